This design comes from an exercise in tuning for small area, a short achievable clock period and few clock cycles on the open sky130 flow, not from production work.
Where RTL was checked, it was by simulation tests only, not by an equivalence proof against the original.
Runs are listed by start time; runs that overlapped did not see each other's results, and the first one shown may already differ from the original design.
Not every run is shown, and edits may drop behaviour that the tests do not exercise.
Only the layout flow was run in run 2; the RTL was not checked for function there.

$ cat flow/design.v
`timescale 1ns/1ps
module Fp32Decoder (
  input [31:0] data,
  output sign,
  output [7:0] exponent,
  output [22:0] mantissa,
  output is_zero,
  output is_denorm,
  output is_inf,
  output is_nan
);
  assign sign     = data[31];
  assign exponent = data[30:23];
  assign mantissa = data[22:0];
  wire exponent_all_clr = exponent ==   0 ? 1 : 0;
  wire exponent_all_set = exponent == 255 ? 1 : 0;
  wire mantissa_all_clr = mantissa ==   0 ? 1 : 0;
  assign is_zero   =  exponent_all_clr &  mantissa_all_clr;
  assign is_denorm =  exponent_all_clr & !mantissa_all_clr;
  assign is_inf    =  exponent_all_set &  mantissa_all_clr;
  assign is_nan    =  exponent_all_set & !mantissa_all_clr;
endmodule
`timescale 1ns/1ps
module Fp32ToQ15 (
  input [31:0] fp32_data,
  output [63:0] q15_data
);
  wire sign;
  wire [7:0] exponent;
  wire [22:0] mantissa;
  wire zero, denorm, inf, nan;
  Fp32Decoder decoder(
    .data(fp32_data),
    .sign(sign),
    .exponent(exponent),
    .mantissa(mantissa),
    .is_zero(zero),
    .is_denorm(denorm),
    .is_inf(inf),
    .is_nan(nan)
  );
  wire inf_override  = inf  | (exponent >= 142 ? 1 : 0);
  wire zero_override = zero | (exponent < 78 ? 1 : 0);
  wire [6:0] shamt = 8'd142 - exponent;
  wire signed [63:0] shifted = {2'b1, mantissa, 40'b0} >> shamt;
  wire [63:0] signed_shifted = sign ? -shifted : shifted;
  wire [63:0] mantissa_extended = {sign, 15'b0, mantissa, 25'b0};
  assign q15_data =
    nan           ? 64'h8000000000000000 :
    inf_override  ? (sign ? 64'h8000000000000001 : 64'h7fffffffffffffff) :
    zero_override ? 0 :
                    signed_shifted;
endmodule
`timescale 1ns/1ps
module Q15Decoder (
  input [63:0] data,
  output sign,
  output nan,
  output zero,
  output inf
);
  assign sign = data[63];
  assign inf = (data == 64'h8000000000000001 ? 1 : 0) | (data == 63'h7fffffffffffffff ? 1 : 0);
  assign zero = data[62:0] == 0 ? 1 : 0;
  assign nan = sign & zero;
endmodule
`timescale 1ns/1ps
module Q15ToFp32 (
  input signed [63:0] q15_data,
  output [31:0] fp32_data
);
  wire sign = q15_data[63];
  wire [63:0] unsigned_q15 = sign ? -q15_data : q15_data;
  wire [7:0] exponent;
  wire [22:0] mantissa;
  assign {exponent, mantissa} =
    unsigned_q15[62] == 1 ? {8'd141, unsigned_q15[61:39]} :
    unsigned_q15[61] == 1 ? {8'd140, unsigned_q15[60:38]} :
    unsigned_q15[60] == 1 ? {8'd139, unsigned_q15[59:37]} :
    unsigned_q15[59] == 1 ? {8'd138, unsigned_q15[58:36]} :
    unsigned_q15[58] == 1 ? {8'd137, unsigned_q15[57:35]} :
    unsigned_q15[57] == 1 ? {8'd136, unsigned_q15[56:34]} :
    unsigned_q15[56] == 1 ? {8'd135, unsigned_q15[55:33]} :
    unsigned_q15[55] == 1 ? {8'd134, unsigned_q15[54:32]} :
    unsigned_q15[54] == 1 ? {8'd133, unsigned_q15[53:31]} :
    unsigned_q15[53] == 1 ? {8'd132, unsigned_q15[52:30]} :
    unsigned_q15[52] == 1 ? {8'd131, unsigned_q15[51:29]} :
    unsigned_q15[51] == 1 ? {8'd130, unsigned_q15[50:28]} :
    unsigned_q15[50] == 1 ? {8'd129, unsigned_q15[49:27]} :
    unsigned_q15[49] == 1 ? {8'd128, unsigned_q15[48:26]} :
    unsigned_q15[48] == 1 ? {8'd127, unsigned_q15[47:25]} :
    unsigned_q15[47] == 1 ? {8'd126, unsigned_q15[46:24]} :
    unsigned_q15[46] == 1 ? {8'd125, unsigned_q15[45:23]} :
    unsigned_q15[45] == 1 ? {8'd124, unsigned_q15[44:22]} :
    unsigned_q15[44] == 1 ? {8'd123, unsigned_q15[43:21]} :
    unsigned_q15[43] == 1 ? {8'd122, unsigned_q15[42:20]} :
    unsigned_q15[42] == 1 ? {8'd121, unsigned_q15[41:19]} :
    unsigned_q15[41] == 1 ? {8'd120, unsigned_q15[40:18]} :
    unsigned_q15[40] == 1 ? {8'd119, unsigned_q15[39:17]} :
    unsigned_q15[39] == 1 ? {8'd118, unsigned_q15[38:16]} :
    unsigned_q15[38] == 1 ? {8'd117, unsigned_q15[37:15]} :
    unsigned_q15[37] == 1 ? {8'd116, unsigned_q15[36:14]} :
    unsigned_q15[36] == 1 ? {8'd115, unsigned_q15[35:13]} :
    unsigned_q15[35] == 1 ? {8'd114, unsigned_q15[34:12]} :
    unsigned_q15[34] == 1 ? {8'd113, unsigned_q15[33:11]} :
    unsigned_q15[33] == 1 ? {8'd112, unsigned_q15[32:10]} :
    unsigned_q15[32] == 1 ? {8'd111, unsigned_q15[31:09]} :
    unsigned_q15[31] == 1 ? {8'd110, unsigned_q15[30:08]} :
    unsigned_q15[30] == 1 ? {8'd109, unsigned_q15[29:07]} :
    unsigned_q15[29] == 1 ? {8'd108, unsigned_q15[28:06]} :
    unsigned_q15[28] == 1 ? {8'd107, unsigned_q15[27:05]} :
    unsigned_q15[27] == 1 ? {8'd106, unsigned_q15[26:04]} :
    unsigned_q15[26] == 1 ? {8'd105, unsigned_q15[25:03]} :
    unsigned_q15[25] == 1 ? {8'd104, unsigned_q15[24:02]} :
    unsigned_q15[24] == 1 ? {8'd103, unsigned_q15[23:01]} :
    unsigned_q15[23] == 1 ? {8'd102, unsigned_q15[22:00]} :
    unsigned_q15[22] == 1 ? {8'd101, unsigned_q15[21:00], 1'b0} :
    unsigned_q15[21] == 1 ? {8'd100, unsigned_q15[20:00], 2'b0} :
    unsigned_q15[20] == 1 ? {8'd099, unsigned_q15[19:00], 3'b0} :
    unsigned_q15[19] == 1 ? {8'd098, unsigned_q15[18:00], 4'b0} :
    unsigned_q15[18] == 1 ? {8'd097, unsigned_q15[17:00], 5'b0} :
    unsigned_q15[17] == 1 ? {8'd096, unsigned_q15[16:00], 6'b0} :
    unsigned_q15[16] == 1 ? {8'd095, unsigned_q15[15:00], 7'b0} :
    unsigned_q15[15] == 1 ? {8'd094, unsigned_q15[14:00], 8'b0} :
    unsigned_q15[14] == 1 ? {8'd093, unsigned_q15[13:00], 9'b0} :
    unsigned_q15[13] == 1 ? {8'd092, unsigned_q15[12:00], 10'b0} :
    unsigned_q15[12] == 1 ? {8'd091, unsigned_q15[11:00], 11'b0} :
    unsigned_q15[11] == 1 ? {8'd090, unsigned_q15[10:00], 12'b0} :
    unsigned_q15[10] == 1 ? {8'd089, unsigned_q15[09:00], 13'b0} :
    unsigned_q15[09] == 1 ? {8'd088, unsigned_q15[08:00], 14'b0} :
    unsigned_q15[08] == 1 ? {8'd087, unsigned_q15[07:00], 15'b0} :
    unsigned_q15[07] == 1 ? {8'd086, unsigned_q15[06:00], 16'b0} :
    unsigned_q15[06] == 1 ? {8'd085, unsigned_q15[05:00], 17'b0} :
    unsigned_q15[05] == 1 ? {8'd084, unsigned_q15[04:00], 18'b0} :
    unsigned_q15[04] == 1 ? {8'd083, unsigned_q15[03:00], 19'b0} :
    unsigned_q15[03] == 1 ? {8'd082, unsigned_q15[02:00], 20'b0} :
    unsigned_q15[02] == 1 ? {8'd081, unsigned_q15[01:00], 21'b0} :
    unsigned_q15[01] == 1 ? {8'd080, unsigned_q15[00:00], 22'b0} :
    unsigned_q15[00] == 1 ? {8'd079, 23'b0} :
    0;
  assign fp32_data = 
    q15_data == 64'h8000000000000000 ? 32'h7fc00000 :
    q15_data == 64'h7fffffffffffffff ? 32'h7f800000 :
    q15_data == 64'h8000000000000001 ? 32'hff800000 :
    {sign, exponent, mantissa};
endmodule
`timescale 1ns/1ps
module Q15ToX32 (
  input [63:0] q15_data,
  output [31:0] i32_data,
  output [31:0] u32_data
);
  wire sign, inf, zero, nan;
  Q15Decoder q15_decode(
    .data(q15_data),
    .sign(sign),
    .inf(inf),
    .zero(zero),
    .nan(nan)
  );
  assign u32_data =
    (nan | sign) ? 0 :
    inf ? 32'h7fffffff :
    {16'b0, q15_data[63:48]};
  assign i32_data =
    nan ? 0 :
    inf ? (sign ? 32'h80000000 : 32'h7fffffff) :
    {{16{sign}}, q15_data[63:48]};
endmodule
`timescale 1ns/1ps
module X32ToQ15 (
  input sign_mask,
  input [31:0] x32_data,
  output [63:0] q15_data
);
  wire sign = sign_mask & x32_data[31];
  wire signed [31:0] unsigned_x32 = sign ? -x32_data : x32_data;
  wire overflow = unsigned_x32[31:15] != 0 ? 1 : 0;
  assign q15_data =
    overflow ? (sign ? 64'h8000000000000001 : 64'h7fffffffffffffff) :
    (sign ? {-(unsigned_x32[15:0]), 48'b0} : {unsigned_x32[15:0], 48'b0});
endmodule
`timescale 1ns/1ps
module Q15Adder (
  input signed [63:0] a,
  input signed [63:0] b,
  output signed [63:0] res
);
  wire a_sign, a_nan, a_zero, a_inf;
  Q15Decoder decode_a(
    .data(a),
    .sign(a_sign),
    .nan (a_nan),
    .zero(a_zero),
    .inf (a_inf)
  );
  wire b_sign, b_nan, b_zero, b_inf;
  Q15Decoder decode_b(
    .data(b),
    .sign(b_sign),
    .nan (b_nan),
    .zero(b_zero),
    .inf (b_inf)
  );
  wire nan = a_nan | b_nan | (a_inf & b_inf);
  wire signed [64:0] a_extended = {a_sign, a};
  wire signed [64:0] b_extended = {b_sign, b};
  wire signed [64:0] sum_extended = a_extended + b_extended;
  wire signed [63:0] sum = sum_extended[63:0];
  wire sum_sign = sum[63];
  wire a_b_same_sign   = a_sign ==   b_sign ? 1 : 0;
  wire a_sum_diff_sign = a_sign != sum_sign ? 1 : 0;
  wire overflow = a_inf | b_inf | (a_b_same_sign & a_sum_diff_sign);
  assign res =
    nan      ? 64'h8000000000000000 :
    overflow ? (sum_sign ? 64'h7fffffffffffffff : 64'h8000000000000001) :
               sum;
endmodule
`timescale 1ns/1ps
module Q15Multiplier (
  input signed [63:0] a,
  input signed [63:0] b,
  output signed [63:0] res
);
  wire a_sign, a_nan, a_zero, a_inf;
  Q15Decoder decode_a(
    .data(a),
    .sign(a_sign),
    .nan (a_nan),
    .zero(a_zero),
    .inf (a_inf)
  );
  wire b_sign, b_nan, b_zero, b_inf;
  Q15Decoder decode_b(
    .data(b),
    .sign(b_sign),
    .nan (b_nan),
    .zero(b_zero),
    .inf (b_inf)
  );
  wire signed [126:0] a_extended = {{63{a_sign}}, a};
  wire signed [126:0] b_extended = {{63{b_sign}}, b};
  wire signed [126:0] product_extended = a_extended * b_extended;
  wire signed [63:0]  product = product_extended[111:48];
  wire product_sign  = product[63];
  wire expected_sign = (a_sign ^ b_sign) & !a_zero & !b_zero;
  wire overflow = a_inf | b_inf | (product_sign != expected_sign ? 1 : 0);
  wire nan = a_nan | b_nan | (a_inf & b_inf);
  assign res =
    nan      ? 64'h8000000000000000 :
    overflow ? (expected_sign ? 64'h7fffffffffffffff : 64'h8000000000000001) :
               product;
endmodule
`timescale 1ns / 1ps
module Divider #(parameter WIDTH=4) (
  input clk,
  input reset,
  input launch,
  input [WIDTH-1:0] dividend,
  input [WIDTH-1:0] divisor,
  output reg busy,
  output reg div_by_zero,
  output [WIDTH-1:0] quotient,
  output [WIDTH-1:0] remainder
);
  reg [WIDTH-1:0] divisor_;   
  reg [WIDTH-1:0] quotient_;  
  reg [WIDTH:0] remainder_;   
  reg [$clog2(WIDTH):0] it_count;
  wire div_digit = remainder_ >= divisor_ ? 1 : 0;
  assign quotient = quotient_;
  assign remainder = remainder_[WIDTH-1:0];
  wire [WIDTH:0] remainder_minus_divisor = remainder_ - divisor_;
  wire [WIDTH:0] remainder_updated = div_digit ?
    {remainder_minus_divisor[WIDTH-1:0], quotient[WIDTH-1]} :
    {remainder, quotient[WIDTH-1]};
  wire [$clog2(WIDTH):0] next_it_count  = it_count + 1;
  wire [WIDTH-1:0]       next_quotient  = launch ?
    {dividend[WIDTH-2:0], 1'b0} :
    {quotient[WIDTH-2:0], div_digit};
  wire [WIDTH:0]         next_remainder = launch ?
    {{(WIDTH-1){1'b0}}, dividend[WIDTH-1]} :
    remainder_updated;
  always @(posedge clk, posedge reset) begin
    if (reset) begin
      busy <= 0;
      div_by_zero <= 0;
      it_count <= 0;
      divisor_ <= 0;
      quotient_ <= 0;
      remainder_ <= 0;
    end else if (launch) begin
      if (divisor == 0) begin
        busy <= 0;
        div_by_zero <= 1;
        it_count <= 0;
        divisor_ <= 0;
        quotient_ <= 0;
        remainder_ <= 0;
      end else begin
        busy <= 1;
        div_by_zero <= 0;
        it_count <= 0;
        divisor_ <= divisor;
        quotient_ <= next_quotient;
        remainder_ <= next_remainder;
      end
    end else if (busy) begin
      if (next_it_count == WIDTH) begin
        busy <= 0;
        div_by_zero <= 0;
        it_count <= 0;
        divisor_ <= divisor_;
        quotient_ <= next_quotient;
        remainder_ <= next_remainder;
      end else begin
        busy <= 1;
        div_by_zero <= 0;
        it_count <= next_it_count;
        divisor_ <= divisor_;
        quotient_ <= next_quotient;
        remainder_ <= next_remainder;
      end
    end
  end
endmodule
`timescale 1ns/1ps
module Q15Divider (
  input clk,
  input reset,
  input launch,
  input signed [63:0] a,
  input signed [63:0] b,
  output busy,
  output done,
  output launching,
  output signed [63:0] res
);
  wire a_sign, a_nan, a_zero, a_inf;
  Q15Decoder decode_a(
    .data(a),
    .sign(a_sign),
    .nan (a_nan),
    .zero(a_zero),
    .inf (a_inf)
  );
  wire b_sign, b_nan, b_zero, b_inf;
  Q15Decoder decode_b(
    .data(b),
    .sign(b_sign),
    .nan (b_nan),
    .zero(b_zero),
    .inf (b_inf)
  );
  wire [63:0] a_unsigned = a_sign ? -a : a;
  wire [63:0] b_unsigned = b_sign ? -b : b;
  wire [111:0] a_extended = {a_unsigned, 48'b0};
  wire [111:0] b_extended = {48'b0, b_unsigned};
  wire launch_inner = launch & !a_zero & !b_zero & !a_inf & !a_inf;
  assign launching = launch_inner;
  reg busy_d;
  always @(posedge clk, posedge reset) begin
    if (reset)
      busy_d <= 0;
    else
      busy_d <= busy;
  end
  assign done = busy_d & !busy;
  wire div_by_zero;
  wire [111:0] quotient_extended;
  wire [63:0] quotient = quotient_extended[63:0];
  Divider #(.WIDTH(112)) inner(
    .clk(clk),
    .reset(reset),
    .launch(launch_inner),
    .dividend(a_extended),
    .divisor(b_extended),
    .busy(busy),
    .div_by_zero(div_by_zero),
    .quotient(quotient_extended)
  );
  wire nan = a_nan | b_nan | b_zero | (a_inf & b_inf) | div_by_zero;
  wire res_sign = (a_sign ^ b_sign) & !a_zero;
  assign res =
    busy   ? 0 :
    nan    ? 64'h8000000000000000 :
    a_inf  ? a :
    b_inf  ? 0 :
    a_zero ? 0 :
    (res_sign ? -quotient : quotient);
endmodule
`timescale 1ns/1ps
module Fpu (
  input clk,
  input reset,
  input [3:0] fpu_op,
  input signed [63:0] a_data,
  input signed [63:0] b_data,
  output busy,
  output signed [63:0] fpu_res
);
  wire signed [63:0] prod;
  Q15Multiplier mul(
    .a(a_data),
    .b(b_data),
    .res(prod)
  );
  wire signed [63:0] sum;
  Q15Adder add(
    .a(a_data),
    .b(b_data),
    .res(sum)
  );
  wire signed [63:0] diff;
  Q15Adder sub(
    .a(a_data),
    .b(-b_data),
    .res(diff)
  );
  wire div_busy;
  wire div_done;
  wire div_launching;
  wire launch_div = (fpu_op == 4'b0011 ? 1 : 0) & !div_busy & !div_done;
  wire signed [63:0] quot;
  Q15Divider div(
    .clk(clk),
    .reset(reset),
    .launch(launch_div),
    .a(a_data),
    .b(b_data),
    .busy(div_busy),
    .done(div_done),
    .launching(div_launching),
    .res(quot)
  );
  wire a_sign = a_data[63];
  wire b_sign = b_data[63];
  wire [63:0] unsigned_a_data = a_sign ? -a_data : a_data;
  wire nan = fpu_res == 64'h8000000000000000 ? 1 : 0;
  wire inf = fpu_res == 64'h7fffffffffffffff | fpu_res == 64'h8000000000000001 ? 1 : 0; 
  assign busy = div_busy | div_launching;
  assign fpu_res =
    fpu_op == 4'b0000 ? sum :
    fpu_op == 4'b0001 ? diff :
    fpu_op == 4'b0010 ? prod :
    fpu_op == 4'b0011 ? quot :
    fpu_op == 4'b0100 ? (b_sign          ? -unsigned_a_data : unsigned_a_data) :
    fpu_op == 4'b0101 ? (b_sign          ? -unsigned_a_data : unsigned_a_data) :
    fpu_op == 4'b0110 ? (b_sign ^ a_sign ? -unsigned_a_data : unsigned_a_data) :
    fpu_op == 4'b1000 ? (a_data <= b_data ? 64'h0001000000000000 : 0) :
    fpu_op == 4'b1001 ? (a_data <  b_data ? 64'h0001000000000000 : 0) :
    fpu_op == 4'b1010 ? (a_data == b_data ? 64'h0001000000000000 : 0) :
    fpu_op == 4'b1100 ? (a_data < b_data ? a_data : b_data) :
    fpu_op == 4'b1101 ? (a_data < b_data ? b_data : a_data) :
    64'b0;
endmodule
`timescale 1ns/1ps
module SignedArithShiftWorkaround(
  input signed [31:0] data,
  input [4:0] shamt,
  output [31:0] res
);
  assign res =
    shamt == 5'b00000 ? data[31:0] :
    shamt == 5'b00001 ? { { 1{data[31]}}, data[31: 1] } :
    shamt == 5'b00010 ? { { 2{data[31]}}, data[31: 2] } :
    shamt == 5'b00011 ? { { 3{data[31]}}, data[31: 3] } :
    shamt == 5'b00100 ? { { 4{data[31]}}, data[31: 4] } :
    shamt == 5'b00101 ? { { 5{data[31]}}, data[31: 5] } :
    shamt == 5'b00110 ? { { 6{data[31]}}, data[31: 6] } :
    shamt == 5'b00111 ? { { 7{data[31]}}, data[31: 7] } :
    shamt == 5'b01000 ? { { 8{data[31]}}, data[31: 8] } :
    shamt == 5'b01001 ? { { 9{data[31]}}, data[31: 9] } :
    shamt == 5'b01010 ? { {10{data[31]}}, data[31:10] } :
    shamt == 5'b01011 ? { {11{data[31]}}, data[31:11] } :
    shamt == 5'b01100 ? { {12{data[31]}}, data[31:12] } :
    shamt == 5'b01101 ? { {13{data[31]}}, data[31:13] } :
    shamt == 5'b01110 ? { {14{data[31]}}, data[31:14] } :
    shamt == 5'b01111 ? { {15{data[31]}}, data[31:15] } :
    shamt == 5'b10000 ? { {16{data[31]}}, data[31:16] } :
    shamt == 5'b10001 ? { {17{data[31]}}, data[31:17] } :
    shamt == 5'b10010 ? { {18{data[31]}}, data[31:18] } :
    shamt == 5'b10011 ? { {19{data[31]}}, data[31:19] } :
    shamt == 5'b10100 ? { {20{data[31]}}, data[31:20] } :
    shamt == 5'b10101 ? { {21{data[31]}}, data[31:21] } :
    shamt == 5'b10110 ? { {22{data[31]}}, data[31:22] } :
    shamt == 5'b10111 ? { {23{data[31]}}, data[31:23] } :
    shamt == 5'b11000 ? { {24{data[31]}}, data[31:24] } :
    shamt == 5'b11001 ? { {25{data[31]}}, data[31:25] } :
    shamt == 5'b11010 ? { {26{data[31]}}, data[31:26] } :
    shamt == 5'b11011 ? { {27{data[31]}}, data[31:27] } :
    shamt == 5'b11100 ? { {28{data[31]}}, data[31:28] } :
    shamt == 5'b11101 ? { {29{data[31]}}, data[31:29] } :
    shamt == 5'b11110 ? { {30{data[31]}}, data[31:30] } :
    shamt == 5'b11111 ? { {31{data[31]}}, data[31:31] } :
    32'b0;
endmodule
module Alu(
  input [3:0] alu_op,
  input [31:0] a_data,
  input [31:0] b_data,
  output [31:0] alu_res
);
  wire signed [31:0] signed_a_data = $signed(a_data);
  wire signed [31:0] signed_b_data = $signed(b_data);
  wire [4:0] shamt = b_data[4:0];
  wire [31:0] signed_shifted_data;
  SignedArithShiftWorkaround sasw(
    .data(a_data),
    .shamt(shamt),
    .res(signed_shifted_data)
  ); 
  assign alu_res =
    alu_op == 4'b0000 ? a_data + b_data :
    alu_op == 4'b0001 ? a_data - b_data :
    alu_op == 4'b0010 ? a_data * b_data :
    alu_op == 4'b0100 ? a_data << shamt :
    alu_op == 4'b0110 ? a_data >> shamt :
    alu_op == 4'b0111 ? signed_shifted_data :
    alu_op == 4'b1001 ? a_data & b_data :
    alu_op == 4'b1010 ? a_data | b_data :
    alu_op == 4'b1011 ? a_data ^ b_data :
    alu_op == 4'b1100 ? a_data < b_data ? 1 : 0 :
    alu_op == 4'b1101 ? signed_a_data < signed_b_data ? 1 : 0 :
    {32'b0};
endmodule
`timescale 1ns/1ps
module AluInputMux(
  input [2:0] src,
  input [31:0] instr_addr,
  input [31:0] instr,
  input [31:0] rs_data,
  input [63:0] xs_data,
  output [31:0] data
);
  wire sign = instr[31];
  wire [31:0] imm12   = { {20{ sign }}, instr[31:20]              };
  wire [31:0] imm20   = {               instr[31:12], 12'b0       };
  wire [31:0] imm12hl = { {20{ sign }}, instr[31:25], instr[11:7] };
  wire [31:0] xs_fp32;
  Q15ToFp32 xs_cvt(
    .q15_data(xs_data),
    .fp32_data(xs_fp32)
  );
  assign data = 
    src == 3'b000 ? 0 :
    src == 3'b001 ? instr_addr + 4 :
    src == 3'b010 ? instr_addr :
    src == 3'b011 ? rs_data :
    src == 3'b100 ? imm12 :
    src == 3'b101 ? imm20 :
    src == 3'b110 ? xs_fp32 :
    src == 3'b111 ? imm12hl :
    32'b0;
endmodule
`timescale 1ns/1ps
module FpuInputMux(
  input [2:0] src,
  input [31:0] rs_data,
  input signed [63:0] xs_data,
  output [63:0] data
);
  wire [63:0] rs_float_q15;
  Fp32ToQ15 rs_float_cvt(
    .fp32_data(rs_data),
    .q15_data(rs_float_q15)
  );
  wire [63:0] rs_int_q15;
  X32ToQ15 rs_int_cvt(
    .sign_mask(src[0]),
    .x32_data(rs_data),
    .q15_data(rs_int_q15)
  );
  assign data =
    src == 3'b000 ? 0 :
    src == 3'b001 ? 64'h0001000000000000 :
    src == 3'b010 ? xs_data :
    src == 3'b011 ? rs_float_q15 :
    src == 3'b100 ? rs_int_q15 :
    src == 3'b101 ? rs_int_q15 :
    32'b0;
endmodule
`timescale 1ns/1ps
module BranchInputMux(
  input [2:0] src,
  input [31:0] instr_addr,
  input [31:0] instr,
  input [31:0] rs_data,
  output [31:0] data
);
  wire sign = instr[31];
  wire [31:0] imm12 = { {20{ sign }}, instr[31:20]        };
  wire [31:0] branch_offset = { {20{ instr[31] }},     instr[7], instr[30:25],  instr[11:8], 1'b0 };
  wire [31:0] jump_offset   = { {12{ instr[31] }}, instr[19:12],    instr[20], instr[30:21], 1'b0 };
  assign data = 
    src == 3'b000 ? 0 :
    src == 3'b001 ? instr_addr + 4 :
    src == 3'b010 ? instr_addr :
    src == 3'b011 ? rs_data :
    src == 3'b100 ? imm12 :
    src == 3'b101 ? jump_offset :
    src == 3'b110 ? branch_offset :
    32'b0;
endmodule
`timescale 1ns/1ps
module BranchUnit(
  input [1:0] branch_op,
  input [31:0] branch_base_data,
  input [31:0] branch_offset_data,
  input [31:0] instr_addr,
  input alu_res_is_zero,
  output [31:0] next_pc
);
  wire take_branch = (branch_op[0] & ~alu_res_is_zero) | (branch_op[1] & alu_res_is_zero);
  assign next_pc = take_branch ? branch_base_data + branch_offset_data : instr_addr + 4;
endmodule
`timescale 1ns/1ps
module RegisterWriteMux(
  input [2:0] src,
  input [31:0] alu_res,
  input [31:0] mem_read_data,
  input [63:0] fpu_res,
  output [31:0] reg_write_data
);
  wire [31:0] fpu_res_fp32;
  Q15ToFp32 fpu_res_float_cvt(
    .q15_data(fpu_res),
    .fp32_data(fpu_res_fp32)
  );
  wire [31:0] fpu_res_i32;
  wire [31:0] fpu_res_u32;
  Q15ToX32 fpu_res_int_cvt(
    .q15_data(fpu_res),
    .i32_data(fpu_res_i32),
    .u32_data(fpu_res_u32)
  );
  assign reg_write_data =
    src == 3'b000 ? fpu_res_i32 :
    src == 3'b001 ? fpu_res_u32 :
    src == 3'b010 ? alu_res :
    src == 3'b100 ? mem_read_data :
    src == 3'b110 ? fpu_res_fp32 :
    32'b0;
endmodule
`timescale 1ns/1ps
module XmmRegisterWriteMux(
  input [2:0] src,
  input [31:0] alu_res,
  input [31:0] mem_read_data,
  input [63:0] fpu_res,
  output [63:0] xmm_write_data
);
  wire [63:0] alu_res_float_q15;
  Fp32ToQ15 alu_res_float_cvt(
    .fp32_data(alu_res),
    .q15_data(alu_res_float_q15)
  );
  wire [63:0] mem_read_data_q15;
  Fp32ToQ15 mem_read_data_cvt(
    .fp32_data(mem_read_data),
    .q15_data(mem_read_data_q15)
  );
  wire [63:0] alu_res_int_q15;
  X32ToQ15 alu_res_int_cvt(
    .sign_mask(src[0]),
    .x32_data(alu_res),
    .q15_data(alu_res_int_q15)
  );
  assign xmm_write_data =
    src[2:1] == 2'b00 ? alu_res_int_q15 :
    src[2:1] == 2'b01 ? alu_res_float_q15 :
    src[2:1] == 2'b10 ? mem_read_data_q15 :
    src[2:1] == 2'b11 ? fpu_res :
    64'b0;
endmodule
`timescale 1ns/1ps
module MemoryWriteMux(
  input [1:0] src,
  input [31:0] rs2_data,
  input [63:0] xs2_data,
  output [31:0] mem_write_data
);
  wire [31:0] xs2_fp32;
  Q15ToFp32 xs2_cvt(
    .q15_data(xs2_data),
    .fp32_data(xs2_fp32)
  );
  assign mem_write_data =
    src == 2'b01 ? rs2_data :
    src == 2'b10 ? xs2_fp32 :
    32'b0;
endmodule
`timescale 1ns/1ps
module InstructionControlExtractor(
  input [31:0] instr,
  output reg should_read_mem,
  output reg should_write_mem,
  output reg should_write_reg,
  output reg should_write_xmm,
  output [4:0] rs1_addr,
  output [4:0] rs2_addr,
  output [4:0] rd_addr,
  output reg [2:0] alu_a_src,
  output reg [2:0] alu_b_src,
  output reg [3:0] fpu_op,
  output reg [2:0] fpu_a_src,
  output reg [2:0] fpu_b_src,
  output reg [2:0] reg_write_src,
  output reg [2:0] xmm_write_src,
  output reg [1:0] mem_write_src
);
  assign rs1_addr = instr[19:15];
  assign rs2_addr = instr[24:20];
  assign rd_addr = instr[11:7];
  localparam ALU_SRC_ZERO      = 3'b000;
  localparam ALU_SRC_PC_PLUS4  = 3'b001;
  localparam ALU_SRC_PC        = 3'b010;
  localparam ALU_SRC_REG       = 3'b011;
  localparam ALU_SRC_IMM12     = 3'b100;
  localparam ALU_SRC_IMM20     = 3'b101;
  localparam ALU_SRC_XMM       = 3'b110;
  localparam ALU_SRC_IMM12HL   = 3'b111;
  localparam ALU_SRC_DONT_CARE = 3'b000;
  localparam FPU_SRC_ZERO      = 3'b000;
  localparam FPU_SRC_ONE       = 3'b001;
  localparam FPU_SRC_XMM       = 3'b010;
  localparam FPU_SRC_REG_FP32  = 3'b011;
  localparam FPU_SRC_REG_U32   = 3'b100;
  localparam FPU_SRC_REG_I32   = 3'b101;
  localparam FPU_SRC_DONT_CARE = 3'b000;
  localparam REG_WRITE_SRC_FPU_U32   = 3'b000;
  localparam REG_WRITE_SRC_FPU_I32   = 3'b001;
  localparam REG_WRITE_SRC_ALU       = 3'b010;
  localparam REG_WRITE_SRC_MEM       = 3'b100;
  localparam REG_WRITE_SRC_FPU_FP32  = 3'b110;
  localparam REG_WRITE_SRC_DONT_CARE = 3'b000;
  localparam XMM_WRITE_SRC_ALU_U32   = 3'b000;
  localparam XMM_WRITE_SRC_ALU_I32   = 3'b001;
  localparam XMM_WRITE_SRC_ALU_FP32  = 3'b010;
  localparam XMM_WRITE_SRC_MEM       = 3'b100;
  localparam XMM_WRITE_SRC_FPU       = 3'b110;
  localparam XMM_WRITE_SRC_DONT_CARE = 3'b000;
  localparam MEM_WRITE_SRC_REG = 2'b01;
  localparam MEM_WRITE_SRC_XMM = 2'b10;
  localparam MEM_WRITE_SRC_DONT_CARE = 2'b00;
  always @(*) begin
    case (instr[6:2])
      5'h00: begin
        should_read_mem        <= 1;
        should_write_mem       <= 0;
        should_write_reg       <= 1;
        should_write_xmm       <= 0;
        alu_a_src              <= ALU_SRC_REG;
        alu_b_src              <= ALU_SRC_IMM12;
        fpu_op                 <= 4'b0000;
        fpu_a_src              <= FPU_SRC_DONT_CARE;
        fpu_b_src              <= FPU_SRC_DONT_CARE;
        reg_write_src          <= REG_WRITE_SRC_MEM;
        xmm_write_src          <= XMM_WRITE_SRC_DONT_CARE;
        mem_write_src          <= MEM_WRITE_SRC_DONT_CARE;
      end
      5'h01: begin
        should_read_mem        <= 1;
        should_write_mem       <= 0;
        should_write_reg       <= 0;
        should_write_xmm       <= 1;
        alu_a_src              <= ALU_SRC_REG;
        alu_b_src              <= ALU_SRC_IMM12;
        fpu_op                 <= 4'b0000;
        fpu_a_src              <= FPU_SRC_DONT_CARE;
        fpu_b_src              <= FPU_SRC_DONT_CARE;
        reg_write_src          <= REG_WRITE_SRC_DONT_CARE;
        xmm_write_src          <= XMM_WRITE_SRC_MEM;
        mem_write_src          <= MEM_WRITE_SRC_DONT_CARE;
      end
      5'h03: begin
        should_read_mem        <= 0;
        should_write_mem       <= 0;
        should_write_reg       <= 0;
        should_write_xmm       <= 0;
        alu_a_src              <= ALU_SRC_DONT_CARE;
        alu_b_src              <= ALU_SRC_DONT_CARE;
        fpu_op                 <= 4'b0000;
        fpu_a_src              <= FPU_SRC_DONT_CARE;
        fpu_b_src              <= FPU_SRC_DONT_CARE;
        reg_write_src          <= REG_WRITE_SRC_DONT_CARE;
        xmm_write_src          <= XMM_WRITE_SRC_DONT_CARE;
        mem_write_src          <= MEM_WRITE_SRC_DONT_CARE;
      end
      5'h04: begin
        should_read_mem        <= 0;
        should_write_mem       <= 0;
        should_write_reg       <= 1;
        should_write_xmm       <= 0;
        alu_a_src              <= ALU_SRC_REG;
        alu_b_src              <= ALU_SRC_IMM12;
        fpu_op                 <= 4'b0000;
        fpu_a_src              <= FPU_SRC_DONT_CARE;
        fpu_b_src              <= FPU_SRC_DONT_CARE;
        reg_write_src          <= REG_WRITE_SRC_ALU;
        xmm_write_src          <= XMM_WRITE_SRC_DONT_CARE;
        mem_write_src          <= MEM_WRITE_SRC_DONT_CARE;
      end
      5'h05: begin
        should_read_mem        <= 0;
        should_write_mem       <= 0;
        should_write_reg       <= 1;
        should_write_xmm       <= 0;
        alu_a_src              <= ALU_SRC_PC;
        alu_b_src              <= ALU_SRC_IMM20;
        fpu_op                 <= 4'b0000;
        fpu_a_src              <= FPU_SRC_DONT_CARE;
        fpu_b_src              <= FPU_SRC_DONT_CARE;
        reg_write_src          <= REG_WRITE_SRC_ALU;
        xmm_write_src          <= XMM_WRITE_SRC_DONT_CARE;
        mem_write_src          <= MEM_WRITE_SRC_DONT_CARE;
      end
      5'h08: begin
        should_read_mem        <= 0;
        should_write_mem       <= 1;
        should_write_reg       <= 0;
        should_write_xmm       <= 0;
        alu_a_src              <= ALU_SRC_REG;
        alu_b_src              <= ALU_SRC_IMM12HL;
        fpu_op                 <= 4'b0000;
        fpu_a_src              <= FPU_SRC_DONT_CARE;
        fpu_b_src              <= FPU_SRC_DONT_CARE;
        reg_write_src          <= REG_WRITE_SRC_DONT_CARE;
        xmm_write_src          <= XMM_WRITE_SRC_DONT_CARE;
        mem_write_src          <= MEM_WRITE_SRC_REG;
      end
      5'h09: begin
        should_read_mem        <= 0;
        should_write_mem       <= 1;
        should_write_reg       <= 0;
        should_write_xmm       <= 0;
        alu_a_src              <= ALU_SRC_REG;
        alu_b_src              <= ALU_SRC_IMM12HL;
        fpu_op                 <= 4'b0000;
        fpu_a_src              <= FPU_SRC_DONT_CARE;
        fpu_b_src              <= FPU_SRC_DONT_CARE;
        reg_write_src          <= REG_WRITE_SRC_DONT_CARE;
        xmm_write_src          <= XMM_WRITE_SRC_DONT_CARE;
        mem_write_src          <= MEM_WRITE_SRC_XMM;
      end
      5'h0c: begin
        should_read_mem        <= 0;
        should_write_mem       <= 0;
        should_write_reg       <= 1;
        should_write_xmm       <= 0;
        alu_a_src              <= ALU_SRC_REG;
        alu_b_src              <= ALU_SRC_REG;
        fpu_op                 <= 4'b0000;
        fpu_a_src              <= FPU_SRC_DONT_CARE;
        fpu_b_src              <= FPU_SRC_DONT_CARE;
        reg_write_src          <= REG_WRITE_SRC_ALU;
        xmm_write_src          <= XMM_WRITE_SRC_DONT_CARE;
        mem_write_src          <= MEM_WRITE_SRC_DONT_CARE;
      end
      5'h0d: begin
        should_read_mem        <= 0;
        should_write_mem       <= 0;
        should_write_reg       <= 1;
        should_write_xmm       <= 0;
        alu_a_src              <= ALU_SRC_ZERO;
        alu_b_src              <= ALU_SRC_IMM20;
        fpu_op                 <= 4'b0000;
        fpu_a_src              <= FPU_SRC_DONT_CARE;
        fpu_b_src              <= FPU_SRC_DONT_CARE;
        reg_write_src          <= REG_WRITE_SRC_ALU;
        xmm_write_src          <= XMM_WRITE_SRC_DONT_CARE;
        mem_write_src          <= MEM_WRITE_SRC_DONT_CARE;
      end
      5'h14: begin
        case (instr[31:27])
          5'h00: begin  
            should_read_mem        <= 0;
            should_write_mem       <= 0;
            should_write_reg       <= 0;
            should_write_xmm       <= 1;
            alu_a_src              <= ALU_SRC_DONT_CARE;
            alu_b_src              <= ALU_SRC_DONT_CARE;
            fpu_op                 <= 4'b0000;
            fpu_a_src              <= FPU_SRC_XMM;
            fpu_b_src              <= FPU_SRC_XMM;
            reg_write_src          <= REG_WRITE_SRC_DONT_CARE;
            xmm_write_src          <= XMM_WRITE_SRC_FPU;
            mem_write_src          <= MEM_WRITE_SRC_DONT_CARE;
          end
          5'h01: begin  
            should_read_mem        <= 0;
            should_write_mem       <= 0;
            should_write_reg       <= 0;
            should_write_xmm       <= 1;
            alu_a_src              <= ALU_SRC_DONT_CARE;
            alu_b_src              <= ALU_SRC_DONT_CARE;
            fpu_op                 <= 4'b0001;
            fpu_a_src              <= FPU_SRC_XMM;
            fpu_b_src              <= FPU_SRC_XMM;
            reg_write_src          <= REG_WRITE_SRC_DONT_CARE;
            xmm_write_src          <= XMM_WRITE_SRC_FPU;
            mem_write_src          <= MEM_WRITE_SRC_DONT_CARE;
          end
          5'h02: begin  
            should_read_mem        <= 0;
            should_write_mem       <= 0;
            should_write_reg       <= 0;
            should_write_xmm       <= 1;
            alu_a_src              <= ALU_SRC_DONT_CARE;
            alu_b_src              <= ALU_SRC_DONT_CARE;
            fpu_op                 <= 4'b0010;
            fpu_a_src              <= FPU_SRC_XMM;
            fpu_b_src              <= FPU_SRC_XMM;
            reg_write_src          <= REG_WRITE_SRC_DONT_CARE;
            xmm_write_src          <= XMM_WRITE_SRC_FPU;
            mem_write_src          <= MEM_WRITE_SRC_DONT_CARE;
          end
          5'h03: begin  
            should_read_mem        <= 0;
            should_write_mem       <= 0;
            should_write_reg       <= 0;
            should_write_xmm       <= 1;
            alu_a_src              <= ALU_SRC_DONT_CARE;
            alu_b_src              <= ALU_SRC_DONT_CARE;
            fpu_op                 <= 4'b0011;
            fpu_a_src              <= FPU_SRC_XMM;
            fpu_b_src              <= FPU_SRC_XMM;
            reg_write_src          <= REG_WRITE_SRC_DONT_CARE;
            xmm_write_src          <= XMM_WRITE_SRC_FPU;
            mem_write_src          <= MEM_WRITE_SRC_DONT_CARE;
          end
          5'h04: begin  
            should_read_mem        <= 0;
            should_write_mem       <= 0;
            should_write_reg       <= 0;
            should_write_xmm       <= 1;
            alu_a_src              <= ALU_SRC_DONT_CARE;
            alu_b_src              <= ALU_SRC_DONT_CARE;
            fpu_op                 <= {2'b01, instr[13:12]};
            fpu_a_src              <= FPU_SRC_XMM;
            fpu_b_src              <= FPU_SRC_XMM;
            reg_write_src          <= REG_WRITE_SRC_DONT_CARE;
            xmm_write_src          <= XMM_WRITE_SRC_FPU;
            mem_write_src          <= MEM_WRITE_SRC_DONT_CARE;
          end
          5'h05: begin  
            should_read_mem        <= 0;
            should_write_mem       <= 0;
            should_write_reg       <= 0;
            should_write_xmm       <= 1;
            alu_a_src              <= ALU_SRC_DONT_CARE;
            alu_b_src              <= ALU_SRC_DONT_CARE;
            fpu_op                 <= {3'b110, instr[12]};
            fpu_a_src              <= FPU_SRC_XMM;
            fpu_b_src              <= FPU_SRC_XMM;
            reg_write_src          <= REG_WRITE_SRC_DONT_CARE;
            xmm_write_src          <= XMM_WRITE_SRC_FPU;
            mem_write_src          <= MEM_WRITE_SRC_DONT_CARE;
          end
          5'h14: begin  
            should_read_mem        <= 0;
            should_write_mem       <= 0;
            should_write_reg       <= 1;
            should_write_xmm       <= 0;
            alu_a_src              <= ALU_SRC_DONT_CARE;
            alu_b_src              <= ALU_SRC_DONT_CARE;
            fpu_op                 <= {2'b10, instr[13:12]};
            fpu_a_src              <= FPU_SRC_XMM;
            fpu_b_src              <= FPU_SRC_XMM;
            reg_write_src          <= REG_WRITE_SRC_FPU_U32;
            xmm_write_src          <= XMM_WRITE_SRC_DONT_CARE;
            mem_write_src          <= MEM_WRITE_SRC_DONT_CARE;
          end
          5'h18: begin  
            should_read_mem        <= 0;
            should_write_mem       <= 0;
            should_write_reg       <= 1;
            should_write_xmm       <= 0;
            alu_a_src              <= ALU_SRC_DONT_CARE;
            alu_b_src              <= ALU_SRC_DONT_CARE;
            fpu_op                 <= 4'b0000;
            fpu_a_src              <= FPU_SRC_XMM;
            fpu_b_src              <= FPU_SRC_ZERO;
            reg_write_src          <= instr[20] ? REG_WRITE_SRC_FPU_U32 : REG_WRITE_SRC_FPU_I32;
            xmm_write_src          <= XMM_WRITE_SRC_DONT_CARE;
            mem_write_src          <= MEM_WRITE_SRC_DONT_CARE;
          end
          5'h1A: begin  
            should_read_mem        <= 0;
            should_write_mem       <= 0;
            should_write_reg       <= 0;
            should_write_xmm       <= 1;
            alu_a_src              <= ALU_SRC_REG;
            alu_b_src              <= ALU_SRC_ZERO;
            fpu_op                 <= 4'b0000;
            fpu_a_src              <= FPU_SRC_DONT_CARE;
            fpu_b_src              <= FPU_SRC_DONT_CARE;
            reg_write_src          <= REG_WRITE_SRC_DONT_CARE;
            xmm_write_src          <= instr[20] ? XMM_WRITE_SRC_ALU_U32 : XMM_WRITE_SRC_ALU_I32;
            mem_write_src          <= MEM_WRITE_SRC_DONT_CARE;
          end
          5'h1C: begin  
            should_read_mem        <= 0;
            should_write_mem       <= 0;
            should_write_reg       <= 1;
            should_write_xmm       <= 0;
            alu_a_src              <= ALU_SRC_DONT_CARE;
            alu_b_src              <= ALU_SRC_DONT_CARE;
            fpu_op                 <= 4'b0000;
            fpu_a_src              <= FPU_SRC_XMM;
            fpu_b_src              <= FPU_SRC_ZERO;
            reg_write_src          <= REG_WRITE_SRC_FPU_FP32;
            xmm_write_src          <= XMM_WRITE_SRC_DONT_CARE;
            mem_write_src          <= MEM_WRITE_SRC_DONT_CARE;
          end
          5'h1E: begin  
            should_read_mem        <= 0;
            should_write_mem       <= 0;
            should_write_reg       <= 0;
            should_write_xmm       <= 1;
            alu_a_src              <= ALU_SRC_REG;
            alu_b_src              <= ALU_SRC_ZERO;
            fpu_op                 <= 4'b0000;
            fpu_a_src              <= FPU_SRC_DONT_CARE;
            fpu_b_src              <= FPU_SRC_DONT_CARE;
            reg_write_src          <= REG_WRITE_SRC_DONT_CARE;
            xmm_write_src          <= XMM_WRITE_SRC_ALU_FP32;
            mem_write_src          <= MEM_WRITE_SRC_DONT_CARE;
          end
          default: begin
            should_read_mem        <= 0;
            should_write_mem       <= 0;
            should_write_reg       <= 0;
            should_write_xmm       <= 0;
            alu_a_src              <= ALU_SRC_DONT_CARE;
            alu_b_src              <= ALU_SRC_DONT_CARE;
            fpu_op                 <= 4'b0000;
            fpu_a_src              <= FPU_SRC_DONT_CARE;
            fpu_b_src              <= FPU_SRC_DONT_CARE;
            reg_write_src          <= REG_WRITE_SRC_DONT_CARE;
            xmm_write_src          <= XMM_WRITE_SRC_DONT_CARE;
            mem_write_src          <= MEM_WRITE_SRC_DONT_CARE;
          end
        endcase
      end
      5'h18: begin
        should_read_mem        <= 0;
        should_write_mem       <= 0;
        should_write_reg       <= 0;
        should_write_xmm       <= 0;
        alu_a_src              <= ALU_SRC_REG;
        alu_b_src              <= ALU_SRC_REG;
        fpu_op                 <= 4'b0000;
        fpu_a_src              <= FPU_SRC_DONT_CARE;
        fpu_b_src              <= FPU_SRC_DONT_CARE;
        reg_write_src          <= REG_WRITE_SRC_DONT_CARE;
        xmm_write_src          <= XMM_WRITE_SRC_DONT_CARE;
        mem_write_src          <= MEM_WRITE_SRC_DONT_CARE;
      end
      5'h19: begin
        should_read_mem        <= 0;
        should_write_mem       <= 0;
        should_write_reg       <= 1;
        should_write_xmm       <= 0;
        alu_a_src              <= ALU_SRC_PC_PLUS4;
        alu_b_src              <= ALU_SRC_ZERO;
        fpu_op                 <= 4'b0000;
        fpu_a_src              <= FPU_SRC_DONT_CARE;
        fpu_b_src              <= FPU_SRC_DONT_CARE;
        reg_write_src          <= REG_WRITE_SRC_ALU;
        xmm_write_src          <= XMM_WRITE_SRC_DONT_CARE;
        mem_write_src          <= MEM_WRITE_SRC_DONT_CARE;
      end
      5'h1b: begin
        should_read_mem        <= 0;
        should_write_mem       <= 0;
        should_write_reg       <= 1;
        should_write_xmm       <= 0;
        alu_a_src              <= ALU_SRC_PC_PLUS4;
        alu_b_src              <= ALU_SRC_ZERO;
        fpu_op                 <= 4'b0000;
        fpu_a_src              <= FPU_SRC_DONT_CARE;
        fpu_b_src              <= FPU_SRC_DONT_CARE;
        reg_write_src          <= REG_WRITE_SRC_ALU;
        xmm_write_src          <= XMM_WRITE_SRC_DONT_CARE;
        mem_write_src          <= MEM_WRITE_SRC_DONT_CARE;
      end
      default: begin
        should_read_mem        <= 0;
        should_write_mem       <= 0;
        should_write_reg       <= 0;
        should_write_xmm       <= 0;
        alu_a_src              <= ALU_SRC_DONT_CARE;
        alu_b_src              <= ALU_SRC_DONT_CARE;
        fpu_op                 <= 4'b0000;
        fpu_a_src              <= FPU_SRC_DONT_CARE;
        fpu_b_src              <= FPU_SRC_DONT_CARE;
        reg_write_src          <= REG_WRITE_SRC_DONT_CARE;
        xmm_write_src          <= XMM_WRITE_SRC_DONT_CARE;
        mem_write_src          <= MEM_WRITE_SRC_DONT_CARE;
      end
    endcase
  end
endmodule
`timescale 1ns/1ps
module InstructionAluOpTranslator(
  input [31:0] instr,
  output reg [3:0] alu_op
);
  wire [2:0] funct3 = instr[14:12];
  wire [7:0] funct7 = instr[31:25];
  always @(*) begin
    case (instr[6:2])
      5'h04:  
        case (funct3)
          3'b000: alu_op = 4'b0000;
          3'b001: alu_op = 4'b0100;
          3'b010: alu_op = 4'b1101;
          3'b011: alu_op = 4'b1100;
          3'b100: alu_op = 4'b1011;
          3'b101: alu_op = funct7[5] ? 4'b0111 : 4'b0110;
          3'b110: alu_op = 4'b1010;
          3'b111: alu_op = 4'b1001;
        endcase
      5'h0c:  
        case (funct3)
          3'b000: alu_op =
            funct7[0] ? 4'b0010 :
            funct7[5] ? 4'b0001 :
            4'b0000;
          3'b001: alu_op = 4'b0100;
          3'b010: alu_op = 4'b1101;
          3'b011: alu_op = 4'b1100;
          3'b100: alu_op = 4'b1011;
          3'b101: alu_op = funct7[5] ? 4'b0111 : 4'b0110;
          3'b110: alu_op = 4'b1010;
          3'b111: alu_op = 4'b1001;
        endcase
      5'h18: begin
        case (funct3)
          3'b000: alu_op = 4'b0001;  
          3'b001: alu_op = 4'b0001;  
          3'b100: alu_op = 4'b1101;  
          3'b101: alu_op = 4'b1101;  
          3'b110: alu_op = 4'b1100;  
          3'b111: alu_op = 4'b1100;  
          default: alu_op = 4'b0000;
        endcase
      end
      default: alu_op = 4'b0000;  
    endcase
  end
endmodule
`timescale 1ns/1ps
module InstructionBranchSelTranslator(
  input [31:0] instr,
  output reg [1:0] branch_op,
  output reg [2:0] branch_base_src,
  output reg [2:0] branch_offset_src
);
  localparam BRANCH_NEVER        = 2'b00;
  localparam BRANCH_ALU_NON_ZERO = 2'b01;
  localparam BRANCH_ALU_ZERO     = 2'b10;
  localparam BRANCH_ALWAYS       = 2'b11;
  localparam BRANCH_DONT_CARE    = 2'b00;
  localparam BRANCH_SRC_ZERO      = 3'b000;
  localparam BRANCH_SRC_PC_PLUS4  = 3'b001;
  localparam BRANCH_SRC_PC        = 3'b010;
  localparam BRANCH_SRC_REG       = 3'b011;
  localparam BRANCH_SRC_IMM12     = 3'b100;
  localparam BRANCH_SRC_JUMP      = 3'b101;
  localparam BRANCH_SRC_BRANCH    = 3'b110;
  localparam BRANCH_SRC_DONT_CARE = 3'b000;
  wire [2:0] funct3 = instr[14:12];
  always @(*) begin
    case (instr[6:2])
      5'h18: begin
        case (funct3)
        3'b000:  branch_op <= BRANCH_ALU_ZERO;
        3'b001:  branch_op <= BRANCH_ALU_NON_ZERO;
        3'b100:  branch_op <= BRANCH_ALU_NON_ZERO;
        3'b101:  branch_op <= BRANCH_ALU_ZERO;
        3'b110:  branch_op <= BRANCH_ALU_NON_ZERO;
        3'b111:  branch_op <= BRANCH_ALU_ZERO;
        default: branch_op <= BRANCH_DONT_CARE;
        endcase
        branch_base_src   <= BRANCH_SRC_PC;
        branch_offset_src <= BRANCH_SRC_BRANCH;
      end
      5'h19: begin
        branch_op         <= BRANCH_ALWAYS;
        branch_base_src   <= BRANCH_SRC_REG;
        branch_offset_src <= BRANCH_SRC_IMM12;
      end
      5'h1b: begin
        branch_op         <= BRANCH_ALWAYS;
        branch_base_src   <= BRANCH_SRC_PC;
        branch_offset_src <= BRANCH_SRC_JUMP;
      end
      default: begin
        branch_op         <= BRANCH_NEVER;
        branch_base_src   <= BRANCH_SRC_ZERO;
        branch_offset_src <= BRANCH_SRC_ZERO;
      end
    endcase
  end
endmodule
`timescale 1ns/1ps
module RegisterFile(
  input clk,
  input reset,
  input [4:0] read_addr1,
  input [4:0] read_addr2,
  input should_write,
  input [4:0] write_addr,
  input [31:0] write_data,
  output [31:0] read_data1,
  output [31:0] read_data2
);
  wire [32*32-1:0] flat;
  assign flat[31:0] = 32'b0;
  genvar g;
  generate
    for (g = 1; g < 32; g = g + 1) begin : entry
      reg [31:0] q;
      always @(posedge clk, posedge reset) begin
        if (reset)
          q <= 0;
        else if (should_write && write_addr == g)
          q <= write_data;
      end
      assign flat[g*32 +: 32] = q;
    end
  endgenerate
  assign read_data1 = flat[read_addr1*32 +: 32];
  assign read_data2 = flat[read_addr2*32 +: 32];
endmodule
`timescale 1ns/1ps
module XmmRegisterFile(
  input clk,
  input reset,
  input [4:0] read_addr1,
  input [4:0] read_addr2,
  input should_write,
  input [4:0] write_addr,
  input [63:0] write_data,
  output [63:0] read_data1,
  output [63:0] read_data2
);
  wire [32*64-1:0] flat;
  genvar g;
  generate
    for (g = 0; g < 32; g = g + 1) begin : entry
      reg [63:0] q;
      always @(posedge clk, posedge reset) begin
        if (reset)
          q <= 0;
        else if (should_write && write_addr == g)
          q <= write_data;
      end
      assign flat[g*64 +: 64] = q;
    end
  endgenerate
  assign read_data1 = flat[read_addr1*64 +: 64];
  assign read_data2 = flat[read_addr2*64 +: 64];
endmodule
`timescale 1ns/1ps
module ProgramCounter(
  input clk,
  input reset,
  input no_update,
  input [31:0] next_pc,
  output [31:0] instr_addr
);
  reg [31:0] pc;
  assign instr_addr = pc;
  always @(posedge clk, posedge reset) begin
    if (reset)
      pc <= 0;
    else if (no_update)
      pc <= pc;
    else
      pc <= next_pc;
  end
endmodule
`timescale 1ns/1ps
module Riscv(
  input clk,
  input reset,
  input [31:0] instr,
  input [31:0] mem_read_data,
  output [31:0] instr_addr,
  output [31:0] data_addr,
  output should_read_mem,
  output should_write_mem,
  output [31:0] mem_write_data
);
wire [31:0] next_pc;
wire [2:0] alu_a_src, alu_b_src;
wire [2:0] fpu_a_src, fpu_b_src;
wire [2:0] branch_base_src, branch_offset_src;
wire [2:0] reg_write_src;
wire [2:0] xmm_write_src;
wire [1:0] mem_write_src;
wire [3:0] alu_op;
wire [3:0] fpu_op;
wire [1:0] branch_op;
wire [4:0] rs1_addr, rs2_addr, rd_addr;
wire [31:0] rs1_data, rs2_data;
wire [63:0] xs1_data, xs2_data;
wire [31:0] a_data, b_data;
wire [63:0] fa_data, fb_data;
wire [31:0] branch_base_data, branch_offset_data;
wire fpu_busy;
wire [31:0] alu_res;
wire [63:0] fpu_res;
wire should_write_reg;
wire should_write_xmm;
wire [31:0] reg_write_data;
wire [63:0] xmm_write_data;
wire no_update = fpu_busy;
assign data_addr = alu_res;
wire alu_res_is_zero = alu_res == 0 ? 1 : 0;
ProgramCounter pc(.clk(clk), .reset(reset),
  .no_update(no_update),
  .next_pc(next_pc),
  .instr_addr(instr_addr)
);
wire should_write_mem_;
InstructionControlExtractor instr_ctrl_extract(
  .instr(instr),
  .should_read_mem(should_read_mem),
  .should_write_mem(should_write_mem_),
  .should_write_reg(should_write_reg),
  .should_write_xmm(should_write_xmm),
  .rs1_addr(rs1_addr),
  .rs2_addr(rs2_addr),
  .rd_addr(rd_addr),
  .alu_a_src(alu_a_src),
  .alu_b_src(alu_b_src),
  .fpu_op(fpu_op),
  .fpu_a_src(fpu_a_src),
  .fpu_b_src(fpu_b_src),
  .reg_write_src(reg_write_src),
  .xmm_write_src(xmm_write_src),
  .mem_write_src(mem_write_src)
);
assign should_write_mem = should_write_mem_ & ~no_update;
InstructionAluOpTranslator instr_alu_op_trans(
  .instr(instr),
  .alu_op(alu_op)
);
InstructionBranchSelTranslator instr_branch_sel_trans(
  .instr(instr),
  .branch_op(branch_op),
  .branch_base_src(branch_base_src),
  .branch_offset_src(branch_offset_src)
);
RegisterFile reg_file(.clk(clk), .reset(reset),
  .read_addr1(rs1_addr),
  .read_addr2(rs2_addr),
  .write_addr(rd_addr),
  .should_write(should_write_reg & ~no_update),
  .write_data(reg_write_data),
  .read_data1(rs1_data),
  .read_data2(rs2_data)
);
XmmRegisterFile xmm_reg_file(.clk(clk), .reset(reset),
  .read_addr1(rs1_addr),
  .read_addr2(rs2_addr),
  .write_addr(rd_addr),
  .should_write(should_write_xmm & ~no_update),
  .write_data(xmm_write_data),
  .read_data1(xs1_data),
  .read_data2(xs2_data)
);
AluInputMux alu_a_mux(
  .src(alu_a_src),
  .instr_addr(instr_addr),
  .instr(instr),
  .rs_data(rs1_data),
  .xs_data(xs1_data),
  .data(a_data)
);
AluInputMux alu_b_mux(
  .src(alu_b_src),
  .instr_addr(instr_addr),
  .instr(instr),
  .rs_data(rs2_data),
  .xs_data(xs2_data),
  .data(b_data)
);
FpuInputMux fpu_a_mux(
  .src(fpu_a_src),
  .rs_data(rs1_data),
  .xs_data(xs1_data),
  .data(fa_data)
);
FpuInputMux fpu_b_mux(
  .src(fpu_b_src),
  .rs_data(rs2_data),
  .xs_data(xs2_data),
  .data(fb_data)
);
BranchInputMux branch_base_mux(
  .src(branch_base_src),
  .instr_addr(instr_addr),
  .instr(instr),
  .rs_data(rs1_data),
  .data(branch_base_data)
);
BranchInputMux branch_offset_mux(
  .src(branch_offset_src),
  .instr_addr(instr_addr),
  .instr(instr),
  .rs_data(rs2_data),
  .data(branch_offset_data)
);
Alu alu(
  .alu_op(alu_op),
  .a_data(a_data),
  .b_data(b_data),
  .alu_res(alu_res)
);
Fpu fpu(.clk(clk), .reset(reset),
  .fpu_op(fpu_op),
  .a_data(fa_data),
  .b_data(fb_data),
  .busy(fpu_busy),
  .fpu_res(fpu_res)
);
BranchUnit branch_unit(
  .branch_op(branch_op),
  .branch_base_data(branch_base_data),
  .branch_offset_data(branch_offset_data),
  .instr_addr(instr_addr),
  .alu_res_is_zero(alu_res_is_zero),
  .next_pc(next_pc)
);
RegisterWriteMux reg_write_mux(
  .src(reg_write_src),
  .alu_res(alu_res),
  .mem_read_data(mem_read_data),
  .fpu_res(fpu_res),
  .reg_write_data(reg_write_data)
);
XmmRegisterWriteMux xmm_write_mux(
  .src(xmm_write_src),
  .alu_res(alu_res),
  .mem_read_data(mem_read_data),
  .fpu_res(fpu_res),
  .xmm_write_data(xmm_write_data)
);
MemoryWriteMux mem_write_mux(
  .src(mem_write_src),
  .rs2_data(rs2_data),
  .xs2_data(xs2_data),
  .mem_write_data(mem_write_data)
);
endmodule
$ cat flow/run.sh
#!/bin/bash
# synth_recipe.tcl (not shown) runs the flow's synth.tcl, then flattens the netlist and writes it again
# the make line also repeats each setting of config.mk as NAME=value (left out here)
make -C /OpenROAD-flow-scripts/flow DESIGN_CONFIG=/design/flow/config.mk WORK_HOME=/design/flow/orfs CLKGATE_MAP_FILE= SYNTH_SCRIPT=/design/flow/synth_recipe.tcl finish
$ cat flow/config.mk
export PLATFORM = sky130hd
export DESIGN_NAME = Riscv
export DESIGN_NICKNAME = Riscv
export VERILOG_FILES = /design/flow/design.v
export SDC_FILE = /design/flow/constraint.sdc
export NUM_CORES = 8
export LEC_CHECK = 0
export CAP_MARGIN = 20
export CORE_MARGIN = 2
export CORE_UTILIZATION = 30
export PLACE_DENSITY = 0.45
export SLEW_MARGIN = 20
$ cat flow/constraint.sdc
create_clock -name core_clock -period 60.0 [get_ports {clk}]
set_input_delay 12.0000 -clock core_clock [delete_from_list [all_inputs] [get_ports {clk}]]
set_output_delay 12.0000 -clock core_clock [all_outputs]
set_load 0.01 [all_outputs]
==> flow_summary.toml, run 1 <==
[run_status]
run_status = "complete, no violations"

[worst_setup_path]
worstPathArrival_ns = 27.37
cp_slowest_cell = "clkdlybuf4s50_1"
setup.worst_path.start = "instr[16]"
worstSetupEndpointType = "primary output"
crit_family = "buffers and inverters"
path_buf_inv = 13
criticalPathCategory = "input port to primary output"
crit_required_ns = 48.00
max_stage_delay_ns = 0.79
startpoint_type = "input port"
reg2reg_from = "xmm_reg_file.entry[19].q[63]$_DFFE_PP0P_"
rrSetupSlack_ns = 34.24
crit_fanout = 72

[route]
drc = 0
viasPerCell = 6.00
vias = 371000
drt_first_pass_iters = 10
wl_per_cell_um = 37.2
drt-initial-drc-count = 45200
ant_nets = 0
routed_wl_um = 2310000

[global_route]
grt.busiest_layer = "met2"
grt_pass1_wl_um = 3140000
grt_pass1_vias = 369000
grtUsageMet1 = 0.405
use_met3 = 0.0981
grt_max_degree = 188
grt-ovfl-total = 0
antenna_found_initial = 304
grt_util_met2 = 0.512
grt_usage = 0.336

[yosys]
synth_ff_type = "dfrtp_1"
synth_cell_types = 145
synth_seq_cells = 3372
seq_area_frac_synth = 0.213
syn_inst = 45100
synthArstFlopShare = 1.00
synthAdderAreaFrac = 0.256
synth_area_per_cell_um2 = 8.81
synth-edff-count = 0
synth_compound_area_frac = 0.155
muxShareOfSynthArea = 0.120
synth-simple-area-share = 0.146
synth-xor-area-share = 0.0231
synth_area_um2 = 397000
ys.warnings.count = 8
synth_top_family_by_area = "adder cells"

[clock_network]
cts.clk_slew.worst_paths_ns = 0.06
post-cts-setup-buffer-count = 0
cts_resized = 0
clk_latency_ns = 1.12
cts.htree.levels = 5
cts_tree = "done"
numClockSinks = 3372
cts-hold-fix-buffers = 0
cts-buffers-inserted = 417
cts_buffer_depth = 5
clockRootBuffer = "clkbuf_16"

[worst_hold_path]
hold_class = "register to register"
worstHoldStart = "fpu.div.inner.quotient_[90]$_DFFE_PP0P_"

[timing]
fin_crit_ns = 39.37
finalMaxSlewViolations = 0
grt_setup_unrepaired = "false"
fmax_ghz = 0.0254
finalSetupViolCount = 0
skew_ns = 0.128
slew_headroom = 0.0935
worstMarginPinSlew_ns = 1.35
finalCritPeriodShare = 0.656
final-hold-violation-count = 0
fin_setup_tns_ns = 0

[job]
drv_cap = 0

[finish]
layout.nets = 49200
fillers = 137000
synthToLayoutAreaGrowth_pct = 10.7
drive_above_1_share = 0.124

[floorplanning]
ios = 164
start_util = 0.301
die_h_um = 1150
fp-row-count = 422
dieArea_um2 = 1330000
coreArea_um2 = 1320000
dieWidth_um = 1150

[place]
place_congestion = 1.04
io_buffers = 161
hpwl_um = 1710000
==> Yosys cell counts, types with 645 or more instances <==
cell type	n	area share
nand2_1	7072	0.067
inv_1	4863	0.046
fa_1	4470	0.23
o21ai_0	3631	0.046
dfrtp_1	3372	0.21
nor2_1	3229	0.031
clkbuf_1	2724	0.026
a21oi_1	2134	0.027
mux4_2	1371	0.078
mux2i_1	1172	0.030
ha_1	958	0.030
nand3_1	722	0.0091
xnor2_1	667	0.015
nor3_1	645	0.0081
==> cells in the final DEF (no fill, tap or decap), drive strengths merged, types with 218 or more instances in the layout <==
cell    netlist  routed
nand2      7074    7074
inv        4917    4922
fa         4470    4470
o21ai      3836    3836
dfrtp      3372    3372
nor2       3241    3241
a21oi      2139    2139
buf        1112    1882
mux4       1374    1374
mux2i      1172    1172
ha          958     958
nand3       725     725
xnor2       671     671
nor3        652     652
clkbuf     2724     597
o211ai      463     463
a31oi       425     425
a22oi       422     422
mux2        418     418
diode         0     354
xor2        354     354
a211oi      336     336
o22ai       290     290
nand4       263     263
and3        263     263
a21o        258     258
and2        234     234
nor4        218     218
==> worst min-delay path, stage by stage, from the launching register on <==
cell and delay [ns]:
dfrtp_1 0.33, nand2_1 0.05, o21ai_0 0.06
==> final cells by class <==
class / count / area (um^2) / share of cell area
multi-input cells: 32900 / 283000 / 0.645
flip-flops and latches: 3372 / 84400 / 0.192
well taps: 17600 / 22000 / 0.0501
inverters: 4957 / 18700 / 0.0425
repair buffers: 2028 / 16400 / 0.0372
clock buffers: 596 / 12100 / 0.0276
clock inverters: 137 / 1500 / 0.00342
diodes: 354 / 886 / 0.00202
==> stage by stage <==
step           instance area, um^2  std cells  setup WS (ns)  utilization  hold slack [ns]
2_1_floorplan               397000      45100           1.05            -            0.417
3_3_place_gp                424000      60800          20.58        0.321            0.464
3_5_place_dp                425000      60800          20.98        0.322            0.468
4_1_cts                     438000      61600          21.06        0.332            0.481
5_1_grt                     439000      61800          20.36        0.333            0.493
6_report                    439000      61900          20.63        0.333            0.475
==> metal layers <==
layer / up-vias / wire, um
li1: 150000 / -
met1: 193000 / 861000
met2: 21800 / 1010000
met3: 6026 / 233000
met4: 102 / 203000
met5: - / 798
==> logic make-up (layout without fill, tap and decap cells) <==
logic type	Yosys count	in the layout
flops	3372	3372
xor+xnor	1029	1029
other cells	0	354
mux	2964	2964
buf+inv	8793	7718
simple gates	13500	13500
fa+ha+maj	5428	5428
compound gates	9986	9986
==> path summary, 6_finish.rpt <==
kind | end | cells after the start
worst min register to register | fpu.div.inner.quotient_[90]$_DFFE_PP0P_ | 2
worst max-delay path | data_addr[30] | 41
worst min-delay path | fpu.div.inner.quotient_[90]$_DFFE_PP0P_ | 2
min in group asynchronous | pc.pc[22]$_DFFE_PP0N_ | 2
max in group asynchronous | fpu.div.inner.busy$_DFF_PP0_ | 11
worst max register to register | reg_file.entry[7].q[15]$_DFFE_PP0P_ | 64
==> sequential cells by signal, indices dropped and copies added (netlist names) <==
| register | count |
|---|---|
| fpu.div.inner.divisor_ | 64 |
| fpu.div.inner.quotient_ | 112 |
| fpu.div.inner.busy | 1 |
| xmm_reg_file.entry.q | 2048 |
| fpu.div.inner.div_by_zero | 1 |
| pc.pc | 32 |
| reg_file.entry.q | 992 |
| fpu.div.inner.remainder_ | 113 |
| fpu.div.busy_d | 1 |
| fpu.div.inner.it_count | 8 |
Testbench counts, summed over its fixed seeds: cycles 107,889.
Power of run 1 is not shown: the default activity estimate is doubtful for this run.
==> run 2: too many edits to list; what changed since run 1 <==
flow/design.v: 1460 -> 4334 lines; modules unchanged: 0
  Fp32ToQ15: edited, 30 -> 21 lines
  Q15ToFp32: edited, 79 -> 29 lines
  Q15ToX32: edited, 22 -> 18 lines
  X32ToQ15: edited, 12 -> 13 lines
  BoothMul64x34: new, 3749 lines, shown in part
  MulFA: new, 4 lines
  MulHA: new, 4 lines
  Fpu: edited, 64 -> 88 lines
  Alu: edited, 29 -> 47 lines
  RegisterFile: edited, 29 -> 30 lines
  RdBit32: new, 15 lines
  RfAoi222: new, 3 lines
  RfAoi22: new, 3 lines
  RfNand4: new, 3 lines
  RfNand3: new, 3 lines
  RfOr3: new, 3 lines
  XmmRegisterFile: edited, 28 -> 25 lines
  Riscv: edited, 174 -> 267 lines
  removed: Fp32Decoder, Q15Decoder, Q15Adder, Q15Multiplier, Divider, Q15Divider, SignedArithShiftWorkaround, AluInputMux, FpuInputMux, BranchInputMux, BranchUnit, RegisterWriteMux, XmmRegisterWriteMux, MemoryWriteMux, InstructionControlExtractor, InstructionAluOpTranslator, InstructionBranchSelTranslator, ProgramCounter
  code outside the modules changed too, not shown
==> module Fp32ToQ15 as of run 2 <==
module Fp32ToQ15 (
  input [31:0] fp32_data,
  output [63:0] q15_data
);
  wire sign = fp32_data[31];
  wire [7:0] exponent = fp32_data[30:23];
  wire [22:0] mantissa = fp32_data[22:0];
  wire exp_ones = exponent == 8'd255;
  wire man_zero = mantissa == 23'b0;
  wire nan  = exp_ones & !man_zero;
  wire inf  = exponent >= 8'd142;
  wire zero = exponent < 8'd79;       
  wire [7:0] sh8 = 8'd142 - exponent;
  wire [63:0] shifted = {1'b1, mantissa, 40'b0} >> sh8[5:0];
  wire [63:0] signed_shifted = sign ? -shifted : shifted;
  assign q15_data =
    nan  ? 64'h8000000000000000 :
    inf  ? (sign ? 64'h8000000000000001 : 64'h7fffffffffffffff) :
    zero ? 64'b0 :
           signed_shifted;
endmodule
==> module Q15ToFp32 as of run 2 <==
module Q15ToFp32 (
  input [63:0] q15_data,
  output [31:0] fp32_data
);
  wire sign = q15_data[63];
  wire [63:0] u = sign ? -q15_data : q15_data;
  wire [62:0] n0 = u[62:0];
  wire z5 = n0[62:31] == 0;
  wire [62:0] n1 = z5 ? {n0[30:0], 32'b0} : n0;
  wire z4 = n1[62:47] == 0;
  wire [62:0] n2 = z4 ? {n1[46:0], 16'b0} : n1;
  wire z3 = n2[62:55] == 0;
  wire [62:0] n3 = z3 ? {n2[54:0], 8'b0} : n2;
  wire z2 = n3[62:59] == 0;
  wire [62:0] n4 = z2 ? {n3[58:0], 4'b0} : n3;
  wire z1 = n4[62:61] == 0;
  wire [62:0] n5 = z1 ? {n4[60:0], 2'b0} : n4;
  wire z0 = !n5[62];
  wire [62:0] n6 = z0 ? {n5[61:0], 1'b0} : n5;
  wire nz = n6[62];
  wire [5:0] lz = {z5, z4, z3, z2, z1, z0};
  wire [7:0] exponent = nz ? 8'd141 - {2'b0, lz} : 8'd0;
  wire [22:0] mantissa = n6[61:39];
  assign fp32_data =
    q15_data == 64'h8000000000000000 ? 32'h7fc00000 :
    q15_data == 64'h7fffffffffffffff ? 32'h7f800000 :
    q15_data == 64'h8000000000000001 ? 32'hff800000 :
    {sign, exponent, mantissa};
endmodule
==> module Q15ToX32 as of run 2 <==
module Q15ToX32 (
  input [63:0] q15_data,
  output [31:0] i32_data,
  output [31:0] u32_data
);
  wire sign = q15_data[63];
  wire zero = q15_data[62:0] == 0;
  wire nan  = sign & zero;
  wire inf  = (q15_data == 64'h8000000000000001) | (q15_data == 64'h7fffffffffffffff);
  assign u32_data =
    (nan | sign) ? 32'b0 :
    inf ? 32'h7fffffff :
    {16'b0, q15_data[63:48]};
  assign i32_data =
    nan ? 32'b0 :
    inf ? (sign ? 32'h80000000 : 32'h7fffffff) :
    {{16{sign}}, q15_data[63:48]};
endmodule
==> module X32ToQ15 as of run 2 <==
module X32ToQ15 (
  input sign_mask,
  input [31:0] x32_data,
  output [63:0] q15_data
);
  wire sign = sign_mask & x32_data[31];
  wire [31:0] unsigned_x32 = sign ? -x32_data : x32_data;
  wire overflow = unsigned_x32[31:15] != 0;
  wire [15:0] neg_lo = -unsigned_x32[15:0];
  assign q15_data =
    overflow ? (sign ? 64'h8000000000000001 : 64'h7fffffffffffffff) :
    (sign ? {neg_lo, 48'b0} : {unsigned_x32[15:0], 48'b0});
endmodule
==> module BoothMul64x34 as of run 2, first 37 of 3749 lines <==
module BoothMul64x34(input [63:0] a, input [33:0] bm, input [63:0] acc, input hi, output [63:0] p);
  wire [34:0] bx = {bm, 1'b0};
  wire neg0 = bx[2] & ~(bx[1] & bx[0]);
  wire s1_0 = bx[1] ^ bx[0];
  wire s2_0 = (bx[2] & ~bx[1] & ~bx[0]) | (~bx[2] & bx[1] & bx[0]);
  wire neg1 = bx[4] & ~(bx[3] & bx[2]);
  wire s1_1 = bx[3] ^ bx[2];
  wire s2_1 = (bx[4] & ~bx[3] & ~bx[2]) | (~bx[4] & bx[3] & bx[2]);
  wire neg2 = bx[6] & ~(bx[5] & bx[4]);
  wire s1_2 = bx[5] ^ bx[4];
  wire s2_2 = (bx[6] & ~bx[5] & ~bx[4]) | (~bx[6] & bx[5] & bx[4]);
  wire neg3 = bx[8] & ~(bx[7] & bx[6]);
  wire s1_3 = bx[7] ^ bx[6];
  wire s2_3 = (bx[8] & ~bx[7] & ~bx[6]) | (~bx[8] & bx[7] & bx[6]);
  wire neg4 = bx[10] & ~(bx[9] & bx[8]);
  wire s1_4 = bx[9] ^ bx[8];
  wire s2_4 = (bx[10] & ~bx[9] & ~bx[8]) | (~bx[10] & bx[9] & bx[8]);
  wire neg5 = bx[12] & ~(bx[11] & bx[10]);
  wire s1_5 = bx[11] ^ bx[10];
  wire s2_5 = (bx[12] & ~bx[11] & ~bx[10]) | (~bx[12] & bx[11] & bx[10]);
  wire neg6 = bx[14] & ~(bx[13] & bx[12]);
  wire s1_6 = bx[13] ^ bx[12];
  wire s2_6 = (bx[14] & ~bx[13] & ~bx[12]) | (~bx[14] & bx[13] & bx[12]);
  wire neg7 = bx[16] & ~(bx[15] & bx[14]);
  wire s1_7 = bx[15] ^ bx[14];
  wire s2_7 = (bx[16] & ~bx[15] & ~bx[14]) | (~bx[16] & bx[15] & bx[14]);
  wire neg8 = bx[18] & ~(bx[17] & bx[16]);
  wire s1_8 = bx[17] ^ bx[16];
  wire s2_8 = (bx[18] & ~bx[17] & ~bx[16]) | (~bx[18] & bx[17] & bx[16]);
  wire neg9 = bx[20] & ~(bx[19] & bx[18]);
  wire s1_9 = bx[19] ^ bx[18];
  wire s2_9 = (bx[20] & ~bx[19] & ~bx[18]) | (~bx[20] & bx[19] & bx[18]);
  wire neg10 = bx[22] & ~(bx[21] & bx[20]);
  wire s1_10 = bx[21] ^ bx[20];
  wire s2_10 = (bx[22] & ~bx[21] & ~bx[20]) | (~bx[22] & bx[21] & bx[20]);
  wire neg11 = bx[24] & ~(bx[23] & bx[22]);
  wire s1_11 = bx[23] ^ bx[22];
==> module MulFA as of run 2 <==
module MulFA(input a, input b, input c, output s, output co);
  assign s = a ^ b ^ c;
  assign co = (a & b) | (a & c) | (b & c);
endmodule
==> module MulHA as of run 2 <==
module MulHA(input a, input b, output s, output co);
  assign s = a ^ b;
  assign co = a & b;
endmodule
==> module Fpu as of run 2 <==
module Fpu (
  input f_add, input f_sub, input f_mul, input f_div, input f_sgn, input f_mm,
  input f_cmp, input f_cvtws, input f_mvxw, input f_cvtsw, input i_fsw,
  input [2:0] f3,
  input r20,
  input [63:0] a,
  input [63:0] b,
  input [31:0] x1,
  input [31:0] x2,
  input mul_int,
  input mul_ph,
  input [63:0] mul_pl,
  input [63:0] d_q,
  input d_neg,
  output [63:0] res,
  output [31:0] ires,
  output [63:0] mul_p,
  output div_special,
  output [62:0] div_au,
  output [62:0] div_bu,
  output div_big,
  output div_neg
);
  localparam [63:0] NAN  = 64'h8000000000000000;
  localparam [63:0] PINF = 64'h7fffffffffffffff;
  localparam [63:0] NINF = 64'h8000000000000001;
  wire a_sign = a[63];
  wire b_sign = b[63];
  wire a_zero = a[62:0] == 63'b0;
  wire b_zero = b[62:0] == 63'b0;
  wire a_nan  = a_sign & a_zero;
  wire b_nan  = b_sign & b_zero;
  wire a_inf  = (a == PINF) | (a == NINF);
  wire b_inf  = (b == PINF) | (b == NINF);
  wire [63:0] bx = b ^ {64{f_sub}};
  wire [63:0] sum = a + bx + {63'b0, f_sub};
  wire bs_sign = f_sub ? (b_zero ? b_sign : !b_sign) : b_sign;
  wire add_nan = a_nan | b_nan | (a_inf & b_inf);
  wire add_ovf = a_inf | b_inf | ((a_sign == bs_sign) & (a_sign != sum[63]));
  wire [63:0] add_res = add_nan ? NAN : add_ovf ? (sum[63] ? PINF : NINF) : sum;
  wire [63:0] ma = mul_int ? {x1, 32'b0} : a;
  wire [33:0] mb = mul_int ? {2'b00, x2} : mul_ph ? {b[63], b[63], b[63:32]} : {2'b00, b[31:0]};
  BoothMul64x34 mul(.a(ma), .bm(mb), .acc(mul_ph ? mul_pl : 64'b0), .hi(mul_ph), .p(mul_p));
  wire exp_sign = (a_sign ^ b_sign) & !a_zero & !b_zero;
  wire mul_nan = a_nan | b_nan | (a_inf & b_inf);
  wire mul_ovf = a_inf | b_inf | (mul_p[63] != exp_sign);
  wire [63:0] mul_res = mul_nan ? NAN : mul_ovf ? (exp_sign ? PINF : NINF) : mul_p;
  wire [63:0] neg_a = -a;
  wire flip = f3[1] ? b_sign : (a_sign ^ b_sign);
  wire [63:0] sgn_res = (f3[1:0] == 2'b11) ? 64'b0 : (flip ? neg_a : a);
  wire lt = $signed(a) < $signed(b);
  wire eq = a == b;
  reg cmp;
  always @* begin
    case (f3[1:0])
      2'b00: cmp = lt | eq;
      2'b01: cmp = lt;
      2'b10: cmp = eq;
      default: cmp = 1'b0;
    endcase
  end
  wire [63:0] mm_res = (lt ^ f3[0]) ? a : b;
  wire [63:0] neg_b = -b;
  assign div_au  = a_sign ? neg_a[62:0] : a[62:0];
  assign div_bu  = b_sign ? neg_b[62:0] : b[62:0];
  assign div_neg = a_sign ^ b_sign;
  assign div_big = {16'b0, div_au[62:16]} >= div_bu;
  assign div_special = a_nan | b_nan | a_zero | b_zero | a_inf | b_inf;
  wire [63:0] div_spec_res = (a_nan | b_nan | b_zero | (a_inf & b_inf)) ? NAN : a_inf ? a : 64'b0;
  wire [63:0] quot = d_neg ? -d_q : d_q;
  wire [63:0] div_res = div_special ? div_spec_res : quot;
  wire [63:0] a0 = a_inf ? {~a[63:1], a[0]} : a;
  wire [31:0] fp32;
  Q15ToFp32 to_fp32(.q15_data(i_fsw ? b : a0), .fp32_data(fp32));
  wire [31:0] i32, u32;
  Q15ToX32 to_x32(.q15_data(a0), .i32_data(i32), .u32_data(u32));
  wire [63:0] from_x32;
  X32ToQ15 from_x(.sign_mask(!r20), .x32_data(x1), .q15_data(from_x32));
  assign res = (f_add | f_sub) ? add_res :
               f_mul           ? mul_res :
               f_div           ? div_res :
               f_sgn           ? sgn_res :
               f_mm            ? mm_res :
                                 from_x32;
  assign ires = f_cmp   ? {31'b0, cmp} :
                f_cvtws ? (r20 ? i32 : u32) :
                          fp32;
endmodule
==> module Alu as of run 2 <==
module Alu(
  input [2:0] f3,
  input is_op,
  input ir30,
  input ir25,
  input [31:0] a,
  input [31:0] b,
  input [31:0] mul_lo,
  output [31:0] res,
  output [31:0] sum,
  output eq,
  output lt,
  output ltu
);
  assign sum = a + b;
  wire [32:0] d = {1'b0, a} - {1'b0, b};
  wire [31:0] diff = d[31:0];
  assign ltu = d[32];
  assign eq  = diff == 32'b0;
  assign lt  = (a[31] ^ b[31]) ? a[31] : d[32];
  wire left = f3 == 3'b001;
  wire fill = ir30 & a[31] & !left;
  wire [31:0] ra, sh, rsh;
  genvar i;
  generate
    for (i = 0; i < 32; i = i + 1) begin : rv
      assign ra[i]  = a[31 - i];
      assign rsh[i] = sh[31 - i];
    end
  endgenerate
  wire [63:0] shx = {{32{fill}}, left ? ra : a} >> b[4:0];
  assign sh = shx[31:0];
  reg [31:0] r;
  always @* begin
    case (f3)
      3'b000: r = (is_op & ir25) ? mul_lo : (is_op & ir30) ? diff : sum;
      3'b001: r = rsh;
      3'b010: r = {31'b0, lt};
      3'b011: r = {31'b0, ltu};
      3'b100: r = a ^ b;
      3'b101: r = sh;
      3'b110: r = a | b;
      default: r = a & b;
    endcase
  end
  assign res = r;
endmodule
==> module RegisterFile as of run 2 <==
module RegisterFile(
  input [32*32-1:0] q,
  input [31:0] valid,
  input [4:0] ra1,
  input [4:0] ra2,
  output [31:0] rd1,
  output [31:0] rd2
);
  wire [31:0] s1, s2;
  genvar g, j;
  generate
    for (g = 0; g < 32; g = g + 1) begin : sel
      if (g == 0) begin : z
        assign s1[g] = 1'b0;
        assign s2[g] = 1'b0;
      end else begin : nz
        assign s1[g] = (ra1 == g) & valid[g];
        assign s2[g] = (ra2 == g) & valid[g];
      end
    end
    for (j = 0; j < 32; j = j + 1) begin : bt
      wire [31:0] col;
      for (g = 0; g < 32; g = g + 1) begin : c
        assign col[g] = q[g*32 + j];
      end
      RdBit32 r1(.s(s1), .d(col), .y(rd1[j]));
      RdBit32 r2(.s(s2), .d(col), .y(rd2[j]));
    end
  endgenerate
endmodule
==> module RdBit32 as of run 2 <==
module RdBit32(input [31:0] s, input [31:0] d, output y);
  wire [10:0] t;
  genvar k;
  generate
    for (k = 0; k < 10; k = k + 1) begin : g
      RfAoi222 u(.a0(s[3*k]), .b0(d[3*k]), .a1(s[3*k+1]), .b1(d[3*k+1]), .a2(s[3*k+2]), .b2(d[3*k+2]), .y(t[k]));
    end
  endgenerate
  RfAoi22 u10(.a0(s[30]), .b0(d[30]), .a1(s[31]), .b1(d[31]), .y(t[10]));
  wire n0, n1, n2;
  RfNand4 x0(.a(t[0]), .b(t[1]), .c(t[2]), .d(t[3]), .y(n0));
  RfNand4 x1(.a(t[4]), .b(t[5]), .c(t[6]), .d(t[7]), .y(n1));
  RfNand3 x2(.a(t[8]), .b(t[9]), .c(t[10]), .y(n2));
  RfOr3 o(.a(n0), .b(n1), .c(n2), .y(y));
endmodule
==> module RfAoi222 as of run 2 <==
module RfAoi222(input a0, input b0, input a1, input b1, input a2, input b2, output y);
  assign y = ~((a0 & b0) | (a1 & b1) | (a2 & b2));
endmodule
==> module RfAoi22 as of run 2 <==
module RfAoi22(input a0, input b0, input a1, input b1, output y);
  assign y = ~((a0 & b0) | (a1 & b1));
endmodule
==> module RfNand4 as of run 2 <==
module RfNand4(input a, input b, input c, input d, output y);
  assign y = ~(a & b & c & d);
endmodule
==> module RfNand3 as of run 2 <==
module RfNand3(input a, input b, input c, output y);
  assign y = ~(a & b & c);
endmodule
==> module RfOr3 as of run 2 <==
module RfOr3(input a, input b, input c, output y);
  assign y = a | b | c;
endmodule
==> module XmmRegisterFile as of run 2 <==
module XmmRegisterFile(
  input [32*64-1:0] q,
  input [31:0] valid,
  input [4:0] ra1,
  input [4:0] ra2,
  output [63:0] rd1,
  output [63:0] rd2
);
  wire [31:0] s1, s2;
  genvar g, j;
  generate
    for (g = 0; g < 32; g = g + 1) begin : sel
      assign s1[g] = (ra1 == g) & valid[g];
      assign s2[g] = (ra2 == g) & valid[g];
    end
    for (j = 0; j < 64; j = j + 1) begin : bt
      wire [31:0] col;
      for (g = 0; g < 32; g = g + 1) begin : c
        assign col[g] = q[g*64 + j];
      end
      RdBit32 r1(.s(s1), .d(col), .y(rd1[j]));
      RdBit32 r2(.s(s2), .d(col), .y(rd2[j]));
    end
  endgenerate
endmodule
==> module Riscv as of run 2 <==
module Riscv(
  input clk,
  input reset,
  input [31:0] instr,
  input [31:0] mem_read_data,
  output [31:0] instr_addr,
  output [31:0] data_addr,
  output should_read_mem,
  output should_write_mem,
  output [31:0] mem_write_data
);
  reg [31:0] pc;                  
  reg [31:0] ir;                  
  reg [31:0] xpc;                 
  reg        xv;                  
  reg        m_wi, m_wx;          
  reg        m_late;              
  reg        m_ld;                
  reg        m_cvt;               
  reg [4:0]  m_rd;
  reg [63:0] m_res;
  reg [31:0] m_addr;
  reg [31:0] m_wdata;
  reg        m_rd_mem, m_wr_mem;
  reg        w_wi, w_wx, w_cvt;
  reg [4:0]  w_rd;
  reg [63:0] w_data;
  reg [32*32-1:0] xq;
  reg [31:0]      xvalid;
  reg [32*64-1:0] fq;
  reg [31:0]      fvalid;
  reg        mul_ph;
  reg [63:0] mul_pl;
  reg        d_busy, d_done;
  reg [5:0]  d_cnt;
  reg [62:0] d_r;                 
  reg [62:0] d_b;                 
  reg [63:0] d_n;                 
  reg [63:0] d_q;                 
  reg        d_neg;
  assign instr_addr       = pc;
  assign data_addr        = m_addr;
  assign mem_write_data   = m_wdata;
  assign should_read_mem  = m_rd_mem;
  assign should_write_mem = m_wr_mem;
  wire [4:0] op  = ir[6:2];
  wire [2:0] f3  = ir[14:12];
  wire [4:0] f5  = ir[31:27];
  wire [4:0] rd  = ir[11:7];
  wire [4:0] rs1 = ir[19:15];
  wire [4:0] rs2 = ir[24:20];
  wire i_load  = op == 5'h00;
  wire i_flw   = op == 5'h01;
  wire i_opimm = op == 5'h04;
  wire i_auipc = op == 5'h05;
  wire i_store = op == 5'h08;
  wire i_fsw   = op == 5'h09;
  wire i_op    = op == 5'h0c;
  wire i_lui   = op == 5'h0d;
  wire i_fp    = op == 5'h14;
  wire i_br    = op == 5'h18;
  wire i_jalr  = op == 5'h19;
  wire i_jal   = op == 5'h1b;
  wire f_add   = i_fp & (f5 == 5'h00);
  wire f_sub   = i_fp & (f5 == 5'h01);
  wire f_mul   = i_fp & (f5 == 5'h02);
  wire f_div   = i_fp & (f5 == 5'h03);
  wire f_sgn   = i_fp & (f5 == 5'h04);
  wire f_mm    = i_fp & (f5 == 5'h05);
  wire f_cmp   = i_fp & (f5 == 5'h14);
  wire f_cvtws = i_fp & (f5 == 5'h18);
  wire f_cvtsw = i_fp & (f5 == 5'h1a);
  wire f_mvxw  = i_fp & (f5 == 5'h1c);
  wire f_mvwx  = i_fp & (f5 == 5'h1e);
  wire f_bin   = f_add | f_sub | f_mul | f_div | f_sgn | f_mm | f_cmp;
  wire use_x1 = i_load | i_flw | i_store | i_fsw | i_opimm | i_op | i_br | i_jalr | f_cvtsw | f_mvwx;
  wire use_x2 = i_store | i_op | i_br;
  wire use_f1 = f_bin | f_cvtws | f_mvxw;
  wire use_f2 = f_bin | i_fsw;
  wire wr_x = (i_load | i_opimm | i_auipc | i_op | i_lui | i_jal | i_jalr | f_cmp | f_cvtws | f_mvxw) & (rd != 5'd0);
  wire wr_f = i_flw | f_add | f_sub | f_mul | f_div | f_sgn | f_mm | f_cvtsw | f_mvwx;
  wire m1 = m_rd == rs1;
  wire m2 = m_rd == rs2;
  wire w1 = w_rd == rs1;
  wire w2 = w_rd == rs2;
  wire haz = (m_late & m_wi & ((use_x1 & m1) | (use_x2 & m2)))
           | (m_late & m_wx & ((use_f1 & m1) | (use_f2 & m2)))
           | (w_cvt & ((use_f1 & w1) | (use_f2 & w2)));
  wire [31:0] rf_x1, rf_x2;
  wire [63:0] rf_f1, rf_f2;
  RegisterFile xrf(.q(xq), .valid(xvalid), .ra1(rs1), .ra2(rs2), .rd1(rf_x1), .rd2(rf_x2));
  XmmRegisterFile frf(.q(fq), .valid(fvalid), .ra1(rs1), .ra2(rs2), .rd1(rf_f1), .rd2(rf_f2));
  wire [31:0] x1 = (m_wi & m1) ? m_res[31:0] : (w_wi & w1) ? w_data[31:0] : rf_x1;
  wire [31:0] x2 = (m_wi & m2) ? m_res[31:0] : (w_wi & w2) ? w_data[31:0] : rf_x2;
  wire [63:0] a  = (m_wx & m1) ? m_res : (w_wx & w1) ? w_data : rf_f1;
  wire [63:0] b  = (m_wx & m2) ? m_res : (w_wx & w2) ? w_data : rf_f2;
  wire [31:0] imm_i = {{20{ir[31]}}, ir[31:20]};
  wire [31:0] imm_s = {{20{ir[31]}}, ir[31:25], ir[11:7]};
  wire [31:0] imm_b = {{20{ir[31]}}, ir[7], ir[30:25], ir[11:8], 1'b0};
  wire [31:0] imm_j = {{12{ir[31]}}, ir[19:12], ir[20], ir[30:21], 1'b0};
  wire [31:0] imm_u = {ir[31:12], 12'b0};
  wire [31:0] bop = (i_op | i_br) ? x2 : (i_store | i_fsw) ? imm_s : imm_i;
  wire [63:0] mul_p;
  wire [31:0] alu_res;
  wire        alu_eq, alu_lt, alu_ltu;
  wire [31:0] alu_sum;
  Alu alu(.f3(f3), .is_op(i_op), .ir30(ir[30]), .ir25(ir[25]), .a(x1), .b(bop), .mul_lo(mul_p[31:0]),
          .res(alu_res), .sum(alu_sum), .eq(alu_eq), .lt(alu_lt), .ltu(alu_ltu));
  wire [31:0] tgt_sum = xpc + (i_br ? imm_b : i_jal ? imm_j : imm_u);
  reg br_taken;
  always @* begin
    case (f3)
      3'b000: br_taken = alu_eq;
      3'b001: br_taken = !alu_eq;
      3'b100: br_taken = alu_lt;
      3'b101: br_taken = !alu_lt;
      3'b110: br_taken = alu_ltu;
      3'b111: br_taken = !alu_ltu;
      default: br_taken = 1'b0;
    endcase
  end
  wire [63:0] fpu_res;
  wire [31:0] fpu_ires;
  wire        div_special;
  wire [62:0] div_au, div_bu;
  wire        div_big, div_neg;
  Fpu fpu(.f_add(f_add), .f_sub(f_sub), .f_mul(f_mul), .f_div(f_div), .f_sgn(f_sgn), .f_mm(f_mm),
          .f_cmp(f_cmp), .f_cvtws(f_cvtws), .f_mvxw(f_mvxw), .f_cvtsw(f_cvtsw), .i_fsw(i_fsw),
          .f3(f3), .r20(ir[20]),
          .a(a), .b(b), .x1(x1), .x2(x2), .mul_int(i_op), .mul_ph(mul_ph), .mul_pl(mul_pl),
          .d_q(d_q), .d_neg(d_neg),
          .res(fpu_res), .ires(fpu_ires), .mul_p(mul_p),
          .div_special(div_special), .div_au(div_au), .div_bu(div_bu), .div_big(div_big), .div_neg(div_neg));
  wire div_wait = f_div & !div_special & !d_done;
  wire mul_wait = f_mul & !mul_ph;
  wire stall    = xv & (haz | div_wait | mul_wait);
  wire commit   = xv & !stall;
  wire launch   = xv & f_div & !div_special & !haz & !d_busy & !d_done;
  wire redirect = commit & (i_jal | i_jalr | (i_br & br_taken));
  wire [31:0] target = i_jalr ? alu_sum : tgt_sum;
  wire [31:0] ires = (i_opimm | i_op) ? alu_res :
                     i_auipc          ? tgt_sum :
                     i_lui            ? imm_u :
                     (i_jal | i_jalr) ? pc :
                     f_mvwx           ? x1 :
                                        fpu_ires;
  wire [63:0] xres = wr_f & !f_mvwx ? fpu_res : {32'b0, ires};
  always @(posedge clk or posedge reset) begin
    if (reset) begin
      pc <= 32'b0;
      xv <= 1'b0;
    end else if (!stall) begin
      pc <= redirect ? target : pc + 32'd4;
      xv <= !redirect;
    end
  end
  always @(posedge clk) begin
    if (!stall) begin
      ir  <= instr;
      xpc <= pc;
    end
  end
  always @(posedge clk or posedge reset) begin
    if (reset) begin
      m_wi <= 1'b0; m_wx <= 1'b0; m_late <= 1'b0; m_ld <= 1'b0; m_cvt <= 1'b0;
      m_rd_mem <= 1'b0; m_wr_mem <= 1'b0;
    end else begin
      m_wi     <= commit & wr_x;
      m_wx     <= commit & wr_f;
      m_late   <= commit & (i_load | i_flw | f_mvwx);
      m_ld     <= commit & (i_load | i_flw);
      m_cvt    <= commit & (i_flw | f_mvwx);
      m_rd_mem <= commit & (i_load | i_flw);
      m_wr_mem <= commit & (i_store | i_fsw);
    end
  end
  always @(posedge clk) begin
    m_rd    <= rd;
    m_res   <= xres;
    m_addr  <= alu_sum;
    m_wdata <= i_fsw ? fpu_ires : x2;
  end
  always @(posedge clk or posedge reset) begin
    if (reset) begin
      w_wi <= 1'b0; w_wx <= 1'b0; w_cvt <= 1'b0;
    end else begin
      w_wi  <= m_wi;
      w_wx  <= m_wx;
      w_cvt <= m_cvt;
    end
  end
  always @(posedge clk) begin
    w_rd   <= m_rd;
    w_data <= m_ld ? {32'b0, mem_read_data} : m_res;
  end
  wire [63:0] w_conv;
  Fp32ToQ15 wcvt(.fp32_data(w_data[31:0]), .q15_data(w_conv));
  wire [63:0] w_fdata = w_cvt ? w_conv : w_data;
  integer k;
  always @(posedge clk) begin
    for (k = 1; k < 32; k = k + 1)
      if (w_wi && w_rd == k) xq[k*32 +: 32] <= w_data[31:0];
    for (k = 0; k < 32; k = k + 1)
      if (w_wx && w_rd == k) fq[k*64 +: 64] <= w_fdata;
  end
  always @(posedge clk or posedge reset) begin
    if (reset) begin
      xvalid <= 32'b0;
      fvalid <= 32'b0;
    end else begin
      for (k = 1; k < 32; k = k + 1)
        if (w_wi && w_rd == k) xvalid[k] <= 1'b1;
      for (k = 0; k < 32; k = k + 1)
        if (w_wx && w_rd == k) fvalid[k] <= 1'b1;
    end
  end
  always @(posedge clk or posedge reset) begin
    if (reset)
      mul_ph <= 1'b0;
    else if (xv & f_mul & !haz & !mul_ph)
      mul_ph <= 1'b1;
    else if (commit)
      mul_ph <= 1'b0;
  end
  always @(posedge clk)
    mul_pl <= mul_p;
  wire [63:0] d_t1  = {d_r, d_n[63]};
  wire [64:0] d_s1  = {1'b0, d_t1} - {2'b0, d_b};
  wire        d_g1  = !d_s1[64];
  wire [62:0] d_r1  = d_g1 ? d_s1[62:0] : d_t1[62:0];
  wire [63:0] d_t2  = {d_r1, d_n[62]};
  wire [64:0] d_s2  = {1'b0, d_t2} - {2'b0, d_b};
  wire        d_g2  = !d_s2[64];
  wire [62:0] d_r2  = d_g2 ? d_s2[62:0] : d_t2[62:0];
  always @(posedge clk or posedge reset) begin
    if (reset) begin
      d_busy <= 1'b0;
      d_done <= 1'b0;
      d_cnt  <= 6'd0;
    end else if (launch) begin
      d_busy <= 1'b1;
      d_done <= 1'b0;
      d_cnt  <= div_big ? 6'd55 : 6'd31;
    end else if (d_busy) begin
      d_cnt <= d_cnt - 6'd1;
      if (d_cnt == 6'd0) begin
        d_busy <= 1'b0;
        d_done <= 1'b1;
      end
    end else if (commit) begin
      d_done <= 1'b0;
    end
  end
  always @(posedge clk) begin
    if (launch) begin
      d_b   <= div_bu;
      d_neg <= div_neg;
      d_r   <= div_big ? 63'b0 : {16'b0, div_au[62:16]};
      d_n   <= div_big ? {1'b0, div_au} : {div_au[15:0], 48'b0};
      d_q   <= 64'b0;
    end else if (d_busy) begin
      d_r <= d_r2;
      d_n <= {d_n[61:0], 2'b00};
      d_q <= {d_q[61:0], d_g1, d_g2};
    end
  end
endmodule
--- a/flow/config.mk
+++ b/flow/config.mk
@@ -10,3 +10,5 @@
 export CORE_UTILIZATION = 30
 export PLACE_DENSITY = 0.45
 export SLEW_MARGIN = 20
+export SYNTH_HIERARCHICAL = 1
+export SYNTH_MINIMUM_KEEP_SIZE = 0
==> flow_summary.toml, run 2 <==
[worst_setup_path]
criticalPathCategory = "register to register"
worstPathArrival_ns = 19.48
worstSetupEndpointType = "register"
cpMostUsedCell = "buf_4"
crit_fanout = 42
crit_required_ns = 61.00
max_stage_delay_ns = 0.91
cp_slowest_cell = "nor4_1"
startpoint_type = "register"

[timing]
worstMarginPinSlew_ns = 1.36
finalMaxSlewViolations = 0
slew_headroom = 0.0830
fin_crit_ns = 18.47
finalSetupViolCount = 0
skew_ns = 0.142
fmax_ghz = 0.0541
finalCritPeriodShare = 0.308
final-hold-violation-count = 0
fin_setup_tns_ns = 0
grt_setup_unrepaired = "false"

[yosys]
synth_area_um2 = 252000
synth_area_per_cell_um2 = 11.3
syn_inst = 22200
ys.warnings.count = 73

[floorplanning]
coreArea_um2 = 837000
fp-row-count = 336
ios = 164
dieWidth_um = 920
dieArea_um2 = 846000
start_util = 0.301
die_h_um = 920

[clock_network]
post-cts-setup-buffer-count = 0
clockRootBuffer = "clkbuf_16"
numClockSinks = 3737
clk_latency_ns = 1.16
cts_tree = "done"
cts_buffer_depth = 4
cts.clk_slew.worst_paths_ns = 0.06
cts-hold-fix-buffers = 0
cts_resized = 0
cts.htree.levels = 5
cts-buffers-inserted = 426

[place]
io_buffers = 161
place_congestion = 1.04
hpwl_um = 1020000

[job]
drv_cap = 0

[route]
drt-initial-drc-count = 41500
viasPerCell = 6.63
routed_wl_um = 1490000
vias = 226000
drt_first_pass_iters = 14
drc = 0
ant_nets = 0
wl_per_cell_um = 43.5

[global_route]
grt-ovfl-total = 0
grt_pass1_vias = 213000
grt_pass1_wl_um = 1950000
grt_max_degree = 130
antenna_found_initial = 252
grt_usage = 0.334

[finish]
layout.nets = 24100
drive_above_1_share = 0.131
final_cell_mix = "3293 x edfxtp_1, 1925 x a222oi_1, 1486 x xnor2_1"
largest_register = "fq"
top_regs = "fq x2048, xq x992"
synthToLayoutAreaGrowth_pct = 13.5
largest_register_ff_count = 2048
fillers = 84000
final_common_cell = "edfxtp_1"

[worst_hold_path]
hold_class = "register to register"

[run_status]
run_status = "complete, no violations"
[run 2: changes by cell type in the layout (fill, tap and decap cells not counted), sizes merged, moves of 563 or more]
cell,delta
mux2i,-563
a222oi,+1905
inv,-4422
edfxtp,+3293
xnor2,+821
dfrtp,-3258
nand2,-5932
buf,-892
a22oi,+857
a21oi,-1104
o21ai,-2853
mux4,-1352
fa,-3468
nor2,-2184
[run 2: layer usage]
metal  up-vias  wire [um]  global-route usage
met5         -        577             0.00101
met4        82     110000               0.209
met3      3654     177000               0.107
met2     16300     625000               0.488
met1    117000     575000               0.428
li1      89700          -                   -
[run 2: path summary, 6_finish.rpt]
check,startpoint,endpoint,slack (ns),cells after the start
min in group asynchronous,reset,fvalid[22]$_DFFE_PP0P_,11.57,2
setup reg to reg,ir[22]$_DFFE_PN_,m_res[47]$_SDFF_PN0_,41.53,43
hold / removal,m_cvt$_DFF_PP0_,w_cvt$_DFF_PP0_,0.36,0
setup / recovery,ir[22]$_DFFE_PN_,m_res[47]$_SDFF_PN0_,41.53,43
hold reg to reg,m_cvt$_DFF_PP0_,w_cvt$_DFF_PP0_,0.36,0
max in group asynchronous,reset,m_rd_mem$_DFF_PP0_,46.86,3
[run 2: layout make-up]
class / count / area [um^2] / share of cell area
Inverter: 489 / 1850 / 0.00647
Tap cell: 11200 / 14000 / 0.0488
Timing Repair Buffer: 1150 / 9320 / 0.0326
Clock buffer: 550 / 11400 / 0.0398
Sequential cell: 3737 / 108000 / 0.379
Multi-Input combinational cell: 16500 / 138000 / 0.482
Clock inverter: 230 / 2240 / 0.00782
Antenna cell: 335 / 838 / 0.00293
[run 2: critical path: cells and delay by family (launching register included)]
family	cells	cell delay (ns)
buf+inv	7	3.26
flops	1	0.32
mux	3	1.38
compound gates	12	4.67
xor+xnor	2	0.28
fa+ha+maj	8	3.60
simple gates	11	4.59
[run 2: metrics by stage]
step / util / setup slack [ns] / std cells / instance area (um^2) / hold slack (ns)
after CTS: 0.341 / 42.09 / 33800 / 285000 / 0.360
final: 0.342 / 41.53 / 34200 / 286000 / 0.361
after detailed placement: 0.324 / 42.14 / 33100 / 271000 / 0.336
after floorplan: - / 44.98 / 22400 / 252000 / 0.331
after global routing: 0.341 / 41.66 / 34000 / 285000 / 0.367
after global placement: 0.324 / 42.14 / 33100 / 271000 / 0.339
Power of run 2 is not shown: the default activity estimate is doubtful for this run.
==> inputs of run 3 (changes only) <==
--- a/flow/design.v
+++ b/flow/design.v
@@ -1,88 +1,3 @@
-`timescale 1ns/1ps
-module Fp32ToQ15 (
-  input [31:0] fp32_data,
-  output [63:0] q15_data
-);
-  wire sign = fp32_data[31];
-  wire [7:0] exponent = fp32_data[30:23];
-  wire [22:0] mantissa = fp32_data[22:0];
-  wire exp_ones = exponent == 8'd255;
-  wire man_zero = mantissa == 23'b0;
-  wire nan  = exp_ones & !man_zero;
-  wire inf  = exponent >= 8'd142;
-  wire zero = exponent < 8'd79;       
-  wire [7:0] sh8 = 8'd142 - exponent;
-  wire [63:0] shifted = {1'b1, mantissa, 40'b0} >> sh8[5:0];
-  wire [63:0] signed_shifted = sign ? -shifted : shifted;
-  assign q15_data =
-    nan  ? 64'h8000000000000000 :
-    inf  ? (sign ? 64'h8000000000000001 : 64'h7fffffffffffffff) :
-    zero ? 64'b0 :
-           signed_shifted;
-endmodule
-`timescale 1ns/1ps
-module Q15ToFp32 (
-  input [63:0] q15_data,
-  output [31:0] fp32_data
-);
-  wire sign = q15_data[63];
-  wire [63:0] u = sign ? -q15_data : q15_data;
-  wire [62:0] n0 = u[62:0];
-  wire z5 = n0[62:31] == 0;
-  wire [62:0] n1 = z5 ? {n0[30:0], 32'b0} : n0;
-  wire z4 = n1[62:47] == 0;
-  wire [62:0] n2 = z4 ? {n1[46:0], 16'b0} : n1;
-  wire z3 = n2[62:55] == 0;
-  wire [62:0] n3 = z3 ? {n2[54:0], 8'b0} : n2;
-  wire z2 = n3[62:59] == 0;
-  wire [62:0] n4 = z2 ? {n3[58:0], 4'b0} : n3;
-  wire z1 = n4[62:61] == 0;
-  wire [62:0] n5 = z1 ? {n4[60:0], 2'b0} : n4;
-  wire z0 = !n5[62];
-  wire [62:0] n6 = z0 ? {n5[61:0], 1'b0} : n5;
-  wire nz = n6[62];
-  wire [5:0] lz = {z5, z4, z3, z2, z1, z0};
-  wire [7:0] exponent = nz ? 8'd141 - {2'b0, lz} : 8'd0;
-  wire [22:0] mantissa = n6[61:39];
-  assign fp32_data =
-    q15_data == 64'h8000000000000000 ? 32'h7fc00000 :
-    q15_data == 64'h7fffffffffffffff ? 32'h7f800000 :
-    q15_data == 64'h8000000000000001 ? 32'hff800000 :
-    {sign, exponent, mantissa};
-endmodule
-`timescale 1ns/1ps
-module Q15ToX32 (
-  input [63:0] q15_data,
-  output [31:0] i32_data,
-  output [31:0] u32_data
-);
-  wire sign = q15_data[63];
-  wire zero = q15_data[62:0] == 0;
-  wire nan  = sign & zero;
-  wire inf  = (q15_data == 64'h8000000000000001) | (q15_data == 64'h7fffffffffffffff);
-  assign u32_data =
-    (nan | sign) ? 32'b0 :
-    inf ? 32'h7fffffff :
-    {16'b0, q15_data[63:48]};
-  assign i32_data =
-    nan ? 32'b0 :
-    inf ? (sign ? 32'h80000000 : 32'h7fffffff) :
-    {{16{sign}}, q15_data[63:48]};
-endmodule
-`timescale 1ns/1ps
-module X32ToQ15 (
-  input sign_mask,
-  input [31:0] x32_data,
-  output [63:0] q15_data
-);
-  wire sign = sign_mask & x32_data[31];
-  wire [31:0] unsigned_x32 = sign ? -x32_data : x32_data;
-  wire overflow = unsigned_x32[31:15] != 0;
-  wire [15:0] neg_lo = -unsigned_x32[15:0];
-  assign q15_data =
-    overflow ? (sign ? 64'h8000000000000001 : 64'h7fffffffffffffff) :
-    (sign ? {neg_lo, 48'b0} : {unsigned_x32[15:0], 48'b0});
-endmodule
 module BoothMul64x34(input [63:0] a, input [33:0] bm, input [63:0] acc, input hi, output [63:0] p);
   wire [34:0] bx = {bm, 1'b0};
   wire neg0 = bx[2] & ~(bx[1] & bx[0]);
@@ -3841,163 +3756,15 @@
   assign co = a & b;
 endmodule
 `timescale 1ns/1ps
-module Fpu (
-  input f_add, input f_sub, input f_mul, input f_div, input f_sgn, input f_mm,
-  input f_cmp, input f_cvtws, input f_mvxw, input f_cvtsw, input i_fsw,
-  input [2:0] f3,
-  input r20,
-  input [63:0] a,
-  input [63:0] b,
-  input [31:0] x1,
-  input [31:0] x2,
-  input mul_int,
-  input mul_ph,
-  input [63:0] mul_pl,
-  input [63:0] d_q,
-  input d_neg,
-  output [63:0] res,
-  output [31:0] ires,
-  output [63:0] mul_p,
-  output div_special,
-  output [62:0] div_au,
-  output [62:0] div_bu,
-  output div_big,
-  output div_neg
-);
-  localparam [63:0] NAN  = 64'h8000000000000000;
-  localparam [63:0] PINF = 64'h7fffffffffffffff;
-  localparam [63:0] NINF = 64'h8000000000000001;
-  wire a_sign = a[63];
-  wire b_sign = b[63];
-  wire a_zero = a[62:0] == 63'b0;
-  wire b_zero = b[62:0] == 63'b0;
-  wire a_nan  = a_sign & a_zero;
-  wire b_nan  = b_sign & b_zero;
-  wire a_inf  = (a == PINF) | (a == NINF);
-  wire b_inf  = (b == PINF) | (b == NINF);
-  wire [63:0] bx = b ^ {64{f_sub}};
-  wire [63:0] sum = a + bx + {63'b0, f_sub};
-  wire bs_sign = f_sub ? (b_zero ? b_sign : !b_sign) : b_sign;
-  wire add_nan = a_nan | b_nan | (a_inf & b_inf);
-  wire add_ovf = a_inf | b_inf | ((a_sign == bs_sign) & (a_sign != sum[63]));
-  wire [63:0] add_res = add_nan ? NAN : add_ovf ? (sum[63] ? PINF : NINF) : sum;
-  wire [63:0] ma = mul_int ? {x1, 32'b0} : a;
-  wire [33:0] mb = mul_int ? {2'b00, x2} : mul_ph ? {b[63], b[63], b[63:32]} : {2'b00, b[31:0]};
-  BoothMul64x34 mul(.a(ma), .bm(mb), .acc(mul_ph ? mul_pl : 64'b0), .hi(mul_ph), .p(mul_p));
-  wire exp_sign = (a_sign ^ b_sign) & !a_zero & !b_zero;
-  wire mul_nan = a_nan | b_nan | (a_inf & b_inf);
-  wire mul_ovf = a_inf | b_inf | (mul_p[63] != exp_sign);
-  wire [63:0] mul_res = mul_nan ? NAN : mul_ovf ? (exp_sign ? PINF : NINF) : mul_p;
-  wire [63:0] neg_a = -a;
-  wire flip = f3[1] ? b_sign : (a_sign ^ b_sign);
-  wire [63:0] sgn_res = (f3[1:0] == 2'b11) ? 64'b0 : (flip ? neg_a : a);
-  wire lt = $signed(a) < $signed(b);
-  wire eq = a == b;
-  reg cmp;
-  always @* begin
-    case (f3[1:0])
-      2'b00: cmp = lt | eq;
-      2'b01: cmp = lt;
-      2'b10: cmp = eq;
-      default: cmp = 1'b0;
-    endcase
-  end
-  wire [63:0] mm_res = (lt ^ f3[0]) ? a : b;
-  wire [63:0] neg_b = -b;
-  assign div_au  = a_sign ? neg_a[62:0] : a[62:0];
-  assign div_bu  = b_sign ? neg_b[62:0] : b[62:0];
-  assign div_neg = a_sign ^ b_sign;
-  assign div_big = {16'b0, div_au[62:16]} >= div_bu;
-  assign div_special = a_nan | b_nan | a_zero | b_zero | a_inf | b_inf;
-  wire [63:0] div_spec_res = (a_nan | b_nan | b_zero | (a_inf & b_inf)) ? NAN : a_inf ? a : 64'b0;
-  wire [63:0] quot = d_neg ? -d_q : d_q;
-  wire [63:0] div_res = div_special ? div_spec_res : quot;
-  wire [63:0] a0 = a_inf ? {~a[63:1], a[0]} : a;
-  wire [31:0] fp32;
-  Q15ToFp32 to_fp32(.q15_data(i_fsw ? b : a0), .fp32_data(fp32));
-  wire [31:0] i32, u32;
-  Q15ToX32 to_x32(.q15_data(a0), .i32_data(i32), .u32_data(u32));
-  wire [63:0] from_x32;
-  X32ToQ15 from_x(.sign_mask(!r20), .x32_data(x1), .q15_data(from_x32));
-  assign res = (f_add | f_sub) ? add_res :
-               f_mul           ? mul_res :
-               f_div           ? div_res :
-               f_sgn           ? sgn_res :
-               f_mm            ? mm_res :
-                                 from_x32;
-  assign ires = f_cmp   ? {31'b0, cmp} :
-                f_cvtws ? (r20 ? i32 : u32) :
-                          fp32;
-endmodule
-`timescale 1ns/1ps
-module Alu(
-  input [2:0] f3,
-  input is_op,
-  input ir30,
-  input ir25,
-  input [31:0] a,
-  input [31:0] b,
-  input [31:0] mul_lo,
-  output [31:0] res,
-  output [31:0] sum,
-  output eq,
-  output lt,
-  output ltu
-);
-  assign sum = a + b;
-  wire [32:0] d = {1'b0, a} - {1'b0, b};
-  wire [31:0] diff = d[31:0];
-  assign ltu = d[32];
-  assign eq  = diff == 32'b0;
-  assign lt  = (a[31] ^ b[31]) ? a[31] : d[32];
-  wire left = f3 == 3'b001;
-  wire fill = ir30 & a[31] & !left;
-  wire [31:0] ra, sh, rsh;
-  genvar i;
-  generate
-    for (i = 0; i < 32; i = i + 1) begin : rv
-      assign ra[i]  = a[31 - i];
-      assign rsh[i] = sh[31 - i];
-    end
-  endgenerate
-  wire [63:0] shx = {{32{fill}}, left ? ra : a} >> b[4:0];
-  assign sh = shx[31:0];
-  reg [31:0] r;
-  always @* begin
-    case (f3)
-      3'b000: r = (is_op & ir25) ? mul_lo : (is_op & ir30) ? diff : sum;
-      3'b001: r = rsh;
-      3'b010: r = {31'b0, lt};
-      3'b011: r = {31'b0, ltu};
-      3'b100: r = a ^ b;
-      3'b101: r = sh;
-      3'b110: r = a | b;
-      default: r = a & b;
-    endcase
-  end
-  assign res = r;
-endmodule
-`timescale 1ns/1ps
 module RegisterFile(
   input [32*32-1:0] q,
-  input [31:0] valid,
-  input [4:0] ra1,
-  input [4:0] ra2,
+  input [31:0] s1,
+  input [31:0] s2,
   output [31:0] rd1,
   output [31:0] rd2
 );
-  wire [31:0] s1, s2;
   genvar g, j;
   generate
-    for (g = 0; g < 32; g = g + 1) begin : sel
-      if (g == 0) begin : z
-        assign s1[g] = 1'b0;
-        assign s2[g] = 1'b0;
-      end else begin : nz
-        assign s1[g] = (ra1 == g) & valid[g];
-        assign s2[g] = (ra2 == g) & valid[g];
-      end
-    end
     for (j = 0; j < 32; j = j + 1) begin : bt
       wire [31:0] col;
       for (g = 0; g < 32; g = g + 1) begin : c
@@ -4041,19 +3808,13 @@
 `timescale 1ns/1ps
 module XmmRegisterFile(
   input [32*64-1:0] q,
-  input [31:0] valid,
-  input [4:0] ra1,
-  input [4:0] ra2,
+  input [31:0] s1,
+  input [31:0] s2,
   output [63:0] rd1,
   output [63:0] rd2
 );
-  wire [31:0] s1, s2;
   genvar g, j;
   generate
-    for (g = 0; g < 32; g = g + 1) begin : sel
-      assign s1[g] = (ra1 == g) & valid[g];
-      assign s2[g] = (ra2 == g) & valid[g];
-    end
     for (j = 0; j < 64; j = j + 1) begin : bt
       wire [31:0] col;
       for (g = 0; g < 32; g = g + 1) begin : c
@@ -4076,10 +3837,17 @@
   output should_write_mem,
   output [31:0] mem_write_data
 );
+  localparam [63:0] NAN  = 64'h8000000000000000;
+  localparam [63:0] PINF = 64'h7fffffffffffffff;
+  localparam [63:0] NINF = 64'h8000000000000001;
   reg [31:0] pc;                  
   reg [31:0] ir;                  
   reg [31:0] xpc;                 
   reg        xv;                  
+  reg [31:0] sel1, sel2;          
+  reg i_load, i_flw, i_opimm, i_auipc, i_store, i_fsw, i_op, i_lui, i_br, i_jalr, i_jal;
+  reg f_add, f_sub, f_mul, f_div, f_sgn, f_mm, f_cmp, f_cvtws, f_cvtsw, f_mvxw, f_mvwx;
+  reg use_x1, use_x2, use_f1, use_f2, wr_x, wr_f, is_mul, alu_sub;
   reg        m_wi, m_wx;          
   reg        m_late;              
   reg        m_ld;                
@@ -4098,54 +3866,77 @@
   reg [31:0]      fvalid;
   reg        mul_ph;
   reg [63:0] mul_pl;
+  reg        d_pa, d_pc;          
   reg        d_busy, d_done;
   reg [5:0]  d_cnt;
   reg [62:0] d_r;                 
   reg [62:0] d_b;                 
-  reg [63:0] d_n;                 
-  reg [63:0] d_q;                 
+  reg [63:0] d_nq;                
   reg        d_neg;
   assign instr_addr       = pc;
   assign data_addr        = m_addr;
   assign mem_write_data   = m_wdata;
   assign should_read_mem  = m_rd_mem;
   assign should_write_mem = m_wr_mem;
-  wire [4:0] op  = ir[6:2];
+  function [64:0] add64;
+    input [63:0] x, y;
+    input c;
+    reg [63:0] g, p, gg, pp;
+    reg [64:0] cy;
+    integer i, d;
+    begin
+      g = x & y;
+      p = x ^ y;
+      gg = g;
+      pp = p;
+      gg[0] = g[0] | (p[0] & c);
+      for (d = 1; d < 64; d = d * 2)
+        for (i = 2*d - 1; i < 64; i = i + 2*d) begin
+          gg[i] = gg[i] | (pp[i] & gg[i-d]);
+          pp[i] = pp[i] & pp[i-d];
+        end
+      for (d = 16; d >= 1; d = d / 2)
+        for (i = 3*d - 1; i < 64; i = i + 2*d) begin
+          gg[i] = gg[i] | (pp[i] & gg[i-d]);
+          pp[i] = pp[i] & pp[i-d];
+        end
+      cy[0] = c;
+      for (i = 0; i < 64; i = i + 1)
+        cy[i+1] = gg[i];
+      add64 = {cy[64], p ^ cy[63:0]};
+    end
+  endfunction
+  wire [4:0] n_op = instr[6:2];
+  wire [4:0] n_f5 = instr[31:27];
+  wire [4:0] n_rd = instr[11:7];
+  wire n_load  = n_op == 5'h00;
+  wire n_flw   = n_op == 5'h01;
+  wire n_opimm = n_op == 5'h04;
+  wire n_auipc = n_op == 5'h05;
+  wire n_store = n_op == 5'h08;
+  wire n_fsw   = n_op == 5'h09;
+  wire n_op_   = n_op == 5'h0c;
+  wire n_lui   = n_op == 5'h0d;
+  wire n_fp    = n_op == 5'h14;
+  wire n_br    = n_op == 5'h18;
+  wire n_jalr  = n_op == 5'h19;
+  wire n_jal   = n_op == 5'h1b;
+  wire n_fadd  = n_fp & (n_f5 == 5'h00);
+  wire n_fsub  = n_fp & (n_f5 == 5'h01);
+  wire n_fmul  = n_fp & (n_f5 == 5'h02);
+  wire n_fdiv  = n_fp & (n_f5 == 5'h03);
+  wire n_fsgn  = n_fp & (n_f5 == 5'h04);
+  wire n_fmm   = n_fp & (n_f5 == 5'h05);
+  wire n_fcmp  = n_fp & (n_f5 == 5'h14);
+  wire n_cvtws = n_fp & (n_f5 == 5'h18);
+  wire n_cvtsw = n_fp & (n_f5 == 5'h1a);
+  wire n_mvxw  = n_fp & (n_f5 == 5'h1c);
+  wire n_mvwx  = n_fp & (n_f5 == 5'h1e);
+  wire n_fbin  = n_fadd | n_fsub | n_fmul | n_fdiv | n_fsgn | n_fmm | n_fcmp;
   wire [2:0] f3  = ir[14:12];
-  wire [4:0] f5  = ir[31:27];
   wire [4:0] rd  = ir[11:7];
   wire [4:0] rs1 = ir[19:15];
   wire [4:0] rs2 = ir[24:20];
-  wire i_load  = op == 5'h00;
-  wire i_flw   = op == 5'h01;
-  wire i_opimm = op == 5'h04;
-  wire i_auipc = op == 5'h05;
-  wire i_store = op == 5'h08;
-  wire i_fsw   = op == 5'h09;
-  wire i_op    = op == 5'h0c;
-  wire i_lui   = op == 5'h0d;
-  wire i_fp    = op == 5'h14;
-  wire i_br    = op == 5'h18;
-  wire i_jalr  = op == 5'h19;
-  wire i_jal   = op == 5'h1b;
-  wire f_add   = i_fp & (f5 == 5'h00);
-  wire f_sub   = i_fp & (f5 == 5'h01);
-  wire f_mul   = i_fp & (f5 == 5'h02);
-  wire f_div   = i_fp & (f5 == 5'h03);
-  wire f_sgn   = i_fp & (f5 == 5'h04);
-  wire f_mm    = i_fp & (f5 == 5'h05);
-  wire f_cmp   = i_fp & (f5 == 5'h14);
-  wire f_cvtws = i_fp & (f5 == 5'h18);
-  wire f_cvtsw = i_fp & (f5 == 5'h1a);
-  wire f_mvxw  = i_fp & (f5 == 5'h1c);
-  wire f_mvwx  = i_fp & (f5 == 5'h1e);
-  wire f_bin   = f_add | f_sub | f_mul | f_div | f_sgn | f_mm | f_cmp;
-  wire use_x1 = i_load | i_flw | i_store | i_fsw | i_opimm | i_op | i_br | i_jalr | f_cvtsw | f_mvwx;
-  wire use_x2 = i_store | i_op | i_br;
-  wire use_f1 = f_bin | f_cvtws | f_mvxw;
-  wire use_f2 = f_bin | i_fsw;
-  wire wr_x = (i_load | i_opimm | i_auipc | i_op | i_lui | i_jal | i_jalr | f_cmp | f_cvtws | f_mvxw) & (rd != 5'd0);
-  wire wr_f = i_flw | f_add | f_sub | f_mul | f_div | f_sgn | f_mm | f_cvtsw | f_mvwx;
   wire m1 = m_rd == rs1;
   wire m2 = m_rd == rs2;
   wire w1 = w_rd == rs1;
@@ -4155,8 +3946,8 @@
            | (w_cvt & ((use_f1 & w1) | (use_f2 & w2)));
   wire [31:0] rf_x1, rf_x2;
   wire [63:0] rf_f1, rf_f2;
-  RegisterFile xrf(.q(xq), .valid(xvalid), .ra1(rs1), .ra2(rs2), .rd1(rf_x1), .rd2(rf_x2));
-  XmmRegisterFile frf(.q(fq), .valid(fvalid), .ra1(rs1), .ra2(rs2), .rd1(rf_f1), .rd2(rf_f2));
+  RegisterFile xrf(.q(xq), .s1(sel1 & xvalid), .s2(sel2 & xvalid), .rd1(rf_x1), .rd2(rf_x2));
+  XmmRegisterFile frf(.q(fq), .s1(sel1 & fvalid), .s2(sel2 & fvalid), .rd1(rf_f1), .rd2(rf_f2));
   wire [31:0] x1 = (m_wi & m1) ? m_res[31:0] : (w_wi & w1) ? w_data[31:0] : rf_x1;
   wire [31:0] x2 = (m_wi & m2) ? m_res[31:0] : (w_wi & w2) ? w_data[31:0] : rf_x2;
   wire [63:0] a  = (m_wx & m1) ? m_res : (w_wx & w1) ? w_data : rf_f1;
@@ -4167,13 +3958,39 @@
   wire [31:0] imm_j = {{12{ir[31]}}, ir[19:12], ir[20], ir[30:21], 1'b0};
   wire [31:0] imm_u = {ir[31:12], 12'b0};
   wire [31:0] bop = (i_op | i_br) ? x2 : (i_store | i_fsw) ? imm_s : imm_i;
+  wire [64:0] alu_sx  = add64({32'b0, x1}, {32'b0, bop ^ {32{alu_sub}}}, alu_sub);
+  wire [31:0] alu_sum = alu_sx[31:0];
+  wire        alu_ltu = !alu_sx[32];
+  wire        alu_eq  = alu_sum == 32'b0;
+  wire        alu_lt  = (x1[31] ^ bop[31]) ? x1[31] : alu_sum[31];
+  wire        sh_left = f3 == 3'b001;
+  wire        sh_fill = ir[30] & x1[31] & !sh_left;
+  wire [31:0] sh_in, sh_out, sh_rev;
+  genvar gi;
+  generate
+    for (gi = 0; gi < 32; gi = gi + 1) begin : rv
+      assign sh_in[gi]  = sh_left ? x1[31 - gi] : x1[gi];
+      assign sh_rev[gi] = sh_out[31 - gi];
+    end
+  endgenerate
+  wire [63:0] sh_x = {{32{sh_fill}}, sh_in} >> bop[4:0];
+  assign sh_out = sh_x[31:0];
   wire [63:0] mul_p;
-  wire [31:0] alu_res;
-  wire        alu_eq, alu_lt, alu_ltu;
-  wire [31:0] alu_sum;
-  Alu alu(.f3(f3), .is_op(i_op), .ir30(ir[30]), .ir25(ir[25]), .a(x1), .b(bop), .mul_lo(mul_p[31:0]),
-          .res(alu_res), .sum(alu_sum), .eq(alu_eq), .lt(alu_lt), .ltu(alu_ltu));
-  wire [31:0] tgt_sum = xpc + (i_br ? imm_b : i_jal ? imm_j : imm_u);
+  reg [31:0] alu_res;
+  always @* begin
+    case (f3)
+      3'b000: alu_res = is_mul ? mul_p[31:0] : alu_sum;      
+      3'b001: alu_res = sh_rev;
+      3'b010: alu_res = {31'b0, alu_lt};
+      3'b011: alu_res = {31'b0, alu_ltu};
+      3'b100: alu_res = x1 ^ bop;
+      3'b101: alu_res = sh_out;
+      3'b110: alu_res = x1 | bop;
+      default: alu_res = x1 & bop;
+    endcase
+  end
+  wire [64:0] tgt_sx  = add64({32'b0, xpc}, {32'b0, i_br ? imm_b : i_jal ? imm_j : imm_u}, 1'b0);
+  wire [31:0] tgt_sum = tgt_sx[31:0];
   reg br_taken;
   always @* begin
     case (f3)
@@ -4186,23 +4003,93 @@
       default: br_taken = 1'b0;
     endcase
   end
-  wire [63:0] fpu_res;
-  wire [31:0] fpu_ires;
-  wire        div_special;
-  wire [62:0] div_au, div_bu;
-  wire        div_big, div_neg;
-  Fpu fpu(.f_add(f_add), .f_sub(f_sub), .f_mul(f_mul), .f_div(f_div), .f_sgn(f_sgn), .f_mm(f_mm),
-          .f_cmp(f_cmp), .f_cvtws(f_cvtws), .f_mvxw(f_mvxw), .f_cvtsw(f_cvtsw), .i_fsw(i_fsw),
-          .f3(f3), .r20(ir[20]),
-          .a(a), .b(b), .x1(x1), .x2(x2), .mul_int(i_op), .mul_ph(mul_ph), .mul_pl(mul_pl),
-          .d_q(d_q), .d_neg(d_neg),
-          .res(fpu_res), .ires(fpu_ires), .mul_p(mul_p),
-          .div_special(div_special), .div_au(div_au), .div_bu(div_bu), .div_big(div_big), .div_neg(div_neg));
+  wire a_sign = a[63];
+  wire b_sign = b[63];
+  wire a_zero = a[62:0] == 63'b0;
+  wire b_zero = b[62:0] == 63'b0;
+  wire a_nan  = a_sign & a_zero;
+  wire b_nan  = b_sign & b_zero;
+  wire a_inf  = (a == PINF) | (a == NINF);
+  wire b_inf  = (b == PINF) | (b == NINF);
+  wire        sgn_flip = f3[1] ? b_sign : (a_sign ^ b_sign);
+  wire        add_sub = f_sub | f_cmp | f_mm | (f_sgn & sgn_flip) | (f_div & (!d_done | d_neg));
+  wire [63:0] add_a   = (f_div | f_sgn) ? 64'b0 : a;
+  wire [63:0] add_b   = ((f_div & d_done) ? d_nq : ((f_div & d_pa) | f_sgn) ? a : b) ^ {64{add_sub}};
+  wire [64:0] add_sx  = add64(add_a, add_b, add_sub);
+  wire [63:0] add_sum = add_sx[63:0];
+  wire add_bs  = f_sub ? (b_zero ? b_sign : !b_sign) : b_sign;
+  wire add_nan = a_nan | b_nan | (a_inf & b_inf);
+  wire add_ovf = a_inf | b_inf | ((a_sign == add_bs) & (a_sign != add_sum[63]));
+  wire [63:0] add_res = add_nan ? NAN : add_ovf ? (add_sum[63] ? PINF : NINF) : add_sum;
+  wire [63:0] mul_a = is_mul ? {x1, 32'b0} : a;
+  wire [33:0] mul_b = is_mul ? {2'b00, x2} : mul_ph ? {b[63], b[63], b[63:32]} : {2'b00, b[31:0]};
+  BoothMul64x34 mul(.a(mul_a), .bm(mul_b), .acc(mul_ph ? mul_pl : 64'b0), .hi(mul_ph), .p(mul_p));
+  wire mul_es  = (a_sign ^ b_sign) & !a_zero & !b_zero;
+  wire mul_nan = a_nan | b_nan | (a_inf & b_inf);
+  wire mul_ovf = a_inf | b_inf | (mul_p[63] != mul_es);
+  wire [63:0] mul_res = mul_nan ? NAN : mul_ovf ? (mul_es ? PINF : NINF) : mul_p;
+  wire [63:0] sgn_res = (f3[1:0] == 2'b11) ? 64'b0 : add_sum;
+  wire f_lt = (a_sign ^ b_sign) ? a_sign : add_sum[63];
+  wire f_eq = add_sum == 64'b0;
+  reg f_cmpr;
+  always @* begin
+    case (f3[1:0])
+      2'b00: f_cmpr = f_lt | f_eq;
+      2'b01: f_cmpr = f_lt;
+      2'b10: f_cmpr = f_eq;
+      default: f_cmpr = 1'b0;
+    endcase
+  end
+  wire [63:0] mm_res = (f_lt ^ f3[0]) ? a : b;
+  wire [62:0] div_au = a_sign ? add_sum[62:0] : a[62:0];
+  wire [62:0] div_bu = b_sign ? add_sum[62:0] : b[62:0];
+  wire div_special = a_nan | b_nan | a_zero | b_zero | a_inf | b_inf;
+  wire [63:0] div_spec_res = (a_nan | b_nan | b_zero | (a_inf & b_inf)) ? NAN : a_inf ? a : 64'b0;
+  wire [63:0] div_res = div_special ? div_spec_res : add_sum;
+  wire cs_sign = !ir[20] & x1[31];
+  wire cs_ovf  = cs_sign ? !((x1[31:15] == 17'h1ffff) & (x1[14:0] != 15'b0)) : (x1[31:15] != 17'b0);
+  wire [63:0] cvtsw_res = cs_ovf ? (cs_sign ? NINF : PINF) : {x1[15:0], 48'b0};
+  wire [63:0] a0 = a_inf ? {~a[63:1], a[0]} : a;
+  wire a0_sign = a0[63];
+  wire a0_nan  = a_nan;
+  wire [31:0] cvt_u32 = (a0_nan | a0_sign) ? 32'b0 : a_inf ? 32'h7fffffff : {16'b0, a0[63:48]};
+  wire [31:0] cvt_i32 = a0_nan ? 32'b0 : a_inf ? (a0_sign ? 32'h80000000 : 32'h7fffffff) : {{16{a0_sign}}, a0[63:48]};
+  wire [63:0] fp_in = i_fsw ? b : a0;
+  wire        fp_sign = fp_in[63];
+  wire [63:0] fp_u = fp_sign ? -fp_in : fp_in;
+  wire [62:0] fn0 = fp_u[62:0];
+  wire fz5 = fn0[62:31] == 0;
+  wire [62:0] fn1 = fz5 ? {fn0[30:0], 32'b0} : fn0;
+  wire fz4 = fn1[62:47] == 0;
+  wire [62:0] fn2 = fz4 ? {fn1[46:0], 16'b0} : fn1;
+  wire fz3 = fn2[62:55] == 0;
+  wire [62:0] fn3 = fz3 ? {fn2[54:0], 8'b0} : fn2;
+  wire fz2 = fn3[62:59] == 0;
+  wire [62:0] fn4 = fz2 ? {fn3[58:0], 4'b0} : fn3;
+  wire fz1 = fn4[62:61] == 0;
+  wire [62:0] fn5 = fz1 ? {fn4[60:0], 2'b0} : fn4;
+  wire fz0 = !fn5[62];
+  wire [62:0] fn6 = fz0 ? {fn5[61:0], 1'b0} : fn5;
+  wire [7:0] fp_exp = fn6[62] ? 8'd141 - {2'b0, fz5, fz4, fz3, fz2, fz1, fz0} : 8'd0;
+  wire [31:0] fp32 = (fp_in == NAN)  ? 32'h7fc00000 :
+                     (fp_in == PINF) ? 32'h7f800000 :
+                     (fp_in == NINF) ? 32'hff800000 :
+                                       {fp_sign, fp_exp, fn6[61:39]};
+  wire [63:0] fpu_res = (f_add | f_sub) ? add_res :
+                        f_mul           ? mul_res :
+                        f_div           ? div_res :
+                        f_sgn           ? sgn_res :
+                        f_mm            ? mm_res :
+                                          cvtsw_res;
+  wire [31:0] fpu_ires = f_cmp   ? {31'b0, f_cmpr} :
+                         f_cvtws ? (ir[20] ? cvt_i32 : cvt_u32) :
+                                   fp32;
   wire div_wait = f_div & !div_special & !d_done;
   wire mul_wait = f_mul & !mul_ph;
   wire stall    = xv & (haz | div_wait | mul_wait);
   wire commit   = xv & !stall;
-  wire launch   = xv & f_div & !div_special & !haz & !d_busy & !d_done;
+  wire d_idle   = !d_pa & !d_pc & !d_busy & !d_done;
+  wire launch   = xv & f_div & !div_special & !haz & d_idle;
   wire redirect = commit & (i_jal | i_jalr | (i_br & br_taken));
   wire [31:0] target = i_jalr ? alu_sum : tgt_sum;
   wire [31:0] ires = (i_opimm | i_op) ? alu_res :
@@ -4221,10 +4108,46 @@
       xv <= !redirect;
     end
   end
+  integer k;
   always @(posedge clk) begin
     if (!stall) begin
       ir  <= instr;
       xpc <= pc;
+      for (k = 0; k < 32; k = k + 1) begin
+        sel1[k] <= instr[19:15] == k;
+        sel2[k] <= instr[24:20] == k;
+      end
+      i_load  <= n_load;
+      i_flw   <= n_flw;
+      i_opimm <= n_opimm;
+      i_auipc <= n_auipc;
+      i_store <= n_store;
+      i_fsw   <= n_fsw;
+      i_op    <= n_op_;
+      i_lui   <= n_lui;
+      i_br    <= n_br;
+      i_jalr  <= n_jalr;
+      i_jal   <= n_jal;
+      f_add   <= n_fadd;
+      f_sub   <= n_fsub;
+      f_mul   <= n_fmul;
+      f_div   <= n_fdiv;
+      f_sgn   <= n_fsgn;
+      f_mm    <= n_fmm;
+      f_cmp   <= n_fcmp;
+      f_cvtws <= n_cvtws;
+      f_cvtsw <= n_cvtsw;
+      f_mvxw  <= n_mvxw;
+      f_mvwx  <= n_mvwx;
+      use_x1  <= n_load | n_flw | n_store | n_fsw | n_opimm | n_op_ | n_br | n_jalr | n_cvtsw | n_mvwx;
+      use_x2  <= n_store | n_op_ | n_br;
+      use_f1  <= n_fbin | n_cvtws | n_mvxw;
+      use_f2  <= n_fbin | n_fsw;
+      wr_x    <= (n_load | n_opimm | n_auipc | n_op_ | n_lui | n_jal | n_jalr | n_fcmp | n_cvtws | n_mvxw) & (n_rd != 5'd0);
+      wr_f    <= n_flw | n_fadd | n_fsub | n_fmul | n_fdiv | n_fsgn | n_fmm | n_cvtsw | n_mvwx;
+      is_mul  <= n_op_ & (instr[14:12] == 3'b000) & instr[25];
+      alu_sub <= n_br | ((n_op_ | n_opimm) & (instr[14:13] == 2'b01))
+               | (n_op_ & (instr[14:12] == 3'b000) & instr[30] & !instr[25]);
     end
   end
   always @(posedge clk or posedge reset) begin
@@ -4245,7 +4168,7 @@
     m_rd    <= rd;
     m_res   <= xres;
     m_addr  <= alu_sum;
-    m_wdata <= i_fsw ? fpu_ires : x2;
+    m_wdata <= i_fsw ? fp32 : x2;
   end
   always @(posedge clk or posedge reset) begin
     if (reset) begin
@@ -4260,10 +4183,20 @@
     w_rd   <= m_rd;
     w_data <= m_ld ? {32'b0, mem_read_data} : m_res;
   end
-  wire [63:0] w_conv;
-  Fp32ToQ15 wcvt(.fp32_data(w_data[31:0]), .q15_data(w_conv));
+  wire        wc_sign = w_data[31];
+  wire [7:0]  wc_exp  = w_data[30:23];
+  wire [22:0] wc_man  = w_data[22:0];
+  wire        wc_nan  = (wc_exp == 8'd255) & (wc_man != 23'b0);
+  wire        wc_inf  = wc_exp >= 8'd142;
+  wire        wc_zero = wc_exp < 8'd79;         
+  wire [7:0]  wc_sh   = 8'd142 - wc_exp;        
+  wire [63:0] wc_abs  = {1'b1, wc_man, 40'b0} >> wc_sh[5:0];
+  wire [63:0] wc_val  = wc_sign ? -wc_abs : wc_abs;
+  wire [63:0] w_conv  = wc_nan  ? NAN :
+                        wc_inf  ? (wc_sign ? NINF : PINF) :
+                        wc_zero ? 64'b0 :
+                                  wc_val;
   wire [63:0] w_fdata = w_cvt ? w_conv : w_data;
-  integer k;
   always @(posedge clk) begin
     for (k = 1; k < 32; k = k + 1)
       if (w_wi && w_rd == k) xq[k*32 +: 32] <= w_data[31:0];
@@ -4291,23 +4224,33 @@
   end
   always @(posedge clk)
     mul_pl <= mul_p;
-  wire [63:0] d_t1  = {d_r, d_n[63]};
-  wire [64:0] d_s1  = {1'b0, d_t1} - {2'b0, d_b};
-  wire        d_g1  = !d_s1[64];
-  wire [62:0] d_r1  = d_g1 ? d_s1[62:0] : d_t1[62:0];
-  wire [63:0] d_t2  = {d_r1, d_n[62]};
-  wire [64:0] d_s2  = {1'b0, d_t2} - {2'b0, d_b};
-  wire        d_g2  = !d_s2[64];
-  wire [62:0] d_r2  = d_g2 ? d_s2[62:0] : d_t2[62:0];
+  wire       d_zin = d_cnt < 6'd24;           
+  wire       d_n1  = d_nq[63] & !d_zin;
+  wire       d_n2  = d_nq[62] & !d_zin;
+  wire [63:0] d_t1 = d_pc ? {1'b0, d_r} : {d_r, d_n1};
+  wire [64:0] d_s1 = add64(d_t1, {1'b1, ~d_b}, 1'b1);
+  wire        d_g1 = d_s1[64];
+  wire [62:0] d_r1 = d_g1 ? d_s1[62:0] : d_t1[62:0];
+  wire [63:0] d_t2 = {d_r1, d_n2};
+  wire [64:0] d_s2 = add64(d_t2, {1'b1, ~d_b}, 1'b1);
+  wire        d_g2 = d_s2[64];
+  wire [62:0] d_r2 = d_g2 ? d_s2[62:0] : d_t2[62:0];
   always @(posedge clk or posedge reset) begin
     if (reset) begin
+      d_pa   <= 1'b0;
+      d_pc   <= 1'b0;
       d_busy <= 1'b0;
       d_done <= 1'b0;
       d_cnt  <= 6'd0;
     end else if (launch) begin
+      d_pa <= 1'b1;
+    end else if (d_pa) begin
+      d_pa <= 1'b0;
+      d_pc <= 1'b1;
+    end else if (d_pc) begin
+      d_pc   <= 1'b0;
       d_busy <= 1'b1;
-      d_done <= 1'b0;
-      d_cnt  <= div_big ? 6'd55 : 6'd31;
+      d_cnt  <= d_g1 ? 6'd55 : 6'd31;
     end else if (d_busy) begin
       d_cnt <= d_cnt - 6'd1;
       if (d_cnt == 6'd0) begin
@@ -4321,14 +4264,18 @@
   always @(posedge clk) begin
     if (launch) begin
       d_b   <= div_bu;
-      d_neg <= div_neg;
-      d_r   <= div_big ? 63'b0 : {16'b0, div_au[62:16]};
-      d_n   <= div_big ? {1'b0, div_au} : {div_au[15:0], 48'b0};
-      d_q   <= 64'b0;
+      d_neg <= a_sign ^ b_sign;
+    end else if (d_pa) begin
+      d_r   <= {16'b0, div_au[62:16]};
+      d_nq  <= {div_au[15:0], 48'b0};
+    end else if (d_pc) begin
+      if (d_g1) begin                         
+        d_r  <= 63'b0;
+        d_nq <= {1'b0, d_r[46:0], d_nq[63:48]};
+      end
     end else if (d_busy) begin
-      d_r <= d_r2;
-      d_n <= {d_n[61:0], 2'b00};
-      d_q <= {d_q[61:0], d_g1, d_g2};
+      d_r  <= d_r2;
+      d_nq <= {d_nq[61:0], d_g1, d_g2};
     end
   end
 endmodule
==> flow/flow/run.sh (new file) <==
#!/bin/bash
set -euo pipefail
export SETUP_SLACK_MARGIN=46
bash standard.sh > standard.log 2>&1
==> flow/standard.sh (new file) <==
#!/bin/bash
# synth_recipe.tcl (not shown) runs the flow's synth.tcl, then flattens the netlist and writes it again
# the make line also repeats each setting of config.mk as NAME=value (left out here)
make -C /OpenROAD-flow-scripts/flow DESIGN_CONFIG=/design/flow/config.mk WORK_HOME=/design/flow/orfs CLKGATE_MAP_FILE= SYNTH_SCRIPT=/design/flow/synth_recipe.tcl "${@:-finish}"
--- a/flow/config.mk
+++ b/flow/config.mk
@@ -8,6 +8,8 @@
 export CAP_MARGIN = 20
 export CORE_MARGIN = 2
 export CORE_UTILIZATION = 30
+export CTS_CLUSTER_DIAMETER = 100
+export CTS_CLUSTER_SIZE = 20
 export PLACE_DENSITY = 0.45
 export SLEW_MARGIN = 20
 export SYNTH_HIERARCHICAL = 1
removed: flow/run.sh
==> flow_summary.toml, run 3 <==
[run_status]
run_status = "complete, no violations"

[global_route]
grt_pass1_vias = 194000
grt_usage = 0.323
grt.busiest_layer = "met2"
grt_util_met2 = 0.459
grtUsageMet1 = 0.410
use_met3 = 0.113
antenna_found_initial = 171
grt_max_degree = 124
grt-ovfl-total = 0
grt_pass1_wl_um = 1770000

[yosys]
yosys-top-cells-area = "edfxtp_1 43%, fa_1 9.5%, a222oi_1 8.2%"
synth_area_um2 = 236000
synthArstFlopShare = 0.0308
seq_area_frac_synth = 0.465
synth_area_per_cell_um2 = 11.9
synth-edff-count = 3380
synth_common_cells = "3380 x edfxtp_1, 1921 x a222oi_1, 1257 x xnor2_1, 1121 x fa_1, 1081 x nand2_1"
synth_area_leader_cell = "edfxtp_1"
synth_cell_types = 132
syn_inst = 19800
synth_seq_cells = 3762
synth_most_common_cell = "edfxtp_1"
synth_ff_type = "edfxtp_1"
ys.warnings.count = 71
synth_top_area_frac = 0.430

[worst_setup_path]
setup.worst_path.start = "sel2[9]$_DFFE_PN_"
crit_fanout = 64
rrSetupSlack_ns = 45.89
r2r_end = "m_res[37]$_SDFF_PN0_"
cp_slowest_cell = "or3_4"
criticalPathCategory = "register to register"
worstPathArrival_ns = 14.96
cpMostUsedCell = "fa_1"
max_stage_delay_ns = 0.62
reg2reg_depth = 47
reg2reg_from = "sel2[9]$_DFFE_PN_"
crit_required_ns = 60.85
startpoint_type = "register"
worstSetupEndpointType = "register"

[timing]
skew_ns = 0.164
slew_headroom = 0.103
fin_setup_tns_ns = 0
worstMarginPinSlew_ns = 1.33
final-hold-violation-count = 0
grt_setup_unrepaired = "true"
finalMaxSlewViolations = 0
fin_crit_ns = 14.11
fmax_ghz = 0.0709
finalCritPeriodShare = 0.235
finalSetupViolCount = 0

[route]
vias = 208000
ant_nets = 0
wl_per_cell_um = 43.8
drc = 0
routed_wl_um = 1360000
drt-initial-drc-count = 40800
drt_first_pass_iters = 13
viasPerCell = 6.70

[job]
drv_cap = 0

[finish]
synthToLayoutAreaGrowth_pct = 14.0
final_common_cell = "edfxtp_1"
layout.nets = 22100
regArea_um2 = 110000
largest_register_ff_count = 2048
final_cell_mix = "3380 x edfxtp_1, 1921 x a222oi_1, 1240 x xnor2_1"
fillers = 78000
multi_input_area_um2 = 124000
top_regs = "fq x2048, xq x992"
drive_above_1_share = 0.141
largest_register = "fq"

[clock_network]
cts-hold-fix-buffers = 0
cts-buffers-inserted = 230
clk_latency_ns = 1.09
numClockSinks = 3762
cts_tree = "done"
cts_buffer_depth = 4
clockRootBuffer = "clkbuf_16"
cts.htree.levels = 4
cts.clk_slew.worst_paths_ns = 0.10

[floorplanning]
coreArea_um2 = 783000
fp-row-count = 325
start_util = 0.301
dieArea_um2 = 793000
ios = 164
die_h_um = 891
dieWidth_um = 891

[worst_hold_path]
hold_class = "register to register"
holdPathEnd = "w_cvt$_DFF_PP0_"
holdPathStages = 0
worstHoldStart = "m_cvt$_DFF_PP0_"

[place]
io_buffers = 161
place_congestion = 1.05
hpwl_um = 899000
-- run 3: changes by cell type in the layout (fill, tap and decap cells not counted), sizes merged, moves of 106 or more --
cell,before,now
diode,335,151
fa,1002,1121
buf,990,1185
clkinv,185,21
a21oi,1035,858
xnor2,1492,1261
and3,206,48
mux2i,609,367
clkbuf,550,321
ha,711,598
and2,148,254
nor2,1057,929
xor2,345,223
mux2,321,185
-- run 3: repair_timing --
action,4_1_cts,5_1_grt
gates resized for setup,382,284
endpoints found under the setup margin,236,133
gates cloned,14,22
pin swaps,49,128
setup buffers,61,98
-- run 3: layout make-up --
class / count / share of cell area
Antenna cell: 151 / 0.00141
Tap cell: 10500 / 0.0487
Multi-Input combinational cell: 14400 / 0.461
Clock inverter: 45 / 0.00245
Sequential cell: 3762 / 0.409
Timing Repair Buffer: 1370 / 0.0480
Inverter: 496 / 0.00707
Clock buffer: 305 / 0.0227
-- run 3: metrics by stage --
step	hold slack (ns)	area, um^2	worst slack [ns]	util	instances
2_1_floorplan	0.331	236000	46.59	-	19900
3_3_place_gp	0.357	257000	42.82	0.328	30300
3_5_place_dp	0.342	257000	42.82	0.328	30300
4_1_cts	0.380	266000	46.00	0.339	30700
5_1_grt	0.382	268000	45.96	0.343	30900
6_report	0.375	269000	45.89	0.343	31000
-- run 3: worst max-delay path, delay by kind of cell (launching register included) --
| kind | cells | cell delay [ns] |
|---|---|---|
| xor gates and xnor gates | 3 | 0.57 |
| adders and majority gates | 7 | 3.46 |
| and+or+nand+nor | 8 | 2.24 |
| DFF | 1 | 0.42 |
| buffers and inverters | 11 | 2.56 |
| AOI/OAI and AO/OA | 16 | 4.15 |
| muxes | 2 | 0.39 |
-- run 3: kinds of logic after synthesis --
logic type,Yosys count,synth area share
simple gates,4315,0.0907
other cells,1,0.0000159
mux,582,0.0274
compound gates,6167,0.204
fa+ha+maj,1721,0.127
buf+inv,1777,0.0304
flops,3762,0.465
xor+xnor,1484,0.0552
-- run 3: how the worst max path moves through the flow --
stage / end / cells after the start / slack, ns
2_1_floorplan: d_busy$_DFFE_PP0P_ / 1 / 46.59
3_3_place_gp: m_res[58]$_SDFF_PN0_ / 51 / 42.82
3_5_place_dp: m_res[58]$_SDFF_PN0_ / 51 / 42.82
4_1_cts: instr_addr[29] / 1 / 46.00
5_1_grt: m_res[30]$_DFF_P_ / 49 / 45.96
6_report: m_res[37]$_SDFF_PN0_ / 47 / 45.89
-- run 3: per-module statistics from Yosys, one instance, submodules excluded, a selection --
module / flops+latches / copies in the design / area [um^2] / cells
BoothMul64x34: 0 / 1 / 25700 / 3663
RfAoi222: 0 / 1920 / 10.0 / 1
RfNand4: 0 / 384 / 6.26 / 1
RfAoi22: 0 / 192 / 12.5 / 1
MulHA: 0 / 76 / 12.5 / 1
RfNand3: 0 / 192 / 5.00 / 1
MulFA: 0 / 995 / 20.0 / 1
Riscv: 3762 / 1 / 163000 / 12200
RfOr3: 0 / 192 / 6.26 / 1
-- run 3: per-layer routing --
layer | up-vias | wire [um] | share of wire
li1 | 80600 | - | -
met1 | 107000 | 503000 | 0.37
met2 | 16600 | 555000 | 0.41
met3 | 3807 | 184000 | 0.14
met4 | 70 | 117000 | 0.086
met5 | - | 453 | 0.00033
Testbench counts for the RTL of run 3, summed over its fixed seeds: cycles 107,835.
Power of run 3 is not shown: default switching activity piles up to over one toggle a cycle in this logic, so the estimate is an artifact.
==> inputs of run 4 (changes only) <==
--- a/flow/design.v
+++ b/flow/design.v
@@ -3331,420 +3331,8 @@
   wire n3277 = ~n1103;
   wire [95:0] ra = {n3276, n3274, n3272, n3270, n3268, n3266, n3264, n3262, n3260, n3258, n3256, n3254, n3252, n3250, n3248, n3246, n3244, n3242, n3240, n3238, n3236, n3234, n3232, n3230, n3228, n3226, n3224, n3222, n3220, n3218, n3216, n3214, n3212, n3210, n3208, n3206, n3204, n3202, n3200, n3198, n3196, n3194, n3192, n3190, n3188, n3186, n3184, n3182, n3180, n3178, n3176, n3174, n3172, n3170, n3168, n3166, n3164, n3162, n3160, n3158, n3156, n3154, n3152, n3150, n3148, n3146, n3144, n3142, n3140, n3138, n3136, n3134, n3132, n3130, n3128, n3126, n3124, n3122, n3120, n3118, n3116, n3114, n3112, n3110, n3108, n3106, n3104, n3102, n3100, n3098, n3096, n3094, n3092, n3090, n3088, n3087};
   wire [95:0] rb = {n3277, n3275, n3273, n3271, n3269, n3267, n3265, n3263, n3261, n3259, n3257, n3255, n3253, n3251, n3249, n3247, n3245, n3243, n3241, n3239, n3237, n3235, n3233, n3231, n3229, n3227, n3225, n3223, n3221, n3219, n3217, n3215, n3213, n3211, n3209, n3207, n3205, n3203, n3201, n3199, n3197, n3195, n3193, n3191, n3189, n3187, n3185, n3183, n3181, n3179, n3177, n3175, n3173, n3171, n3169, n3167, n3165, n3163, n3161, n3159, n3157, n3155, n3153, n3151, n3149, n3147, n3145, n3143, n3141, n3139, n3137, n3135, n3133, n3131, n3129, n3127, n3125, n3123, n3121, n3119, n3117, n3115, n3113, n3111, n3109, n3107, n3105, n3103, n3101, n3099, n3097, n3095, n3093, n3091, n3089, acc[0]};
-  wire [95:0] g = ra & rb;
-  wire [95:0] pp = ra ^ rb;
-  wire n3278 = g[15] | (pp[15] & g[14]);
-  wire n3279 = pp[15] & pp[14];
-  wire n3280 = g[13] | (pp[13] & g[12]);
-  wire n3281 = pp[13] & pp[12];
-  wire n3282 = n3278 | (n3279 & n3280);
-  wire n3283 = n3279 & n3281;
-  wire n3284 = g[11] | (pp[11] & g[10]);
-  wire n3285 = pp[11] & pp[10];
-  wire n3286 = g[9] | (pp[9] & g[8]);
-  wire n3287 = pp[9] & pp[8];
-  wire n3288 = n3284 | (n3285 & n3286);
-  wire n3289 = n3285 & n3287;
-  wire n3290 = n3282 | (n3283 & n3288);
-  wire n3291 = n3283 & n3289;
-  wire n3292 = g[7] | (pp[7] & g[6]);
-  wire n3293 = pp[7] & pp[6];
-  wire n3294 = g[5] | (pp[5] & g[4]);
-  wire n3295 = pp[5] & pp[4];
-  wire n3296 = n3292 | (n3293 & n3294);
-  wire n3297 = n3293 & n3295;
-  wire n3298 = g[3] | (pp[3] & g[2]);
-  wire n3299 = pp[3] & pp[2];
-  wire n3300 = g[1] | (pp[1] & g[0]);
-  wire n3301 = pp[1] & pp[0];
-  wire n3302 = n3298 | (n3299 & n3300);
-  wire n3303 = n3299 & n3301;
-  wire n3304 = n3296 | (n3297 & n3302);
-  wire n3305 = n3297 & n3303;
-  wire n3306 = n3290 | (n3291 & n3304);
-  wire n3307 = n3291 & n3305;
-  wire n3308 = g[17] | (pp[17] & g[16]);
-  wire n3309 = pp[17] & pp[16];
-  wire n3310 = g[19] | (pp[19] & g[18]);
-  wire n3311 = pp[19] & pp[18];
-  wire n3312 = g[21] | (pp[21] & g[20]);
-  wire n3313 = pp[21] & pp[20];
-  wire n3314 = g[23] | (pp[23] & g[22]);
-  wire n3315 = pp[23] & pp[22];
-  wire n3316 = g[25] | (pp[25] & g[24]);
-  wire n3317 = pp[25] & pp[24];
-  wire n3318 = g[27] | (pp[27] & g[26]);
-  wire n3319 = pp[27] & pp[26];
-  wire n3320 = g[29] | (pp[29] & g[28]);
-  wire n3321 = pp[29] & pp[28];
-  wire n3322 = g[31] | (pp[31] & g[30]);
-  wire n3323 = pp[31] & pp[30];
-  wire n3324 = g[33] | (pp[33] & g[32]);
-  wire n3325 = pp[33] & pp[32];
-  wire n3326 = g[35] | (pp[35] & g[34]);
-  wire n3327 = pp[35] & pp[34];
-  wire n3328 = g[37] | (pp[37] & g[36]);
-  wire n3329 = pp[37] & pp[36];
-  wire n3330 = g[39] | (pp[39] & g[38]);
-  wire n3331 = pp[39] & pp[38];
-  wire n3332 = g[41] | (pp[41] & g[40]);
-  wire n3333 = pp[41] & pp[40];
-  wire n3334 = g[43] | (pp[43] & g[42]);
-  wire n3335 = pp[43] & pp[42];
-  wire n3336 = g[45] | (pp[45] & g[44]);
-  wire n3337 = pp[45] & pp[44];
-  wire n3338 = g[47] | (pp[47] & g[46]);
-  wire n3339 = pp[47] & pp[46];
-  wire n3340 = g[49] | (pp[49] & g[48]);
-  wire n3341 = pp[49] & pp[48];
-  wire n3342 = g[51] | (pp[51] & g[50]);
-  wire n3343 = pp[51] & pp[50];
-  wire n3344 = g[53] | (pp[53] & g[52]);
-  wire n3345 = pp[53] & pp[52];
-  wire n3346 = g[55] | (pp[55] & g[54]);
-  wire n3347 = pp[55] & pp[54];
-  wire n3348 = g[57] | (pp[57] & g[56]);
-  wire n3349 = pp[57] & pp[56];
-  wire n3350 = g[59] | (pp[59] & g[58]);
-  wire n3351 = pp[59] & pp[58];
-  wire n3352 = g[61] | (pp[61] & g[60]);
-  wire n3353 = pp[61] & pp[60];
-  wire n3354 = g[63] | (pp[63] & g[62]);
-  wire n3355 = pp[63] & pp[62];
-  wire n3356 = g[65] | (pp[65] & g[64]);
-  wire n3357 = pp[65] & pp[64];
-  wire n3358 = g[67] | (pp[67] & g[66]);
-  wire n3359 = pp[67] & pp[66];
-  wire n3360 = g[69] | (pp[69] & g[68]);
-  wire n3361 = pp[69] & pp[68];
-  wire n3362 = g[71] | (pp[71] & g[70]);
-  wire n3363 = pp[71] & pp[70];
-  wire n3364 = g[73] | (pp[73] & g[72]);
-  wire n3365 = pp[73] & pp[72];
-  wire n3366 = g[75] | (pp[75] & g[74]);
-  wire n3367 = pp[75] & pp[74];
-  wire n3368 = g[77] | (pp[77] & g[76]);
-  wire n3369 = pp[77] & pp[76];
-  wire n3370 = g[79] | (pp[79] & g[78]);
-  wire n3371 = pp[79] & pp[78];
-  wire n3372 = g[81] | (pp[81] & g[80]);
-  wire n3373 = pp[81] & pp[80];
-  wire n3374 = g[83] | (pp[83] & g[82]);
-  wire n3375 = pp[83] & pp[82];
-  wire n3376 = g[85] | (pp[85] & g[84]);
-  wire n3377 = pp[85] & pp[84];
-  wire n3378 = g[87] | (pp[87] & g[86]);
-  wire n3379 = pp[87] & pp[86];
-  wire n3380 = g[89] | (pp[89] & g[88]);
-  wire n3381 = pp[89] & pp[88];
-  wire n3382 = g[91] | (pp[91] & g[90]);
-  wire n3383 = pp[91] & pp[90];
-  wire n3384 = g[93] | (pp[93] & g[92]);
-  wire n3385 = pp[93] & pp[92];
-  wire n3386 = g[95] | (pp[95] & g[94]);
-  wire n3387 = pp[95] & pp[94];
-  wire n3388 = n3310 | (n3311 & n3308);
-  wire n3389 = n3311 & n3309;
-  wire n3390 = n3314 | (n3315 & n3312);
-  wire n3391 = n3315 & n3313;
-  wire n3392 = n3318 | (n3319 & n3316);
-  wire n3393 = n3319 & n3317;
-  wire n3394 = n3322 | (n3323 & n3320);
-  wire n3395 = n3323 & n3321;
-  wire n3396 = n3326 | (n3327 & n3324);
-  wire n3397 = n3327 & n3325;
-  wire n3398 = n3330 | (n3331 & n3328);
-  wire n3399 = n3331 & n3329;
-  wire n3400 = n3334 | (n3335 & n3332);
-  wire n3401 = n3335 & n3333;
-  wire n3402 = n3338 | (n3339 & n3336);
-  wire n3403 = n3339 & n3337;
-  wire n3404 = n3342 | (n3343 & n3340);
-  wire n3405 = n3343 & n3341;
-  wire n3406 = n3346 | (n3347 & n3344);
-  wire n3407 = n3347 & n3345;
-  wire n3408 = n3350 | (n3351 & n3348);
-  wire n3409 = n3351 & n3349;
-  wire n3410 = n3354 | (n3355 & n3352);
-  wire n3411 = n3355 & n3353;
-  wire n3412 = n3358 | (n3359 & n3356);
-  wire n3413 = n3359 & n3357;
-  wire n3414 = n3362 | (n3363 & n3360);
-  wire n3415 = n3363 & n3361;
-  wire n3416 = n3366 | (n3367 & n3364);
-  wire n3417 = n3367 & n3365;
-  wire n3418 = n3370 | (n3371 & n3368);
-  wire n3419 = n3371 & n3369;
-  wire n3420 = n3374 | (n3375 & n3372);
-  wire n3421 = n3375 & n3373;
-  wire n3422 = n3378 | (n3379 & n3376);
-  wire n3423 = n3379 & n3377;
-  wire n3424 = n3382 | (n3383 & n3380);
-  wire n3425 = n3383 & n3381;
-  wire n3426 = n3386 | (n3387 & n3384);
-  wire n3427 = n3387 & n3385;
-  wire n3428 = n3390 | (n3391 & n3388);
-  wire n3429 = n3391 & n3389;
-  wire n3430 = n3394 | (n3395 & n3392);
-  wire n3431 = n3395 & n3393;
-  wire n3432 = n3398 | (n3399 & n3396);
-  wire n3433 = n3399 & n3397;
-  wire n3434 = n3402 | (n3403 & n3400);
-  wire n3435 = n3403 & n3401;
-  wire n3436 = n3406 | (n3407 & n3404);
-  wire n3437 = n3407 & n3405;
-  wire n3438 = n3410 | (n3411 & n3408);
-  wire n3439 = n3411 & n3409;
-  wire n3440 = n3414 | (n3415 & n3412);
-  wire n3441 = n3415 & n3413;
-  wire n3442 = n3418 | (n3419 & n3416);
-  wire n3443 = n3419 & n3417;
-  wire n3444 = n3422 | (n3423 & n3420);
-  wire n3445 = n3423 & n3421;
-  wire n3446 = n3426 | (n3427 & n3424);
-  wire n3447 = n3427 & n3425;
-  wire n3448 = n3430 | (n3431 & n3428);
-  wire n3449 = n3431 & n3429;
-  wire n3450 = n3434 | (n3435 & n3432);
-  wire n3451 = n3435 & n3433;
-  wire n3452 = n3438 | (n3439 & n3436);
-  wire n3453 = n3439 & n3437;
-  wire n3454 = n3442 | (n3443 & n3440);
-  wire n3455 = n3443 & n3441;
-  wire n3456 = n3446 | (n3447 & n3444);
-  wire n3457 = n3447 & n3445;
-  wire n3458 = n3450 | (n3451 & n3448);
-  wire n3459 = n3451 & n3449;
-  wire n3460 = n3454 | (n3455 & n3452);
-  wire n3461 = n3455 & n3453;
-  wire n3462 = n3460 | (n3461 & n3458);
-  wire n3463 = n3461 & n3459;
-  wire n3464 = n3452 | (n3453 & n3458);
-  wire n3465 = n3453 & n3459;
-  wire n3466 = n3456 | (n3457 & n3462);
-  wire n3467 = n3457 & n3463;
-  wire n3468 = n3432 | (n3433 & n3448);
-  wire n3469 = n3433 & n3449;
-  wire n3470 = n3436 | (n3437 & n3458);
-  wire n3471 = n3437 & n3459;
-  wire n3472 = n3440 | (n3441 & n3464);
-  wire n3473 = n3441 & n3465;
-  wire n3474 = n3444 | (n3445 & n3462);
-  wire n3475 = n3445 & n3463;
-  wire n3476 = n3392 | (n3393 & n3428);
-  wire n3477 = n3393 & n3429;
-  wire n3478 = n3396 | (n3397 & n3448);
-  wire n3479 = n3397 & n3449;
-  wire n3480 = n3400 | (n3401 & n3468);
-  wire n3481 = n3401 & n3469;
-  wire n3482 = n3404 | (n3405 & n3458);
-  wire n3483 = n3405 & n3459;
-  wire n3484 = n3408 | (n3409 & n3470);
-  wire n3485 = n3409 & n3471;
-  wire n3486 = n3412 | (n3413 & n3464);
-  wire n3487 = n3413 & n3465;
-  wire n3488 = n3416 | (n3417 & n3472);
-  wire n3489 = n3417 & n3473;
-  wire n3490 = n3420 | (n3421 & n3462);
-  wire n3491 = n3421 & n3463;
-  wire n3492 = n3424 | (n3425 & n3474);
-  wire n3493 = n3425 & n3475;
-  wire n3494 = n3312 | (n3313 & n3388);
-  wire n3495 = n3313 & n3389;
-  wire n3496 = n3316 | (n3317 & n3428);
-  wire n3497 = n3317 & n3429;
-  wire n3498 = n3320 | (n3321 & n3476);
-  wire n3499 = n3321 & n3477;
-  wire n3500 = n3324 | (n3325 & n3448);
-  wire n3501 = n3325 & n3449;
-  wire n3502 = n3328 | (n3329 & n3478);
-  wire n3503 = n3329 & n3479;
-  wire n3504 = n3332 | (n3333 & n3468);
-  wire n3505 = n3333 & n3469;
-  wire n3506 = n3336 | (n3337 & n3480);
-  wire n3507 = n3337 & n3481;
-  wire n3508 = n3340 | (n3341 & n3458);
-  wire n3509 = n3341 & n3459;
-  wire n3510 = n3344 | (n3345 & n3482);
-  wire n3511 = n3345 & n3483;
-  wire n3512 = n3348 | (n3349 & n3470);
-  wire n3513 = n3349 & n3471;
-  wire n3514 = n3352 | (n3353 & n3484);
-  wire n3515 = n3353 & n3485;
-  wire n3516 = n3356 | (n3357 & n3464);
-  wire n3517 = n3357 & n3465;
-  wire n3518 = n3360 | (n3361 & n3486);
-  wire n3519 = n3361 & n3487;
-  wire n3520 = n3364 | (n3365 & n3472);
-  wire n3521 = n3365 & n3473;
-  wire n3522 = n3368 | (n3369 & n3488);
-  wire n3523 = n3369 & n3489;
-  wire n3524 = n3372 | (n3373 & n3462);
-  wire n3525 = n3373 & n3463;
-  wire n3526 = n3376 | (n3377 & n3490);
-  wire n3527 = n3377 & n3491;
-  wire n3528 = n3380 | (n3381 & n3474);
-  wire n3529 = n3381 & n3475;
-  wire n3530 = n3384 | (n3385 & n3492);
-  wire n3531 = n3385 & n3493;
-  wire n3532 = g[18] | (pp[18] & n3308);
-  wire n3533 = pp[18] & n3309;
-  wire n3534 = g[20] | (pp[20] & n3388);
-  wire n3535 = pp[20] & n3389;
-  wire n3536 = g[22] | (pp[22] & n3494);
-  wire n3537 = pp[22] & n3495;
-  wire n3538 = g[24] | (pp[24] & n3428);
-  wire n3539 = pp[24] & n3429;
-  wire n3540 = g[26] | (pp[26] & n3496);
-  wire n3541 = pp[26] & n3497;
-  wire n3542 = g[28] | (pp[28] & n3476);
-  wire n3543 = pp[28] & n3477;
-  wire n3544 = g[30] | (pp[30] & n3498);
-  wire n3545 = pp[30] & n3499;
-  wire n3546 = g[32] | (pp[32] & n3448);
-  wire n3547 = pp[32] & n3449;
-  wire n3548 = g[34] | (pp[34] & n3500);
-  wire n3549 = pp[34] & n3501;
-  wire n3550 = g[36] | (pp[36] & n3478);
-  wire n3551 = pp[36] & n3479;
-  wire n3552 = g[38] | (pp[38] & n3502);
-  wire n3553 = pp[38] & n3503;
-  wire n3554 = g[40] | (pp[40] & n3468);
-  wire n3555 = pp[40] & n3469;
-  wire n3556 = g[42] | (pp[42] & n3504);
-  wire n3557 = pp[42] & n3505;
-  wire n3558 = g[44] | (pp[44] & n3480);
-  wire n3559 = pp[44] & n3481;
-  wire n3560 = g[46] | (pp[46] & n3506);
-  wire n3561 = pp[46] & n3507;
-  wire n3562 = g[48] | (pp[48] & n3458);
-  wire n3563 = pp[48] & n3459;
-  wire n3564 = g[50] | (pp[50] & n3508);
-  wire n3565 = pp[50] & n3509;
-  wire n3566 = g[52] | (pp[52] & n3482);
-  wire n3567 = pp[52] & n3483;
-  wire n3568 = g[54] | (pp[54] & n3510);
-  wire n3569 = pp[54] & n3511;
-  wire n3570 = g[56] | (pp[56] & n3470);
-  wire n3571 = pp[56] & n3471;
-  wire n3572 = g[58] | (pp[58] & n3512);
-  wire n3573 = pp[58] & n3513;
-  wire n3574 = g[60] | (pp[60] & n3484);
-  wire n3575 = pp[60] & n3485;
-  wire n3576 = g[62] | (pp[62] & n3514);
-  wire n3577 = pp[62] & n3515;
-  wire n3578 = g[64] | (pp[64] & n3464);
-  wire n3579 = pp[64] & n3465;
-  wire n3580 = g[66] | (pp[66] & n3516);
-  wire n3581 = pp[66] & n3517;
-  wire n3582 = g[68] | (pp[68] & n3486);
-  wire n3583 = pp[68] & n3487;
-  wire n3584 = g[70] | (pp[70] & n3518);
-  wire n3585 = pp[70] & n3519;
-  wire n3586 = g[72] | (pp[72] & n3472);
-  wire n3587 = pp[72] & n3473;
-  wire n3588 = g[74] | (pp[74] & n3520);
-  wire n3589 = pp[74] & n3521;
-  wire n3590 = g[76] | (pp[76] & n3488);
-  wire n3591 = pp[76] & n3489;
-  wire n3592 = g[78] | (pp[78] & n3522);
-  wire n3593 = pp[78] & n3523;
-  wire n3594 = g[80] | (pp[80] & n3462);
-  wire n3595 = pp[80] & n3463;
-  wire n3596 = g[82] | (pp[82] & n3524);
-  wire n3597 = pp[82] & n3525;
-  wire n3598 = g[84] | (pp[84] & n3490);
-  wire n3599 = pp[84] & n3491;
-  wire n3600 = g[86] | (pp[86] & n3526);
-  wire n3601 = pp[86] & n3527;
-  wire n3602 = g[88] | (pp[88] & n3474);
-  wire n3603 = pp[88] & n3475;
-  wire n3604 = g[90] | (pp[90] & n3528);
-  wire n3605 = pp[90] & n3529;
-  wire n3606 = g[92] | (pp[92] & n3492);
-  wire n3607 = pp[92] & n3493;
-  wire n3608 = g[94] | (pp[94] & n3530);
-  wire n3609 = pp[94] & n3531;
-  wire n3610 = g[16] | (pp[16] & n3306);
-  wire n3611 = n3308 | (n3309 & n3306);
-  wire n3612 = n3532 | (n3533 & n3306);
-  wire n3613 = n3388 | (n3389 & n3306);
-  wire n3614 = n3534 | (n3535 & n3306);
-  wire n3615 = n3494 | (n3495 & n3306);
-  wire n3616 = n3536 | (n3537 & n3306);
-  wire n3617 = n3428 | (n3429 & n3306);
-  wire n3618 = n3538 | (n3539 & n3306);
-  wire n3619 = n3496 | (n3497 & n3306);
-  wire n3620 = n3540 | (n3541 & n3306);
-  wire n3621 = n3476 | (n3477 & n3306);
-  wire n3622 = n3542 | (n3543 & n3306);
-  wire n3623 = n3498 | (n3499 & n3306);
-  wire n3624 = n3544 | (n3545 & n3306);
-  wire n3625 = n3448 | (n3449 & n3306);
-  wire n3626 = n3546 | (n3547 & n3306);
-  wire n3627 = n3500 | (n3501 & n3306);
-  wire n3628 = n3548 | (n3549 & n3306);
-  wire n3629 = n3478 | (n3479 & n3306);
-  wire n3630 = n3550 | (n3551 & n3306);
-  wire n3631 = n3502 | (n3503 & n3306);
-  wire n3632 = n3552 | (n3553 & n3306);
-  wire n3633 = n3468 | (n3469 & n3306);
-  wire n3634 = n3554 | (n3555 & n3306);
-  wire n3635 = n3504 | (n3505 & n3306);
-  wire n3636 = n3556 | (n3557 & n3306);
-  wire n3637 = n3480 | (n3481 & n3306);
-  wire n3638 = n3558 | (n3559 & n3306);
-  wire n3639 = n3506 | (n3507 & n3306);
-  wire n3640 = n3560 | (n3561 & n3306);
-  wire n3641 = n3458 | (n3459 & n3306);
-  wire n3642 = n3562 | (n3563 & n3306);
-  wire n3643 = n3508 | (n3509 & n3306);
-  wire n3644 = n3564 | (n3565 & n3306);
-  wire n3645 = n3482 | (n3483 & n3306);
-  wire n3646 = n3566 | (n3567 & n3306);
-  wire n3647 = n3510 | (n3511 & n3306);
-  wire n3648 = n3568 | (n3569 & n3306);
-  wire n3649 = n3470 | (n3471 & n3306);
-  wire n3650 = n3570 | (n3571 & n3306);
-  wire n3651 = n3512 | (n3513 & n3306);
-  wire n3652 = n3572 | (n3573 & n3306);
-  wire n3653 = n3484 | (n3485 & n3306);
-  wire n3654 = n3574 | (n3575 & n3306);
-  wire n3655 = n3514 | (n3515 & n3306);
-  wire n3656 = n3576 | (n3577 & n3306);
-  wire n3657 = n3464 | (n3465 & n3306);
-  wire n3658 = n3578 | (n3579 & n3306);
-  wire n3659 = n3516 | (n3517 & n3306);
-  wire n3660 = n3580 | (n3581 & n3306);
-  wire n3661 = n3486 | (n3487 & n3306);
-  wire n3662 = n3582 | (n3583 & n3306);
-  wire n3663 = n3518 | (n3519 & n3306);
-  wire n3664 = n3584 | (n3585 & n3306);
-  wire n3665 = n3472 | (n3473 & n3306);
-  wire n3666 = n3586 | (n3587 & n3306);
-  wire n3667 = n3520 | (n3521 & n3306);
-  wire n3668 = n3588 | (n3589 & n3306);
-  wire n3669 = n3488 | (n3489 & n3306);
-  wire n3670 = n3590 | (n3591 & n3306);
-  wire n3671 = n3522 | (n3523 & n3306);
-  wire n3672 = n3592 | (n3593 & n3306);
-  wire n3673 = n3462 | (n3463 & n3306);
-  wire n3674 = n3594 | (n3595 & n3306);
-  wire n3675 = n3524 | (n3525 & n3306);
-  wire n3676 = n3596 | (n3597 & n3306);
-  wire n3677 = n3490 | (n3491 & n3306);
-  wire n3678 = n3598 | (n3599 & n3306);
-  wire n3679 = n3526 | (n3527 & n3306);
-  wire n3680 = n3600 | (n3601 & n3306);
-  wire n3681 = n3474 | (n3475 & n3306);
-  wire n3682 = n3602 | (n3603 & n3306);
-  wire n3683 = n3528 | (n3529 & n3306);
-  wire n3684 = n3604 | (n3605 & n3306);
-  wire n3685 = n3492 | (n3493 & n3306);
-  wire n3686 = n3606 | (n3607 & n3306);
-  wire n3687 = n3530 | (n3531 & n3306);
-  wire n3688 = n3608 | (n3609 & n3306);
-  wire [95:16] t = {pp[95] ^ n3688, pp[94] ^ n3687, pp[93] ^ n3686, pp[92] ^ n3685, pp[91] ^ n3684, pp[90] ^ n3683, pp[89] ^ n3682, pp[88] ^ n3681, pp[87] ^ n3680, pp[86] ^ n3679, pp[85] ^ n3678, pp[84] ^ n3677, pp[83] ^ n3676, pp[82] ^ n3675, pp[81] ^ n3674, pp[80] ^ n3673, pp[79] ^ n3672, pp[78] ^ n3671, pp[77] ^ n3670, pp[76] ^ n3669, pp[75] ^ n3668, pp[74] ^ n3667, pp[73] ^ n3666, pp[72] ^ n3665, pp[71] ^ n3664, pp[70] ^ n3663, pp[69] ^ n3662, pp[68] ^ n3661, pp[67] ^ n3660, pp[66] ^ n3659, pp[65] ^ n3658, pp[64] ^ n3657, pp[63] ^ n3656, pp[62] ^ n3655, pp[61] ^ n3654, pp[60] ^ n3653, pp[59] ^ n3652, pp[58] ^ n3651, pp[57] ^ n3650, pp[56] ^ n3649, pp[55] ^ n3648, pp[54] ^ n3647, pp[53] ^ n3646, pp[52] ^ n3645, pp[51] ^ n3644, pp[50] ^ n3643, pp[49] ^ n3642, pp[48] ^ n3641, pp[47] ^ n3640, pp[46] ^ n3639, pp[45] ^ n3638, pp[44] ^ n3637, pp[43] ^ n3636, pp[42] ^ n3635, pp[41] ^ n3634, pp[40] ^ n3633, pp[39] ^ n3632, pp[38] ^ n3631, pp[37] ^ n3630, pp[36] ^ n3629, pp[35] ^ n3628, pp[34] ^ n3627, pp[33] ^ n3626, pp[32] ^ n3625, pp[31] ^ n3624, pp[30] ^ n3623, pp[29] ^ n3622, pp[28] ^ n3621, pp[27] ^ n3620, pp[26] ^ n3619, pp[25] ^ n3618, pp[24] ^ n3617, pp[23] ^ n3616, pp[22] ^ n3615, pp[21] ^ n3614, pp[20] ^ n3613, pp[19] ^ n3612, pp[18] ^ n3611, pp[17] ^ n3610, pp[16] ^ n3306};
+  wire [95:0] tt = ra + rb;
+  wire [95:16] t = tt[95:16];
   assign p = hi ? t[79:16] : t[95:32];
 endmodule
 module MulFA(input a, input b, input c, output s, output co);
@@ -3857,6 +3445,8 @@
   reg [31:0] m_addr;
   reg [31:0] m_wdata;
   reg        m_rd_mem, m_wr_mem;
+  reg        m_fmt;               
+  reg        m_mes;               
   reg        w_wi, w_wx, w_cvt;
   reg [4:0]  w_rd;
   reg [63:0] w_data;
@@ -3948,10 +3538,11 @@
   wire [63:0] rf_f1, rf_f2;
   RegisterFile xrf(.q(xq), .s1(sel1 & xvalid), .s2(sel2 & xvalid), .rd1(rf_x1), .rd2(rf_x2));
   XmmRegisterFile frf(.q(fq), .s1(sel1 & fvalid), .s2(sel2 & fvalid), .rd1(rf_f1), .rd2(rf_f2));
-  wire [31:0] x1 = (m_wi & m1) ? m_res[31:0] : (w_wi & w1) ? w_data[31:0] : rf_x1;
-  wire [31:0] x2 = (m_wi & m2) ? m_res[31:0] : (w_wi & w2) ? w_data[31:0] : rf_x2;
-  wire [63:0] a  = (m_wx & m1) ? m_res : (w_wx & w1) ? w_data : rf_f1;
-  wire [63:0] b  = (m_wx & m2) ? m_res : (w_wx & w2) ? w_data : rf_f2;
+  wire [63:0] m_val = (m_fmt & (m_res[63] != m_mes)) ? (m_mes ? PINF : NINF) : m_res;
+  wire [31:0] x1 = (m_wi & m1) ? m_val[31:0] : (w_wi & w1) ? w_data[31:0] : rf_x1;
+  wire [31:0] x2 = (m_wi & m2) ? m_val[31:0] : (w_wi & w2) ? w_data[31:0] : rf_x2;
+  wire [63:0] a  = (m_wx & m1) ? m_val : (w_wx & w1) ? w_data : rf_f1;
+  wire [63:0] b  = (m_wx & m2) ? m_val : (w_wx & w2) ? w_data : rf_f2;
   wire [31:0] imm_i = {{20{ir[31]}}, ir[31:20]};
   wire [31:0] imm_s = {{20{ir[31]}}, ir[31:25], ir[11:7]};
   wire [31:0] imm_b = {{20{ir[31]}}, ir[7], ir[30:25], ir[11:8], 1'b0};
@@ -4025,9 +3616,9 @@
   wire [33:0] mul_b = is_mul ? {2'b00, x2} : mul_ph ? {b[63], b[63], b[63:32]} : {2'b00, b[31:0]};
   BoothMul64x34 mul(.a(mul_a), .bm(mul_b), .acc(mul_ph ? mul_pl : 64'b0), .hi(mul_ph), .p(mul_p));
   wire mul_es  = (a_sign ^ b_sign) & !a_zero & !b_zero;
-  wire mul_nan = a_nan | b_nan | (a_inf & b_inf);
-  wire mul_ovf = a_inf | b_inf | (mul_p[63] != mul_es);
-  wire [63:0] mul_res = mul_nan ? NAN : mul_ovf ? (mul_es ? PINF : NINF) : mul_p;
+  wire mul_special = a_zero | b_zero | a_inf | b_inf;
+  wire [63:0] mul_spec_res = (a_nan | b_nan | (a_inf & b_inf)) ? NAN :
+                             (a_inf | b_inf) ? (mul_es ? PINF : NINF) : 64'b0;
   wire [63:0] sgn_res = (f3[1:0] == 2'b11) ? 64'b0 : add_sum;
   wire f_lt = (a_sign ^ b_sign) ? a_sign : add_sum[63];
   wire f_eq = add_sum == 64'b0;
@@ -4076,7 +3667,7 @@
                      (fp_in == NINF) ? 32'hff800000 :
                                        {fp_sign, fp_exp, fn6[61:39]};
   wire [63:0] fpu_res = (f_add | f_sub) ? add_res :
-                        f_mul           ? mul_res :
+                        f_mul           ? (mul_special ? mul_spec_res : mul_p) :   
                         f_div           ? div_res :
                         f_sgn           ? sgn_res :
                         f_mm            ? mm_res :
@@ -4085,7 +3676,7 @@
                          f_cvtws ? (ir[20] ? cvt_i32 : cvt_u32) :
                                    fp32;
   wire div_wait = f_div & !div_special & !d_done;
-  wire mul_wait = f_mul & !mul_ph;
+  wire mul_wait = f_mul & !mul_ph & !mul_special;
   wire stall    = xv & (haz | div_wait | mul_wait);
   wire commit   = xv & !stall;
   wire d_idle   = !d_pa & !d_pc & !d_busy & !d_done;
@@ -4153,7 +3744,7 @@
   always @(posedge clk or posedge reset) begin
     if (reset) begin
       m_wi <= 1'b0; m_wx <= 1'b0; m_late <= 1'b0; m_ld <= 1'b0; m_cvt <= 1'b0;
-      m_rd_mem <= 1'b0; m_wr_mem <= 1'b0;
+      m_rd_mem <= 1'b0; m_wr_mem <= 1'b0; m_fmt <= 1'b0;
     end else begin
       m_wi     <= commit & wr_x;
       m_wx     <= commit & wr_f;
@@ -4162,6 +3753,7 @@
       m_cvt    <= commit & (i_flw | f_mvwx);
       m_rd_mem <= commit & (i_load | i_flw);
       m_wr_mem <= commit & (i_store | i_fsw);
+      m_fmt    <= commit & f_mul & !mul_special;
     end
   end
   always @(posedge clk) begin
@@ -4169,6 +3761,7 @@
     m_res   <= xres;
     m_addr  <= alu_sum;
     m_wdata <= i_fsw ? fp32 : x2;
+    m_mes   <= mul_es;
   end
   always @(posedge clk or posedge reset) begin
     if (reset) begin
@@ -4181,7 +3774,7 @@
   end
   always @(posedge clk) begin
     w_rd   <= m_rd;
-    w_data <= m_ld ? {32'b0, mem_read_data} : m_res;
+    w_data <= m_ld ? {32'b0, mem_read_data} : m_val;
   end
   wire        wc_sign = w_data[31];
   wire [7:0]  wc_exp  = w_data[30:23];
@@ -4217,7 +3810,7 @@
   always @(posedge clk or posedge reset) begin
     if (reset)
       mul_ph <= 1'b0;
-    else if (xv & f_mul & !haz & !mul_ph)
+    else if (xv & f_mul & !haz & !mul_ph & !mul_special)
       mul_ph <= 1'b1;
     else if (commit)
       mul_ph <= 1'b0;
==> flow/flow/run.sh (replaced) <==
#!/bin/bash
set -euo pipefail
export SETUP_SLACK_MARGIN=46.3
bash standard.sh > standard.log 2>&1
==> flow_summary.toml, run 4 <==
[worst_setup_path]
setup.worst_path.start = "sel1[21]$_DFFE_PN_"
startpoint_type = "register"
max_stage_delay_ns = 0.70
reg2reg_from = "sel1[21]$_DFFE_PN_"
path_buf_inv = 5
crit_required_ns = 60.86
crit_fanout = 45
worstSetupEndpointType = "register"
criticalPathCategory = "register to register"
worstPathArrival_ns = 14.78
crit_family = "simple AND/OR/NAND/NOR gates"
cp_slowest_cell = "or3_1"

[route]
vias = 211000
routed_wl_um = 1400000
drt-initial-drc-count = 40400
viasPerCell = 6.68
drc = 0
drt_first_pass_iters = 15
ant_nets = 0
wl_per_cell_um = 44.4

[timing]
fmax_ghz = 0.0718
finalMaxSlewViolations = 0
slew_headroom = 0.0909
skew_ns = 0.212
fin_setup_tns_ns = 0
grt_setup_unrepaired = "true"
finalSetupViolCount = 0
fin_crit_ns = 13.92
final-hold-violation-count = 0
worstMarginPinSlew_ns = 1.35
finalCritPeriodShare = 0.232

[global_route]
grt_pass1_vias = 197000
grt_pass1_wl_um = 1830000
grt-ovfl-total = 0
antenna_found_initial = 195
grt_max_degree = 133
grt_usage = 0.330

[yosys]
synth_compound_area_frac = 0.211
synth-xor-area-share = 0.0541
synth_top_area_frac = 0.424
synth_area_leader_cell = "edfxtp_1"
syn_inst = 20400
yosys-top-cells-area = "edfxtp_1 42%, fa_1 9.4%, a222oi_1 8.2%"
seq_area_frac_synth = 0.459
synthAdderAreaFrac = 0.125
synth_top_family_by_area = "compound AO/OA/AOI/OAI gates"
synth_area_um2 = 239000
synth-edff-count = 3380
muxShareOfSynthArea = 0.0274
synthArstFlopShare = 0.0311
synth_most_common_cell = "edfxtp_1"
synth_cell_types = 115
synth_common_cells = "3380 x edfxtp_1, 1968 x a222oi_1, 1294 x xnor2_1, 1157 x nand2_1, 1120 x fa_1"
synth-simple-area-share = 0.0933
synth_seq_cells = 3764
synth_ff_type = "edfxtp_1"
synth_area_per_cell_um2 = 11.7
ys.warnings.count = 71

[finish]
largest_register = "fq"
top_regs = "fq x2048, xq x992"
final_common_cell = "edfxtp_1"
layout.nets = 22600
largest_register_ff_count = 2048
fillers = 79300
final_cell_mix = "3380 x edfxtp_1, 1968 x a222oi_1, 1280 x xnor2_1"
drive_above_1_share = 0.137
synthToLayoutAreaGrowth_pct = 13.0

[floorplanning]
dieArea_um2 = 804000
fp-row-count = 327
ios = 164
coreArea_um2 = 794000
start_util = 0.301
dieWidth_um = 897
die_h_um = 897

[worst_hold_path]
worstHoldStart = "m_cvt$_DFF_PP0_"
hold_class = "register to register"

[clock_network]
cts-hold-fix-buffers = 0
cts.clk_slew.worst_paths_ns = 0.10
cts-buffers-inserted = 231
clockRootBuffer = "clkbuf_16"
cts_tree = "done"
numClockSinks = 3764
clk_latency_ns = 1.15
cts_buffer_depth = 4
cts.htree.levels = 4

[place]
io_buffers = 161
hpwl_um = 955000
place_congestion = 1.05

[job]
drv_cap = 0

[run_status]
run_status = "complete, no violations"
run 4: cell families after synthesis:
| family | after synthesis |
|---|---|
| buf+inv | 1862 |
| flops | 3764 |
| simple gates | 4511 |
| compound gates | 6498 |
| mux | 601 |
| fa+ha+maj | 1718 |
| other cells | 1 |
| xor+xnor | 1472 |
run 4: path summary, 6_finish.rpt:
path	end	slack, ns	depth (start not counted)
max	m_res[17]$_DFF_P_	46.08	35
min	w_cvt$_DFF_PP0_	0.37	0
max reg2reg	m_res[17]$_DFF_P_	46.08	35
min reg2reg	w_cvt$_DFF_PP0_	0.37	0
max in group asynchronous	fvalid[14]$_DFFE_PP0P_	46.48	5
min in group asynchronous	pc[27]$_DFFE_PP0N_	11.54	3
run 4: final cells by class:
cell class	instances	area (um^2)	area share
multi-input combinational	14900	127000	0.469
sequential	3764	110000	0.406
tap	10500	13200	0.0487
timing repair buffer	1340	11500	0.0424
clock buffer	317	6180	0.0229
inverter	499	1900	0.00703
clock inverter	49	752	0.00278
antenna	123	308	0.00114
run 4: routing by layer:
layer  vias to the layer above  track usage  wire length, um
li1                      82900            -                -
met1                    109000        0.413           517000
met2                     15800        0.491           593000
met3                      3448       0.0969           169000
met4                        62        0.229           122000
met5                         -     0.000710              655
run 4: metrics by stage:
| step | hold slack (ns) | area, um^2 | instances | setup slack, ns | util |
|---|---|---|---|---|---|
| finish | 0.368 | 270000 | 31600 | 46.08 | 0.341 |
| CTS | 0.374 | 269000 | 31400 | 46.18 | 0.338 |
| detailed placement | 0.342 | 260000 | 30900 | 44.17 | 0.328 |
| global route | 0.382 | 270000 | 31500 | 46.14 | 0.340 |
| global placement | 0.343 | 260000 | 30900 | 44.06 | 0.328 |
| floorplan | 0.331 | 240000 | 20600 | 46.44 | - |
run 4: repair_timing:
action | CTS | global route
gates cloned | 4 | 15
endpoints found under the setup margin | 294 | 253
pin swaps | 24 | 38
buffers inserted | 68 | 68
resized for setup | 640 | 168
run 4: per-module statistics from Yosys (local to each module, per instance), a selection:
module,cell area (um^2),cells inside
Riscv,164000,12400
RfNand4,6.26,1
RfAoi222,10.0,1
MulFA,20.0,1
RfOr3,6.26,1
MulHA,12.5,1
RfNand3,5.00,1
BoothMul64x34,28000,4106
RfAoi22,12.5,1
run 4: worst register-to-register path, delay by kind of cell, from the launching register on:
family / cells / cell delay [ns]
and+or+nand+nor: 13 / 5.52
AOI/OAI and AO/OA: 13 / 4.64
buffers and inverters: 5 / 1.59
muxes: 2 / 0.75
DFF: 1 / 0.53
adders and majority gates: 1 / 0.51
xor gates and xnor gates: 1 / 0.14
Testbench counts for the RTL of run 4, summed over its fixed seeds: cycles 104,155.
Power of run 4 is left out for the same reason.
--- run 5: outline of the changes from run 4 ---
flow/design.v: 3874 -> 2370 lines; modules unchanged: 10
  BoothMul64x18: new, 1770 lines, shown in part
  Riscv: edited, 458 -> 521 lines
  removed: BoothMul64x34
==> module BoothMul64x18 as of run 5, first 36 of 1770 lines <==
module BoothMul64x18(input [63:0] a, input [17:0] bm, input [64:0] acc, output [80:0] t);
  wire [18:0] bx = {bm, 1'b0};
  wire neg0 = bx[2] & ~(bx[1] & bx[0]);
  wire s1_0 = bx[1] ^ bx[0];
  wire s2_0 = (bx[2] & ~bx[1] & ~bx[0]) | (~bx[2] & bx[1] & bx[0]);
  wire neg1 = bx[4] & ~(bx[3] & bx[2]);
  wire s1_1 = bx[3] ^ bx[2];
  wire s2_1 = (bx[4] & ~bx[3] & ~bx[2]) | (~bx[4] & bx[3] & bx[2]);
  wire neg2 = bx[6] & ~(bx[5] & bx[4]);
  wire s1_2 = bx[5] ^ bx[4];
  wire s2_2 = (bx[6] & ~bx[5] & ~bx[4]) | (~bx[6] & bx[5] & bx[4]);
  wire neg3 = bx[8] & ~(bx[7] & bx[6]);
  wire s1_3 = bx[7] ^ bx[6];
  wire s2_3 = (bx[8] & ~bx[7] & ~bx[6]) | (~bx[8] & bx[7] & bx[6]);
  wire neg4 = bx[10] & ~(bx[9] & bx[8]);
  wire s1_4 = bx[9] ^ bx[8];
  wire s2_4 = (bx[10] & ~bx[9] & ~bx[8]) | (~bx[10] & bx[9] & bx[8]);
  wire neg5 = bx[12] & ~(bx[11] & bx[10]);
  wire s1_5 = bx[11] ^ bx[10];
  wire s2_5 = (bx[12] & ~bx[11] & ~bx[10]) | (~bx[12] & bx[11] & bx[10]);
  wire neg6 = bx[14] & ~(bx[13] & bx[12]);
  wire s1_6 = bx[13] ^ bx[12];
  wire s2_6 = (bx[14] & ~bx[13] & ~bx[12]) | (~bx[14] & bx[13] & bx[12]);
  wire neg7 = bx[16] & ~(bx[15] & bx[14]);
  wire s1_7 = bx[15] ^ bx[14];
  wire s2_7 = (bx[16] & ~bx[15] & ~bx[14]) | (~bx[16] & bx[15] & bx[14]);
  wire neg8 = bx[18] & ~(bx[17] & bx[16]);
  wire s1_8 = bx[17] ^ bx[16];
  wire s2_8 = (bx[18] & ~bx[17] & ~bx[16]) | (~bx[18] & bx[17] & bx[16]);
  wire n0 = ((s1_0 & a[0]) | (s2_0 & 1'b0)) ^ neg0;
  wire n1 = ((s1_0 & a[1]) | (s2_0 & a[0])) ^ neg0;
  wire n2 = ((s1_0 & a[2]) | (s2_0 & a[1])) ^ neg0;
  wire n3 = ((s1_0 & a[3]) | (s2_0 & a[2])) ^ neg0;
  wire n4 = ((s1_0 & a[4]) | (s2_0 & a[3])) ^ neg0;
  wire n5 = ((s1_0 & a[5]) | (s2_0 & a[4])) ^ neg0;
  wire n6 = ((s1_0 & a[6]) | (s2_0 & a[5])) ^ neg0;
==> module Riscv, changes in run 5 <==
@@ -16,6 +16,11 @@
   reg [31:0] ir;                  
   reg [31:0] xpc;                 
   reg        xv;                  
+  reg        xhit0, xhit1;        
+  reg [11:0] bt_tag0, bt_tag1;
+  reg [11:0] bt_tgt0, bt_tgt1;
+  reg        bt_v0, bt_v1;
+  reg        bt_lru;              
   reg [31:0] sel1, sel2;          
   reg i_load, i_flw, i_opimm, i_auipc, i_store, i_fsw, i_op, i_lui, i_br, i_jalr, i_jal;
   reg f_add, f_sub, f_mul, f_div, f_sgn, f_mm, f_cmp, f_cvtws, f_cvtsw, f_mvxw, f_mvwx;
@@ -38,8 +43,8 @@
   reg [31:0]      xvalid;
   reg [32*64-1:0] fq;
   reg [31:0]      fvalid;
-  reg        mul_ph;
-  reg [63:0] mul_pl;
+  reg [1:0]  mul_ph;
+  reg [64:0] mul_pl;
   reg        d_pa, d_pc;          
   reg        d_busy, d_done;
   reg [5:0]  d_cnt;
@@ -184,7 +189,7 @@
   wire b_zero = b[62:0] == 63'b0;
   wire a_nan  = a_sign & a_zero;
   wire b_nan  = b_sign & b_zero;
-  wire a_inf  = (a == PINF) | (a == NINF);
+  wire a_inf  = (a == PINF) | (a == NINF);    
   wire b_inf  = (b == PINF) | (b == NINF);
   wire        sgn_flip = f3[1] ? b_sign : (a_sign ^ b_sign);
   wire        add_sub = f_sub | f_cmp | f_mm | (f_sgn & sgn_flip) | (f_div & (!d_done | d_neg));
@@ -196,9 +201,19 @@
   wire add_nan = a_nan | b_nan | (a_inf & b_inf);
   wire add_ovf = a_inf | b_inf | ((a_sign == add_bs) & (a_sign != add_sum[63]));
   wire [63:0] add_res = add_nan ? NAN : add_ovf ? (add_sum[63] ? PINF : NINF) : add_sum;
-  wire [63:0] mul_a = is_mul ? {x1, 32'b0} : a;
-  wire [33:0] mul_b = is_mul ? {2'b00, x2} : mul_ph ? {b[63], b[63], b[63:32]} : {2'b00, b[31:0]};
-  BoothMul64x34 mul(.a(mul_a), .bm(mul_b), .acc(mul_ph ? mul_pl : 64'b0), .hi(mul_ph), .p(mul_p));
+  wire [63:0] mul_a = is_mul ? {16'b0, x1, 16'b0} : a;
+  reg  [17:0] mul_b;
+  always @* begin
+    case (mul_ph)
+      2'd0:    mul_b = {2'b00, is_mul ? x2[15:0] : b[15:0]};
+      2'd1:    mul_b = {2'b00, is_mul ? x2[31:16] : b[31:16]};
+      2'd2:    mul_b = {2'b00, b[47:32]};
+      default: mul_b = {b[63], b[63], b[63:48]};
+    endcase
+  end
+  wire [80:0] mul_t;
+  BoothMul64x18 mul(.a(mul_a), .bm(mul_b), .acc(mul_ph == 2'd0 ? 65'b0 : mul_pl), .t(mul_t));
+  assign mul_p = mul_t[63:0];
   wire mul_es  = (a_sign ^ b_sign) & !a_zero & !b_zero;
   wire mul_special = a_zero | b_zero | a_inf | b_inf;
   wire [63:0] mul_spec_res = (a_nan | b_nan | (a_inf & b_inf)) ? NAN :
@@ -224,13 +239,16 @@
   wire cs_sign = !ir[20] & x1[31];
   wire cs_ovf  = cs_sign ? !((x1[31:15] == 17'h1ffff) & (x1[14:0] != 15'b0)) : (x1[31:15] != 17'b0);
   wire [63:0] cvtsw_res = cs_ovf ? (cs_sign ? NINF : PINF) : {x1[15:0], 48'b0};
-  wire [63:0] a0 = a_inf ? {~a[63:1], a[0]} : a;
-  wire a0_sign = a0[63];
-  wire a0_nan  = a_nan;
-  wire [31:0] cvt_u32 = (a0_nan | a0_sign) ? 32'b0 : a_inf ? 32'h7fffffff : {16'b0, a0[63:48]};
-  wire [31:0] cvt_i32 = a0_nan ? 32'b0 : a_inf ? (a0_sign ? 32'h80000000 : 32'h7fffffff) : {{16{a0_sign}}, a0[63:48]};
-  wire [63:0] fp_in = i_fsw ? b : a0;
+  wire a_pinf = a == PINF;
+  wire a_ninf = a == NINF;
+  wire [31:0] cvt_u32 = (a_nan | a_pinf) ? 32'b0 : a_ninf ? 32'h7fffffff :
+                        a_sign ? 32'b0 : {16'b0, a[63:48]};
+  wire [31:0] cvt_i32 = a_nan ? 32'b0 : a_pinf ? 32'h80000000 : a_ninf ? 32'h7fffffff :
+                        {{16{a_sign}}, a[63:48]};
+  wire [63:0] fp_in = i_fsw ? b : a;
   wire        fp_sign = fp_in[63];
+  wire        fp_pinf = fp_in == PINF;
+  wire        fp_ninf = fp_in == NINF;
   wire [63:0] fp_u = fp_sign ? -fp_in : fp_in;
   wire [62:0] fn0 = fp_u[62:0];
   wire fz5 = fn0[62:31] == 0;
@@ -246,10 +264,10 @@
   wire fz0 = !fn5[62];
   wire [62:0] fn6 = fz0 ? {fn5[61:0], 1'b0} : fn5;
   wire [7:0] fp_exp = fn6[62] ? 8'd141 - {2'b0, fz5, fz4, fz3, fz2, fz1, fz0} : 8'd0;
-  wire [31:0] fp32 = (fp_in == NAN)  ? 32'h7fc00000 :
-                     (fp_in == PINF) ? 32'h7f800000 :
-                     (fp_in == NINF) ? 32'hff800000 :
-                                       {fp_sign, fp_exp, fn6[61:39]};
+  wire [31:0] fp32 = (fp_in == NAN)                    ? 32'h7fc00000 :
+                     (i_fsw ? fp_pinf : fp_ninf)       ? 32'h7f800000 :
+                     (i_fsw ? fp_ninf : fp_pinf)       ? 32'hff800000 :
+                                                         {fp_sign, fp_exp, fn6[61:39]};
   wire [63:0] fpu_res = (f_add | f_sub) ? add_res :
                         f_mul           ? (mul_special ? mul_spec_res : mul_p) :   
                         f_div           ? div_res :
@@ -260,17 +278,24 @@
                          f_cvtws ? (ir[20] ? cvt_i32 : cvt_u32) :
                                    fp32;
   wire div_wait = f_div & !div_special & !d_done;
-  wire mul_wait = f_mul & !mul_ph & !mul_special;
+  wire mul_wait = (f_mul & !mul_special & (mul_ph != 2'd3)) | (is_mul & (mul_ph != 2'd1));
   wire stall    = xv & (haz | div_wait | mul_wait);
   wire commit   = xv & !stall;
   wire d_idle   = !d_pa & !d_pc & !d_busy & !d_done;
   wire launch   = xv & f_div & !div_special & !haz & d_idle;
-  wire redirect = commit & (i_jal | i_jalr | (i_br & br_taken));
+  wire x_taken  = i_jal | i_jalr | (i_br & br_taken);
   wire [31:0] target = i_jalr ? alu_sum : tgt_sum;
+  wire [31:0] xpc4 = xpc + 32'd4;
+  wire xpred    = xhit0 | xhit1;
+  wire mispred  = xpred ? (!x_taken | (target != pc)) : x_taken;
+  wire redirect = commit & mispred;
+  wire [31:0] next_pc = x_taken ? target : xpc4;
+  wire f_hit0 = bt_v0 & (bt_tag0 == pc[13:2]);
+  wire f_hit1 = bt_v1 & (bt_tag1 == pc[13:2]) & !f_hit0;
   wire [31:0] ires = (i_opimm | i_op) ? alu_res :
                      i_auipc          ? tgt_sum :
                      i_lui            ? imm_u :
-                     (i_jal | i_jalr) ? pc :
+                     (i_jal | i_jalr) ? xpc4 :
                      f_mvwx           ? x1 :
                                         fpu_ires;
   wire [63:0] xres = wr_f & !f_mvwx ? fpu_res : {32'b0, ires};
@@ -279,10 +304,48 @@
       pc <= 32'b0;
       xv <= 1'b0;
     end else if (!stall) begin
-      pc <= redirect ? target : pc + 32'd4;
+      pc <= redirect ? next_pc : f_hit0 ? {pc[31:14], bt_tgt0, 2'b00} :
+            f_hit1 ? {pc[31:14], bt_tgt1, 2'b00} : pc + 32'd4;
       xv <= !redirect;
     end
   end
+  always @(posedge clk) begin
+    if (!stall) begin
+      xhit0 <= f_hit0;
+      xhit1 <= f_hit1;
+    end
+  end
+  always @(posedge clk or posedge reset) begin
+    if (reset) begin
+      bt_v0  <= 1'b0;
+      bt_v1  <= 1'b0;
+      bt_lru <= 1'b0;
+    end else if (commit & (i_br | i_jal | i_jalr | xpred)) begin
+      if (x_taken) begin
+        if (xhit0 | (!xhit1 & !bt_lru)) begin
+          bt_v0  <= 1'b1;
+          bt_lru <= 1'b1;
+        end else begin
+          bt_v1  <= 1'b1;
+          bt_lru <= 1'b0;
+        end
+      end else begin
+        if (xhit0) bt_v0 <= 1'b0;
+        if (xhit1) bt_v1 <= 1'b0;
+      end
+    end
+  end
+  always @(posedge clk) begin
+    if (commit & (i_br | i_jal | i_jalr | xpred) & x_taken) begin
+      if (xhit0 | (!xhit1 & !bt_lru)) begin
+        bt_tag0 <= xpc[13:2];
+        bt_tgt0 <= target[13:2];
+      end else begin
+        bt_tag1 <= xpc[13:2];
+        bt_tgt1 <= target[13:2];
+      end
+    end
+  end
   integer k;
   always @(posedge clk) begin
     if (!stall) begin
@@ -393,14 +456,14 @@
   end
   always @(posedge clk or posedge reset) begin
     if (reset)
-      mul_ph <= 1'b0;
-    else if (xv & f_mul & !haz & !mul_ph & !mul_special)
-      mul_ph <= 1'b1;
+      mul_ph <= 2'd0;
+    else if (xv & !haz & mul_wait)
+      mul_ph <= mul_ph + 2'd1;
     else if (commit)
-      mul_ph <= 1'b0;
+      mul_ph <= 2'd0;
   end
   always @(posedge clk)
-    mul_pl <= mul_p;
+    mul_pl <= mul_t[80:16];
   wire       d_zin = d_cnt < 6'd24;           
   wire       d_n1  = d_nq[63] & !d_zin;
   wire       d_n2  = d_nq[62] & !d_zin;
==> flow_summary.toml, run 5 <==
[run_status]
run_status = "complete, no violations"

[timing]
worstMarginPinSlew_ns = 1.39
finalCritPeriodShare = 0.232
finalMaxSlewViolations = 0
fin_setup_tns_ns = 0
grt_setup_unrepaired = "true"
final-hold-violation-count = 0
slew_headroom = 0.0723
fmax_ghz = 0.0719
fin_crit_ns = 13.90
timing.hold.ws_ns = 0.383
finalSetupViolCount = 0
skew_ns = 0.163

[worst_setup_path]
setup.worst_path.start = "sel1[18]$_DFFE_PN_"
r2r_end = "m_res[3]$_DFF_P_"
path_buf_inv = 4
reg2reg_from = "sel1[18]$_DFFE_PN_"
startpoint_type = "register"
cpMostUsedCell = "a21o_1"
rrSetupSlack_ns = 46.10
max_stage_delay_ns = 1.21
crit_required_ns = 60.94
worstSetupEndpointType = "register"
crit_fanout = 29
crit_cells = 48
worstPathArrival_ns = 14.84
critical_path.endpoint = "m_res[3]$_DFF_P_"
reg2reg_depth = 48
crit_family = "compound AO/OA/AOI/OAI gates"
cp_slowest_cell = "a222oi_1"
criticalPathCategory = "register to register"

[clock_network]
cts.clk_slew.worst_paths_ns = 0.09
cts-buffers-inserted = 231
cts_buffer_depth = 4
clockRootBuffer = "clkbuf_16"
clk_latency_ns = 1.14
numClockSinks = 3819
cts_tree = "done"
cts.htree.levels = 4
cts-hold-fix-buffers = 0

[yosys]
synth_seq_cells = 3819
synth_area_per_cell_um2 = 11.7
syn_inst = 19000
synth_ff_type = "edfxtp_1"
synth_area_um2 = 222000
synth_most_common_cell = "edfxtp_1"
ys.warnings.count = 71
synth_common_cells = "3430 x edfxtp_1, 1938 x a222oi_1, 1253 x nand2_1, 1124 x nor2_1, 1043 x a21oi_1"
synth_cell_types = 121
seq_area_frac_synth = 0.502
synth-edff-count = 3430
synth_area_leader_cell = "edfxtp_1"
synthArstFlopShare = 0.0317
synth_top_area_frac = 0.464
yosys-top-cells-area = "edfxtp_1 46%, a222oi_1 8.7%, fa_1 5.6%"

[finish]
largest_register = "fq"
fillers = 73700
drive_above_1_share = 0.126
multi_input_area_um2 = 108000
synthToLayoutAreaGrowth_pct = 12.8
top_regs = "fq x2048, xq x992, mul_pl x65"
largest_register_ff_count = 2048
regArea_um2 = 111000
final_common_cell = "edfxtp_1"
final_cell_mix = "3430 x edfxtp_1, 1938 x a222oi_1, 1244 x nand2_1"
layout.nets = 20600

[floorplanning]
coreArea_um2 = 737000
dieArea_um2 = 747000
ios = 164
dieWidth_um = 864
die_h_um = 864
start_util = 0.301
fp-row-count = 315

[global_route]
grt-ovfl-total = 0
grt_max_degree = 113
grt_pass1_vias = 181000
grt_pass1_wl_um = 1620000
grt_usage = 0.311
antenna_found_initial = 180

[route]
wl_per_cell_um = 41.5
drt-initial-drc-count = 40300
routed_wl_um = 1220000
vias = 195000
ant_nets = 0
drt_first_pass_iters = 14
viasPerCell = 6.62
drc = 0

[place]
hpwl_um = 844000
io_buffers = 161
place_congestion = 1.02

[job]
drv_cap = 0

[worst_hold_path]
hold_class = "register to register"
-- run 5: cell count changes in the layout (fill, tap and decap cells not counted), sizes merged, moves of 98 or more --
cell / change
nand2: +98
a22oi: -487
buf: -153
xnor2: -481
nor2: +157
ha: -112
fa: -494
-- run 5: timing repair --
| item | in CTS | in global routing |
|---|---|---|
| gates resized for setup | 381 | 87 |
| pin swaps | 15 | 41 |
| setup buffers | 41 | 24 |
| gates cloned | 1 | 6 |
| endpoints found under the hold margin | 0 | 0 |
| endpoints found under the setup margin | 212 | 208 |
-- run 5: metrics by stage --
stage           util  area (um^2)  worst slack (ns)  instances
2_1_floorplan      -       222000             46.48      19100
3_3_place_gp   0.328       242000             43.22      28900
3_5_place_dp   0.328       242000             43.45      29000
4_1_cts        0.338       249000             46.16      29400
5_1_grt        0.340       250000             46.09      29400
6_report       0.340       250000             46.10      29500
-- run 5: cell type report --
cell class,count,area share
clock inverters,47,0.00258
well taps,9827,0.0491
multi-input cells,13700,0.430
repair buffers,1203,0.0400
clock buffers,313,0.0246
flip-flops and latches,3819,0.445
inverters,474,0.00718
diodes,103,0.00103
-- run 5: cells by family after synthesis --
kind of cell,count (synthesis),synth area share
adder cells (fa/ha/maj),1112,0.0838
multiplexers,571,0.0276
XOR/XNOR,1057,0.0418
AO/OA/AOI/OAI,6171,0.215
flip-flops,3819,0.502
AND/OR/NAND/NOR,4665,0.102
other,1,0.0000169
buffers and inverters,1585,0.0277
-- run 5: per-module statistics from Yosys, one instance, submodules excluded, a selection --
module,area [um^2],times used,cells,flops+latches
Riscv,169000,1,13200,3819
BoothMul64x18,16100,1,2379,0
MulFA,20.0,500,1,0
MulHA,12.5,69,1,0
RfAoi222,10.0,1920,1,0
RfNand4,6.26,384,1,0
RfOr3,6.26,192,1,0
RfNand3,5.00,192,1,0
-- run 5: how the worst min path moves through the flow --
stage / start / end / slack, ns / depth (start not counted)
after detailed placement: m_cvt$_DFF_PP0_ / w_cvt$_DFF_PP0_ / 0.33 / 0
after global placement: m_cvt$_DFF_PP0_ / w_cvt$_DFF_PP0_ / 0.34 / 0
after global routing: m_cvt$_DFF_PP0_ / w_cvt$_DFF_PP0_ / 0.40 / 0
after CTS: m_cvt$_DFF_PP0_ / w_cvt$_DFF_PP0_ / 0.38 / 0
after floorplan: m_cvt$_DFF_PP0_ / w_cvt$_DFF_PP0_ / 0.33 / 0
final: m_cvt$_DFF_PP0_ / w_cvt$_DFF_PP0_ / 0.38 / 0
-- run 5: metal layers --
| layer | track usage | share of wire | vias up |
|---|---|---|---|
| li1 | - | - | 78000 |
| met4 | 0.185 | 0.072 | 54 |
| met2 | 0.456 | 0.42 | 14100 |
| met5 | 0.000762 | 0.00032 | - |
| met3 | 0.0827 | 0.12 | 2691 |
| met1 | 0.410 | 0.39 | 100000 |
Testbench counts for the RTL of run 5, summed over its fixed seeds: cycles 105,531.
Power of run 5 is left out for the same reason.
==> inputs of run 6 (changes only) <==
--- a/flow/design.v
+++ b/flow/design.v
@@ -1885,6 +1885,8 @@
   reg        m_rd_mem, m_wr_mem;
   reg        m_fmt;               
   reg        m_mes;               
+  reg        m_afmt;              
+  reg        m_ainf, m_asame, m_asign;
   reg        w_wi, w_wx, w_cvt;
   reg [4:0]  w_rd;
   reg [63:0] w_data;
@@ -1976,7 +1978,10 @@
   wire [63:0] rf_f1, rf_f2;
   RegisterFile xrf(.q(xq), .s1(sel1 & xvalid), .s2(sel2 & xvalid), .rd1(rf_x1), .rd2(rf_x2));
   XmmRegisterFile frf(.q(fq), .s1(sel1 & fvalid), .s2(sel2 & fvalid), .rd1(rf_f1), .rd2(rf_f2));
-  wire [63:0] m_val = (m_fmt & (m_res[63] != m_mes)) ? (m_mes ? PINF : NINF) : m_res;
+  wire        m_aovf = m_ainf | (m_asame & (m_asign != m_res[63]));
+  wire        m_sat  = (m_afmt & m_aovf) | (m_fmt & (m_res[63] != m_mes));
+  wire        m_satp = m_afmt ? m_res[63] : m_mes;
+  wire [63:0] m_val  = m_sat ? (m_satp ? PINF : NINF) : m_res;
   wire [31:0] x1 = (m_wi & m1) ? m_val[31:0] : (w_wi & w1) ? w_data[31:0] : rf_x1;
   wire [31:0] x2 = (m_wi & m2) ? m_val[31:0] : (w_wi & w2) ? w_data[31:0] : rf_x2;
   wire [63:0] a  = (m_wx & m1) ? m_val : (w_wx & w1) ? w_data : rf_f1;
@@ -2048,8 +2053,7 @@
   wire [63:0] add_sum = add_sx[63:0];
   wire add_bs  = f_sub ? (b_zero ? b_sign : !b_sign) : b_sign;
   wire add_nan = a_nan | b_nan | (a_inf & b_inf);
-  wire add_ovf = a_inf | b_inf | ((a_sign == add_bs) & (a_sign != add_sum[63]));
-  wire [63:0] add_res = add_nan ? NAN : add_ovf ? (add_sum[63] ? PINF : NINF) : add_sum;
+  wire [63:0] add_res = add_nan ? NAN : add_sum;       
   wire [63:0] mul_a = is_mul ? {16'b0, x1, 16'b0} : a;
   reg  [17:0] mul_b;
   always @* begin
@@ -2240,7 +2244,7 @@
   always @(posedge clk or posedge reset) begin
     if (reset) begin
       m_wi <= 1'b0; m_wx <= 1'b0; m_late <= 1'b0; m_ld <= 1'b0; m_cvt <= 1'b0;
-      m_rd_mem <= 1'b0; m_wr_mem <= 1'b0; m_fmt <= 1'b0;
+      m_rd_mem <= 1'b0; m_wr_mem <= 1'b0; m_fmt <= 1'b0; m_afmt <= 1'b0;
     end else begin
       m_wi     <= commit & wr_x;
       m_wx     <= commit & wr_f;
@@ -2250,6 +2254,7 @@
       m_rd_mem <= commit & (i_load | i_flw);
       m_wr_mem <= commit & (i_store | i_fsw);
       m_fmt    <= commit & f_mul & !mul_special;
+      m_afmt   <= commit & (f_add | f_sub) & !add_nan;
     end
   end
   always @(posedge clk) begin
@@ -2258,6 +2263,9 @@
     m_addr  <= alu_sum;
     m_wdata <= i_fsw ? fp32 : x2;
     m_mes   <= mul_es;
+    m_ainf  <= a_inf | b_inf;
+    m_asame <= a_sign == add_bs;
+    m_asign <= a_sign;
   end
   always @(posedge clk or posedge reset) begin
     if (reset) begin
==> flow/flow/run.sh (replaced) <==
#!/bin/bash
set -euo pipefail
export SETUP_SLACK_MARGIN=46.8
bash standard.sh > standard.log 2>&1
==> flow_summary.toml, run 6 <==
[worst_setup_path]
worstSetupEndpointType = "primary output"
worstPathArrival_ns = 1.69
rrSetupSlack_ns = 46.45
path_buf_inv = 1
startpoint_type = "register"
max_stage_delay_ns = 0.53
reg2reg_from = "sel1[14]$_DFFE_PN_"
crit_fanout = 2
r2r_end = "m_res[28]$_DFF_P_"
crit_required_ns = 48.00
crit_chain = "buf_6"
reg2reg_depth = 38
cp_slowest_cell = "dfrtp_4"
crit_family = "flip-flops"
criticalPathCategory = "register to primary output"

[run_status]
run_status = "complete, no violations"

[timing]
fin_setup_tns_ns = 0
fmax_ghz = 0.0730
skew_ns = 0.177
worstMarginPinSlew_ns = 1.37
finalCritPeriodShare = 0.228
finalMaxSlewViolations = 0
grt_setup_unrepaired = "true"
slew_headroom = 0.0810
finalSetupViolCount = 0
final-hold-violation-count = 0
timing.hold.ws_ns = 0.363
fin_crit_ns = 13.69

[route]
vias = 195000
routed_wl_um = 1290000
ant_nets = 0
wl_per_cell_um = 43.9
drt_first_pass_iters = 17
drt-initial-drc-count = 38500
viasPerCell = 6.62
drc = 0

[yosys]
synth_area_per_cell_um2 = 11.8
seq_area_frac_synth = 0.505
synth_area_um2 = 221000
synthArstFlopShare = 0.0319
synth_ff_type = "edfxtp_1"
synth_most_common_cell = "edfxtp_1"
yosys-top-cells-area = "edfxtp_1 47%, a222oi_1 8.8%, fa_1 5.7%"
synth_seq_cells = 3823
synth_common_cells = "3430 x edfxtp_1, 1934 x a222oi_1, 1307 x nor2_1, 1050 x nand2_1, 1025 x a21oi_1"
synth_top_area_frac = 0.466
syn_inst = 18700
synth-edff-count = 3430
synth_area_leader_cell = "edfxtp_1"
synth_cell_types = 124
ys.warnings.count = 71

[clock_network]
cts_tree = "done"
cts-buffers-inserted = 237
clockRootBuffer = "clkbuf_16"
cts.htree.levels = 4
cts.clk_slew.worst_paths_ns = 0.09
numClockSinks = 3823
clk_latency_ns = 1.16
cts_buffer_depth = 4

[floorplanning]
dieArea_um2 = 743000
fp-row-count = 315
die_h_um = 862
start_util = 0.301
ios = 164
coreArea_um2 = 735000
dieWidth_um = 862

[place]
hpwl_um = 887000
dpl_cell_area_um2 = 241000
io_buffers = 161
place_congestion = 1.05

[worst_hold_path]
holdPathStages = 0
holdPathEnd = "w_cvt$_DFF_PP0_"
hold_class = "register to register"
worstHoldStart = "m_cvt$_DFF_PP0_"

[finish]
layout.nets = 20500
stdcell_area_um2 = 251000
top_regs = "fq x2048, xq x992, mul_pl x65"
final_common_cell = "edfxtp_1"
largest_register = "fq"
synthToLayoutAreaGrowth_pct = 13.8
drive_above_1_share = 0.142
largest_register_ff_count = 2048
fillers = 73500
final_cell_mix = "3430 x edfxtp_1, 1934 x a222oi_1, 1200 x nor2_1"

[global_route]
antenna_found_initial = 211
grt_pass1_vias = 181000
grt-ovfl-total = 0
grt_pass1_wl_um = 1700000
grt_usage = 0.332
grt_max_degree = 119

[job]
drv_cap = 0
-- run 6: worst max-delay path by stage --
| stage | from | endpoint | cells after the start |
|---|---|---|---|
| floorplan | reset | bt_lru$_DFFE_PP0P_ | 1 |
| global placement | ir[18]$_DFFE_PN_ | m_res[21]$_DFF_P_ | 52 |
| detailed placement | ir[18]$_DFFE_PN_ | m_res[21]$_DFF_P_ | 52 |
| CTS | m_ld$_DFF_PP0_ | should_read_mem | 1 |
| global route | m_ld$_DFF_PP0_ | should_read_mem | 1 |
| finish | pc[3]$_DFFE_PP0N_ | instr_addr[3] | 1 |
-- run 6: logic make-up after synthesis --
logic type               after synthesis  share of synthesized area
flip-flops                          3823                      0.505
XOR/XNOR                            1035                     0.0412
AO/OA/AOI/OAI                       5943                      0.207
buffers and inverters               1545                     0.0275
AND/OR/NAND/NOR                     4588                      0.101
other                                  1                  0.0000170
adder cells (fa/ha/maj)             1112                     0.0843
multiplexers                         700                     0.0339
-- run 6: cell type report --
cell class | instances | area, um^2 | share of cell area
Timing Repair Buffer | 1260 | 10800 | 0.0429
Antenna cell | 185 | 463 | 0.00184
Sequential cell | 3823 | 112000 | 0.444
Tap cell | 9827 | 12300 | 0.0489
Clock inverter | 51 | 758 | 0.00302
Multi-Input combinational cell | 13500 | 107000 | 0.427
Inverter | 483 | 1850 | 0.00735
Clock buffer | 326 | 6380 | 0.0254
-- run 6: per-module statistics from Yosys (local to each module, per instance), excerpt --
module,cells,flip-flops and latches
MulFA,1,0
RfNand4,1,0
RfNand3,1,0
BoothMul64x18,2379,0
MulHA,1,0
RfAoi222,1,0
Riscv,12900,3823
RfOr3,1,0
RfAoi22,1,0
-- run 6: stage by stage --
stage | cells | worst slack [ns] | utilization
floorplan | 18900 | 46.50 | -
global placement | 28800 | 44.23 | 0.328
detailed placement | 28800 | 44.28 | 0.329
CTS | 29200 | 46.24 | 0.340
global route | 29400 | 46.29 | 0.342
finish | 29500 | 46.31 | 0.342
-- run 6: worst register-to-register path, delay by kind of cell (launching register included) --
kind	cells	cell delay, ns
DFF	1	0.44
and+or+nand+nor	13	4.08
adders and majority gates	1	0.31
xor gates and xnor gates	1	0.14
buffers and inverters	8	2.51
AOI/OAI and AO/OA	15	5.93
-- run 6: routing by layer --
| layer | track usage | vias up | wire (um) |
|---|---|---|---|
| li1 | - | 77200 | - |
| met5 | 0.000512 | - | 472 |
| met4 | 0.202 | 66 | 95700 |
| met1 | 0.441 | 101000 | 505000 |
| met2 | 0.484 | 14200 | 541000 |
| met3 | 0.0887 | 2943 | 150000 |
-- run 6: timing repair --
action,CTS,global route
setup buffers,61,22
gates resized for setup,690,151
hold buffers,0,0
cloned,4,2
pin swaps,14,22
setup endpoints to repair,349,307
Testbench counts for the RTL of run 6, summed over its fixed seeds: cycles 105,531.
Power of run 6 is left out for the same reason.
==> inputs of run 7 (changes only) <==
--- a/flow/design.v
+++ b/flow/design.v
@@ -2010,10 +2010,12 @@
   wire [63:0] sh_x = {{32{sh_fill}}, sh_in} >> bop[4:0];
   assign sh_out = sh_x[31:0];
   wire [63:0] mul_p;
+  wire [80:0] mul_t;
   reg [31:0] alu_res;
   always @* begin
     case (f3)
-      3'b000: alu_res = is_mul ? mul_p[31:0] : alu_sum;      
+      3'b000: alu_res = !is_mul ? alu_sum :                   
+                        (mul_ph == 2'd0) ? mul_t[47:16] : mul_t[31:0];
       3'b001: alu_res = sh_rev;
       3'b010: alu_res = {31'b0, alu_lt};
       3'b011: alu_res = {31'b0, alu_ltu};
@@ -2064,7 +2066,6 @@
       default: mul_b = {b[63], b[63], b[63:48]};
     endcase
   end
-  wire [80:0] mul_t;
   BoothMul64x18 mul(.a(mul_a), .bm(mul_b), .acc(mul_ph == 2'd0 ? 65'b0 : mul_pl), .t(mul_t));
   assign mul_p = mul_t[63:0];
   wire mul_es  = (a_sign ^ b_sign) & !a_zero & !b_zero;
@@ -2131,7 +2132,7 @@
                          f_cvtws ? (ir[20] ? cvt_i32 : cvt_u32) :
                                    fp32;
   wire div_wait = f_div & !div_special & !d_done;
-  wire mul_wait = (f_mul & !mul_special & (mul_ph != 2'd3)) | (is_mul & (mul_ph != 2'd1));
+  wire mul_wait = (f_mul & !mul_special & (mul_ph != 2'd3)) | (is_mul & (mul_ph != 2'd1) & (x2[31:16] != 16'b0));
   wire stall    = xv & (haz | div_wait | mul_wait);
   wire commit   = xv & !stall;
   wire d_idle   = !d_pa & !d_pc & !d_busy & !d_done;
==> flow_summary.toml, run 7 <==
[run_status]
run_status = "complete, no violations"

[yosys]
synthArstFlopShare = 0.0319
synth_cell_types = 135
synth_top_area_frac = 0.464
ys.warnings.count = 71
synth_common_cells = "3430 x edfxtp_1, 1933 x a222oi_1, 1349 x nor2_1, 1077 x a21oi_1, 1064 x nand2_1"
synth_seq_cells = 3823
syn_inst = 19000
synth_area_per_cell_um2 = 11.7
synth_area_leader_cell = "edfxtp_1"
synth_area_um2 = 222000
seq_area_frac_synth = 0.503
synth_most_common_cell = "edfxtp_1"
synth-edff-count = 3430
yosys-top-cells-area = "edfxtp_1 46%, a222oi_1 8.7%, fa_1 5.7%"
synth_ff_type = "edfxtp_1"

[route]
drt_first_pass_iters = 14
vias = 197000
drc = 0
ant_nets = 0
viasPerCell = 6.63
top_layer_used = "met5"
wl_met3_um = 145000
wl_per_cell_um = 43.5
routed_wl_um = 1290000
wl_met1_um = 486000
dr_wl_met2_um = 551000
drt-initial-drc-count = 39000

[clock_network]
numClockSinks = 3823
cts_buffer_depth = 4
clk_latency_ns = 1.15
cts.htree.levels = 4
cts_tree = "done"
clockRootBuffer = "clkbuf_16"
cts.clk_slew.worst_paths_ns = 0.10
cts-buffers-inserted = 240

[timing]
fmax_ghz = 0.0727
skew_ns = 0.133
finalCritPeriodShare = 0.229
fin_setup_tns_ns = 0
grt_setup_unrepaired = "true"
worstMarginPinSlew_ns = 1.41
fin_crit_ns = 13.76
final-hold-violation-count = 0
finalMaxSlewViolations = 0
slew_headroom = 0.0586
finalSetupViolCount = 0

[global_route]
antenna_found_initial = 169
grt_pass1_vias = 184000
grt_max_degree = 108
grt_pass1_wl_um = 1700000
grt-ovfl-total = 0
grt_usage = 0.329

[worst_setup_path]
criticalPathCategory = "register to primary output"
cp_slowest_cell = "dfrtp_4"
crit_family = "flip-flops"
worstSetupEndpointType = "primary output"
max_stage_delay_ns = 0.54
startpoint_type = "register"
crit_fanout = 2
crit_required_ns = 48.00
crit_chain = "buf_6"
worstPathArrival_ns = 1.76
path_buf_inv = 1

[job]
drv_cap = 0

[finish]
final_cell_mix = "3430 x edfxtp_1, 1933 x a222oi_1, 1266 x nor2_1"
drive_above_1_share = 0.141
synthToLayoutAreaGrowth_pct = 13.8
final_common_cell = "edfxtp_1"
largest_register = "fq"
largest_register_ff_count = 2048
top_regs = "fq x2048, xq x992, mul_pl x65"
layout.nets = 20700

[floorplanning]
dieArea_um2 = 746000
dieWidth_um = 864
ios = 164
die_h_um = 864
fp-row-count = 315
coreArea_um2 = 736000
start_util = 0.301

[place]
io_buffers = 161
place_congestion = 1.05
hpwl_um = 882000

[worst_hold_path]
hold_class = "register to register"
## run 7: area by class of cell
type | instances | area (um^2)
Antenna cell | 155 | 388
Clock buffer | 325 | 6400
Clock inverter | 56 | 851
Fill cell | 73900 | 484000
Inverter | 506 | 1930
Multi-Input combinational cell | 13700 | 108000
Sequential cell | 3823 | 112000
Tap cell | 9827 | 12300
Timing Repair Buffer | 1271 | 11100
Timing Repair inverter | 2 | 10.0
## run 7: cell families (layout without fill, tap and decap cells)
logic type               after synthesis  count (layout)  share of synthesized area
other                                  1             283                  0.0000169
AND/OR/NAND/NOR                     4708            4713                      0.103
flip-flops                          3823            3823                      0.503
XOR/XNOR                            1067            1067                     0.0421
AO/OA/AOI/OAI                       6129            6130                      0.213
multiplexers                         560             560                     0.0272
adder cells (fa/ha/maj)             1113            1113                     0.0840
buffers and inverters               1599            2160                     0.0284
## run 7: modules after synthesis (local to each module, per instance), a selection
module,flops+latches,times used,cell area (um^2),cells
RfNand3,0,192,5.00,1
RfAoi222,0,1920,10.0,1
MulFA,0,500,20.0,1
MulHA,0,69,12.5,1
BoothMul64x18,0,1,16100,2379
RfAoi22,0,192,12.5,1
RfNand4,0,384,6.26,1
RfOr3,0,192,6.26,1
Riscv,3823,1,169000,13200
## run 7: path summary, 6_finish.rpt
| kind | start | endpoint | slack, ns | cells past startpoint |
|---|---|---|---|---|
| worst min-delay path | m_cvt$_DFF_PP0_ | w_cvt$_DFF_PP0_ | 0.36 | 0 |
| worst min register to register | m_cvt$_DFF_PP0_ | w_cvt$_DFF_PP0_ | 0.36 | 0 |
| min in group asynchronous | reset | xvalid[21]$_DFFE_PP0P_ | 11.48 | 2 |
| worst max register to register | fvalid[15]$_DFFE_PP0P_ | m_res[27]$_DFF_P_ | 46.70 | 43 |
| worst max-delay path | pc[9]$_DFFE_PP0N_ | instr_addr[9] | 46.24 | 1 |
| max in group asynchronous | reset | pc[27]$_DFFE_PP0P_ | 46.98 | 5 |
## run 7: layer usage
| metal | GRT usage | up-vias |
|---|---|---|
| li1 | - | 78100 |
| met1 | 0.417 | 101000 |
| met2 | 0.489 | 14300 |
| met3 | 0.0858 | 3143 |
| met4 | 0.228 | 50 |
| met5 | 0 | - |
## run 7: metrics by stage
step | hold slack, ns | cells | util | worst slack [ns] | cell area, um^2
floorplan | 0.331 | 19100 | - | 46.50 | 222000
global placement | 0.342 | 29000 | 0.328 | 43.82 | 242000
detailed placement | 0.347 | 29000 | 0.329 | 44.00 | 242000
CTS | 0.359 | 29500 | 0.340 | 46.21 | 251000
global route | 0.371 | 29600 | 0.342 | 46.22 | 252000
finish | 0.358 | 29700 | 0.343 | 46.24 | 252000
## run 7: timing repair
item	CTS	global route
buffers inserted	55	31
endpoints found under the setup margin	308	256
pin swaps	25	51
gates resized for setup	748	171
gates cloned	7	6
hold buffers	0	0
Testbench counts for the RTL of run 7, summed over its fixed seeds: cycles 104,016.
Power of run 7 is left out for the same reason.
==> inputs of run 8 (changes only) <==
--- a/flow/design.v
+++ b/flow/design.v
@@ -1936,6 +1936,27 @@
       add64 = {cy[64], p ^ cy[63:0]};
     end
   endfunction
+  function [6:0] lzc64;
+    input [63:0] v;
+    reg [63:0] zr, zn;
+    reg [6*64-1:0] cr, cn;
+    integer l, g;
+    begin
+      zr = ~v;
+      cr = 0;
+      for (l = 0; l < 6; l = l + 1) begin
+        zn = 0;
+        cn = 0;
+        for (g = 0; g < (32 >> l); g = g + 1) begin
+          zn[g] = zr[2*g+1] & zr[2*g];
+          cn[6*g +: 6] = zr[2*g+1] ? (cr[6*(2*g) +: 6] | (6'd1 << l)) : cr[6*(2*g+1) +: 6];
+        end
+        zr = zn;
+        cr = cn;
+      end
+      lzc64 = {zr[0], cr[5:0]};
+    end
+  endfunction
   wire [4:0] n_op = instr[6:2];
   wire [4:0] n_f5 = instr[31:27];
   wire [4:0] n_rd = instr[11:7];
@@ -2105,19 +2126,15 @@
   wire        fp_ninf = fp_in == NINF;
   wire [63:0] fp_u = fp_sign ? -fp_in : fp_in;
   wire [62:0] fn0 = fp_u[62:0];
-  wire fz5 = fn0[62:31] == 0;
-  wire [62:0] fn1 = fz5 ? {fn0[30:0], 32'b0} : fn0;
-  wire fz4 = fn1[62:47] == 0;
-  wire [62:0] fn2 = fz4 ? {fn1[46:0], 16'b0} : fn1;
-  wire fz3 = fn2[62:55] == 0;
-  wire [62:0] fn3 = fz3 ? {fn2[54:0], 8'b0} : fn2;
-  wire fz2 = fn3[62:59] == 0;
-  wire [62:0] fn4 = fz2 ? {fn3[58:0], 4'b0} : fn3;
-  wire fz1 = fn4[62:61] == 0;
-  wire [62:0] fn5 = fz1 ? {fn4[60:0], 2'b0} : fn4;
-  wire fz0 = !fn5[62];
-  wire [62:0] fn6 = fz0 ? {fn5[61:0], 1'b0} : fn5;
-  wire [7:0] fp_exp = fn6[62] ? 8'd141 - {2'b0, fz5, fz4, fz3, fz2, fz1, fz0} : 8'd0;
+  wire [6:0]  fp_lzc = lzc64({fn0, 1'b1});
+  wire [5:0]  fz = fp_lzc[5:0];
+  wire [62:0] fn1 = fz[5] ? {fn0[30:0], 32'b0} : fn0;
+  wire [62:0] fn2 = fz[4] ? {fn1[46:0], 16'b0} : fn1;
+  wire [62:0] fn3 = fz[3] ? {fn2[54:0], 8'b0} : fn2;
+  wire [62:0] fn4 = fz[2] ? {fn3[58:0], 4'b0} : fn3;
+  wire [62:0] fn5 = fz[1] ? {fn4[60:0], 2'b0} : fn4;
+  wire [62:0] fn6 = fz[0] ? {fn5[61:0], 1'b0} : fn5;
+  wire [7:0] fp_exp = (fn0 != 63'b0) ? 8'd141 - {2'b0, fz} : 8'd0;
   wire [31:0] fp32 = (fp_in == NAN)                    ? 32'h7fc00000 :
                      (i_fsw ? fp_pinf : fp_ninf)       ? 32'h7f800000 :
                      (i_fsw ? fp_ninf : fp_pinf)       ? 32'hff800000 :
@@ -2154,14 +2171,17 @@
                                         fpu_ires;
   wire [63:0] xres = wr_f & !f_mvwx ? fpu_res : {32'b0, ires};
   always @(posedge clk or posedge reset) begin
-    if (reset) begin
-      pc <= 32'b0;
+    if (reset)
       xv <= 1'b0;
-    end else if (!stall) begin
+    else if (!stall)
+      xv <= !redirect;
+  end
+  always @(posedge clk) begin
+    if (reset)
+      pc <= 32'b0;
+    else if (!stall)
       pc <= redirect ? next_pc : f_hit0 ? {pc[31:14], bt_tgt0, 2'b00} :
             f_hit1 ? {pc[31:14], bt_tgt1, 2'b00} : pc + 32'd4;
-      xv <= !redirect;
-    end
   end
   always @(posedge clk) begin
     if (!stall) begin
@@ -2245,20 +2265,20 @@
   always @(posedge clk or posedge reset) begin
     if (reset) begin
       m_wi <= 1'b0; m_wx <= 1'b0; m_late <= 1'b0; m_ld <= 1'b0; m_cvt <= 1'b0;
-      m_rd_mem <= 1'b0; m_wr_mem <= 1'b0; m_fmt <= 1'b0; m_afmt <= 1'b0;
+      m_fmt <= 1'b0; m_afmt <= 1'b0;
     end else begin
       m_wi     <= commit & wr_x;
       m_wx     <= commit & wr_f;
       m_late   <= commit & (i_load | i_flw | f_mvwx);
       m_ld     <= commit & (i_load | i_flw);
       m_cvt    <= commit & (i_flw | f_mvwx);
-      m_rd_mem <= commit & (i_load | i_flw);
-      m_wr_mem <= commit & (i_store | i_fsw);
       m_fmt    <= commit & f_mul & !mul_special;
       m_afmt   <= commit & (f_add | f_sub) & !add_nan;
     end
   end
   always @(posedge clk) begin
+    m_rd_mem <= commit & (i_load | i_flw);
+    m_wr_mem <= commit & (i_store | i_fsw);
     m_rd    <= rd;
     m_res   <= xres;
     m_addr  <= alu_sum;
==> flow_summary.toml, run 8 <==
[run_status]
run_status = "complete, no violations"

[worst_setup_path]
startpoint_type = "register"
critical_path.endpoint = "instr_addr[5]"
crit_chain = "buf_8 > buf_6"
r2r_end = "m_res[62]$_SDFF_PN0_"
path_buf_inv = 2
criticalPathCategory = "register to primary output"
cp_slowest_cell = "dfxtp_2"
crit_required_ns = 48.00
reg2reg_from = "sel2[3]$_DFFE_PN_"
rrSetupSlack_ns = 46.74
setup.worst_path.start = "pc[5]$_SDFFE_PP0N_"
worstSetupEndpointType = "primary output"
crit_cells = 2
crit_fanout = 2
reg2reg_depth = 38
worstPathArrival_ns = 1.67
crit_family = "flip-flops"
max_stage_delay_ns = 0.33

[finish]
fin_util = 0.341
final_cell_mix = "3430 x edfxtp_1, 1941 x a222oi_1, 1128 x nor2_1"
layout.nets = 20800
largest_register_ff_count = 2048
largest_register = "fq"
drive_above_1_share = 0.136
final_common_cell = "edfxtp_1"
top_regs = "fq x2048, xq x992, mul_pl x65"
synthToLayoutAreaGrowth_pct = 13.4

[floorplanning]
start_util = 0.301
dieWidth_um = 866
die_h_um = 866
fp-row-count = 316
dieArea_um2 = 749000
ios = 164
coreArea_um2 = 740000

[clock_network]
cts-hold-fix-buffers = 0
cts.clk_slew.worst_paths_ns = 0.09
clockRootBuffer = "clkbuf_16"
numClockSinks = 3824
cts_buffer_depth = 4
clk_latency_ns = 1.11
cts.htree.levels = 4
cts_tree = "done"
cts-buffers-inserted = 241

[yosys]
seq_area_frac_synth = 0.500
synthArstFlopShare = 0.0233
synth_seq_cells = 3824
ys.warnings.count = 71
synth_area_per_cell_um2 = 11.7
synth_most_common_cell = "edfxtp_1"
synth_top_area_frac = 0.462
yosys-top-cells-area = "edfxtp_1 46%, a222oi_1 8.7%, fa_1 5.6%"
synth_area_leader_cell = "edfxtp_1"
syn_inst = 19000
synth_area_um2 = 223000
synth_ff_type = "edfxtp_1"
synth_common_cells = "3430 x edfxtp_1, 1941 x a222oi_1, 1218 x nor2_1, 1094 x nand2_1, 1062 x o21ai_0"
synth_cell_types = 127
synth-edff-count = 3430

[place]
hpwl_um = 895000
io_buffers = 161
place_congestion = 1.04

[global_route]
grt_max_degree = 117
antenna_found_initial = 178
grt_usage = 0.329
grt-ovfl-total = 0
grt_pass1_wl_um = 1700000
grt_pass1_vias = 185000

[worst_hold_path]
holdPathStages = 0
hold_class = "register to register"

[route]
vias = 198000
ant_nets = 0
drt_first_pass_iters = 13
drt-initial-drc-count = 37600
wl_per_cell_um = 43.4
viasPerCell = 6.65
drc = 0
routed_wl_um = 1290000

[timing]
worstMarginPinSlew_ns = 1.38
skew_ns = 0.146
grt_setup_unrepaired = "true"
slew_headroom = 0.0762
fmax_ghz = 0.0732
fin_setup_tns_ns = 0
finalCritPeriodShare = 0.228
finalSetupViolCount = 0
finalMaxSlewViolations = 0
fin_crit_ns = 13.67
final-hold-violation-count = 0

[job]
drv_cap = 0
-- run 8: kinds of logic after synthesis --
logic type,Yosys count,synth area share
AOI/OAI and AO/OA,6226,0.215
and+or+nand+nor,4645,0.102
DFF,3824,0.500
buffers and inverters,1583,0.0286
adders and majority gates,1114,0.0837
xor gates and xnor gates,1064,0.0420
muxes,592,0.0285
other,1,0.0000168
-- run 8: layer usage --
| layer | share of wire | GRT usage | up-vias |
|---|---|---|---|
| met3 | 0.11 | 0.0837 | 3285 |
| met1 | 0.38 | 0.415 | 102000 |
| li1 | - | - | 78700 |
| met4 | 0.084 | 0.227 | 42 |
| met5 | 0.00022 | 0.000318 | - |
| met2 | 0.43 | 0.494 | 14300 |
-- run 8: cell type report --
type,instances,area (um^2)
diodes,167,418
clock buffers,337,6440
clock inverters,60,898
fillers,74200,488000
inverters,475,1810
multi-input cells,13800,108000
flip-flops and latches,3824,112000
well taps,9858,12300
repair buffers,1280,10800
-- run 8: worst min-delay path by stage --
stage / slack [ns] / end / startpoint
final: 0.36 / w_cvt$_DFF_PP0_ / m_cvt$_DFF_PP0_
after global routing: 0.38 / w_cvt$_DFF_PP0_ / m_cvt$_DFF_PP0_
after global placement: 0.34 / w_cvt$_DFF_PP0_ / m_cvt$_DFF_PP0_
after CTS: 0.37 / w_cvt$_DFF_PP0_ / m_cvt$_DFF_PP0_
after floorplan: 0.33 / w_cvt$_DFF_PP0_ / m_cvt$_DFF_PP0_
after detailed placement: 0.35 / w_cvt$_DFF_PP0_ / m_cvt$_DFF_PP0_
-- run 8: repair_timing --
item	4_1_cts	5_1_grt
gates cloned	2	9
hold endpoints to repair	0	0
resized for setup	675	110
pin swaps	7	9
endpoints found under the setup margin	250	202
setup buffers	34	6
-- run 8: stage by stage --
stage                     worst slack, ns  std cells  cell area (um^2)  hold WS [ns]
after floorplan                     46.60      19200            223000         0.331
after global placement              44.97      29100            243000         0.344
after detailed placement            44.96      29200            243000         0.345
after CTS                           46.27      29600            251000         0.366
after global routing                46.30      29600            252000         0.382
final                               46.33      29800            253000         0.365
-- run 8: Yosys stat by module, one instance, submodules excluded, a selection --
module         cells inside  cell area, um^2  copies in the design  flops+latches
Riscv                 13200           170000                     1           3824
BoothMul64x18          2379            16100                     1              0
MulFA                     1             20.0                   500              0
RfAoi22                   1             12.5                   192              0
RfAoi222                  1             10.0                  1920              0
RfNand4                   1             6.26                   384              0
RfNand3                   1             5.00                   192              0
Testbench counts for the RTL of run 8, summed over its fixed seeds: cycles 104,016.
Power of run 8 is left out for the same reason.
==> inputs of run 9 (changes only) <==
--- a/flow/design.v
+++ b/flow/design.v
@@ -1894,7 +1894,8 @@
   reg [31:0]      xvalid;
   reg [32*64-1:0] fq;
   reg [31:0]      fvalid;
-  reg [1:0]  mul_ph;
+  reg        mul_st;              
+  reg [1:0]  mul_ph;              
   reg [64:0] mul_pl;
   reg        d_pa, d_pc;          
   reg        d_busy, d_done;
@@ -2032,11 +2033,12 @@
   assign sh_out = sh_x[31:0];
   wire [63:0] mul_p;
   wire [80:0] mul_t;
+  wire [1:0]  mul_phx;             
   reg [31:0] alu_res;
   always @* begin
     case (f3)
       3'b000: alu_res = !is_mul ? alu_sum :                   
-                        (mul_ph == 2'd0) ? mul_t[47:16] : mul_t[31:0];
+                        (mul_phx == 2'd0) ? mul_t[47:16] : mul_t[31:0];
       3'b001: alu_res = sh_rev;
       3'b010: alu_res = {31'b0, alu_lt};
       3'b011: alu_res = {31'b0, alu_ltu};
@@ -2077,17 +2079,22 @@
   wire add_bs  = f_sub ? (b_zero ? b_sign : !b_sign) : b_sign;
   wire add_nan = a_nan | b_nan | (a_inf & b_inf);
   wire [63:0] add_res = add_nan ? NAN : add_sum;       
+  wire [15:0] mb0 = is_mul ? x2[15:0] : b[15:0];
+  wire [15:0] mb1 = is_mul ? x2[31:16] : b[31:16];
+  wire [1:0]  mul_f0 = (mb0 != 16'b0) ? 2'd0 : (is_mul | (mb1 != 16'b0)) ? 2'd1 :
+                       (b[47:32] != 16'b0) ? 2'd2 : 2'd3;
+  assign mul_phx = mul_st ? mul_ph : mul_f0;
   wire [63:0] mul_a = is_mul ? {16'b0, x1, 16'b0} : a;
   reg  [17:0] mul_b;
   always @* begin
-    case (mul_ph)
-      2'd0:    mul_b = {2'b00, is_mul ? x2[15:0] : b[15:0]};
-      2'd1:    mul_b = {2'b00, is_mul ? x2[31:16] : b[31:16]};
+    case (mul_phx)
+      2'd0:    mul_b = {2'b00, mb0};
+      2'd1:    mul_b = {2'b00, mb1};
       2'd2:    mul_b = {2'b00, b[47:32]};
       default: mul_b = {b[63], b[63], b[63:48]};
     endcase
   end
-  BoothMul64x18 mul(.a(mul_a), .bm(mul_b), .acc(mul_ph == 2'd0 ? 65'b0 : mul_pl), .t(mul_t));
+  BoothMul64x18 mul(.a(mul_a), .bm(mul_b), .acc(mul_st ? mul_pl : 65'b0), .t(mul_t));
   assign mul_p = mul_t[63:0];
   wire mul_es  = (a_sign ^ b_sign) & !a_zero & !b_zero;
   wire mul_special = a_zero | b_zero | a_inf | b_inf;
@@ -2149,7 +2156,8 @@
                          f_cvtws ? (ir[20] ? cvt_i32 : cvt_u32) :
                                    fp32;
   wire div_wait = f_div & !div_special & !d_done;
-  wire mul_wait = (f_mul & !mul_special & (mul_ph != 2'd3)) | (is_mul & (mul_ph != 2'd1) & (x2[31:16] != 16'b0));
+  wire mul_last = f_mul ? (mul_phx == 2'd3) : (mul_phx == 2'd1) | (x2[31:16] == 16'b0);
+  wire mul_wait = ((f_mul & !mul_special) | is_mul) & !mul_last;
   wire stall    = xv & (haz | div_wait | mul_wait);
   wire commit   = xv & !stall;
   wire d_idle   = !d_pa & !d_pc & !d_busy & !d_done;
@@ -2333,12 +2341,14 @@
     end
   end
   always @(posedge clk or posedge reset) begin
-    if (reset)
-      mul_ph <= 2'd0;
-    else if (xv & !haz & mul_wait)
-      mul_ph <= mul_ph + 2'd1;
-    else if (commit)
+    if (reset) begin
+      mul_st <= 1'b0;
       mul_ph <= 2'd0;
+    end else if (xv & !haz & mul_wait) begin
+      mul_st <= 1'b1;
+      mul_ph <= mul_phx + 2'd1;
+    end else if (commit)
+      mul_st <= 1'b0;
   end
   always @(posedge clk)
     mul_pl <= mul_t[80:16];
==> flow_summary.toml, run 9 <==
[run_status]
run_status = "complete, no violations"

[global_route]
grt-ovfl-total = 0
grt_pass1_wl_um = 1790000
antenna_found_initial = 216
grt_pass1_vias = 188000
grt_usage = 0.349
grt_max_degree = 128

[job]
drv_cap = 0

[route]
viasPerCell = 6.76
drt_first_pass_iters = 12
routed_wl_um = 1380000
vias = 203000
wl_per_cell_um = 45.7
drt-initial-drc-count = 42200
ant_nets = 0
drc = 0

[floorplanning]
dieWidth_um = 866
coreArea_um2 = 740000
ios = 164
fp-row-count = 316
die_h_um = 866
dieArea_um2 = 749000
start_util = 0.301

[worst_setup_path]
crit_required_ns = 48.00
crit_chain = "buf_8 > buf_6"
max_stage_delay_ns = 0.35
cp_slowest_cell = "dfxtp_2"
startpoint_type = "register"
crit_fanout = 2
criticalPathCategory = "register to primary output"
worstSetupEndpointType = "primary output"
worstPathArrival_ns = 1.68

[yosys]
synth_area_leader_cell = "edfxtp_1"
synth-edff-count = 3430
yosys-top-cells-area = "edfxtp_1 46%, a222oi_1 8.7%, fa_1 5.6%"
syn_inst = 19100
ys.warnings.count = 71
synth_compound_area_frac = 0.211
synth_area_um2 = 223000
synth_cell_types = 130
synthArstFlopShare = 0.0235
synth_top_area_frac = 0.463
synth_most_common_cell = "edfxtp_1"
synth_ff_type = "edfxtp_1"
synthAdderAreaFrac = 0.0837
synth-simple-area-share = 0.103
synth_common_cells = "3430 x edfxtp_1, 1929 x a222oi_1, 1380 x nor2_1, 1073 x nand2_1, 1035 x a21oi_1"
synth_seq_cells = 3825
synth-xor-area-share = 0.0422
seq_area_frac_synth = 0.500
synth_area_per_cell_um2 = 11.7
synth_top_family_by_area = "compound AO/OA/AOI/OAI gates"
muxShareOfSynthArea = 0.0315

[timing]
finalSetupViolCount = 0
timing.hold.ws_ns = 0.355
fmax_ghz = 0.0731
fin_crit_ns = 13.68
finalMaxSlewViolations = 0
worstMarginPinSlew_ns = 1.35
fin_setup_tns_ns = 0
fin_ws_ns = 46.32
final-hold-violation-count = 0
grt_setup_unrepaired = "true"
slew_headroom = 0.100
finalCritPeriodShare = 0.228
skew_ns = 0.157

[clock_network]
cts-hold-fix-buffers = 0
numClockSinks = 3825
cts-buffers-inserted = 243
clk_latency_ns = 1.15
cts.htree.levels = 4
cts_tree = "done"
clockRootBuffer = "clkbuf_16"
cts.clk_slew.worst_paths_ns = 0.08
cts_buffer_depth = 4

[finish]
layout.nets = 21100
top_regs = "fq x2048, xq x992, mul_pl x65"
final_cells = 30100
synthToLayoutAreaGrowth_pct = 16.2
drive_above_1_share = 0.165
largest_register_ff_count = 2048
final_common_cell = "edfxtp_1"
largest_register = "fq"
final_cell_mix = "3430 x edfxtp_1, 1929 x a222oi_1, 1270 x nor2_1"

[place]
dp_cells = 29200
pre_cts_slack_ns = 42.08
io_buffers = 161
hpwl_um = 940000
place_congestion = 1.04

[worst_hold_path]
hold_class = "register to register"
[run 9: Yosys stat by module (local to each module, per instance), a selection]
module	copies in the design	area, um^2	flops+latches
Riscv	1	170000	3825
BoothMul64x18	1	16100	0
MulFA	500	20.0	0
MulHA	69	12.5	0
RfAoi22	192	12.5	0
RfAoi222	1920	10.0	0
RfNand4	384	6.26	0
RfOr3	192	6.26	0
RfNand3	192	5.00	0
[run 9: final cells by class]
type / instances / area (um^2)
Fill cell: 73500 / 481000
Timing Repair Buffer: 1576 / 14900
Sequential cell: 3825 / 112000
Clock buffer: 303 / 6340
Antenna cell: 171 / 428
Tap cell: 9858 / 12300
Inverter: 497 / 1910
Clock inverter: 67 / 973
Multi-Input combinational cell: 13800 / 110000
[run 9: routing by layer]
layer,vias to the layer above,global-route usage,wire length [um]
met2,15900,0.485,551000
met3,3075,0.111,182000
met1,105000,0.478,549000
met5,-,0.00159,613
met4,72,0.195,92800
li1,79100,-,-
[run 9: stage by stage]
step                      utilization  cell area, um^2
after floorplan                     -           223000
after global placement          0.329           244000
after detailed placement        0.329           244000
after CTS                       0.345           256000
after global routing            0.349           259000
final                           0.350           259000
[run 9: what timing repair did]
item | CTS | global route
resized for setup | 1101 | 323
buffers inserted | 164 | 107
pin swaps | 139 | 163
gates cloned | 26 | 12
setup endpoints to repair | 305 | 244
[run 9: critical path: cells and delay by family (launching register included)]
family	cells	cell delay, ns
flops	1	0.35
buf+inv	2	0.25
[run 9: worst paths after layout]
kind | startpoint | slack (ns) | cells past startpoint | to
setup / recovery | pc[12]$_SDFFE_PP0N_ | 46.32 | 2 | instr_addr[12]
hold / removal | m_cvt$_DFF_PP0_ | 0.35 | 0 | w_cvt$_DFF_PP0_
setup reg to reg | sel2[18]$_DFFE_PN_ | 46.53 | 53 | m_res[26]$_DFF_P_
hold reg to reg | m_cvt$_DFF_PP0_ | 0.35 | 0 | w_cvt$_DFF_PP0_
max in group asynchronous | reset | 47.10 | 3 | fvalid[26]$_DFFE_PP0P_
min in group asynchronous | reset | 11.53 | 2 | m_ld$_DFF_PP0_
[run 9: kinds of logic after synthesis]
| logic type | count (synthesis) |
|---|---|
| buf+inv | 1595 |
| mux | 648 |
| other cells | 1 |
| compound gates | 6115 |
| fa+ha+maj | 1115 |
| simple gates | 4711 |
| flops | 3825 |
| xor+xnor | 1072 |
Testbench counts for the RTL of run 9, summed over its fixed seeds: cycles 103,144.
Power of run 9 is left out for the same reason.
==> inputs of run 10 (changes only) <==
--- a/flow/design.v
+++ b/flow/design.v
@@ -1862,6 +1862,7 @@
   localparam [63:0] PINF = 64'h7fffffffffffffff;
   localparam [63:0] NINF = 64'h8000000000000001;
   reg [31:0] pc;                  
+  reg [31:0] pc_n;                
   reg [31:0] ir;                  
   reg [31:0] xpc;                 
   reg        xv;                  
@@ -1894,8 +1895,7 @@
   reg [31:0]      xvalid;
   reg [32*64-1:0] fq;
   reg [31:0]      fvalid;
-  reg        mul_st;              
-  reg [1:0]  mul_ph;              
+  reg [1:0]  mul_ph;
   reg [64:0] mul_pl;
   reg        d_pa, d_pc;          
   reg        d_busy, d_done;
@@ -1904,7 +1904,7 @@
   reg [62:0] d_b;                 
   reg [63:0] d_nq;                
   reg        d_neg;
-  assign instr_addr       = pc;
+  assign instr_addr       = ~pc_n;
   assign data_addr        = m_addr;
   assign mem_write_data   = m_wdata;
   assign should_read_mem  = m_rd_mem;
@@ -2033,12 +2033,11 @@
   assign sh_out = sh_x[31:0];
   wire [63:0] mul_p;
   wire [80:0] mul_t;
-  wire [1:0]  mul_phx;             
   reg [31:0] alu_res;
   always @* begin
     case (f3)
       3'b000: alu_res = !is_mul ? alu_sum :                   
-                        (mul_phx == 2'd0) ? mul_t[47:16] : mul_t[31:0];
+                        (mul_ph == 2'd0) ? mul_t[47:16] : mul_t[31:0];
       3'b001: alu_res = sh_rev;
       3'b010: alu_res = {31'b0, alu_lt};
       3'b011: alu_res = {31'b0, alu_ltu};
@@ -2079,22 +2078,17 @@
   wire add_bs  = f_sub ? (b_zero ? b_sign : !b_sign) : b_sign;
   wire add_nan = a_nan | b_nan | (a_inf & b_inf);
   wire [63:0] add_res = add_nan ? NAN : add_sum;       
-  wire [15:0] mb0 = is_mul ? x2[15:0] : b[15:0];
-  wire [15:0] mb1 = is_mul ? x2[31:16] : b[31:16];
-  wire [1:0]  mul_f0 = (mb0 != 16'b0) ? 2'd0 : (is_mul | (mb1 != 16'b0)) ? 2'd1 :
-                       (b[47:32] != 16'b0) ? 2'd2 : 2'd3;
-  assign mul_phx = mul_st ? mul_ph : mul_f0;
   wire [63:0] mul_a = is_mul ? {16'b0, x1, 16'b0} : a;
   reg  [17:0] mul_b;
   always @* begin
-    case (mul_phx)
-      2'd0:    mul_b = {2'b00, mb0};
-      2'd1:    mul_b = {2'b00, mb1};
+    case (mul_ph)
+      2'd0:    mul_b = {2'b00, is_mul ? x2[15:0] : b[15:0]};
+      2'd1:    mul_b = {2'b00, is_mul ? x2[31:16] : b[31:16]};
       2'd2:    mul_b = {2'b00, b[47:32]};
       default: mul_b = {b[63], b[63], b[63:48]};
     endcase
   end
-  BoothMul64x18 mul(.a(mul_a), .bm(mul_b), .acc(mul_st ? mul_pl : 65'b0), .t(mul_t));
+  BoothMul64x18 mul(.a(mul_a), .bm(mul_b), .acc(mul_ph == 2'd0 ? 65'b0 : mul_pl), .t(mul_t));
   assign mul_p = mul_t[63:0];
   wire mul_es  = (a_sign ^ b_sign) & !a_zero & !b_zero;
   wire mul_special = a_zero | b_zero | a_inf | b_inf;
@@ -2156,8 +2150,7 @@
                          f_cvtws ? (ir[20] ? cvt_i32 : cvt_u32) :
                                    fp32;
   wire div_wait = f_div & !div_special & !d_done;
-  wire mul_last = f_mul ? (mul_phx == 2'd3) : (mul_phx == 2'd1) | (x2[31:16] == 16'b0);
-  wire mul_wait = ((f_mul & !mul_special) | is_mul) & !mul_last;
+  wire mul_wait = (f_mul & !mul_special & (mul_ph != 2'd3)) | (is_mul & (mul_ph != 2'd1) & (x2[31:16] != 16'b0));
   wire stall    = xv & (haz | div_wait | mul_wait);
   wire commit   = xv & !stall;
   wire d_idle   = !d_pa & !d_pc & !d_busy & !d_done;
@@ -2184,12 +2177,16 @@
     else if (!stall)
       xv <= !redirect;
   end
+  wire [31:0] pc_next = redirect ? next_pc : f_hit0 ? {pc[31:14], bt_tgt0, 2'b00} :
+                        f_hit1 ? {pc[31:14], bt_tgt1, 2'b00} : pc + 32'd4;
   always @(posedge clk) begin
-    if (reset)
-      pc <= 32'b0;
-    else if (!stall)
-      pc <= redirect ? next_pc : f_hit0 ? {pc[31:14], bt_tgt0, 2'b00} :
-            f_hit1 ? {pc[31:14], bt_tgt1, 2'b00} : pc + 32'd4;
+    if (reset) begin
+      pc   <= 32'b0;
+      pc_n <= 32'hffffffff;
+    end else if (!stall) begin
+      pc   <= pc_next;
+      pc_n <= ~pc_next;
+    end
   end
   always @(posedge clk) begin
     if (!stall) begin
@@ -2341,14 +2338,12 @@
     end
   end
   always @(posedge clk or posedge reset) begin
-    if (reset) begin
-      mul_st <= 1'b0;
+    if (reset)
+      mul_ph <= 2'd0;
+    else if (xv & !haz & mul_wait)
+      mul_ph <= mul_ph + 2'd1;
+    else if (commit)
       mul_ph <= 2'd0;
-    end else if (xv & !haz & mul_wait) begin
-      mul_st <= 1'b1;
-      mul_ph <= mul_phx + 2'd1;
-    end else if (commit)
-      mul_st <= 1'b0;
   end
   always @(posedge clk)
     mul_pl <= mul_t[80:16];
==> flow/flow/run.sh (replaced) <==
#!/bin/bash
set -euo pipefail
export SETUP_SLACK_MARGIN=47.0
bash standard.sh > standard.log 2>&1
--- a/flow/config.mk
+++ b/flow/config.mk
@@ -5,12 +5,12 @@
 export SDC_FILE = /design/flow/constraint.sdc
 export NUM_CORES = 8
 export LEC_CHECK = 0
-export CAP_MARGIN = 20
+export CAP_MARGIN = 40
 export CORE_MARGIN = 2
 export CORE_UTILIZATION = 30
 export CTS_CLUSTER_DIAMETER = 100
 export CTS_CLUSTER_SIZE = 20
 export PLACE_DENSITY = 0.45
-export SLEW_MARGIN = 20
+export SLEW_MARGIN = 40
 export SYNTH_HIERARCHICAL = 1
 export SYNTH_MINIMUM_KEEP_SIZE = 0
==> flow_summary.toml, run 10 <==
[timing]
finalMaxSlewViolations = 0
skew_ns = 0.105
finalSetupViolCount = 0
grt_setup_unrepaired = "true"
final-hold-violation-count = 0
worstMarginPinSlew_ns = 1.11
fin_crit_ns = 13.58
timing.hold.ws_ns = 0.360
slew_headroom = 0.257
fmax_ghz = 0.0737
finalCritPeriodShare = 0.226
fin_setup_tns_ns = 0

[finish]
multi_input_area_um2 = 109000
fin_util = 0.344
final_common_cell = "edfxtp_1"
layout.nets = 20800
synthToLayoutAreaGrowth_pct = 14.4
fillers = 73800
drive_above_1_share = 0.150
top_regs = "fq x2048, xq x992, mul_pl x65"
regArea_um2 = 112000
largest_register = "fq"
final_cell_mix = "3430 x edfxtp_1, 1943 x a222oi_1, 1097 x nand2_1"
largest_register_ff_count = 2048

[clock_network]
cts-hold-fix-buffers = 0
cts.htree.levels = 4
cts.clk_slew.worst_paths_ns = 0.09
clk_latency_ns = 1.11
cts-buffers-inserted = 244
cts_buffer_depth = 4
cts_tree = "done"
clockRootBuffer = "clkbuf_16"
numClockSinks = 3856

[floorplanning]
dieWidth_um = 866
die_h_um = 866
coreArea_um2 = 741000
start_util = 0.301
fp-row-count = 316
ios = 164
dieArea_um2 = 750000

[yosys]
ys.warnings.count = 71
synth_area_um2 = 223000
synthArstFlopShare = 0.0231
synth_area_leader_cell = "edfxtp_1"
synth_ff_type = "edfxtp_1"
synth-edff-count = 3430
synth_common_cells = "3430 x edfxtp_1, 1943 x a222oi_1, 1178 x nor2_1, 1107 x nand2_1, 1077 x a21oi_1"
yosys-top-cells-area = "edfxtp_1 46%, a222oi_1 8.7%, fa_1 5.6%"
synth_seq_cells = 3856
seq_area_frac_synth = 0.502
synth_top_area_frac = 0.462
synth_area_per_cell_um2 = 11.8
syn_inst = 18900
synth_cell_types = 134
synth_most_common_cell = "edfxtp_1"

[run_status]
run_status = "complete, no violations"

[global_route]
grt_pass1_wl_um = 1680000
grt_pass1_vias = 185000
grt_max_degree = 121
grt-ovfl-total = 0
antenna_found_initial = 206
grt_usage = 0.322

[route]
wl_per_cell_um = 42.5
drc = 0
routed_wl_um = 1260000
drt-initial-drc-count = 37600
viasPerCell = 6.62
ant_nets = 0
drt_first_pass_iters = 13
vias = 197000

[worst_setup_path]
crit_fanout = 2
startpoint_type = "register"
worstSetupEndpointType = "primary output"
crit_required_ns = 48.00
criticalPathCategory = "register to primary output"
worstPathArrival_ns = 1.58

[job]
drv_cap = 0

[place]
io_buffers = 161
place_congestion = 1.06
hpwl_um = 878000

[worst_hold_path]
hold_class = "register to register"
-- run 10: cell types whose count changed in the layout (fill, tap and decap cells not counted), sizes merged, moves of 34 or more --
cell	delta
a21oi	+39
nor3	+38
and2	-62
mux2i	-74
nor2b	+73
o21ai	-84
buf	-201
xnor2	+37
nand2	+34
nor2	-200
-- run 10: stage by stage --
| step | setup slack, ns | cells | cell area, um^2 |
|---|---|---|---|
| after floorplan | 45.84 | 19100 | 223000 |
| after global placement | 44.06 | 29000 | 243000 |
| after detailed placement | 44.47 | 29100 | 245000 |
| after CTS | 46.37 | 29500 | 253000 |
| after global routing | 46.38 | 29600 | 255000 |
| final | 46.42 | 29700 | 255000 |
-- run 10: path summary, 6_finish.rpt --
path | start | to | slack [ns] | cells past startpoint
worst min register to register | m_cvt$_DFF_PP0_ | w_cvt$_DFF_PP0_ | 0.36 | 0
worst min-delay path | m_cvt$_DFF_PP0_ | w_cvt$_DFF_PP0_ | 0.36 | 0
max in group asynchronous | reset | xvalid[19]$_DFFE_PP0P_ | 47.35 | 4
min in group asynchronous | reset | m_cvt$_DFF_PP0_ | 11.29 | 2
worst max-delay path | pc_n[4]$_SDFFE_PP1N_ | instr_addr[4] | 46.42 | 2
worst max register to register | sel2[11]$_DFFE_PN_ | m_res[26]$_DFF_P_ | 47.12 | 41
-- run 10: Yosys stat by module, one instance, submodules excluded, a selection --
module / flops+latches / area (um^2) / cells / copies in the design
RfAoi222: 0 / 10.0 / 1 / 1920
MulHA: 0 / 12.5 / 1 / 69
RfNand4: 0 / 6.26 / 1 / 384
RfOr3: 0 / 6.26 / 1 / 192
RfNand3: 0 / 5.00 / 1 / 192
BoothMul64x18: 0 / 16100 / 2379 / 1
MulFA: 0 / 20.0 / 1 / 500
RfAoi22: 0 / 12.5 / 1 / 192
Riscv: 3856 / 170000 / 13100 / 1
-- run 10: timing repair --
item,4_1_cts,5_1_grt
endpoints found under the setup margin,406,341
buffers inserted,44,26
cloned,7,2
resized for setup,678,194
pin swaps,14,40
-- run 10: layer usage --
layer / wire length (um) / vias to the layer above / share of wire / track usage
met3: 150000 / 3072 / 0.12 / 0.0987
met4: 96200 / 78 / 0.076 / 0.202
met2: 540000 / 14200 / 0.43 / 0.478
met1: 477000 / 101000 / 0.38 / 0.407
li1: - / 78400 / - / -
met5: 814 / - / 0.00064 / 0.00279
-- run 10: area by class of cell --
class                      instances  share of cell area
clock buffer                     328              0.0256
tap                             9858              0.0484
timing repair buffer            1350              0.0471
inverter                         495             0.00745
clock inverter                    62             0.00345
antenna                          144             0.00141
multi-input combinational      13600               0.427
sequential                      3856               0.440
-- run 10: worst max-delay path, cell delays in order (launching register included) --
cell and delay (ns):
dfxtp_2 0.33, inv_2 0.09, buf_6 0.11
-- run 10: cell families (layout without fill, tap and decap cells) --
family / count (synthesis) / after routing / synth area share
XOR/XNOR: 1083 / 1083 / 0.0428
other: 1 / 272 / 0.0000168
AO/OA/AOI/OAI: 6180 / 6180 / 0.215
buffers and inverters: 1589 / 2235 / 0.0282
adder cells (fa/ha/maj): 1113 / 1113 / 0.0835
AND/OR/NAND/NOR: 4542 / 4547 / 0.100
multiplexers: 578 / 578 / 0.0278
flip-flops: 3856 / 3856 / 0.502
Testbench counts for the RTL of run 10, summed over its fixed seeds: cycles 104,016.
Power of run 10 is left out for the same reason.
==> inputs of run 11 (changes only) <==
--- a/flow/config.mk
+++ b/flow/config.mk
@@ -10,7 +10,7 @@
 export CORE_UTILIZATION = 30
 export CTS_CLUSTER_DIAMETER = 100
 export CTS_CLUSTER_SIZE = 20
-export PLACE_DENSITY = 0.45
+export PLACE_DENSITY = 0.6
 export SLEW_MARGIN = 40
 export SYNTH_HIERARCHICAL = 1
 export SYNTH_MINIMUM_KEEP_SIZE = 0
==> flow_summary.toml, run 11 <==
[run_status]
run_status = "complete, no violations"

[worst_setup_path]
crit_required_ns = 48.00
worstPathArrival_ns = 1.54
startpoint_type = "register"
worstSetupEndpointType = "primary output"
r2r_end = "m_res[20]$_DFF_P_"
max_stage_delay_ns = 0.33
crit_chain = "inv_4 > buf_6"
criticalPathCategory = "register to primary output"
crit_family = "flip-flops"
rrSetupSlack_ns = 46.80
cp_slowest_cell = "dfxtp_2"
path_buf_inv = 2
reg2reg_from = "sel1[19]$_DFFE_PN_"
crit_fanout = 2
reg2reg_depth = 50

[clock_network]
clockRootBuffer = "clkbuf_16"
cts.htree.levels = 4
clk_latency_ns = 1.13
cts-hold-fix-buffers = 0
numClockSinks = 3856
cts_buffer_depth = 4
cts_tree = "done"
cts-buffers-inserted = 237
cts.clk_slew.worst_paths_ns = 0.09

[yosys]
synth_ff_type = "edfxtp_1"
synth-edff-count = 3430
seq_area_frac_synth = 0.502
ys.warnings.count = 71
synthArstFlopShare = 0.0231
syn_inst = 18900
synth_most_common_cell = "edfxtp_1"
synth_area_leader_cell = "edfxtp_1"
synth_area_um2 = 223000
synth_area_per_cell_um2 = 11.8
synth_top_area_frac = 0.462
synth_common_cells = "3430 x edfxtp_1, 1943 x a222oi_1, 1178 x nor2_1, 1107 x nand2_1, 1077 x a21oi_1"
synth_seq_cells = 3856
synth_cell_types = 134
yosys-top-cells-area = "edfxtp_1 46%, a222oi_1 8.7%, fa_1 5.6%"

[timing]
final-hold-violation-count = 0
fmax_ghz = 0.0738
finalMaxSlewViolations = 0
fin_crit_ns = 13.54
finalSetupViolCount = 0
fin_setup_tns_ns = 0
grt_setup_unrepaired = "true"
slew_headroom = 0.221
worstMarginPinSlew_ns = 1.16
skew_ns = 0.157
finalCritPeriodShare = 0.226

[floorplanning]
dieWidth_um = 866
ios = 164
start_util = 0.301
dieArea_um2 = 750000
die_h_um = 866
coreArea_um2 = 741000
fp-row-count = 316

[worst_hold_path]
hold_class = "register to register"
worstHoldStart = "m_cvt$_DFF_PP0_"
holdPathEnd = "w_cvt$_DFF_PP0_"
holdPathStages = 0

[route]
vias = 200000
routed_wl_um = 1210000
drt-initial-drc-count = 43100
drc = 0
drt_first_pass_iters = 14
wl_per_cell_um = 40.8
viasPerCell = 6.73
ant_nets = 0

[global_route]
grt_pass1_wl_um = 1610000
grt-ovfl-total = 0
grt_usage = 0.306
grt_pass1_vias = 186000
grt_max_degree = 111
antenna_found_initial = 183

[finish]
layout.nets = 20700
drive_above_1_share = 0.146
largest_register = "fq"
final_common_cell = "edfxtp_1"
largest_register_ff_count = 2048
top_regs = "fq x2048, xq x992, mul_pl x65"
fillers = 73200
synthToLayoutAreaGrowth_pct = 14.1
final_cell_mix = "3430 x edfxtp_1, 1943 x a222oi_1, 1095 x nand2_1"

[place]
place_congestion = 1.04
io_buffers = 161
hpwl_um = 836000

[job]
drv_cap = 0
==> run 11: logic make-up (layout without fill, tap and decap cells) <==
kind of cell,after synthesis,count (layout),synth area share
adders and majority gates,1113,1113,0.0835
DFF,3856,3856,0.502
AOI/OAI and AO/OA,6180,6180,0.215
and+or+nand+nor,4542,4546,0.100
xor gates and xnor gates,1083,1083,0.0428
muxes,578,578,0.0278
buffers and inverters,1589,2191,0.0282
other,1,271,0.0000168
==> run 11: worst max path at each step <==
stage	slack [ns]	start	end	cells past startpoint
after floorplan	45.84	reset	pc[15]$_SDFFE_PP0N_	4
after global placement	43.14	sel2[18]$_DFFE_PN_	m_res[20]$_DFF_P_	50
after detailed placement	43.58	sel2[18]$_DFFE_PN_	m_res[20]$_DFF_P_	50
after CTS	46.41	pc_n[22]$_SDFFE_PP1N_	instr_addr[22]	2
after global routing	46.42	pc_n[11]$_SDFFE_PP1N_	instr_addr[11]	2
final	46.46	pc_n[29]$_SDFFE_PP1N_	instr_addr[29]	2
==> run 11: cell type report <==
type | count | area (um^2) | area share
clock inverters | 44 | 666 | 0.00262
diodes | 143 | 358 | 0.00141
multi-input cells | 13600 | 109000 | 0.428
repair buffers | 1334 | 11700 | 0.0461
inverters | 495 | 1890 | 0.00744
clock buffers | 318 | 6290 | 0.0247
flip-flops and latches | 3856 | 112000 | 0.441
well taps | 9858 | 12300 | 0.0485
==> run 11: metrics by stage <==
stage	setup WS (ns)	hold WS [ns]	cell area, um^2	utilization	cells
3_3_place_gp	43.14	0.340	243000	0.328	29000
3_5_place_dp	43.58	0.350	244000	0.330	29100
6_report	46.46	0.371	254000	0.343	29700
2_1_floorplan	45.84	0.331	223000	-	19100
4_1_cts	46.41	0.381	252000	0.341	29500
5_1_grt	46.42	0.386	254000	0.343	29600
==> run 11: per-layer routing <==
metal	wire [um]	share of wire	global-route usage
met1	426000	0.35	0.377
met2	501000	0.41	0.445
met3	171000	0.14	0.103
met4	113000	0.093	0.228
met5	809	0.00067	0.00108
==> run 11: modules after synthesis (local to each module, per instance), a selection <==
module	times used	cell area (um^2)	cells inside	flops+latches
RfOr3	192	6.26	1	0
RfAoi22	192	12.5	1	0
BoothMul64x18	1	16100	2379	0
RfNand4	384	6.26	1	0
RfAoi222	1920	10.0	1	0
MulHA	69	12.5	1	0
RfNand3	192	5.00	1	0
MulFA	500	20.0	1	0
Riscv	1	170000	13100	3856
==> run 11: what timing repair did <==
action | in CTS | in global routing
setup endpoints to repair | 298 | 289
cloned | 8 | 8
pin swaps | 23 | 40
setup buffers | 46 | 34
resized for setup | 709 | 159
Power of run 11 is left out for the same reason.
==> inputs of run 12 (changes only) <==
--- a/flow/config.mk
+++ b/flow/config.mk
@@ -5,12 +5,12 @@
 export SDC_FILE = /design/flow/constraint.sdc
 export NUM_CORES = 8
 export LEC_CHECK = 0
-export CAP_MARGIN = 40
+export CAP_MARGIN = 30
 export CORE_MARGIN = 2
 export CORE_UTILIZATION = 30
 export CTS_CLUSTER_DIAMETER = 100
 export CTS_CLUSTER_SIZE = 20
 export PLACE_DENSITY = 0.6
-export SLEW_MARGIN = 40
+export SLEW_MARGIN = 30
 export SYNTH_HIERARCHICAL = 1
 export SYNTH_MINIMUM_KEEP_SIZE = 0
==> flow_summary.toml, run 12 <==
[run_status]
run_status = "complete, no violations"

[global_route]
grt-ovfl-total = 0
grt_pass1_wl_um = 1610000
grt_usage = 0.307
grt_pass1_vias = 186000
antenna_found_initial = 181
grt_max_degree = 111

[yosys]
synth_common_cells = "3430 x edfxtp_1, 1943 x a222oi_1, 1178 x nor2_1, 1107 x nand2_1, 1077 x a21oi_1"
synth_most_common_cell = "edfxtp_1"
synth_area_per_cell_um2 = 11.8
synth_top_area_frac = 0.462
synth_ff_type = "edfxtp_1"
syn_inst = 18900
synth-edff-count = 3430
synth_cell_types = 134
synth_area_um2 = 223000
yosys-top-cells-area = "edfxtp_1 46%, a222oi_1 8.7%, fa_1 5.6%"
seq_area_frac_synth = 0.502
synth_seq_cells = 3856
synth_area_leader_cell = "edfxtp_1"
synthArstFlopShare = 0.0231
ys.warnings.count = 71

[finish]
layout.nets = 20700
final_cell_mix = "3430 x edfxtp_1, 1943 x a222oi_1, 1097 x nand2_1"
fin_util = 0.343
final_cells = 29700
top_regs = "fq x2048, xq x992, mul_pl x65"
drive_above_1_share = 0.144
synthToLayoutAreaGrowth_pct = 13.8
largest_register = "fq"
fillers = 73300
largest_register_ff_count = 2048
final_common_cell = "edfxtp_1"

[worst_setup_path]
criticalPathCategory = "register to primary output"
startpoint_type = "register"
crit_required_ns = 48.00
worstSetupEndpointType = "primary output"
crit_fanout = 2
reg2reg_from = "sel2[6]$_DFFE_PN_"
setup.worst_path.start = "pc_n[28]$_SDFFE_PP1N_"
worstPathArrival_ns = 1.55

[route]
viasPerCell = 6.72
drt-initial-drc-count = 42400
ant_nets = 0
vias = 200000
drc = 0
drt_first_pass_iters = 14
wl_per_cell_um = 40.8
routed_wl_um = 1210000

[timing]
fin_crit_ns = 13.55
worstMarginPinSlew_ns = 1.35
finalMaxSlewViolations = 0
fin_setup_tns_ns = 0
final-hold-violation-count = 0
slew_headroom = 0.0982
finalCritPeriodShare = 0.226
skew_ns = 0.149
fin_ws_ns = 46.45
finalSetupViolCount = 0
grt_setup_unrepaired = "true"
fmax_ghz = 0.0738

[place]
hpwl_um = 835000
io_buffers = 161
dp_cells = 29100
place_congestion = 1.04
pre_cts_slack_ns = 43.19

[floorplanning]
dieArea_um2 = 750000
ios = 164
dieWidth_um = 866
coreArea_um2 = 741000
fp-row-count = 316
start_util = 0.301
die_h_um = 866

[clock_network]
clockRootBuffer = "clkbuf_16"
cts.clk_slew.worst_paths_ns = 0.09
cts_tree = "done"
numClockSinks = 3856
cts-buffers-inserted = 235
clk_latency_ns = 1.13
cts_buffer_depth = 4
cts.htree.levels = 4

[worst_hold_path]
hold_class = "register to register"
worstHoldStart = "m_cvt$_DFF_PP0_"

[job]
drv_cap = 0
-- run 12: per-module statistics from Yosys (local to each module, per instance), excerpt --
module / flip-flops and latches / area (um^2) / copies in the design / cells inside
RfNand3: 0 / 5.00 / 192 / 1
RfNand4: 0 / 6.26 / 384 / 1
MulHA: 0 / 12.5 / 69 / 1
Riscv: 3856 / 170000 / 1 / 13100
RfAoi222: 0 / 10.0 / 1920 / 1
RfAoi22: 0 / 12.5 / 192 / 1
BoothMul64x18: 0 / 16100 / 1 / 2379
MulFA: 0 / 20.0 / 500 / 1
RfOr3: 0 / 6.26 / 192 / 1
-- run 12: layout make-up --
class | count | area [um^2] | share of cell area
Antenna cell | 168 | 420 | 0.00166
Clock buffer | 325 | 6270 | 0.0247
Clock inverter | 43 | 622 | 0.00245
Inverter | 495 | 1900 | 0.00748
Multi-Input combinational cell | 13600 | 109000 | 0.428
Sequential cell | 3856 | 112000 | 0.442
Tap cell | 9858 | 12300 | 0.0486
Timing Repair Buffer | 1348 | 11600 | 0.0457
-- run 12: kinds of logic (layout without fill, tap and decap cells) --
kind of cell               Yosys count  count (layout)  synth area share
xor gates and xnor gates          1083            1083            0.0428
buffers and inverters             1589            2211            0.0282
adders and majority gates         1113            1113            0.0835
DFF                               3856            3856             0.502
muxes                              578             578            0.0278
and+or+nand+nor                   4542            4547             0.100
AOI/OAI and AO/OA                 6180            6180             0.215
other                                1             296         0.0000168
-- run 12: final timing paths --
| path | slack, ns | cells after the start | to |
|---|---|---|---|
| min | 0.38 | 0 | w_cvt$_DFF_PP0_ |
| max in group asynchronous | 47.07 | 4 | xvalid[12]$_DFFE_PP0P_ |
| max | 46.45 | 2 | instr_addr[28] |
| max reg2reg | 46.88 | 37 | m_res[22]$_DFF_P_ |
| min reg2reg | 0.38 | 0 | w_cvt$_DFF_PP0_ |
| min in group asynchronous | 11.78 | 3 | bt_v1$_DFFE_PP0P_ |
-- run 12: metal layers --
layer | global-route usage | vias to the layer above | part of all wire
met2 | 0.445 | 17200 | 0.41
li1 | - | 78400 | -
met3 | 0.103 | 4041 | 0.14
met1 | 0.379 | 99900 | 0.35
met4 | 0.227 | 94 | 0.092
met5 | 0.0000635 | - | 0.00053
-- run 12: worst max-delay path, cell delays in order (launching register included) --
cell,delay (ns)
dfxtp_2,0.34
inv_4,0.08
buf_6,0.11
-- run 12: repair_timing --
action,CTS,global route
cloned,9,5
buffers inserted,50,64
pin swaps,23,43
hold buffers,0,0
resized for setup,742,161
endpoints found under the setup margin,319,294
endpoints found under the hold margin,0,0
-- run 12: metrics by stage --
stage          area (um^2)  hold WS, ns
6_report            254000        0.377
3_5_place_dp        244000        0.353
3_3_place_gp        243000        0.340
5_1_grt             253000        0.394
2_1_floorplan       223000        0.331
4_1_cts             252000        0.383
Power of run 12 is left out for the same reason.
==> inputs of run 13 (changes only) <==
==> flow/config.mk (replaced) <==
export PLATFORM = sky130hd
export DESIGN_NAME = Riscv
export DESIGN_NICKNAME = Riscv
export VERILOG_FILES = /design/flow/design.v
export SDC_FILE = /design/flow/constraint.sdc
export NUM_CORES = 8
export LEC_CHECK = 0
export CAP_MARGIN = 40
export CORE_MARGIN = 2
export CORE_UTILIZATION = 30
export CTS_CLUSTER_DIAMETER = 100
export CTS_CLUSTER_SIZE = 20
export PLACE_DENSITY = 0.7
export SLEW_MARGIN = 40
export SYNTH_HIERARCHICAL = 1
export SYNTH_MINIMUM_KEEP_SIZE = 0
==> flow_summary.toml, run 13 <==
[yosys]
synth-simple-area-share = 0.100
synth_area_leader_cell = "edfxtp_1"
synth_top_family_by_area = "compound AO/OA/AOI/OAI gates"
synth_area_um2 = 223000
synth_ff_type = "edfxtp_1"
synthArstFlopShare = 0.0231
seq_area_frac_synth = 0.502
muxShareOfSynthArea = 0.0278
synth_cell_types = 134
synthAdderAreaFrac = 0.0835
yosys-top-cells-area = "edfxtp_1 46%, a222oi_1 8.7%, fa_1 5.6%"
synth-edff-count = 3430
ys.warnings.count = 71
synth_most_common_cell = "edfxtp_1"
synth_common_cells = "3430 x edfxtp_1, 1943 x a222oi_1, 1178 x nor2_1, 1107 x nand2_1, 1077 x a21oi_1"
synth_compound_area_frac = 0.215
synth-xor-area-share = 0.0428
synth_area_per_cell_um2 = 11.8
synth_top_area_frac = 0.462
synth_seq_cells = 3856
syn_inst = 18900

[global_route]
grt-ovfl-total = 0
grt_pass1_vias = 188000
grt_pass1_wl_um = 1600000
antenna_found_initial = 203
grt_max_degree = 122
grt_usage = 0.302

[clock_network]
cts_tree = "done"
cts.clk_slew.worst_paths_ns = 0.09
cts-buffers-inserted = 235
numClockSinks = 3856
cts-hold-fix-buffers = 0
clockRootBuffer = "clkbuf_16"
clk_latency_ns = 1.12
cts_buffer_depth = 4
cts.htree.levels = 4

[place]
pre_cts_slack_ns = 44.84
dpl_cell_area_um2 = 244000
hpwl_um = 820000
io_buffers = 161
place_congestion = 1.11

[route]
routed_wl_um = 1200000
viasPerCell = 6.87
drt_first_pass_iters = 17
drc = 0
ant_nets = 0
drt-initial-drc-count = 49500
vias = 204000
wl_per_cell_um = 40.3

[timing]
fin_ws_ns = 46.42
worstMarginPinSlew_ns = 1.12
slew_headroom = 0.257
final-hold-violation-count = 0
fin_crit_ns = 13.58
fin_setup_tns_ns = 0
grt_setup_unrepaired = "true"
finalSetupViolCount = 0
finalCritPeriodShare = 0.226
fmax_ghz = 0.0736
finalMaxSlewViolations = 0
skew_ns = 0.147

[worst_setup_path]
criticalPathCategory = "register to primary output"
reg2reg_from = "fvalid[10]$_DFFE_PP0P_"
reg2reg_depth = 36
crit_chain = "inv_2 > buf_6"
worstSetupEndpointType = "primary output"
cp_slowest_cell = "dfxtp_2"
r2r_end = "m_res[62]$_SDFF_PN0_"
rrSetupSlack_ns = 46.80
startpoint_type = "register"
crit_required_ns = 48.00
worstPathArrival_ns = 1.58
max_stage_delay_ns = 0.33
crit_fanout = 2

[finish]
largest_register = "fq"
synthToLayoutAreaGrowth_pct = 14.3
stdcell_area_um2 = 255000
drive_above_1_share = 0.148
final_cell_mix = "3430 x edfxtp_1, 1943 x a222oi_1, 1095 x nand2_1"
layout.nets = 20800
top_regs = "fq x2048, xq x992, mul_pl x65"
largest_register_ff_count = 2048
final_common_cell = "edfxtp_1"

[worst_hold_path]
holdPathEnd = "w_cvt$_DFF_PP0_"
worstHoldStart = "m_cvt$_DFF_PP0_"
holdPathStages = 0
hold_class = "register to register"

[floorplanning]
die_h_um = 866
start_util = 0.301
dieArea_um2 = 750000
coreArea_um2 = 741000
ios = 164
fp-row-count = 316
dieWidth_um = 866

[job]
drv_cap = 0

[run_status]
run_status = "complete, no violations"
run 13: cell counts after synthesis:
No cell type changed its count.
run 13: worst max-delay path by stage:
stage                               start                   to  slack (ns)  cells past startpoint
floorplan                           reset  pc[15]$_SDFFE_PP0N_       45.84                      4
global placement         ir[21]$_DFFE_PN_    m_res[11]$_DFF_P_       44.49                     49
detailed placement     sel2[15]$_DFFE_PN_    m_res[27]$_DFF_P_       44.84                     49
CTS                 pc_n[15]$_SDFFE_PP1N_       instr_addr[15]       46.38                      2
global route        pc_n[15]$_SDFFE_PP1N_       instr_addr[15]       46.40                      2
finish              pc_n[15]$_SDFFE_PP1N_       instr_addr[15]       46.42                      2
run 13: critical path: cells and delay by family (launching register included):
| kind | cells | cell delay [ns] |
|---|---|---|
| buffers and inverters | 2 | 0.18 |
| flip-flops | 1 | 0.33 |
run 13: stage by stage:
stage | instances | hold slack [ns] | utilization
after floorplan | 19100 | 0.331 | -
after global routing | 29600 | 0.376 | 0.344
after detailed placement | 29000 | 0.346 | 0.330
after global placement | 29000 | 0.339 | 0.328
after CTS | 29500 | 0.366 | 0.341
final | 29700 | 0.363 | 0.344
run 13: final cells by class:
type | instances | area, um^2
diodes | 143 | 358
clock buffers | 331 | 6260
clock inverters | 44 | 659
fillers | 72300 | 486000
inverters | 495 | 1890
multi-input cells | 13600 | 109000
flip-flops and latches | 3856 | 112000
well taps | 9858 | 12300
repair buffers | 1376 | 12000
run 13: cell families (layout without fill, tap and decap cells):
family,count (synthesis),after routing
AO/OA/AOI/OAI,6180,6180
XOR/XNOR,1083,1083
adder cells (fa/ha/maj),1113,1113
buffers and inverters,1589,2246
flip-flops,3856,3856
multiplexers,578,578
other,1,271
AND/OR/NAND/NOR,4542,4561
run 13: timing repair:
action                                  CTS  global route
gates cloned                             14            12
endpoints found under the setup margin  354           353
buffers inserted                         60            69
pin swaps                                25            49
resized for setup                       665           204
run 13: modules after synthesis, one instance, submodules excluded, excerpt:
module | cells inside | flip-flops and latches | cell area, um^2
RfNand3 | 1 | 0 | 5.00
MulHA | 1 | 0 | 12.5
RfAoi22 | 1 | 0 | 12.5
RfAoi222 | 1 | 0 | 10.0
Riscv | 13100 | 3856 | 170000
MulFA | 1 | 0 | 20.0
RfNand4 | 1 | 0 | 6.26
run 13: routing by layer:
layer  track usage  share of wire
met1         0.359           0.33
met2         0.421           0.40
met3         0.135           0.17
met4         0.237           0.10
met5        0.0107         0.0016
Power of run 13 is left out for the same reason.

## afterwards: timing with drivers on the ports
No port has a modelled driver above. Below, the same layouts with a new extraction and two added sets of constraints.
Step 1, drivers: a clkbuf_16 drives clk and a buf_2 each remaining input, both assumed.
Step 2 also shifts input and output timing later by t, the mid clock arrival at the registers, as if the neighbouring blocks saw the same clock.
Three values: ideal ports, drivers, drivers and shift; two values: the first two.
run | t, ns | slack for setup (ns) | hold slack, ns | worst setup path after step 2
run 1 | 1.210 | 20.634 / 20.586 / 20.018 | 0.475 / 0.475 / 0.475 | input to register
run 2 | 1.218 | 41.528 / 41.528 / 41.528 | 0.361 / 0.361 / 0.361 | register to register
run 3 | 1.155 | 45.893 / 45.893 / 45.353 | 0.375 / 0.375 / 0.375 | input, reset recovery
run 4 | 1.193 | 46.080 / 46.067 / 45.342 | 0.368 / 0.368 / 0.368 | input to register
run 5 | 1.209 | 46.101 / 46.052 / 45.243 | 0.383 / 0.383 / 0.383 | input to register
run 6 | 1.234 | 46.308 / 46.146 / 45.917 | 0.363 / 0.363 / 0.363 | input, reset recovery
run 7 | 1.232 | 46.245 / 46.085 / 45.781 | 0.358 / 0.358 / 0.358 | input to register
run 8 | 1.203 | 46.330 / 46.174 / 45.878 | 0.365 / 0.365 / 0.365 | input to register
run 9 | 1.215 | 46.321 / 46.174 / 45.987 | 0.355 / 0.355 / 0.355 | input to register
run 10 | 1.202 | 46.425 / 46.290 / 45.978 | 0.360 / 0.360 / 0.360 | input to register
run 11 | 1.176 | 46.455 / 46.328 / 45.958 | 0.371 / 0.371 / 0.371 | input to register
run 12 | 1.188 | 46.447 / 46.316 / 45.892 | 0.377 / 0.377 / 0.377 | input to register
run 13 | 1.183 | 46.422 / 46.285 / 46.003 | 0.363 / 0.363 / 0.363 | input to register
After both steps setup and hold are still met in every run listed. For run 5, which loses most, drivers alone change the setup slack by -0.049 ns; drivers and shift together by -0.858 ns. The worst setup slack also covers recovery checks on asynchronous resets.
